What follows belongs to an exercise in optimizing a design on an open flow for small area; a production flow would make more cautious choices.
At most, simulation tests tie the RTL to the original design; equivalence was not proved.
Order is by start time. A run may have started before the one above it ended, and the first run may already hold edits.
Some runs may be left out. An edit can pass the tests and still lose a function that they never use.
Only the layout flow was run in run 1; the RTL was not checked for function there.
Power and IR drop assume default switching activity.

File: config.mk
export PLATFORM = sky130hd
export DESIGN_NAME = frogger
export DESIGN_NICKNAME = frogger
export VERILOG_FILES = /design/flow/design.v
export SDC_FILE = /design/flow/constraint.sdc
export NUM_CORES = 4
export LEC_CHECK = 0
export CAP_MARGIN = 20
export CORE_MARGIN = 2
export CORE_UTILIZATION = 40
export SLEW_MARGIN = 20
File: constraint.sdc
create_clock -name core_clock -period 20.0 [get_ports {clk}]
set_input_delay 4.0000 -clock core_clock [delete_from_list [all_inputs] [get_ports {clk}]]
set_output_delay 4.0000 -clock core_clock [all_outputs]
set_load 0.01 [all_outputs]
File: design.v
`timescale 1ns / 1ps
module cars(
    output wire red_car1,
    output wire red_car2,
    output wire yellow_car1,
    output wire yellow_car2, 
	output wire signed [11:0]car1_s,
	output wire signed [11:0]car1_e,
	output wire signed [11:0]car2_s,
	output wire signed [11:0]car2_e,
	output wire signed [11:0]car3_s,
	output wire signed [11:0]car3_e,
	output wire signed [11:0]car4_s,
	output wire signed [11:0]car4_e,
	input clk,
  	input rst,
    input [15:0]sec_count,
    input [10:0]col,
    input [10:0]row
    );
wire [159:0]red_car[0:59];
assign red_car[0]  = 160'b0000001111111111111111111111111111111111000111111111111111111111111111111111111111111111111111111111111111111111111111111111111111111111111111111111111111000000;
assign red_car[1]  = 160'b0000111111111111111111111111111111111110001111111111111111111111111111111111111111111111111111111111111111111111111111111111111111111111111111111111111111110000;
assign red_car[2]  = 160'b0011111111111111111111111111111111111100011100000011111111100000011111111100000000000111111111111111111111111111111111111111111111111111111111111111111111111100;
assign red_car[3]  = 160'b0011111111111111111111111111111111111000100000000001111000000111000011110000001111000001111111111111111111111111111111111111111111111111111111111111111111111100;
assign red_car[4]  = 160'b0111111111111111111111111111111111110000000011111000000001111111111000000001111111111000000000111111111111111111111111111111111111111111111111111111111111111110;
assign red_car[5]  = 160'b0111111111111111111111111111111111100001111111111111111111111111111111111111111111111111100000000011111111111111111111111111111111111111111111111111111111111110;
assign red_car[6]  = 160'b1111111111111111111111111111111111000001111111111111111111111111111111111111111111111111111100000000111111111111111111111111111111111111111111111111111111111111;
assign red_car[7]  = 160'b1111111111111111111111111111111111000011111111111111111111111111111111111111111111111111111111111000000001111111111111111111111111111111111111111111111111111111;
assign red_car[8]  = 160'b1111111111111111111111111111111110000011111111111111111111111111111111111111111111111111111111111111100000000111111111111111111111111111111111111111111111111111;
assign red_car[9]  = 160'b1111111111111111111111111111111100000000000000000000000000000000000000000000000000000000000000000000000000000000000000000000000000000000000000000000000000000000;
assign red_car[10] = 160'b1111111111111111111111111111111100000000000000000000000000000000000000000000000000000000000000000000000000000000000000000000000000000000000000000000000000000000;
assign red_car[11] = 160'b1111111111111111111111111111111000000000000000000000000000000000000000000000000000000000000000000000000000000000000000000000000000000000000000000000000000000000;
assign red_car[12] = 160'b1111111111111111111111111111111000000000000000000000000000000000000000000000000000000000000000000000000000000000000000000000000000000000000000000000000000000000;
assign red_car[13] = 160'b1111111111111111111111111111110000001111111111111111110000000111111111111111111111111111111111111111111111111111111111111111111111000000000000111111111111111111;
assign red_car[14] = 160'b0011111111111111111111111111110000011111111111111111111111000000000011111111111111111111111111111111111111111111111111111111110000000000000111111111111111111111;
assign red_car[15] = 160'b0000111111111111111111111111100000011111111111111111111111111110000000000000000000000000000000000000000000000000000000000000000000001111111111111111111111111111;
assign red_car[16] = 160'b0000011111111111111111111111100000011111111111111111111111111111111111111111111111111111111111111111111111111111111111111111111111111111111111111111111111111111;
assign red_car[17] = 160'b0000001111111111111111111111000000011111111111111111111111111111111111111111111111111111111111111111111111111111111111111111111111111111111111111111111111111111;
assign red_car[18] = 160'b0000001111111111111111111111000000011111111111111111111111111111111111111111111111111111111111111111111111111111111111111111111111111111111111111111111111111111;
assign red_car[19] = 160'b0000001111111111111111111110000000011111111111111111111111111111111111111111111111111111111111111111111111111111111111111111111111111111111111111111111111111111;
assign red_car[20] = 160'b0000001111111111111111111110000000111111111110000000000111111111111111111111100000111111111111111000000001111111111111111111000000011111111111111111111111111111;
assign red_car[21] = 160'b0000001111111111111111111110000000111111110000000000000111111111111111111110000000011111111111111000000001111111111111110000000000011111111111111111111111111111;
assign red_car[22] = 160'b0000011111111111111111111100000000111111000011111110000111111111111111111100011110001111111111111000000001111111111111000011111000011111111111111111111111111111;
assign red_car[23] = 160'b0000111111111111111111111100000000111100000011111111000111111111111111111000111111000111111111111000000001111111111100000111111000011111111111111111111111111111;
assign red_car[24] = 160'b0011111111111111111111111100000000111111000011111111000111111111111111110001111111100011111111111000000001111111111100001111111000011111111111111111111111111111;
assign red_car[25] = 160'b1111111111111111111111111100000000111111100000000000000111111111111111100000000000000001111111111000000001111111111100001111111000011111111111111111111111111111;
assign red_car[26] = 160'b1111111111111111111111111100000000111111100000000001000111111111111111000000000000000000111111111000000001111111111110000111111000011111111111111111111111111111;
assign red_car[27] = 160'b1111111111111111111111111100000000111111000011111111000111111111111110001111111111111100011111111000000001111111111110000011111000011111111111111111111111111111;
assign red_car[28] = 160'b1111111111111111111111111100000000111100000111111111000111111111111100011111111111111110001111111000000001111111111111100000111000011111111111111111111111111111;
assign red_car[29] = 160'b1111111111111111111111111100000000111000000111111111000111111111111000111111111111111111000111111000000001111111111111111100000000011111111111111111111111111111;
assign red_car[30] = 160'b1111111111111111111111111100000000111110000000000001000111111111110001111111111111111111100011111000000001111111111111111111100000011111111111111111111111111111;
assign red_car[31] = 160'b1111111111111111111111111100000000111111111111111111111111111111111111111111111111111111111111111000000001111111111111111111111111111111111111111111111111111111;
assign red_car[32] = 160'b1111111111111111111111111100000000111111111111111111111111111111111111111111111111111111111111111000000001111111111111111111111111111111111111111111111111111111;
assign red_car[33] = 160'b1111111111111111111111111100000000111111111111111111111111111111111111111111111111111111111111111000000001111111111111111111111111111111111111111111111111111111;
assign red_car[34] = 160'b1111111111111111111111111100000000111111111111111111111111111111111111111111111111111111111111111000000001111111111111111111111111111111111111111111111111111111;
assign red_car[35] = 160'b0011111111111111111111111100000000111111111111111111000000000000000000000000000000000000000000000000000001111111111111111111111111111111111111111111111111111111;
assign red_car[36] = 160'b0000111111111111111111111100000000111111111111111111000000000000000000000000000000000000000000000000000001111111111111111111111111111111111111111111111111111111;
assign red_car[37] = 160'b0000011111111111111111111100000000111111111111111111111111111111111111111111111111111111111111111111111111111111111111111111111111111111111111111111111111111111;
assign red_car[38] = 160'b0000001111111111111111111110000000111111111111111111111111111111111111111111111111111111111111111111111111111111111111111111111111111111111111111111111111111111;
assign red_car[39] = 160'b0000001111111111111111111110000000111111111111111111111111111111111111111111111111111111111111111111111111111111111111111111111111111111111111111111111111111111;
assign red_car[40] = 160'b0000001111111111111111111110000000011111111111111111111111111111111111111111111111111111111111111111111111111111111111111111111111111111111111111111111111111111;
assign red_car[41] = 160'b0000001111111111111111111111000000011111111111111111111111111111111111111111111111111111111111111111111111111111111111111111111111111111111111111111111111111111;
assign red_car[42] = 160'b0000001111111111111111111111000000011111111111111111111111111111111111111111111111111111111111111111111111111111111111111111111111111111111111111111111111111111;
assign red_car[43] = 160'b0000011111111111111111111111100000011111111111111111111111111111111111111111111111111111111111111111111111111111111111111111111111111111111111111111111111111111;
assign red_car[44] = 160'b0000111111111111111111111111100000011111111111111111111111111110000000000000000000000000000000000000000000000000000000000000000000001111111111111111111111111111;
assign red_car[45] = 160'b0011111111111111111111111111110000011111111111111111111111000000000011111111111111111111111111111111111111111111111111111111110000000000000111111111111111111111;
assign red_car[46] = 160'b1111111111111111111111111111110000001111111111111111110000000111111111111111111111111111111111111111111111111111111111111111111111000000000000111111111111111111;
assign red_car[47] = 160'b1111111111111111111111111111111000000000000000000000000000000000000000000000000000000000000000000000000000000000000000000000000000000000000000000000000000000000;
assign red_car[48] = 160'b1111111111111111111111111111111000000000000000000000000000000000000000000000000000000000000000000000000000000000000000000000000000000000000000000000000000000000;
assign red_car[49] = 160'b1111111111111111111111111111111100000000000000000000000000000000000000000000000000000000000000000000000000000000000000000000000000000000000000000000000000000000;
assign red_car[50] = 160'b1111111111111111111111111111111100000000000000000000000000000000000000000000000000000000000000000000000000000000000000000000000000000000000000000000000000000000;
assign red_car[51] = 160'b1111111111111111111111111111111110000011111111111111111111111111111111111111111111111111111111111111100000000111111111111111111111111111111111111111111111111111;
assign red_car[52] = 160'b1111111111111111111111111111111111000011111111111111111111111111111111111111111111111111111111111000000001111111111111111111111111111111111111111111111111111111;
assign red_car[53] = 160'b1111111111111111111111111111111111000001111111111111111111111111111111111111111111111111111100000000111111111111111111111111111111111111111111111111111111111111;
assign red_car[54] = 160'b0111111111111111111111111111111111100001111111111111111111111111111111111111111111111111100000000011111111111111111111111111111111111111111111111111111111111110;
assign red_car[55] = 160'b0111111111111111111111111111111111110000000011111000000001111111111000000001111111111000000000111111111111111111111111111111111111111111111111111111111111111110;
assign red_car[56] = 160'b0011111111111111111111111111111111111000100000000001111000000111000011110000001111000001111111111111111111111111111111111111111111111111111111111111111111111100;
assign red_car[57] = 160'b0011111111111111111111111111111111111100011100000011111111100000011111111100000000000111111111111111111111111111111111111111111111111111111111111111111111111100;
assign red_car[58] = 160'b0000111111111111111111111111111111111110001111111111111111111111111111111111111111111111111111111111111111111111111111111111111111111111111111111111111111110000;
assign red_car[59] = 160'b0000001111111111111111111111111111111111000111111111111111111111111111111111111111111111111111111111111111111111111111111111111111111111111111111111111111000000;
reg [5:0]red_car_count;
reg [159:0]red_car_pix;
reg signed[11:0]red_car_flag1;
reg signed[11:0]red_car_start1;
reg signed[11:0]red_car_end1;
reg signed[11:0]red_car_flag2;
reg signed[11:0]red_car_start2;
reg signed[11:0]red_car_end2;
always@(posedge clk)
  if(rst)                                          red_car_count<=0;
  else if(row>510)                             red_car_count<=0;
  else if(row>450 && row <=510 && col==1000) red_car_count<=red_car_count+1;
  else                                             red_car_count<=red_car_count;
always@(posedge clk)
  if(rst)                                          red_car_pix<=0;
  else if(row>450 && row <=510)             red_car_pix<=red_car[red_car_count];
  else                                             red_car_pix<=0;    
always@(posedge clk)
  if(rst) red_car_flag1<=0;
  else if(sec_count==0)
    if(red_car_flag1<=180) red_car_flag1<=red_car_flag1+6;
    else red_car_flag1 <= -779;
  else red_car_flag1<=red_car_flag1;
always@(posedge clk)
  if(rst) red_car_flag2<=0;
  else if(sec_count==0)
    if(red_car_flag2<=580) red_car_flag2<=red_car_flag2+6;
    else red_car_flag2 <= -379;
  else red_car_flag2<=red_car_flag2;
always@(posedge clk)
  if(rst) begin
    red_car_start1<=620;
    red_car_end1<=779;
  end
  else begin
    red_car_start1<=620+red_car_flag1;
    red_car_end1<=779+red_car_flag1;
  end
always@(posedge clk)
  if(rst) begin
    red_car_start2<=220;
    red_car_end2<=379;
  end
  else begin
    red_car_start2<=220+red_car_flag2;
    red_car_end2<=379+red_car_flag2;
  end
wire signed[11:0]temp1;
wire signed[11:0]temp2;
assign temp1=(red_car_start1<=0)?0:red_car_start1;
assign temp2=(red_car_start2<=0)?0:red_car_start2;
assign red_car1=(row>450 && row <=510 && temp1+104<=col && red_car_end1+104 >=col)?red_car_pix[col-red_car_end1-104+159]:0;
assign red_car2=(row>450 && row <=510 && temp2+104<=col && red_car_end2+104 >=col)?red_car_pix[col-red_car_end2-104+159]:0;
reg [5:0]yellow_car_count;
reg [0:159]yellow_car_pix;
reg signed[11:0]yellow_car_flag1;
reg signed[11:0]yellow_car_start1;
reg signed[11:0]yellow_car_end1;
reg signed[11:0]yellow_car_flag2;
reg signed[11:0]yellow_car_start2;
reg signed[11:0]yellow_car_end2;
assign car1_s=red_car_start1+104;
assign car1_e=red_car_end1+104;
assign car2_s=red_car_start2+104;
assign car2_e=red_car_end2+104;
assign car3_s=yellow_car_start1+104;
assign car3_e=yellow_car_end1+104;
assign car4_s=yellow_car_start2+104;
assign car4_e=yellow_car_end2+104;
always@(posedge clk)
  if(rst)                                          yellow_car_count<=0;
  else if(row>430)                             yellow_car_count<=0;
  else if(row>370 && row <=430 && col==1000) yellow_car_count<=yellow_car_count+1;
  else                                             yellow_car_count<=yellow_car_count;
always@(posedge clk)
  if(rst)                                          yellow_car_pix<=0;
  else if(row>370 && row <=430)             yellow_car_pix<=red_car[yellow_car_count];
  else                                             yellow_car_pix<=0;    
always@(posedge clk)
  if(rst)                       yellow_car_flag1<=0;
  else if(sec_count==0)
      if(yellow_car_flag1>=-459)yellow_car_flag1<=yellow_car_flag1-8;
      else                      yellow_car_flag1 <= 500;
  else                          yellow_car_flag1<=yellow_car_flag1;
always@(posedge clk)
  if(rst)                       yellow_car_flag2<=0;
  else if(sec_count==0)
    if(yellow_car_flag2>=-779)  yellow_car_flag2<=yellow_car_flag2-8;
    else                        yellow_car_flag2 <= 180;
  else                          yellow_car_flag2<=yellow_car_flag2;
always@(posedge clk)
  if(rst) begin
    yellow_car_start1<=300;
    yellow_car_end1<=459;
  end
  else begin
    yellow_car_start1<=300+yellow_car_flag1;
    yellow_car_end1<=459+yellow_car_flag1;
  end
always@(posedge clk)
  if(rst) begin
    yellow_car_start2<=620;
    yellow_car_end2<=779;
  end
  else begin
    yellow_car_start2<=620+yellow_car_flag2;
    yellow_car_end2<=779+yellow_car_flag2;
  end
wire signed[11:0]temp3;
wire signed[11:0]temp4;
assign temp3=(yellow_car_end1>=800)?800:yellow_car_end1;
assign temp4=(yellow_car_end2>=800)?800:yellow_car_end2;
assign yellow_car1=(row>370 && row <=430 && yellow_car_start1+104<=col && temp3+104 >=col)?yellow_car_pix[col-yellow_car_end1-104+159]:0;
assign yellow_car2=(row>370 && row <=430 && yellow_car_start2+104<=col && temp4+104 >=col)?yellow_car_pix[col-yellow_car_end2-104+159]:0;
endmodule
`timescale 1ns / 1ps
module word(
    input clk,
  	input rst,
    input [10:0]col,
    input [10:0]row,
	output gameover
    );
reg [7:0]data;
reg [11:0]word_count;
reg [11:0]row_count;
always@(posedge clk)
  if(rst) word_count<=0;
  else begin
    case(col)
      184,264,344,424,504,584,664,744: word_count<=7;    
      194,274,354,434,514,594,674,754: word_count<=6;  
      204,284,364,444,524,604,684,764: word_count<=5;  
      214,294,374,454,534,614,694,774: word_count<=4;  
      224,304,384,464,544,624,704,784: word_count<=3;  
      234,314,394,474,554,634,714,794: word_count<=2;  
      244,324,404,484,564,644,724,804: word_count<=1;  
      254,334,414,494,574,654,734,814: word_count<=0;  
      default:word_count<=word_count;
     endcase   
  end
always@(posedge clk)
  if(rst) row_count<=0;
  else begin
    case(row)
      250,251,252,253,254,255,256,257,258,259: row_count<=0;    
      260,261,262,263,264,265,266,267,268,269: row_count<=1;   
      270,271,272,273,274,275,276,277,278,279: row_count<=2;   
      280,281,282,283,284,285,286,287,288,289: row_count<=3;   
      290,291,292,293,294,295,296,297,298,299: row_count<=4;   
      300,301,302,303,304,305,306,307,308,309: row_count<=5;   
      310,311,312,313,314,315,316,317,318,319: row_count<=6;   
      320,321,322,323,324,325,326,327,328,329: row_count<=7;   
      330,331,332,333,334,335,336,337,338,339: row_count<=8;   
      340,341,342,343,344,345,346,347,348,349: row_count<=9;   
      350,351,352,353,354,355,356,357,358,359: row_count<=10;   
      360,361,362,363,364,365,366,367,368,369: row_count<=11;   
      370,371,372,373,374,375,376,377,378,379: row_count<=12;   
      380,381,382,383,384,385,386,387,388,389: row_count<=13;   
      390,391,392,393,394,395,396,397,398,399: row_count<=14;    
      default:row_count<=row_count;
     endcase   
  end
assign gameover=(row>=250 && row <400 && col>=184 && col<824) ? data[word_count]:0;
always@(posedge clk)
  if(rst) data<=0;
  else if(row<400 && row>=250) 
      case (col)
         183:      
         case  (row_count) 
             0:   data <= 8'b00000000; 
             1:   data <= 8'b00111100;  
             2:   data <= 8'b01100110;  
             3:   data <= 8'b11000010;  
             4:   data <= 8'b11000000;  
             5:   data <= 8'b11000000;  
             6:   data <= 8'b11011110;  
             7:   data <= 8'b11000110;  
             8:   data <= 8'b11000110;  
             9:   data <= 8'b01100110;  
             10:  data <= 8'b00111010;  
             11:  data <= 8'b00000000; 
             12:  data <= 8'b00000000; 
             13:  data <= 8'b00000000; 
             14:  data <= 8'b00000000; 
             default: data<=data;
         endcase
         263:
         case  (row_count) 
             0:   data <= 8'b00000000; 
             1:   data <= 8'b00010000;  
             2:   data <= 8'b00111000;  
             3:   data <= 8'b01101100;  
             4:   data <= 8'b11000110;  
             5:   data <= 8'b11000110;  
             6:   data <= 8'b11111110;  
             7:   data <= 8'b11000110;  
             8:   data <= 8'b11000110;  
             9:   data <= 8'b11000110;  
             10:  data <= 8'b11000110;  
             11:  data <= 8'b00000000; 
             12:  data <= 8'b00000000; 
             13:  data <= 8'b00000000; 
             14:  data <= 8'b00000000; 
             default: data<=data;
         endcase
         343 :      
         case  (row_count) 
             0:   data <= 8'b00000000; 
             1:   data <= 8'b11000011;  
             2:   data <= 8'b11100111;  
             3:   data <= 8'b11111111;  
             4:   data <= 8'b11111111;  
             5:   data <= 8'b11011011;  
             6:   data <= 8'b11000011;  
             7:   data <= 8'b11000011;  
             8:   data <= 8'b11000011;  
             9:   data <= 8'b11000011;  
             10:  data <= 8'b11000011;  
             11:  data <= 8'b00000000; 
             12:  data <= 8'b00000000; 
             13:  data <= 8'b00000000; 
             14:  data <= 8'b00000000; 
             default: data<=data;
         endcase
         423:
         case  (row_count) 
             0:   data <= 8'b00000000; 
             1:   data <= 8'b11111110;  
             2:   data <= 8'b01100110;  
             3:   data <= 8'b01100010;  
             4:   data <= 8'b01101000;  
             5:   data <= 8'b01111000;  
             6:   data <= 8'b01101000;  
             7:   data <= 8'b01100000;  
             8:   data <= 8'b01100010;  
             9:   data <= 8'b01100110;  
             10:  data <= 8'b11111110;  
             11:  data <= 8'b00000000; 
             12:  data <= 8'b00000000; 
             13:  data <= 8'b00000000; 
             14:  data <= 8'b00000000; 
             default: data<=data;
         endcase         
         503:
         case  (row_count) 
             0:   data <= 8'b00000000; 
             1:   data <= 8'b01111100;  
             2:   data <= 8'b11000110;  
             3:   data <= 8'b11000110;  
             4:   data <= 8'b11000110;  
             5:   data <= 8'b11000110;  
             6:   data <= 8'b11000110;  
             7:   data <= 8'b11000110;  
             8:   data <= 8'b11000110;  
             9:   data <= 8'b11000110;  
             10:  data <= 8'b01111100;  
             11:  data <= 8'b00000000; 
             12:  data <= 8'b00000000; 
             13:  data <= 8'b00000000; 
             14:  data <= 8'b00000000; 
             default: data<=data;
         endcase 
         583:
         case  (row_count) 
             0:   data <= 8'b00000000; 
             1:   data <= 8'b11000011;  
             2:   data <= 8'b11000011;  
             3:   data <= 8'b11000011;  
             4:   data <= 8'b11000011;  
             5:   data <= 8'b11000011;  
             6:   data <= 8'b11000011;  
             7:   data <= 8'b11000011;  
             8:   data <= 8'b01100110;  
             9:   data <= 8'b00111100;  
             10:  data <= 8'b00011000;  
             11:  data <= 8'b00000000; 
             12:  data <= 8'b00000000; 
             13:  data <= 8'b00000000; 
             14:  data <= 8'b00000000; 
             default: data<=data;
         endcase 
         663:
         case  (row_count) 
             0:   data <= 8'b00000000; 
             1:   data <= 8'b11111110;  
             2:   data <= 8'b01100110;  
             3:   data <= 8'b01100010;  
             4:   data <= 8'b01101000;  
             5:   data <= 8'b01111000;  
             6:   data <= 8'b01101000;  
             7:   data <= 8'b01100000;  
             8:   data <= 8'b01100010;  
             9:   data <= 8'b01100110;  
             10:  data <= 8'b11111110;  
             11:  data <= 8'b00000000; 
             12:  data <= 8'b00000000; 
             13:  data <= 8'b00000000; 
             14:  data <= 8'b00000000; 
             default: data<=data;
         endcase               
         743:	
         case  (row_count) 
             0:   data <= 8'b00000000; 
             1:   data <= 8'b11111100;  
             2:   data <= 8'b01100110;  
             3:   data <= 8'b01100110;  
             4:   data <= 8'b01100110;  
             5:   data <= 8'b01111100;  
             6:   data <= 8'b01101100;  
             7:   data <= 8'b01101100;  
             8:   data <= 8'b01101100;  
             9:   data <= 8'b01100110;  
             10:  data <= 8'b11100110;  
             11:  data <= 8'b00000000; 
             12:  data <= 8'b00000000; 
             13:  data <= 8'b00000000; 
             14:  data <= 8'b00000000; 
             default: data<=data;
         endcase
         default: data<=data;
   endcase
   else data<=data;
endmodule
`timescale 1ns / 1ps
module skull(
	input clk,
	input rst,
	input [10:0]col,
	input [10:0]row,
	output danger
    );
reg [10:0]row_count;
reg [10:0]col_count;
reg [41:0]sk;
assign danger=(row>=210&&row<=460&&col>=294&&col<714)?sk[col_count]:0;
always@(posedge clk) begin
	if(rst)
		col_count<=0;
	else begin
		case(col)
			294: col_count<=41;
			304: col_count<=40;
			314: col_count<=39;
			324: col_count<=38;
			334: col_count<=37;
			344: col_count<=36;
			354: col_count<=35;
			364: col_count<=34;
			374: col_count<=33;
			384: col_count<=32;
			394: col_count<=31;
			404: col_count<=30;
			414: col_count<=29;
			424: col_count<=28;
			434: col_count<=27;
			444: col_count<=26;
			454: col_count<=25;
			464: col_count<=24;
			474: col_count<=23;
			484: col_count<=22;
			494: col_count<=21;
			504: col_count<=20;
			514: col_count<=19;
			524: col_count<=18;
			534: col_count<=17;
			544: col_count<=16;
			554: col_count<=15;
			564: col_count<=14;
			574: col_count<=13;
			584: col_count<=12;
			594: col_count<=11;
			604: col_count<=10;
			614: col_count<=9;
			624: col_count<=8;
			634: col_count<=7;
			644: col_count<=6;
			654: col_count<=5;
			664: col_count<=4;
			674: col_count<=3;
			684: col_count<=2;
			694: col_count<=1;
			704: col_count<=0;
			default:col_count<=col_count;
		endcase
	end
end
always@(posedge clk) begin
	if(rst)
		row_count<=0;
	else begin
		case(row)
			210:	row_count<=0;
			220:	row_count<=1;
			230:	row_count<=2;
			240:	row_count<=3;
			250:	row_count<=4;
			260:	row_count<=5;
			270:	row_count<=6;
			280:	row_count<=7;
			290:	row_count<=8;
			300:	row_count<=9;
			310:	row_count<=10;
			320:	row_count<=11;
			330:	row_count<=12;
			340:	row_count<=13;
			350:	row_count<=14;
			360:	row_count<=15;
			370:	row_count<=16;
			380:	row_count<=17;
			390:	row_count<=18;
			400:	row_count<=19;
			410:	row_count<=20;
			420:	row_count<=21;
			430:	row_count<=22;
			440:	row_count<=23;
			450:	row_count<=24;
			460:	row_count<=25;
			default:row_count<=row_count;
		endcase
	end
end
always@(posedge clk) begin
	if(rst)
		sk<=0;
	else if(row>=210&&row<=460) begin
		case(col)
			294:
			case (row_count)
				0:	sk<=42'b000000000000000011111110000000000000000000;
				1:	sk<=42'b000000000000011111111111111100000000000000;
				2:	sk<=42'b000000000011111111111111111111100000000000;
				3:	sk<=42'b000000000111111111111111111111110000000000;
				4:	sk<=42'b000000001111111111111111111111111000000000;
				5:	sk<=42'b000000011111111111111111111111111100000000;
				6:	sk<=42'b000000011111111111111111111111111100000000;
				7:	sk<=42'b000000011111110001111100011111111100000000;
				8:	sk<=42'b000000011111100000011100000001111100000000;
				9:	sk<=42'b000000001111000000011100000001111000000000;
				10:	sk<=42'b000000001111000000111110000001111000000000;
				11:	sk<=42'b000000000111111111100011111111110000000000;
				12:	sk<=42'b000000000011111111100011111111100000000000;
				13:	sk<=42'b000000000000111111111111111110000000000000;
				14:	sk<=42'b000000000000011111111111111100000000000000;
				15:	sk<=42'b001110000000011110101010111100000001110000;
				16:	sk<=42'b011111000000001111111111111000000011111000;
				17:	sk<=42'b001111111000000111111111110000011111111000;
				18:	sk<=42'b111111111111110000111110000111111111111110;
				19:	sk<=42'b111111111111111111110001111111111111111110;
				20:	sk<=42'b011100000011111111111111101111110000000000;
				21:	sk<=42'b000000000001111011111111111111100000000000;
				22:	sk<=42'b001111111111111111110111111111111111111100;
				23:	sk<=42'b001111111111111100000000000111111111111110;
				24:	sk<=42'b000111111100000000000000000000001111111100;
				25:	sk<=42'b000001111000000000000000000000000011111000;
				default:sk<=sk;
			endcase         
			default:sk<=sk;           
		endcase             
	end                     
	else                    
		sk<=sk;
end
endmodule
`timescale 1ns / 1ps
module frog_mona(
	input clk,
	input rst,
	input [10:0]col,
	input [10:0]row,
	input [10:0]frog_s,
	input [10:0]frog_e,
	input [10:0]frog_up,
	input [10:0]frog_down,
	output fro
    );
reg [10:0]row_count;
reg [10:0]col_count;
reg [63:0]mona; 
assign fro=(row>frog_up-2&&row<=frog_down-2&&col>frog_s&&col<=frog_e)?mona[col_count]:0;
always@(posedge clk) begin
	if(rst)
		col_count<=0;
	else begin
		case(col)
			frog_s+1:	col_count<=63;
			frog_s+2:	col_count<=62;
			frog_s+3:	col_count<=61;
			frog_s+4:	col_count<=60;
			frog_s+5:	col_count<=59;
			frog_s+6:	col_count<=58;
			frog_s+7:	col_count<=57;
			frog_s+8:	col_count<=56;
			frog_s+9:	col_count<=55;
			frog_s+10:	col_count<=54;
			frog_s+11:	col_count<=53;
			frog_s+12:	col_count<=52;
			frog_s+13:	col_count<=51;
			frog_s+14:	col_count<=50;
			frog_s+15:	col_count<=49;
			frog_s+16:	col_count<=48;
			frog_s+17:	col_count<=47;
			frog_s+18:	col_count<=46;
			frog_s+19:	col_count<=45;
			frog_s+20:	col_count<=44;
			frog_s+21:	col_count<=43;
			frog_s+22:	col_count<=42;
			frog_s+23:	col_count<=41;
			frog_s+24:	col_count<=40;
			frog_s+25:	col_count<=39;
			frog_s+26:	col_count<=38;
			frog_s+27:	col_count<=37;
			frog_s+28:	col_count<=36;
			frog_s+29:	col_count<=35;
			frog_s+30:	col_count<=34;
			frog_s+31:	col_count<=33;
			frog_s+32:	col_count<=32;
			frog_s+33:	col_count<=31;
			frog_s+34:	col_count<=30;
			frog_s+35:	col_count<=29;
			frog_s+36:	col_count<=28;
			frog_s+37:	col_count<=27;
			frog_s+38:	col_count<=26;
			frog_s+39:	col_count<=25;
			frog_s+40:	col_count<=24;
			frog_s+41:	col_count<=23;
			frog_s+42:	col_count<=22;
			frog_s+43:	col_count<=21;
			frog_s+44:	col_count<=20;
			frog_s+45:	col_count<=19;
			frog_s+46:	col_count<=18;
			frog_s+47:	col_count<=17;
			frog_s+48:	col_count<=16;
			frog_s+49:	col_count<=15;
			frog_s+50:	col_count<=14;
			frog_s+51:	col_count<=13;
			frog_s+52:	col_count<=12;
			frog_s+53:	col_count<=11;
			frog_s+54:	col_count<=10;
			frog_s+55:	col_count<=9;
			frog_s+56:	col_count<=8;
			frog_s+57:	col_count<=7;
			frog_s+58:	col_count<=6;
			frog_s+59:	col_count<=5;
			frog_s+60:	col_count<=4;
			frog_s+61:	col_count<=3;
			frog_s+62:	col_count<=2;
			frog_s+63:	col_count<=1;
			frog_s+64:	col_count<=0;
			default:	col_count<=col_count;
		endcase
	end
end
always@(posedge clk) begin
	if(rst)
		mona<=0;
	else if(row>frog_up-2&&row<=frog_down-2) begin
		case(row)
			frog_up-1:	mona<=64'b0000000000000000000000000000011111110000000000000000000000000000;
			frog_up:	mona<=64'b0000000000000000000000011111111111111111110000000000000000000000;
			frog_up+1:	mona<=64'b0000000000000000000111111111111111111111111110000000000000000000;
			frog_up+2:	mona<=64'b0000000000000000011111111111111111111111111111100000000000000000;
			frog_up+3:	mona<=64'b0000000000000001111111111111111111111111111111111100000000000000;
			frog_up+4:	mona<=64'b0000000000000011111111111111111111111111111111111110000000000000;
			frog_up+5:	mona<=64'b0000000000000111111111111111111111111111111111111111000000000000;
			frog_up+6:	mona<=64'b0000000000001111111000000000011111111111111111111111110000000000;
			frog_up+7:	mona<=64'b0000000000011111000000000001100111111111111111111111111100000000;
			frog_up+8:	mona<=64'b0000000000111101000000000000000101111111111111111111111110000000;
			frog_up+9:	mona<=64'b0000000001111000000000000000000001111111111111111111111111000000;
			frog_up+10:	mona<=64'b0000000011111000000000000000000001111111111111111111111111000000;
			frog_up+11:	mona<=64'b0000000111110000000000000000000001111111111111111111111110000000;
            frog_up+12:	mona<=64'b0000001111110000000000000000000001111111111111111111111111000000;
			frog_up+13:	mona<=64'b0000001111110000000000000000000000111111111111111111111111000000;
			frog_up+14:	mona<=64'b0000001111110000000000000000000000101111111111111111111111100000;
           	frog_up+15:	mona<=64'b0000001111110000000000000000000000101111111111111111111111100000;
            frog_up+16:	mona<=64'b0000001111110000000000000000000010001111111111111111111111100000;
            frog_up+17:	mona<=64'b0000001111110000000000000000000000001111111111111111111111000000;
			frog_up+18:	mona<=64'b0000001111110000000000000000000000001011111111111111111111100000;
			frog_up+19:	mona<=64'b0000011111110000000000000000000000001001111111111111111111110000;
			frog_up+20:	mona<=64'b0000011111100000000000000000000000001111111111111111111111110000;
			frog_up+21:	mona<=64'b0000011111110000000000000011111110111111111111111111111111110000;
			frog_up+22:	mona<=64'b0000011111101111111000000111111111111111111111111111111111110000;
            frog_up+23:	mona<=64'b0000011111111111111000001111111111111111111111111111111111110000;
			frog_up+24:	mona<=64'b0000011111111111111100001111111111111111111111111111111111110000;
			frog_up+25:	mona<=64'b0000111111111101111110001110000011111111111111111111111111110000;
			frog_up+26:	mona<=64'b0000011111111000111110011110000011111101111111111111111111110000;
			frog_up+27:	mona<=64'b0000111111011000111100001111001111111000011111111111111111111100;
			frog_up+28:	mona<=64'b0000111111000000000000001110000000000000111111111111111111111000;
			frog_up+29:	mona<=64'b0000111111000000000000011100000000000001111111111111111111111000;
            frog_up+30:	mona<=64'b0000111111100000000000001001000000000001111111111111111111111000;
			frog_up+31:	mona<=64'b0000011101100000000000000110000000000000111111111111111111111000;
			frog_up+32:	mona<=64'b0000111111100000000000001001000000000001111111111111111111111000;
			frog_up+33:	mona<=64'b0000011101100000000000000110000000000000111111111111111111111000;
			frog_up+34:	mona<=64'b0001010111110000000000001111000000000001111111111111111111110110;
			frog_up+35:	mona<=64'b0001111111110000000100011111000000000011111111111111111011111100;
			frog_up+36:	mona<=64'b0001111111110000000111111111000000000111111101111011110111111010;
			frog_up+37:	mona<=64'b0001111111111000000011111111000000001111011011101111111111101110;
            frog_up+38:	mona<=64'b0000111111111100000111111111000000001111011011101111111111101110;
            frog_up+39:	mona<=64'b0000111111111110000111111111000000001111011011101111111111101110;
			frog_up+40:	mona<=64'b0001101111111110000000111111100000011111101111111110111111111110;
			frog_up+41:	mona<=64'b0001111101111110100010111111100000011111111111110111111111111010;
			frog_up+42:	mona<=64'b0000111110111110001111111111100000011111111111111110111110101110;
            frog_up+43:	mona<=64'b0001111111111111000011111111100000111111011111111111111111111110;
			frog_up+44:	mona<=64'b0000111111111111100001111111000010011111011111111111111111111110;
			frog_up+45:	mona<=64'b0000111110111110100001110010000000110111111111011111111111111110;
            frog_up+46:	mona<=64'b0001111111101110101000000000000001101111111111111111111111011110;
			frog_up+47:	mona<=64'b0001111111101110100000000000010011101111111111111111111111011110;
			frog_up+48:	mona<=64'b0010111111111111110000000000010011101111011111101111111011111110;
			frog_up+49:	mona<=64'b0001111110111111111100000000000110111111111111111111111111011110;
			frog_up+50:	mona<=64'b0010110101111111111111000000011011111111111111111111111110111110;
			frog_up+51:	mona<=64'b0000101111111111111111100001111111111101111111111111111111111110;
			frog_up+52:	mona<=64'b0001111011111111111111111111111111111111101110111111111111111110;
			frog_up+53:	mona<=64'b0001111110111111111111111111111011011111111111111111110111111110;
			frog_up+54:	mona<=64'b0001111111111111111111111101111111111111111111111110111111111010;
			frog_up+55:	mona<=64'b0001111111111111111111111000011111110111111111011111111111110110;
			frog_up+56:	mona<=64'b0001111010111111111111111000000111111111111111011111110111111110;
			frog_up+57:	mona<=64'b0001111111101110111111111100000000010000001101111111111101111110;
			frog_up+58:	mona<=64'b0001111111111111111111111101000000000000001011111111111111111110;
            frog_up+59:	mona<=64'b0001111111111111111111111101000000000000000011111111111111111110;
            frog_up+60:	mona<=64'b0001111111111111111111111101000000000000000011111111111111111110;
            frog_up+61:	mona<=64'b0001111111111111111111111101111111111110011001111111111111111110;
            frog_up+62:	mona<=64'b0001111111111111111111111111111111111111111111111111111111111110;
			default:	mona<=mona;
		endcase
	end
	else
		mona<=mona;
end
endmodule
`timescale 1ns / 1ps
module frogger(
	input clk,
	input PS2_CLK,
	input PS2_DATA,
	input rst,
	input [3:0]SW,
	output reg [4:0]LED,
	output VGA_RED,
	output VGA_GREEN,
	output VGA_BLUE,
	output VGA_HSYNC,
	output VGA_VSYNC,
	output reg LCD_E,
	output reg LCD_RS,
	output reg LCD_RW,
	output reg SF_8,
	output reg SF_9,
	output reg SF_10,
	output reg SF_11
    );
reg current_state,next_state;
reg crazy;
reg [21:0] key_reg;
reg [10:0] key_data;
reg [3:0] key_counter;
reg [7:0]move;
reg [12:0] count;
reg flag;
wire check;
always@(posedge clk) begin
	if(rst) begin
		current_state<=0;
		next_state<=0;
	end
	else begin
		current_state<=next_state;
		next_state<=PS2_CLK;
	end
end
reg [47:0]row1;
reg [63:0]row2;
reg [15:0]score1;
reg [39:0]score2;
reg [17:0]lcd_count;
reg [5:0]code;
reg refresh;
parameter IDLE=0,PLAY=1,OVER=2,CRAZY=3,PLUGIN=4,DANGER=5;
reg [16:0] count4;
reg flag4,flag5;
reg [2:0] cstate,nstate;
reg [3:0]over;
always@(posedge clk) begin
	if(rst)
		score1<=16'b0010000000100000;
    else if(crazy)
        score1<=16'b0011111100111111;
	else begin
		if(LED>9) begin
			score1[15:8]<=8'h31;
            case(LED)
                10:  score1[7:0]<=8'h30;
                11:  score1[7:0]<=8'h31;
                12:  score1[7:0]<=8'h32;
                13:  score1[7:0]<=8'h33;
                14:  score1[7:0]<=8'h34;
                15:  score1[7:0]<=8'h35;
                default:    score1<=score1;
            endcase
		end
        else begin
            score1[15:8]<=8'h30;
            case(LED)
                0:  score1[7:0]<=8'h30;
                1:  score1[7:0]<=8'h31;
                2:  score1[7:0]<=8'h32;
                3:  score1[7:0]<=8'h33;
                4:  score1[7:0]<=8'h34;
                5:  score1[7:0]<=8'h35;
                6:  score1[7:0]<=8'h36;
                7:  score1[7:0]<=8'h37;
                8:  score1[7:0]<=8'h38;
                9:  score1[7:0]<=8'h39;
                default:    score1<=score1;
            endcase
        end
	end
end
always@(posedge clk) begin
	if(rst)
		row1<=48'b010011000110010101110110011001010110110000111010;
	else row1<=row1;
end
always@(posedge clk) begin
	if(rst)
		row2<=64'b0010000000100000001000000010000000100000001000000010000000100000;
	else if(cstate==OVER)
		row2<=64'b0101100101101111011101010010000001000100011010010110010100100001;
	else if(crazy)
		row2<=64'b0100010001000001010011100100011101000101010100100010000100100001;
	else
		row2<=64'b0010000000100000001000000010000000100000001000000010000000100000;
end
always@(posedge clk)begin
  if(rst) begin
    code<=0;
    lcd_count<=0;
  end 
  else begin
    lcd_count<=lcd_count+1;
    case(lcd_count[17:8])
      0:  code<=6'h03;
      1:  code<=6'h03;
      2:  code<=6'h03;
      3:  code<=6'h02;
      4:  code<=6'b000010;
      5:  code<=6'b001000;
      6:  code<=6'b000000;
      7:  code<=6'b000110;
      8:  code<=6'b000000;
      9:  code<=6'b001100;
     10:  code<=6'b000000;
     11:  code<=6'b000001;
	 12:  code<=32+row1[47:44];
	 13:  code<=32+row1[43:40];
	 14:  code<=32+row1[39:36];
	 15:  code<=32+row1[35:32];
	 16:  code<=32+row1[31:28];
	 17:  code<=32+row1[27:24];
	 18:  code<=32+row1[23:20];
	 19:  code<=32+row1[19:16];
	 20:  code<=32+row1[15:12];
	 21:  code<=32+row1[11:8];
	 22:  code<=32+row1[7:4];
	 23:  code<=32+row1[3:0];
	 24:  code<=32+score1[15:12];
	 25:  code<=32+score1[11:8];
	 26:  code<=32+score1[7:4];
	 27:  code<=32+score1[3:0];
	 28:  code<=6'b001100;
     29:  code<=6'b000000;
     30:  code<=32+row2[63:60];
     31:  code<=32+row2[59:56];
     32:  code<=32+row2[55:52];
     33:  code<=32+row2[51:48];
	 34:  code<=32+row2[47:44];
	 35:  code<=32+row2[43:40];
	 36:  code<=32+row2[39:36];
	 37:  code<=32+row2[35:32];
	 38:  code<=32+row2[31:28];
	 39:  code<=32+row2[27:24];
	 40:  code<=32+row2[23:20];
	 41:  code<=32+row2[19:16];
	 42:  code<=32+row2[15:12];
	 43:  code<=32+row2[11:8];
	 44:  code<=32+row2[7:4];
	 45:  code<=32+row2[3:0];
     46:  code<=6'b001000;
     47:  code<=6'b000000;
     default:
          lcd_count<=18'b000000110000000000; 
    endcase
    refresh<=lcd_count[7];
    {LCD_E,LCD_RS,LCD_RW,SF_11,SF_10,SF_9,SF_8}<={refresh,code};
  end
end
always@(posedge clk) begin
	if(rst)
		key_reg<=0;
	else begin
		case({current_state,next_state})
			2'b10: key_reg <= {PS2_DATA, key_reg[21:1]};
            default: key_reg <= key_reg; 
		endcase
	end
end
assign check = key_reg[1]^key_reg[2]^key_reg[3]^key_reg[4]^key_reg[5]^key_reg[6]^key_reg[7]^key_reg[8]^key_reg[9];
always@(posedge clk) begin
	if(rst)
		key_counter<=0;
	else if(PS2_CLK)
		key_counter<= (key_counter<11)? key_counter+1:0;
	else 
		key_counter<=key_counter;
end
always@(posedge clk) begin
	if(rst)
		count4<=0;
	else if(cstate==IDLE) begin
		if(count4<=50000)
			count4<=count4+1;
		else
			count4<=count4;
	end
	else if(cstate==DANGER) begin
		if(count4<=100000)
			count4<=count4+1;
		else
			count4<=count4;
	end
	else
		count4<=0;
end
always@(posedge clk) begin
	if(rst)
		flag5<=0;
	else if(cstate==DANGER)
		flag5<=(count4>=100000)?1:0;
	else
		flag5<=0;
end
always@(posedge clk) begin
	if(rst)
		flag4<=0;
	else if(cstate==IDLE)
		flag4<=(count4>=50000)?1:0;
	else
		flag4<=0;
end
always@(posedge clk) begin
	if(rst)
		cstate<=0;
	else
		cstate<=nstate;
end
always@(*) begin
	case(cstate)
        IDLE:begin
            if(flag4)
				nstate<=PLAY;
			else
				nstate<=IDLE;
        end
		PLAY:begin
			if(over==1)
				nstate<=OVER;
            else if(over==2)
                nstate<=IDLE;
            else if(key_data==8'h76)
                nstate<=DANGER;
            else if(key_data==8'h01)
                nstate<=PLUGIN;
			else
				nstate<=PLAY;
		end
		OVER:begin
			if(key_data==8'h14)
				nstate<=PLAY;
			else
				nstate<=OVER;
		end
        CRAZY: begin
            if(over==1)
                nstate<=OVER;
            else if(over==2)
                nstate<=IDLE;
            else if(key_data==8'h01)
                nstate<=PLUGIN;
            else
                nstate<=CRAZY;
        end
        PLUGIN: begin
            if(over==1)
                nstate<=OVER;
            else if(over==2)
                nstate<=IDLE;
            else
                nstate<=PLUGIN;
        end
		DANGER: begin
			if(flag5)
				nstate<=CRAZY;
			else
				nstate<=DANGER;
		end
		default:nstate<=0;
	endcase
end
always @(posedge clk) begin
    if(rst||cstate==IDLE) 
		key_data <= 0;
    else if(key_counter == 4'd11 && check == 1) begin
        if(key_reg[8:1]==8'hf0)
			key_data<=0;
        else 
			key_data <= key_reg[19:12];
    end
    else 
		key_data <= key_data;
end
always@(posedge clk) begin
	if(rst||cstate==IDLE)
		move<=0;
	else begin
		case(key_data)
			8'h75:	move<=1;
			8'h72:	move<=2;
			8'h6b:	move<=3;
			8'h74:	move<=4;
			default:move<=0;
		endcase
	end
end
always@(posedge clk) begin
	if(rst||key_data==8'hf0)
		LED<=SW;
	else begin
		LED<=SW;
	end
end
reg [2:0]color;
wire visible;
reg [10:0]col,row;
assign {VGA_RED,VGA_GREEN,VGA_BLUE}=color;
always@(posedge clk) begin
	if(rst)	col<=0;
	else if(col==1039)	col<=0;
	else	col<=col+1;
end
always@(posedge clk) begin
	if(rst)	row<=0;
	else if(row==665)	row<=0;
	else if(col==1039)	row<=row+1;
	else	row<=row;
end
assign VGA_HSYNC = ~((col>=919)&(col<1039));
assign VGA_VSYNC = ~((row>=659)&row<665);
assign visible	= ((col>=104)&(col<904)&(row>=23)&(row<623));
reg frog;
always@(posedge clk) begin
	if(rst)
		count<=0;
    else if(crazy) begin
        if(count==100)
            count<=0;
        else
            count<=count+1;
    end
	else begin
		case(LED)
			0: begin
				if(count==6000)
					count<=0;
				else
					count<=count+1;
			end
			1: begin
				if(count==5500)
					count<=0;
				else
					count<=count+1;
			end
			2: begin
				if(count==5000)
					count<=0;
				else
					count<=count+1;
			end
			3: begin
				if(count==4500)
					count<=0;
				else
					count<=count+1;
			end
			4: begin
				if(count==4000)
					count<=0;
				else
					count<=count+1;
			end
			5: begin
				if(count==3500)
					count<=0;
				else
					count<=count+1;
			end
			6: begin
				if(count==3000)
					count<=0;
				else
					count<=count+1;
			end
			7: begin
				if(count==2500)
					count<=0;
				else
					count<=count+1;
			end
			8: begin
				if(count==2000)
					count<=0;
				else
					count<=count+1;
			end
			9: begin
				if(count==1500)
					count<=0;
				else
					count<=count+1;
			end
			10: begin
				if(count==1000)
					count<=0;
				else
					count<=count+1;
			end
			11: begin
				if(count==850)
					count<=0;
				else
					count<=count+1;
			end
			12: begin
				if(count==700)
					count<=0;
				else
					count<=count+1;
			end
			13: begin
				if(count==550)
					count<=0;
				else
					count<=count+1;
			end
			14: begin
				if(count==400)
					count<=0;
				else
					count<=count+1;
			end
			15: begin
				if(count==250)
					count<=0;
				else
					count<=count+1;
			end
		endcase
	end
end
reg flag2;
reg [10:0]count2;
reg [15:0]count3;
reg flag3;
always@(posedge clk) begin
    if(rst)
        count3<=0;
    else
        count3<=count3+1;
end
always@(posedge clk) begin
    if(rst)
        flag3<=0;
    else
        flag3<=count3[15];
end
always@(posedge clk) begin
	if(rst)
		count2<=0;
	else begin
		if(count2==2000)
			count2<=0;
		else
			count2<=count2+1;
	end
end
always@(posedge clk) begin
	if(rst)
		flag2<=0;
	else begin
		if(count2==0)
			flag2<=!flag2;
		else
			flag2<=flag2;
	end
end
always@(posedge clk) begin
	if(rst)
		flag<=0;
	else begin
		if(count==0)
			flag<=!flag;
		else
			flag<=flag;
	end
end
reg signed [10:0]a,b,c,d,e,f,g,h;
wire flag_rise=(count==0)&&!flag;
wire flag2_rise=(count2==0)&&!flag2;
reg [15:0]sec_count;
reg signed [10:0] x,y,z,w;
reg f1;
wire signed [11:0] car1_s,car1_e,car2_s,car2_e,car3_s,car3_e,car4_s,car4_e;
wire signed [11:0] t_s,t_e;
wire  red_car_1,red_car_2,yellow_car_1,yellow_car_2;
wire  white_train,last;
wire leaf1,leaf2,leaf3,leaf4,leaf5,leaf6,leaf7;
wire frog_1;
wire signed [10:0]x1,y1;
assign x1=x+w+z;
assign y1=y;
assign white_train=(500+h>0)?(((row>290&&row<=350)&&(col>500+h&&col<=750+h))):(750+h>0)?(((row>290&&row<=350)&&(col>0&&col<=750+h))):((row>290&&row<=350)&&(col>0&&col<=80));
assign leaf1=(((row-160)*(row-160)+(col+b-200)*(col+b-200))<=900)?1:0;
assign leaf2=(((row-160)*(row-160)+(col+a-260)*(col+a-260))<=900)?1:0;
assign leaf3=(((row-160)*(row-160)+(col+c-650)*(col+c-650))<=900)?1:0;
assign leaf4=(((row-160)*(row-160)+(col+d-710)*(col+d-710))<=900)?1:0;
assign leaf5=(((row-240)*(row-240)+(col+e-500)*(col+e-500))<=900)?1:0;
assign leaf6=(((row-240)*(row-240)+(col+f-560)*(col+f-560))<=900)?1:0;
assign leaf7=(((row-240)*(row-240)+(col+g-620)*(col+g-620))<=900)?1:0;
always@(posedge clk) begin
	if(rst)
		a<=0;
	else if(!flag_rise)
		a<=a;
	else if(key_data==8'h14)
		a<=0;
	else begin
		if(a<-670)
			a<=170;
		else
			a<=a-10;
	end
end
always@(posedge clk) begin
	if(rst)
		b<=0;
	else if(!flag_rise)
		b<=b;
	else if(key_data==8'h14)
		b<=0;
	else begin
		if(b<-730)
			b<=110;
		else
			b<=b-10;
	end
end
always@(posedge clk) begin
	if(rst)
		c<=0;
	else if(!flag_rise)
		c<=c;
	else if(key_data==8'h14)
		c<=0;
	else begin
		if(c<-280)
			c<=560;
		else
			c<=c-10;
	end
end
always@(posedge clk) begin
	if(rst)
		d<=0;
	else if(!flag_rise)
		d<=d;
	else if(key_data==8'h14)
		d<=0;
	else begin
		if(d<-220)
			d<=620;
		else
			d<=d-10;
	end
end
always@(posedge clk) begin
	if(rst)
		e<=0;
	else if(!flag_rise)
		e<=e;
	else if(key_data==8'h14)
		e<=0;
	else begin
		if(e>410)
			e<=-430;
		else
			e<=e+10;
	end
end
always@(posedge clk) begin
	if(rst)
		f<=0;
	else if(!flag_rise)
		f<=f;
	else if(key_data==8'h14)
		f<=0;
	else begin
		if(f>470)
			f<=-370;
		else
			f<=f+10;
	end
end
always@(posedge clk) begin
	if(rst)
		g<=0;
	else if(!flag_rise)
		g<=g;
	else if(key_data==8'h14)
		g<=0;
	else begin
		if(g>530)
			g<=-310;
		else
			g<=g+10;
	end
end
always@(posedge clk) begin
	if(rst)
		h<=0;
	else if(!flag_rise)
		h<=h;
	else if(key_data==8'h14)
		h<=0;
	else begin
		if(h>400)
			h<=-900;
		else
			h<=h+15;
	end
end
wire danger;
cars car(.red_car1(red_car1),.red_car2(red_car2),.yellow_car1(yellow_car1),.yellow_car2(yellow_car2),.car1_s(car1_s),.car1_e(car1_e),.car2_s(car2_s),.car2_e(car2_e),.car3_s(car3_s),.car3_e(car3_e),.car4_s(car4_s),.car4_e(car4_e),.sec_count(sec_count),.clk(clk),.rst(rst),.col(col),.row(row));
word word(.gameover(gameover),.clk(clk),.rst(rst),.col(col),.row(row));
skull skull(.clk(clk),.rst(rst),.col(col),.row(row),.danger(danger));
frog_mona mona(.clk(clk),.rst(rst),.row(row),.col(col),.fro(frog_1),.frog_s(x1),.frog_e(x1+64),.frog_up(y1),.frog_down(y1+64));
always@(posedge clk) begin
	if(rst) begin
		x<=840;
		y<=530;
	end
	else if(!flag2_rise) begin
		x<=x;
		y<=y;
	end
	else if(key_data==8'h14||cstate==IDLE) begin
		x<=840;
		y<=530;
	end
	else if(cstate==PLUGIN) begin
		case(move)
				1: begin
					x<=x;
					if(y>=130)
						y<=y-80;
				end
				2: begin
					x<=x;
					if(y<=450)
						y<=y+80;
				end
				3: begin
					if(x>=150)
						x<=x-30;
					y<=y;
				end
				4: begin
					if(x<=810)
						x<=x+30;
					y<=y;
				end
				default: begin
					x<=x;
					y<=y;
				end
			endcase
	end
	else if(cstate==PLAY||cstate==CRAZY)begin
		begin
			case(move)
				1: begin
					x<=x;
					if(y>=130)
						y<=y-80;
				end
				2: begin
					x<=x;
					if(y<=450)
						y<=y+80;
				end
				3: begin
					if(x+z+w>=150)
						x<=x-30;
					y<=y;
				end
				4: begin
					if(x+z+w<=810)
						x<=x+30;
					y<=y;
				end
				default: begin
					x<=x;
					y<=y;
				end
			endcase
		end
	end
end
always@(posedge clk) begin
	if(rst)
		z<=0;
	else if(!flag_rise)
		z<=z;
	else if(key_data==8'h14||cstate==IDLE||cstate==PLUGIN)
		z<=0;
	else if((y==130&&((x+w+z+60>200-b-30))&&((x+w+z<260-a+30))))begin
		if(x+z+w>900)
			z<=60-x-w;
		else
			z<=z+10;
	end
	else if(y==130&&((x+z+w+60>650-c-30))&&((x+z+w<710-d+30))) begin
		if(x+w+z>900)
			z<=60-x-w;
		else
			z<=z+10;
	end
	else
		z<=z;
end
always@(posedge clk) begin
	if(rst)
		w<=0;
	else if(!flag_rise)
		w<=w;
	else if(key_data==8'h14||cstate==IDLE||cstate==PLUGIN)
		w<=0;
	else if(y==210&&((x+w+z+60>500-e-30)&&(x+w+z<620-g+30))) begin
		if(x+w+z<100)
            w<=900-x-z;
        else
            w<=w-10;
	end
	else
		w<=w;
end
always@(posedge clk) begin
	if(key_data==8'h14||cstate==IDLE) begin
		frog<=((row>530&row<=590)&(col>840&col<=900));
		over<=0;
	end
    else if(cstate==PLUGIN) begin
        if(y==50&&x>=60&&x<=180) begin
            frog<=((row>530&row<=590)&(col>840&col<=900));
            over<=2;
		end
        else begin
            frog<=((row>y&row<=y+60)&(col>x&col<=60+x));
			over<=over;
        end     
    end
	else if(cstate==PLAY||cstate==CRAZY)begin
		if(y==50&&x+z+w>=60&&x+z+w<=180) begin
            frog<=((row>530&row<=590)&(col>840&col<=900));
            over<=2;
		end
		else if(y==130) begin
			if(x+z+w+60>909||x+w+z<104) begin
				frog<=((row>530&row<=590)&(col>840&col<=900));
				over<=1;
			end
			else if(x+w+z+60>200-b-30&&x+w+z<260-a+30)begin
				frog<=((row>y&row<=y+60)&(col>x+z+w&col<=60+x+z+w));
				over<=over;
			end
			else if(x+w+z+60>650-c-30&&x+w+z<710-d+30)begin
				frog<=((row>y&row<=y+60)&(col>x+z+w&col<=60+x+z+w));
				over<=over;
			end
			else begin
				frog<=((row>530&row<=590)&(col>840&col<=900));
				over<=1;
			end
		end
		else if(y==210) begin
			if(x+w+z+60>909||x+w+z<104) begin
				frog<=((row>530&row<=590)&(col>840&col<=900));
				over<=1;
			end
			else if(x+w+z+60>500-e-30&&x+w+z<620-g+30)
				frog<=((row>y&row<=y+60)&(col>x+w+z&col<=60+x+w+z));
			else begin
				frog<=((row>530&row<=590)&(col>840&col<=900));
				over<=1;
			end
		end
		else if(y==450&&((x+z+w+60>car1_s&x+z+w<car1_e)||(x+w+z+60>car2_s&&x+w+z<car2_e))) begin
			frog<=((row>530&row<=590)&(col>840&col<=900));
			over<=1;
		end
		else if(y==370&&((x+z+w+60>car3_s&x+w+z<car3_e)||(x+w+z+60>car4_s&x+w+z<car4_e))) begin
			frog<=((row>530&row<=590)&(col>840&col<=900));
			over<=1;
		end
		else if(y==290&&(x+z+w+60>500+h&x+z+w<750+h)) begin
			frog<=((row>530&row<=590)&(col>840&col<=900));
			over<=1;
		end
		else begin
			frog<=((row>y&row<=y+60)&(col>x+z+w&col<=60+x+z+w));
			over<=over;
		end
	end
end
wire ground,road,river,line,rail,rail2,cave2;
reg cave;
assign road=(row<=600&row>360&col>104&col<=904);
assign ground=(((row>280&row<=360)||(row>40&row<=120))&(col>104&col<=904));
assign river=(row>120&row<=280&col>104&col<=904);
assign line=((row>118&row<=122)||(row>518&row<=522)||(row>438&row<=442)||(row>358&row<=362)||(row>278&row<=282));	 
assign rail=((row>303&row<=307)||(row>333&row<=337));
assign rail2=((row>295&row<345));
assign cave2=(row<=120)?(((((120-row)*(120-row)+(180-col)*(180-col))>=3600)&(((120-row)*(120-row)+(180-col)*(180-col))<=3900))?1:0):0;
always@(posedge clk) begin
	if(rst)
		cave<=0;
	else if(row<=120)
		cave<=(((120-row)*(120-row)+(180-col)*(180-col))<=3600)?1:0;
	else 
		cave<=cave;
end
always@(posedge clk) begin
  if(rst)
    sec_count<=0;
    else if(crazy) begin
        if(sec_count==599)
            sec_count<=0;
        else
            sec_count<=sec_count+1;
    end
	else begin
		case(LED)
			0:	begin
				if(sec_count==19999)
					sec_count<=0;
				else
					sec_count<=sec_count+1;
			end
			1:	begin
				if(sec_count==18999)
					sec_count<=0;
				else
					sec_count<=sec_count+1;
			end
			2:	begin
				if(sec_count==17999)
					sec_count<=0;
				else
					sec_count<=sec_count+1;
			end
			3:	begin
				if(sec_count==16999)
					sec_count<=0;
				else
					sec_count<=sec_count+1;
			end
			4:	begin
				if(sec_count==15999)
					sec_count<=0;
				else
					sec_count<=sec_count+1;
			end
			5:	begin
				if(sec_count==14999)
					sec_count<=0;
				else
					sec_count<=sec_count+1;
			end
			6:	begin
				if(sec_count==13999)
					sec_count<=0;
				else
					sec_count<=sec_count+1;
			end
			7:	begin
				if(sec_count==12999)
					sec_count<=0;
				else
					sec_count<=sec_count+1;
			end
			8:	begin
				if(sec_count==10999)
					sec_count<=0;
				else
					sec_count<=sec_count+1;
			end
			9:	begin
				if(sec_count==8999)
					sec_count<=0;
				else
					sec_count<=sec_count+1;
			end
			10:	begin
				if(sec_count==69999)
					sec_count<=0;
				else
					sec_count<=sec_count+1;
			end
			11:	begin
				if(sec_count==4999)
					sec_count<=0;
				else
					sec_count<=sec_count+1;
			end
			12:	begin
				if(sec_count==3999)
					sec_count<=0;
				else
					sec_count<=sec_count+1;
			end
			13:	begin
				if(sec_count==2999)
					sec_count<=0;
				else
					sec_count<=sec_count+1;
			end
			14:	begin
				if(sec_count==1999)
					sec_count<=0;
				else
					sec_count<=sec_count+1;
			end
			15:	begin
				if(sec_count==1599)
					sec_count<=0;
				else
					sec_count<=sec_count+1;
			end
		endcase
	end
end
always@(posedge clk) begin
    if(rst||cstate==IDLE||cstate==OVER) 
        crazy<=0;
    else if(key_data==8'h76)
        crazy<=1;
    else
        crazy<=crazy;
end
always@(posedge clk) begin
    if(rst)
        f1<=0;
    else begin
        f1<=count3[14];
    end
end
always@(posedge clk) begin
	if(rst)
		color<=0;    
	else if(visible) begin
        if(cstate==OVER) begin
          if(gameover)
            color<=3'b111;
          else
            color<=3'b000;
        end
		else if(cstate==DANGER) begin
			if(danger)
				color<=3'b111;
			else
				color<=0;
		end
        else if(cstate==PLUGIN) begin
            if(frog_1) begin
                if(f1)
                    color<=(flag3)?3'b101:3'b111;
                else 
                    color<=(flag3)?3'b011:3'b110;
            end
            else if(line) begin
				if(((row>358&&row<=362)||(row>278&&row<=282))&&h<-640) begin
					if(flag)
						color<=3'b100;
					else
						color<=3'b111;
				end	
				else
					color<=3'b111;
			end
            else if(red_car1||red_car2)
                color<=3'b100;          
            else if(yellow_car1||yellow_car2)
                color<=3'b110;
			else if(white_train)
				color<=3'b111;
            else if(leaf1||leaf2||leaf3||leaf4||leaf5||leaf6||leaf7) 
                color<=3'b010;
            else if(cave)
                color<=0;
            else if(cave2)
                color<=3'b110;
            else if(rail)
                color<=0;
            else if(rail2) begin
                if((col>110&col<114)||(col>140&col<144)||(col>170&col<174)||(col>200&col<204)||(col>230&col<234)||(col>260&col<264)||(col>290&col<294)||(col>320&col<324)||(col>350&col<354)||(col>380&col<384)||(col>410&col<414)||(col>440&col<444)||(col>470&col<474)||(col>500&col<504)||(col>530&col<534))
                    color<=0;
                else if((col>560&col<564)||(col>590&col<594)||(col>620&col<624)||(col>650&col<654)||(col>680&col<684)||(col>710&col<714)||(col>740&col<744)||(col>770&col<774)||(col>800&col<804)||(col>830&col<834)||(col>860&col<864)||(col>890&col<894))
                    color<=0;
                else
                    color<=3'b010;
            end		
            else if(road) begin
                if(row>450&&row<=510) begin
                    if((col>car1_s&&col<=car1_e)||(col>car2_s&&col<=car2_e)) begin
                        if((col<=car1_e-10&&col>car1_s)||(col<=car2_e-10&&col>car2_s)) begin   
                            color<=(flag3==1)?3'b110:3'b000;
                        end
                        else begin
                            if(row>460&&row<=500) begin
                                if(flag)
                                    color<=3'b110;
                                else
                                    color<=0;
                            end
                            else
                                color<=0;
                        end
                    end
                    else begin
                        if((row%2)^(col%2))
							color<=3'b111;
						else
							color<=0;
					end
                end
                else if(row>370&&row<=430) begin
                    if((col>car3_s&&col<=car3_e)||(col>car4_s&&col<=car4_e)) begin
                        if((col>car3_s+10&&col<=car3_e)||(col>car4_s+10&&col<=car4_e))
                            color<=(flag3==1)?3'b100:0;
                        else begin
                            if(row>380&&row<=420) begin
                                if(flag)
                                    color<=3'b100;
                                else
                                    color<=0;
                            end
                            else
                                color<=0;
                        end
                    end
                    else begin
                        if((row%2)^(col%2))
							color<=3'b111;
						else
							color<=0;
					end
                end
                else begin
                        if((row%2)^(col%2))
							color<=3'b111;
						else
							color<=0;
				end
            end
            else if(ground)
                color<=3'b010;
            else if(river)
                color<=3'b001;
            else 
                color<=3'b011;
        end
        else begin
            if(line) begin
                if(((row>358&&row<=362)||(row>278&&row<=282))&&h<-640) begin
					if(flag)
						color<=3'b100;
					else
						color<=3'b111;				
				end
				else
					color<=3'b111;
			end
            else if(red_car1||red_car2)
                color<=3'b100;          
            else if(yellow_car1||yellow_car2)
                color<=3'b110;
			else if(white_train)
				color<=3'b111;
            else if(frog_1)
                color<=(3'b110+3'b100)/2;
            else if(leaf1||leaf2||leaf3||leaf4||leaf5||leaf6||leaf7) 
                color<=3'b010;
            else if(cave)
                color<=0;
            else if(cave2)
                color<=3'b110;
            else if(rail)
                color<=0;
            else if(rail2) begin
                if((col>110&col<114)||(col>140&col<144)||(col>170&col<174)||(col>200&col<204)||(col>230&col<234)||(col>260&col<264)||(col>290&col<294)||(col>320&col<324)||(col>350&col<354)||(col>380&col<384)||(col>410&col<414)||(col>440&col<444)||(col>470&col<474)||(col>500&col<504)||(col>530&col<534))
                    color<=0;
                else if((col>560&col<564)||(col>590&col<594)||(col>620&col<624)||(col>650&col<654)||(col>680&col<684)||(col>710&col<714)||(col>740&col<744)||(col>770&col<774)||(col>800&col<804)||(col>830&col<834)||(col>860&col<864)||(col>890&col<894))
                    color<=0;
                else
                    color<=3'b010;
            end		
            else if(road) begin
                if(row>450&&row<=510) begin
                    if((col>car1_s&&col<=car1_e)||(col>car2_s&&col<=car2_e)) begin
                        if((col<=car1_e-10&&col>car1_s)||(col<=car2_e-10&&col>car2_s)) begin   
                            color<=(flag3==1)?3'b110:3'b000;
                        end
                        else begin
                            if(row>460&&row<=500) begin
                                if(flag)
                                    color<=3'b110;
                                else
                                    color<=0;
                            end
                            else
                                color<=0;
                        end
                    end
                    else begin
                        if((row%2)^(col%2))
							color<=3'b111;
						else
							color<=0;
					end
                end
                else if(row>370&&row<=430) begin
                    if((col>car3_s&&col<=car3_e)||(col>car4_s&&col<=car4_e)) begin
                        if((col>car3_s+10&&col<=car3_e)||(col>car4_s+10&&col<=car4_e))
                            color<=(flag3==1)?3'b100:0;
                        else begin
                            if(row>380&&row<=420) begin
                                if(flag)
                                    color<=3'b100;
                                else
                                    color<=0;
                            end
                            else
                                color<=0;
                        end
                    end
                    else begin
                        if((row%2)^(col%2))
							color<=3'b111;
						else
							color<=0;
					end
                end
                else begin
                    if((row%2)^(col%2))
						color<=3'b111;
					else
						color<=0;
				end
            end
            else if(ground)
                color<=3'b010;
            else if(river)
                color<=3'b001;
            else 
                color<=3'b011;
        end
    end
	else
		color<=0;
end
endmodule
File: run.sh
#!/bin/bash
# synth_recipe.tcl (not shown) runs the flow's synth.tcl, then flattens the netlist and writes it again
# the make line also repeats each setting of config.mk as NAME=value (left out here)
make -C /OpenROAD-flow-scripts/flow DESIGN_CONFIG=/design/flow/config.mk WORK_HOME=/design/flow/orfs CLKGATE_MAP_FILE= SYNTH_SCRIPT=/design/flow/synth_recipe.tcl finish
==> run notes, run 1 <==
Logic synthesis
After Yosys synthesis, XOR and XNOR cells account for between 6 and 7% of the synthesized area. sky130_fd_sc_hd__fa_1 takes more of the synthesized area than any other cell. During synthesis, Yosys emitted a total of 12 warnings. After synthesis, the cell types taking the most area are sky130_fd_sc_hd__fa_1 (25%), sky130_fd_sc_hd__ha_1 (14%), sky130_fd_sc_hd__dfxtp_1 (11%). Dividing the synthesized area by the synthesized cell count gives 8.17 um2. Of the total synthesized cell area, the portion taken by AND, OR, NAND and NOR gates is 17.5%. In the synthesized netlist, the number of instances is 17,566. The proportion of synthesized chip area in sequential cells is 10.7%. Synthesis inferred 761 register bits. The most used flip-flop cell after synthesis is sky130_fd_sc_hd__dfxtp_1.

The number of synthesized flops with an enable pin is 7. By area, the combinational part of the netlist is dominated by adder cells. After synthesis, the share of flip-flops with an asynchronous set or reset is 0%. Summing the areas of all fa, ha and maj instances in the mapped netlist gives between 30% and 40% of the synthesized area. The share of cell area taken by muxes after synthesis is 2.42%. The synthesized area is 143,000 um2. The number of different library cells used by synthesis comes to ~120. Summing the areas of all compound-gate instances in the mapped netlist gives about 15% of the synthesized area. After synthesis, the largest area contributor takes up approximately 25% of total cell area.

Place
The congestion estimate from routability-driven global placement came to between 1 and 1.5. Buffers placed on the I/O ports in this run total 22. The half-perimeter wire length of the detailed placement result is 398,000 um.

Worst setup path
The worst setup slack for register-to-register paths is around 4.3 ns. The required time of the worst setup path is 20.61 ns. The slowest stage of the critical path belongs to the cell sky130_fd_sc_hd__o41ai_1. Among cell families on the critical path, the largest total delay comes from adder cells. STA classifies the critical path startpoint as a register. In this design, the stage delay of the slowest critical-path cell is 0.78 ns. The worst setup path is captured at a register.

In this run the worst path has a maximum fanout of 21. The count of buffer and inverter cells on the critical path is 6. The critical path arrival is roughly 16 ns. The class of the most critical setup path is reg -> reg. The cell seen most often among critical-path stages is sky130_fd_sc_hd__fa_1.

Clock tree
The longest clock path from root to sink contains 3 buffers. The post-cts resize count is 0. CTS placed an instance of sky130_fd_sc_hd__clkbuf_16 at the clock tree root. For this design, the CTS-stage hold fixing added 0 buffers. The post-CTS setup buffer count is 0. For the worst-skew pair, the clock arrives at the later sink with an insertion delay of 0.78 ns. In this run, CTS created clock tree buffers numbering 92. CTS saw 761 sinks.

The clock-pin slew on the worst setup and hold paths is 0.06 ns. CTS built an H-tree with a depth of 3. The CTS tree is done.

Floorplan
The die is 603 um tall. The top-level I/O count is 25. After floorplanning, the core was sized to cover 356,000 um2. The die covers 363,000 um2. The initial cell density of the core is 40.2%. The chip width is 603 um. Row generation in the floorplan step produced approximately 220 rows.

Timing
The transition time at the pin with the least slew margin is around 1.2 ns. The tightest slew margin relative to the limit is between 10% and 20%. Setup repair after global routing left no endpoint under its margin. The number of hold violations in the final report came to 0. The final-report max-slew violation count is 0.

The timing-limited maximum frequency is 0.0637 GHz. On the final layout, the worst clock skew is between 0.06 and 0.07 ns. The number of setup violations in the final report is 0.

The smallest clock period supported by the final layout is computed as 15.69 ns. The final critical path takes up 78.5% of the cycle. Hold is met by 0.425 ns.

The final total negative setup slack is 0 ns.

Global route
The final global-route overflow total is 0. Entering global routing, the biggest net connects 73 pins. The first global-routing pass estimated 774,000 um of wire.

The initial antenna violation count is 33. The all-layer global routing usage is roughly 28%. The number of global-route vias before repair is 125,134.

Drt
Once detail routing completed, the nets flagged for antenna violations numbered 0. The average detailed-routed wire length per instance is 22.9 um. After detailed routing, the total wire length is 509,000 um.

Dividing the detail-routed via count by the number of cells gives 5.73. The number of design rule violations left after detail routing is 0. After the first detailed-routing iteration, the DRC count stood at around 12,000. The total iterations of the first detailed-routing run is 7.

The via count is about 130k.

Cells and area
Leaving out fill and tap cells, the most frequent cell in the layout is sky130_fd_sc_hd__inv_1. In the layout the commonest cells are sky130_fd_sc_hd__inv_1 (2,637), sky130_fd_sc_hd__fa_1 (1,793), sky130_fd_sc_hd__nor2_1 (1,649). Relative to the synthesized area, the layout overhead comes to 6.94%. The final-stage net count is 20,730. Cells with a size suffix above 1 make up 4.69% of the layout.

Status
The flow ran to the end and the layout has no timing, DRC or antenna violations.

Run
The max-capacitance violation count is 0.

Hold path
The class of the worst hold path is reg -> reg.
## path summary, 6_finish.rpt
| check | from | to | cells after the start |
|---|---|---|---|
| max | row[4] | color[2] | 48 |
| min | refresh | LCD_E | 0 |
| max reg2reg | row[4] | color[2] | 48 |
| min reg2reg | refresh | LCD_E | 0 |
## per-layer routing
metal	up-vias	part of all wire (%)	global-route usage, %
met3	1245	9.0	5.71
met5	-	0.024	0
li1	58420	-	-
met2	5556	43	42.8
met4	18	4.9	11.3
met1	61787	43	37.2
## metrics by stage
step / setup WS [ns] / cell area (um2) / util, % / instances
after floorplan: 7.27 / 144000 / - / 17581
after global placement: 4.86 / 150000 / 42.1 / 21987
after CTS: 4.33 / 153000 / 43.0 / 22160
after detailed placement: 4.41 / 150000 / 42.1 / 21988
final: 4.31 / 153000 / 43.0 / 22172
after global routing: 3.06 / 153000 / 43.0 / 22163
## cells by family (layout without fill, tap and decap cells)
family	after synthesis	after routing
buffers and inverters	3400	3229
adder cells (fa/ha/maj)	3391	3391
flip-flops	761	761
other	2	28
AND/OR/NAND/NOR	5353	5353
XOR/XNOR	962	962
multiplexers	246	246
AO/OA/AOI/OAI	3451	3451
## cells in the mapped netlist (all sizes together) (32+ instances only)
cell     instances
and3           124
nand2         1538
nor2b          179
a41oi           46
nor2          1654
a21o           221
nand2b         176
and2           160
nand4          203
mux2            32
clkinv          41
a22oi           47
nor4           160
o21a           130
a31oi          206
fa            1794
a311oi          38
or4             34
o21bai         109
inv           2649
a211o           32
a221oi          35
o21ai          691
xor2           279
dfxtp          754
nor3           377
ha            1596
buf            142
or2             54
mux4            78
mux2i          136
nand3b          48
clkbuf         568
or3             99
nor3b           46
nand3          382
o31ai           62
a211oi         130
o22ai           81
a21boi          35
a2111oi         62
a21oi         1096
xnor2          661
o2111ai         53
o211ai          92
## area by class of cell
class / count / area (um2)
diodes: 11 / 27.5
clock buffers: 120 / 2580
clock inverters: 52 / 847
fillers: 36027 / 203000
inverters: 2690 / 10100
multi-input cells: 13420 / 116000
flip-flops and latches: 761 / 15300
well taps: 4751 / 5940
repair buffers: 367 / 2830
Power of run 1 is left out: the tool's default activity adds up to more than one toggle a clock period on the data nets, which glitch-free logic cannot reach.
==> inputs of run 2 (changes only) <==
==> design.v (replaced) <==
module car_rom(input [5:0] r, output reg [159:0] v);
always @* begin
  case (r)
    6'd0: v = 160'b0000001111111111111111111111111111111111000111111111111111111111111111111111111111111111111111111111111111111111111111111111111111111111111111111111111111000000;
    6'd1: v = 160'b0000111111111111111111111111111111111110001111111111111111111111111111111111111111111111111111111111111111111111111111111111111111111111111111111111111111110000;
    6'd2: v = 160'b0011111111111111111111111111111111111100011100000011111111100000011111111100000000000111111111111111111111111111111111111111111111111111111111111111111111111100;
    6'd3: v = 160'b0011111111111111111111111111111111111000100000000001111000000111000011110000001111000001111111111111111111111111111111111111111111111111111111111111111111111100;
    6'd4: v = 160'b0111111111111111111111111111111111110000000011111000000001111111111000000001111111111000000000111111111111111111111111111111111111111111111111111111111111111110;
    6'd5: v = 160'b0111111111111111111111111111111111100001111111111111111111111111111111111111111111111111100000000011111111111111111111111111111111111111111111111111111111111110;
    6'd6: v = 160'b1111111111111111111111111111111111000001111111111111111111111111111111111111111111111111111100000000111111111111111111111111111111111111111111111111111111111111;
    6'd7: v = 160'b1111111111111111111111111111111111000011111111111111111111111111111111111111111111111111111111111000000001111111111111111111111111111111111111111111111111111111;
    6'd8: v = 160'b1111111111111111111111111111111110000011111111111111111111111111111111111111111111111111111111111111100000000111111111111111111111111111111111111111111111111111;
    6'd9: v = 160'b1111111111111111111111111111111100000000000000000000000000000000000000000000000000000000000000000000000000000000000000000000000000000000000000000000000000000000;
    6'd10: v = 160'b1111111111111111111111111111111100000000000000000000000000000000000000000000000000000000000000000000000000000000000000000000000000000000000000000000000000000000;
    6'd11: v = 160'b1111111111111111111111111111111000000000000000000000000000000000000000000000000000000000000000000000000000000000000000000000000000000000000000000000000000000000;
    6'd12: v = 160'b1111111111111111111111111111111000000000000000000000000000000000000000000000000000000000000000000000000000000000000000000000000000000000000000000000000000000000;
    6'd13: v = 160'b1111111111111111111111111111110000001111111111111111110000000111111111111111111111111111111111111111111111111111111111111111111111000000000000111111111111111111;
    6'd14: v = 160'b0011111111111111111111111111110000011111111111111111111111000000000011111111111111111111111111111111111111111111111111111111110000000000000111111111111111111111;
    6'd15: v = 160'b0000111111111111111111111111100000011111111111111111111111111110000000000000000000000000000000000000000000000000000000000000000000001111111111111111111111111111;
    6'd16: v = 160'b0000011111111111111111111111100000011111111111111111111111111111111111111111111111111111111111111111111111111111111111111111111111111111111111111111111111111111;
    6'd17: v = 160'b0000001111111111111111111111000000011111111111111111111111111111111111111111111111111111111111111111111111111111111111111111111111111111111111111111111111111111;
    6'd18: v = 160'b0000001111111111111111111111000000011111111111111111111111111111111111111111111111111111111111111111111111111111111111111111111111111111111111111111111111111111;
    6'd19: v = 160'b0000001111111111111111111110000000011111111111111111111111111111111111111111111111111111111111111111111111111111111111111111111111111111111111111111111111111111;
    6'd20: v = 160'b0000001111111111111111111110000000111111111110000000000111111111111111111111100000111111111111111000000001111111111111111111000000011111111111111111111111111111;
    6'd21: v = 160'b0000001111111111111111111110000000111111110000000000000111111111111111111110000000011111111111111000000001111111111111110000000000011111111111111111111111111111;
    6'd22: v = 160'b0000011111111111111111111100000000111111000011111110000111111111111111111100011110001111111111111000000001111111111111000011111000011111111111111111111111111111;
    6'd23: v = 160'b0000111111111111111111111100000000111100000011111111000111111111111111111000111111000111111111111000000001111111111100000111111000011111111111111111111111111111;
    6'd24: v = 160'b0011111111111111111111111100000000111111000011111111000111111111111111110001111111100011111111111000000001111111111100001111111000011111111111111111111111111111;
    6'd25: v = 160'b1111111111111111111111111100000000111111100000000000000111111111111111100000000000000001111111111000000001111111111100001111111000011111111111111111111111111111;
    6'd26: v = 160'b1111111111111111111111111100000000111111100000000001000111111111111111000000000000000000111111111000000001111111111110000111111000011111111111111111111111111111;
    6'd27: v = 160'b1111111111111111111111111100000000111111000011111111000111111111111110001111111111111100011111111000000001111111111110000011111000011111111111111111111111111111;
    6'd28: v = 160'b1111111111111111111111111100000000111100000111111111000111111111111100011111111111111110001111111000000001111111111111100000111000011111111111111111111111111111;
    6'd29: v = 160'b1111111111111111111111111100000000111000000111111111000111111111111000111111111111111111000111111000000001111111111111111100000000011111111111111111111111111111;
    6'd30: v = 160'b1111111111111111111111111100000000111110000000000001000111111111110001111111111111111111100011111000000001111111111111111111100000011111111111111111111111111111;
    6'd31: v = 160'b1111111111111111111111111100000000111111111111111111111111111111111111111111111111111111111111111000000001111111111111111111111111111111111111111111111111111111;
    6'd32: v = 160'b1111111111111111111111111100000000111111111111111111111111111111111111111111111111111111111111111000000001111111111111111111111111111111111111111111111111111111;
    6'd33: v = 160'b1111111111111111111111111100000000111111111111111111111111111111111111111111111111111111111111111000000001111111111111111111111111111111111111111111111111111111;
    6'd34: v = 160'b1111111111111111111111111100000000111111111111111111111111111111111111111111111111111111111111111000000001111111111111111111111111111111111111111111111111111111;
    6'd35: v = 160'b0011111111111111111111111100000000111111111111111111000000000000000000000000000000000000000000000000000001111111111111111111111111111111111111111111111111111111;
    6'd36: v = 160'b0000111111111111111111111100000000111111111111111111000000000000000000000000000000000000000000000000000001111111111111111111111111111111111111111111111111111111;
    6'd37: v = 160'b0000011111111111111111111100000000111111111111111111111111111111111111111111111111111111111111111111111111111111111111111111111111111111111111111111111111111111;
    6'd38: v = 160'b0000001111111111111111111110000000111111111111111111111111111111111111111111111111111111111111111111111111111111111111111111111111111111111111111111111111111111;
    6'd39: v = 160'b0000001111111111111111111110000000111111111111111111111111111111111111111111111111111111111111111111111111111111111111111111111111111111111111111111111111111111;
    6'd40: v = 160'b0000001111111111111111111110000000011111111111111111111111111111111111111111111111111111111111111111111111111111111111111111111111111111111111111111111111111111;
    6'd41: v = 160'b0000001111111111111111111111000000011111111111111111111111111111111111111111111111111111111111111111111111111111111111111111111111111111111111111111111111111111;
    6'd42: v = 160'b0000001111111111111111111111000000011111111111111111111111111111111111111111111111111111111111111111111111111111111111111111111111111111111111111111111111111111;
    6'd43: v = 160'b0000011111111111111111111111100000011111111111111111111111111111111111111111111111111111111111111111111111111111111111111111111111111111111111111111111111111111;
    6'd44: v = 160'b0000111111111111111111111111100000011111111111111111111111111110000000000000000000000000000000000000000000000000000000000000000000001111111111111111111111111111;
    6'd45: v = 160'b0011111111111111111111111111110000011111111111111111111111000000000011111111111111111111111111111111111111111111111111111111110000000000000111111111111111111111;
    6'd46: v = 160'b1111111111111111111111111111110000001111111111111111110000000111111111111111111111111111111111111111111111111111111111111111111111000000000000111111111111111111;
    6'd47: v = 160'b1111111111111111111111111111111000000000000000000000000000000000000000000000000000000000000000000000000000000000000000000000000000000000000000000000000000000000;
    6'd48: v = 160'b1111111111111111111111111111111000000000000000000000000000000000000000000000000000000000000000000000000000000000000000000000000000000000000000000000000000000000;
    6'd49: v = 160'b1111111111111111111111111111111100000000000000000000000000000000000000000000000000000000000000000000000000000000000000000000000000000000000000000000000000000000;
    6'd50: v = 160'b1111111111111111111111111111111100000000000000000000000000000000000000000000000000000000000000000000000000000000000000000000000000000000000000000000000000000000;
    6'd51: v = 160'b1111111111111111111111111111111110000011111111111111111111111111111111111111111111111111111111111111100000000111111111111111111111111111111111111111111111111111;
    6'd52: v = 160'b1111111111111111111111111111111111000011111111111111111111111111111111111111111111111111111111111000000001111111111111111111111111111111111111111111111111111111;
    6'd53: v = 160'b1111111111111111111111111111111111000001111111111111111111111111111111111111111111111111111100000000111111111111111111111111111111111111111111111111111111111111;
    6'd54: v = 160'b0111111111111111111111111111111111100001111111111111111111111111111111111111111111111111100000000011111111111111111111111111111111111111111111111111111111111110;
    6'd55: v = 160'b0111111111111111111111111111111111110000000011111000000001111111111000000001111111111000000000111111111111111111111111111111111111111111111111111111111111111110;
    6'd56: v = 160'b0011111111111111111111111111111111111000100000000001111000000111000011110000001111000001111111111111111111111111111111111111111111111111111111111111111111111100;
    6'd57: v = 160'b0011111111111111111111111111111111111100011100000011111111100000011111111100000000000111111111111111111111111111111111111111111111111111111111111111111111111100;
    6'd58: v = 160'b0000111111111111111111111111111111111110001111111111111111111111111111111111111111111111111111111111111111111111111111111111111111111111111111111111111111110000;
    6'd59: v = 160'b0000001111111111111111111111111111111111000111111111111111111111111111111111111111111111111111111111111111111111111111111111111111111111111111111111111111000000;
    default: v = 160'b0000000000000000000000000000000000000000000000000000000000000000000000000000000000000000000000000000000000000000000000000000000000000000000000000000000000000000;
  endcase
end
endmodule
module word_rom(input [6:0] r, output reg [7:0] v);
always @* begin
  case (r)
    7'd0: v = 8'b00000000;
    7'd1: v = 8'b00111100;
    7'd2: v = 8'b01100110;
    7'd3: v = 8'b01000011;
    7'd4: v = 8'b00000011;
    7'd5: v = 8'b00000011;
    7'd6: v = 8'b01111011;
    7'd7: v = 8'b01100011;
    7'd8: v = 8'b01100011;
    7'd9: v = 8'b01100110;
    7'd10: v = 8'b01011100;
    7'd11: v = 8'b00000000;
    7'd12: v = 8'b00000000;
    7'd13: v = 8'b00000000;
    7'd14: v = 8'b00000000;
    7'd15: v = 8'b00000000;
    7'd16: v = 8'b00000000;
    7'd17: v = 8'b00001000;
    7'd18: v = 8'b00011100;
    7'd19: v = 8'b00110110;
    7'd20: v = 8'b01100011;
    7'd21: v = 8'b01100011;
    7'd22: v = 8'b01111111;
    7'd23: v = 8'b01100011;
    7'd24: v = 8'b01100011;
    7'd25: v = 8'b01100011;
    7'd26: v = 8'b01100011;
    7'd27: v = 8'b00000000;
    7'd28: v = 8'b00000000;
    7'd29: v = 8'b00000000;
    7'd30: v = 8'b00000000;
    7'd31: v = 8'b00000000;
    7'd32: v = 8'b00000000;
    7'd33: v = 8'b11000011;
    7'd34: v = 8'b11100111;
    7'd35: v = 8'b11111111;
    7'd36: v = 8'b11111111;
    7'd37: v = 8'b11011011;
    7'd38: v = 8'b11000011;
    7'd39: v = 8'b11000011;
    7'd40: v = 8'b11000011;
    7'd41: v = 8'b11000011;
    7'd42: v = 8'b11000011;
    7'd43: v = 8'b00000000;
    7'd44: v = 8'b00000000;
    7'd45: v = 8'b00000000;
    7'd46: v = 8'b00000000;
    7'd47: v = 8'b00000000;
    7'd48: v = 8'b00000000;
    7'd49: v = 8'b01111111;
    7'd50: v = 8'b01100110;
    7'd51: v = 8'b01000110;
    7'd52: v = 8'b00010110;
    7'd53: v = 8'b00011110;
    7'd54: v = 8'b00010110;
    7'd55: v = 8'b00000110;
    7'd56: v = 8'b01000110;
    7'd57: v = 8'b01100110;
    7'd58: v = 8'b01111111;
    7'd59: v = 8'b00000000;
    7'd60: v = 8'b00000000;
    7'd61: v = 8'b00000000;
    7'd62: v = 8'b00000000;
    7'd63: v = 8'b00000000;
    7'd64: v = 8'b00000000;
    7'd65: v = 8'b00111110;
    7'd66: v = 8'b01100011;
    7'd67: v = 8'b01100011;
    7'd68: v = 8'b01100011;
    7'd69: v = 8'b01100011;
    7'd70: v = 8'b01100011;
    7'd71: v = 8'b01100011;
    7'd72: v = 8'b01100011;
    7'd73: v = 8'b01100011;
    7'd74: v = 8'b00111110;
    7'd75: v = 8'b00000000;
    7'd76: v = 8'b00000000;
    7'd77: v = 8'b00000000;
    7'd78: v = 8'b00000000;
    7'd79: v = 8'b00000000;
    7'd80: v = 8'b00000000;
    7'd81: v = 8'b11000011;
    7'd82: v = 8'b11000011;
    7'd83: v = 8'b11000011;
    7'd84: v = 8'b11000011;
    7'd85: v = 8'b11000011;
    7'd86: v = 8'b11000011;
    7'd87: v = 8'b11000011;
    7'd88: v = 8'b01100110;
    7'd89: v = 8'b00111100;
    7'd90: v = 8'b00011000;
    7'd91: v = 8'b00000000;
    7'd92: v = 8'b00000000;
    7'd93: v = 8'b00000000;
    7'd94: v = 8'b00000000;
    7'd95: v = 8'b00000000;
    7'd96: v = 8'b00000000;
    7'd97: v = 8'b01111111;
    7'd98: v = 8'b01100110;
    7'd99: v = 8'b01000110;
    7'd100: v = 8'b00010110;
    7'd101: v = 8'b00011110;
    7'd102: v = 8'b00010110;
    7'd103: v = 8'b00000110;
    7'd104: v = 8'b01000110;
    7'd105: v = 8'b01100110;
    7'd106: v = 8'b01111111;
    7'd107: v = 8'b00000000;
    7'd108: v = 8'b00000000;
    7'd109: v = 8'b00000000;
    7'd110: v = 8'b00000000;
    7'd111: v = 8'b00000000;
    7'd112: v = 8'b00000000;
    7'd113: v = 8'b00111111;
    7'd114: v = 8'b01100110;
    7'd115: v = 8'b01100110;
    7'd116: v = 8'b01100110;
    7'd117: v = 8'b00111110;
    7'd118: v = 8'b00110110;
    7'd119: v = 8'b00110110;
    7'd120: v = 8'b00110110;
    7'd121: v = 8'b01100110;
    7'd122: v = 8'b01100111;
    7'd123: v = 8'b00000000;
    7'd124: v = 8'b00000000;
    7'd125: v = 8'b00000000;
    7'd126: v = 8'b00000000;
    7'd127: v = 8'b00000000;
    default: v = 8'b00000000;
  endcase
end
endmodule
module skull_rom(input [4:0] r, output reg [41:0] v);
always @* begin
  case (r)
    5'd0: v = 42'b000000000000000000011111110000000000000000;
    5'd1: v = 42'b000000000000001111111111111110000000000000;
    5'd2: v = 42'b000000000001111111111111111111110000000000;
    5'd3: v = 42'b000000000011111111111111111111111000000000;
    5'd4: v = 42'b000000000111111111111111111111111100000000;
    5'd5: v = 42'b000000001111111111111111111111111110000000;
    5'd6: v = 42'b000000001111111111111111111111111110000000;
    5'd7: v = 42'b000000001111111110001111100011111110000000;
    5'd8: v = 42'b000000001111100000001110000001111110000000;
    5'd9: v = 42'b000000000111100000001110000000111100000000;
    5'd10: v = 42'b000000000111100000011111000000111100000000;
    5'd11: v = 42'b000000000011111111110001111111111000000000;
    5'd12: v = 42'b000000000001111111110001111111110000000000;
    5'd13: v = 42'b000000000000011111111111111111000000000000;
    5'd14: v = 42'b000000000000001111111111111110000000000000;
    5'd15: v = 42'b000011100000001111010101011110000000011100;
    5'd16: v = 42'b000111110000000111111111111100000000111110;
    5'd17: v = 42'b000111111110000011111111111000000111111100;
    5'd18: v = 42'b011111111111111000011111000011111111111111;
    5'd19: v = 42'b011111111111111111100011111111111111111111;
    5'd20: v = 42'b000000000011111101111111111111110000001110;
    5'd21: v = 42'b000000000001111111111111110111100000000000;
    5'd22: v = 42'b001111111111111111111011111111111111111100;
    5'd23: v = 42'b011111111111111000000000001111111111111100;
    5'd24: v = 42'b001111111100000000000000000000001111111000;
    5'd25: v = 42'b000111110000000000000000000000000111100000;
    default: v = 42'b000000000000000000000000000000000000000000;
  endcase
end
endmodule
module frog_rom(input [5:0] r, output reg [63:0] v);
always @* begin
  case (r)
    6'd0: v = 64'b0000000000000000000000000000011111110000000000000000000000000000;
    6'd1: v = 64'b0000000000000000000000011111111111111111110000000000000000000000;
    6'd2: v = 64'b0000000000000000000111111111111111111111111110000000000000000000;
    6'd3: v = 64'b0000000000000000011111111111111111111111111111100000000000000000;
    6'd4: v = 64'b0000000000000001111111111111111111111111111111111100000000000000;
    6'd5: v = 64'b0000000000000011111111111111111111111111111111111110000000000000;
    6'd6: v = 64'b0000000000000111111111111111111111111111111111111111000000000000;
    6'd7: v = 64'b0000000000001111111000000000011111111111111111111111110000000000;
    6'd8: v = 64'b0000000000011111000000000001100111111111111111111111111100000000;
    6'd9: v = 64'b0000000000111101000000000000000101111111111111111111111110000000;
    6'd10: v = 64'b0000000001111000000000000000000001111111111111111111111111000000;
    6'd11: v = 64'b0000000011111000000000000000000001111111111111111111111111000000;
    6'd12: v = 64'b0000000111110000000000000000000001111111111111111111111110000000;
    6'd13: v = 64'b0000001111110000000000000000000001111111111111111111111111000000;
    6'd14: v = 64'b0000001111110000000000000000000000111111111111111111111111000000;
    6'd15: v = 64'b0000001111110000000000000000000000101111111111111111111111100000;
    6'd16: v = 64'b0000001111110000000000000000000000101111111111111111111111100000;
    6'd17: v = 64'b0000001111110000000000000000000010001111111111111111111111100000;
    6'd18: v = 64'b0000001111110000000000000000000000001111111111111111111111000000;
    6'd19: v = 64'b0000001111110000000000000000000000001011111111111111111111100000;
    6'd20: v = 64'b0000011111110000000000000000000000001001111111111111111111110000;
    6'd21: v = 64'b0000011111100000000000000000000000001111111111111111111111110000;
    6'd22: v = 64'b0000011111110000000000000011111110111111111111111111111111110000;
    6'd23: v = 64'b0000011111101111111000000111111111111111111111111111111111110000;
    6'd24: v = 64'b0000011111111111111000001111111111111111111111111111111111110000;
    6'd25: v = 64'b0000011111111111111100001111111111111111111111111111111111110000;
    6'd26: v = 64'b0000111111111101111110001110000011111111111111111111111111110000;
    6'd27: v = 64'b0000011111111000111110011110000011111101111111111111111111110000;
    6'd28: v = 64'b0000111111011000111100001111001111111000011111111111111111111100;
    6'd29: v = 64'b0000111111000000000000001110000000000000111111111111111111111000;
    6'd30: v = 64'b0000111111000000000000011100000000000001111111111111111111111000;
    6'd31: v = 64'b0000111111100000000000001001000000000001111111111111111111111000;
    6'd32: v = 64'b0000011101100000000000000110000000000000111111111111111111111000;
    6'd33: v = 64'b0000111111100000000000001001000000000001111111111111111111111000;
    6'd34: v = 64'b0000011101100000000000000110000000000000111111111111111111111000;
    6'd35: v = 64'b0001010111110000000000001111000000000001111111111111111111110110;
    6'd36: v = 64'b0001111111110000000100011111000000000011111111111111111011111100;
    6'd37: v = 64'b0001111111110000000111111111000000000111111101111011110111111010;
    6'd38: v = 64'b0001111111111000000011111111000000001111011011101111111111101110;
    6'd39: v = 64'b0000111111111100000111111111000000001111011011101111111111101110;
    6'd40: v = 64'b0000111111111110000111111111000000001111011011101111111111101110;
    6'd41: v = 64'b0001101111111110000000111111100000011111101111111110111111111110;
    6'd42: v = 64'b0001111101111110100010111111100000011111111111110111111111111010;
    6'd43: v = 64'b0000111110111110001111111111100000011111111111111110111110101110;
    6'd44: v = 64'b0001111111111111000011111111100000111111011111111111111111111110;
    6'd45: v = 64'b0000111111111111100001111111000010011111011111111111111111111110;
    6'd46: v = 64'b0000111110111110100001110010000000110111111111011111111111111110;
    6'd47: v = 64'b0001111111101110101000000000000001101111111111111111111111011110;
    6'd48: v = 64'b0001111111101110100000000000010011101111111111111111111111011110;
    6'd49: v = 64'b0010111111111111110000000000010011101111011111101111111011111110;
    6'd50: v = 64'b0001111110111111111100000000000110111111111111111111111111011110;
    6'd51: v = 64'b0010110101111111111111000000011011111111111111111111111110111110;
    6'd52: v = 64'b0000101111111111111111100001111111111101111111111111111111111110;
    6'd53: v = 64'b0001111011111111111111111111111111111111101110111111111111111110;
    6'd54: v = 64'b0001111110111111111111111111111011011111111111111111110111111110;
    6'd55: v = 64'b0001111111111111111111111101111111111111111111111110111111111010;
    6'd56: v = 64'b0001111111111111111111111000011111110111111111011111111111110110;
    6'd57: v = 64'b0001111010111111111111111000000111111111111111011111110111111110;
    6'd58: v = 64'b0001111111101110111111111100000000010000001101111111111101111110;
    6'd59: v = 64'b0001111111111111111111111101000000000000001011111111111111111110;
    6'd60: v = 64'b0001111111111111111111111101000000000000000011111111111111111110;
    6'd61: v = 64'b0001111111111111111111111101000000000000000011111111111111111110;
    6'd62: v = 64'b0001111111111111111111111101111111111110011001111111111111111110;
    6'd63: v = 64'b0001111111111111111111111111111111111111111111111111111111111110;
    default: v = 64'b0000000000000000000000000000000000000000000000000000000000000000;
  endcase
end
endmodule
`timescale 1ns / 1ps
module frogger(
	input clk,
	input PS2_CLK,
	input PS2_DATA,
	input rst,
	input [3:0]SW,
	output [4:0]LED,
	output VGA_RED,
	output VGA_GREEN,
	output VGA_BLUE,
	output VGA_HSYNC,
	output VGA_VSYNC,
	output reg LCD_E,
	output reg LCD_RS,
	output reg LCD_RW,
	output reg SF_8,
	output reg SF_9,
	output reg SF_10,
	output reg SF_11
    );
localparam IDLE=3'd0, PLAY=3'd1, OVER=3'd2, CRAZY=3'd3, PLUGIN=3'd4, DANGER=3'd5;
function [4:0] leaf_hw;
  input [4:0] i;
  begin
    case (i)
      5'd0: leaf_hw = 5'd30;
      5'd1: leaf_hw = 5'd29;
      5'd2: leaf_hw = 5'd29;
      5'd3: leaf_hw = 5'd29;
      5'd4: leaf_hw = 5'd29;
      5'd5: leaf_hw = 5'd29;
      5'd6: leaf_hw = 5'd29;
      5'd7: leaf_hw = 5'd29;
      5'd8: leaf_hw = 5'd28;
      5'd9: leaf_hw = 5'd28;
      5'd10: leaf_hw = 5'd28;
      5'd11: leaf_hw = 5'd27;
      5'd12: leaf_hw = 5'd27;
      5'd13: leaf_hw = 5'd27;
      5'd14: leaf_hw = 5'd26;
      5'd15: leaf_hw = 5'd25;
      5'd16: leaf_hw = 5'd25;
      5'd17: leaf_hw = 5'd24;
      5'd18: leaf_hw = 5'd24;
      5'd19: leaf_hw = 5'd23;
      5'd20: leaf_hw = 5'd22;
      5'd21: leaf_hw = 5'd21;
      5'd22: leaf_hw = 5'd20;
      5'd23: leaf_hw = 5'd19;
      5'd24: leaf_hw = 5'd18;
      5'd25: leaf_hw = 5'd16;
      5'd26: leaf_hw = 5'd14;
      5'd27: leaf_hw = 5'd13;
      5'd28: leaf_hw = 5'd10;
      5'd29: leaf_hw = 5'd7;
      5'd30: leaf_hw = 5'd0;
      default: leaf_hw = 5'd0;
    endcase
  end
endfunction
function [5:0] cave_a;
  input [5:0] i;
  begin
    case (i)
      6'd0: cave_a = 6'd60;
      6'd1: cave_a = 6'd59;
      6'd2: cave_a = 6'd59;
      6'd3: cave_a = 6'd59;
      6'd4: cave_a = 6'd59;
      6'd5: cave_a = 6'd59;
      6'd6: cave_a = 6'd59;
      6'd7: cave_a = 6'd59;
      6'd8: cave_a = 6'd59;
      6'd9: cave_a = 6'd59;
      6'd10: cave_a = 6'd59;
      6'd11: cave_a = 6'd58;
      6'd12: cave_a = 6'd58;
      6'd13: cave_a = 6'd58;
      6'd14: cave_a = 6'd58;
      6'd15: cave_a = 6'd58;
      6'd16: cave_a = 6'd57;
      6'd17: cave_a = 6'd57;
      6'd18: cave_a = 6'd57;
      6'd19: cave_a = 6'd56;
      6'd20: cave_a = 6'd56;
      6'd21: cave_a = 6'd56;
      6'd22: cave_a = 6'd55;
      6'd23: cave_a = 6'd55;
      6'd24: cave_a = 6'd54;
      6'd25: cave_a = 6'd54;
      6'd26: cave_a = 6'd54;
      6'd27: cave_a = 6'd53;
      6'd28: cave_a = 6'd53;
      6'd29: cave_a = 6'd52;
      6'd30: cave_a = 6'd51;
      6'd31: cave_a = 6'd51;
      6'd32: cave_a = 6'd50;
      6'd33: cave_a = 6'd50;
      6'd34: cave_a = 6'd49;
      6'd35: cave_a = 6'd48;
      6'd36: cave_a = 6'd48;
      6'd37: cave_a = 6'd47;
      6'd38: cave_a = 6'd46;
      6'd39: cave_a = 6'd45;
      6'd40: cave_a = 6'd44;
      6'd41: cave_a = 6'd43;
      6'd42: cave_a = 6'd42;
      6'd43: cave_a = 6'd41;
      6'd44: cave_a = 6'd40;
      6'd45: cave_a = 6'd39;
      6'd46: cave_a = 6'd38;
      6'd47: cave_a = 6'd37;
      6'd48: cave_a = 6'd36;
      6'd49: cave_a = 6'd34;
      6'd50: cave_a = 6'd33;
      6'd51: cave_a = 6'd31;
      6'd52: cave_a = 6'd29;
      6'd53: cave_a = 6'd28;
      6'd54: cave_a = 6'd26;
      6'd55: cave_a = 6'd23;
      6'd56: cave_a = 6'd21;
      6'd57: cave_a = 6'd18;
      6'd58: cave_a = 6'd15;
      6'd59: cave_a = 6'd10;
      6'd60: cave_a = 6'd0;
      default: cave_a = 6'd0;
    endcase
  end
endfunction
function [5:0] cave_b;
  input [5:0] i;
  begin
    case (i)
      6'd0: cave_b = 6'd60;
      6'd1: cave_b = 6'd60;
      6'd2: cave_b = 6'd60;
      6'd3: cave_b = 6'd60;
      6'd4: cave_b = 6'd60;
      6'd5: cave_b = 6'd60;
      6'd6: cave_b = 6'd60;
      6'd7: cave_b = 6'd60;
      6'd8: cave_b = 6'd60;
      6'd9: cave_b = 6'd60;
      6'd10: cave_b = 6'd60;
      6'd11: cave_b = 6'd59;
      6'd12: cave_b = 6'd59;
      6'd13: cave_b = 6'd59;
      6'd14: cave_b = 6'd59;
      6'd15: cave_b = 6'd59;
      6'd16: cave_b = 6'd58;
      6'd17: cave_b = 6'd58;
      6'd18: cave_b = 6'd58;
      6'd19: cave_b = 6'd57;
      6'd20: cave_b = 6'd57;
      6'd21: cave_b = 6'd57;
      6'd22: cave_b = 6'd56;
      6'd23: cave_b = 6'd56;
      6'd24: cave_b = 6'd55;
      6'd25: cave_b = 6'd55;
      6'd26: cave_b = 6'd55;
      6'd27: cave_b = 6'd54;
      6'd28: cave_b = 6'd54;
      6'd29: cave_b = 6'd53;
      6'd30: cave_b = 6'd52;
      6'd31: cave_b = 6'd52;
      6'd32: cave_b = 6'd51;
      6'd33: cave_b = 6'd51;
      6'd34: cave_b = 6'd50;
      6'd35: cave_b = 6'd49;
      6'd36: cave_b = 6'd48;
      6'd37: cave_b = 6'd48;
      6'd38: cave_b = 6'd47;
      6'd39: cave_b = 6'd46;
      6'd40: cave_b = 6'd45;
      6'd41: cave_b = 6'd44;
      6'd42: cave_b = 6'd43;
      6'd43: cave_b = 6'd42;
      6'd44: cave_b = 6'd41;
      6'd45: cave_b = 6'd40;
      6'd46: cave_b = 6'd39;
      6'd47: cave_b = 6'd38;
      6'd48: cave_b = 6'd36;
      6'd49: cave_b = 6'd35;
      6'd50: cave_b = 6'd34;
      6'd51: cave_b = 6'd32;
      6'd52: cave_b = 6'd30;
      6'd53: cave_b = 6'd29;
      6'd54: cave_b = 6'd27;
      6'd55: cave_b = 6'd24;
      6'd56: cave_b = 6'd22;
      6'd57: cave_b = 6'd19;
      6'd58: cave_b = 6'd16;
      6'd59: cave_b = 6'd11;
      6'd60: cave_b = 6'd0;
      6'd61: cave_b = 6'd0;
      6'd62: cave_b = 6'd0;
      default: cave_b = 6'd0;
    endcase
  end
endfunction
function [5:0] cave_c;
  input [5:0] i;
  begin
    case (i)
      6'd0: cave_c = 6'd62;
      6'd1: cave_c = 6'd62;
      6'd2: cave_c = 6'd62;
      6'd3: cave_c = 6'd62;
      6'd4: cave_c = 6'd62;
      6'd5: cave_c = 6'd62;
      6'd6: cave_c = 6'd62;
      6'd7: cave_c = 6'd62;
      6'd8: cave_c = 6'd61;
      6'd9: cave_c = 6'd61;
      6'd10: cave_c = 6'd61;
      6'd11: cave_c = 6'd61;
      6'd12: cave_c = 6'd61;
      6'd13: cave_c = 6'd61;
      6'd14: cave_c = 6'd60;
      6'd15: cave_c = 6'd60;
      6'd16: cave_c = 6'd60;
      6'd17: cave_c = 6'd60;
      6'd18: cave_c = 6'd59;
      6'd19: cave_c = 6'd59;
      6'd20: cave_c = 6'd59;
      6'd21: cave_c = 6'd58;
      6'd22: cave_c = 6'd58;
      6'd23: cave_c = 6'd58;
      6'd24: cave_c = 6'd57;
      6'd25: cave_c = 6'd57;
      6'd26: cave_c = 6'd56;
      6'd27: cave_c = 6'd56;
      6'd28: cave_c = 6'd55;
      6'd29: cave_c = 6'd55;
      6'd30: cave_c = 6'd54;
      6'd31: cave_c = 6'd54;
      6'd32: cave_c = 6'd53;
      6'd33: cave_c = 6'd53;
      6'd34: cave_c = 6'd52;
      6'd35: cave_c = 6'd51;
      6'd36: cave_c = 6'd51;
      6'd37: cave_c = 6'd50;
      6'd38: cave_c = 6'd49;
      6'd39: cave_c = 6'd48;
      6'd40: cave_c = 6'd47;
      6'd41: cave_c = 6'd47;
      6'd42: cave_c = 6'd46;
      6'd43: cave_c = 6'd45;
      6'd44: cave_c = 6'd44;
      6'd45: cave_c = 6'd43;
      6'd46: cave_c = 6'd42;
      6'd47: cave_c = 6'd41;
      6'd48: cave_c = 6'd39;
      6'd49: cave_c = 6'd38;
      6'd50: cave_c = 6'd37;
      6'd51: cave_c = 6'd36;
      6'd52: cave_c = 6'd34;
      6'd53: cave_c = 6'd33;
      6'd54: cave_c = 6'd31;
      6'd55: cave_c = 6'd29;
      6'd56: cave_c = 6'd27;
      6'd57: cave_c = 6'd25;
      6'd58: cave_c = 6'd23;
      6'd59: cave_c = 6'd20;
      6'd60: cave_c = 6'd17;
      6'd61: cave_c = 6'd13;
      6'd62: cave_c = 6'd7;
      default: cave_c = 6'd0;
    endcase
  end
endfunction
function [4:0] div10;
  input [7:0] i;
  begin
    case (i)
      8'd0: div10 = 5'd0;
      8'd1: div10 = 5'd0;
      8'd2: div10 = 5'd0;
      8'd3: div10 = 5'd0;
      8'd4: div10 = 5'd0;
      8'd5: div10 = 5'd0;
      8'd6: div10 = 5'd0;
      8'd7: div10 = 5'd0;
      8'd8: div10 = 5'd0;
      8'd9: div10 = 5'd0;
      8'd10: div10 = 5'd1;
      8'd11: div10 = 5'd1;
      8'd12: div10 = 5'd1;
      8'd13: div10 = 5'd1;
      8'd14: div10 = 5'd1;
      8'd15: div10 = 5'd1;
      8'd16: div10 = 5'd1;
      8'd17: div10 = 5'd1;
      8'd18: div10 = 5'd1;
      8'd19: div10 = 5'd1;
      8'd20: div10 = 5'd2;
      8'd21: div10 = 5'd2;
      8'd22: div10 = 5'd2;
      8'd23: div10 = 5'd2;
      8'd24: div10 = 5'd2;
      8'd25: div10 = 5'd2;
      8'd26: div10 = 5'd2;
      8'd27: div10 = 5'd2;
      8'd28: div10 = 5'd2;
      8'd29: div10 = 5'd2;
      8'd30: div10 = 5'd3;
      8'd31: div10 = 5'd3;
      8'd32: div10 = 5'd3;
      8'd33: div10 = 5'd3;
      8'd34: div10 = 5'd3;
      8'd35: div10 = 5'd3;
      8'd36: div10 = 5'd3;
      8'd37: div10 = 5'd3;
      8'd38: div10 = 5'd3;
      8'd39: div10 = 5'd3;
      8'd40: div10 = 5'd4;
      8'd41: div10 = 5'd4;
      8'd42: div10 = 5'd4;
      8'd43: div10 = 5'd4;
      8'd44: div10 = 5'd4;
      8'd45: div10 = 5'd4;
      8'd46: div10 = 5'd4;
      8'd47: div10 = 5'd4;
      8'd48: div10 = 5'd4;
      8'd49: div10 = 5'd4;
      8'd50: div10 = 5'd5;
      8'd51: div10 = 5'd5;
      8'd52: div10 = 5'd5;
      8'd53: div10 = 5'd5;
      8'd54: div10 = 5'd5;
      8'd55: div10 = 5'd5;
      8'd56: div10 = 5'd5;
      8'd57: div10 = 5'd5;
      8'd58: div10 = 5'd5;
      8'd59: div10 = 5'd5;
      8'd60: div10 = 5'd6;
      8'd61: div10 = 5'd6;
      8'd62: div10 = 5'd6;
      8'd63: div10 = 5'd6;
      8'd64: div10 = 5'd6;
      8'd65: div10 = 5'd6;
      8'd66: div10 = 5'd6;
      8'd67: div10 = 5'd6;
      8'd68: div10 = 5'd6;
      8'd69: div10 = 5'd6;
      8'd70: div10 = 5'd7;
      8'd71: div10 = 5'd7;
      8'd72: div10 = 5'd7;
      8'd73: div10 = 5'd7;
      8'd74: div10 = 5'd7;
      8'd75: div10 = 5'd7;
      8'd76: div10 = 5'd7;
      8'd77: div10 = 5'd7;
      8'd78: div10 = 5'd7;
      8'd79: div10 = 5'd7;
      8'd80: div10 = 5'd8;
      8'd81: div10 = 5'd8;
      8'd82: div10 = 5'd8;
      8'd83: div10 = 5'd8;
      8'd84: div10 = 5'd8;
      8'd85: div10 = 5'd8;
      8'd86: div10 = 5'd8;
      8'd87: div10 = 5'd8;
      8'd88: div10 = 5'd8;
      8'd89: div10 = 5'd8;
      8'd90: div10 = 5'd9;
      8'd91: div10 = 5'd9;
      8'd92: div10 = 5'd9;
      8'd93: div10 = 5'd9;
      8'd94: div10 = 5'd9;
      8'd95: div10 = 5'd9;
      8'd96: div10 = 5'd9;
      8'd97: div10 = 5'd9;
      8'd98: div10 = 5'd9;
      8'd99: div10 = 5'd9;
      8'd100: div10 = 5'd10;
      8'd101: div10 = 5'd10;
      8'd102: div10 = 5'd10;
      8'd103: div10 = 5'd10;
      8'd104: div10 = 5'd10;
      8'd105: div10 = 5'd10;
      8'd106: div10 = 5'd10;
      8'd107: div10 = 5'd10;
      8'd108: div10 = 5'd10;
      8'd109: div10 = 5'd10;
      8'd110: div10 = 5'd11;
      8'd111: div10 = 5'd11;
      8'd112: div10 = 5'd11;
      8'd113: div10 = 5'd11;
      8'd114: div10 = 5'd11;
      8'd115: div10 = 5'd11;
      8'd116: div10 = 5'd11;
      8'd117: div10 = 5'd11;
      8'd118: div10 = 5'd11;
      8'd119: div10 = 5'd11;
      8'd120: div10 = 5'd12;
      8'd121: div10 = 5'd12;
      8'd122: div10 = 5'd12;
      8'd123: div10 = 5'd12;
      8'd124: div10 = 5'd12;
      8'd125: div10 = 5'd12;
      8'd126: div10 = 5'd12;
      8'd127: div10 = 5'd12;
      8'd128: div10 = 5'd12;
      8'd129: div10 = 5'd12;
      8'd130: div10 = 5'd13;
      8'd131: div10 = 5'd13;
      8'd132: div10 = 5'd13;
      8'd133: div10 = 5'd13;
      8'd134: div10 = 5'd13;
      8'd135: div10 = 5'd13;
      8'd136: div10 = 5'd13;
      8'd137: div10 = 5'd13;
      8'd138: div10 = 5'd13;
      8'd139: div10 = 5'd13;
      8'd140: div10 = 5'd14;
      8'd141: div10 = 5'd14;
      8'd142: div10 = 5'd14;
      8'd143: div10 = 5'd14;
      8'd144: div10 = 5'd14;
      8'd145: div10 = 5'd14;
      8'd146: div10 = 5'd14;
      8'd147: div10 = 5'd14;
      8'd148: div10 = 5'd14;
      8'd149: div10 = 5'd14;
      8'd150: div10 = 5'd15;
      8'd151: div10 = 5'd15;
      8'd152: div10 = 5'd15;
      8'd153: div10 = 5'd15;
      8'd154: div10 = 5'd15;
      8'd155: div10 = 5'd15;
      8'd156: div10 = 5'd15;
      8'd157: div10 = 5'd15;
      8'd158: div10 = 5'd15;
      8'd159: div10 = 5'd15;
      8'd160: div10 = 5'd16;
      8'd161: div10 = 5'd16;
      8'd162: div10 = 5'd16;
      8'd163: div10 = 5'd16;
      8'd164: div10 = 5'd16;
      8'd165: div10 = 5'd16;
      8'd166: div10 = 5'd16;
      8'd167: div10 = 5'd16;
      8'd168: div10 = 5'd16;
      8'd169: div10 = 5'd16;
      8'd170: div10 = 5'd17;
      8'd171: div10 = 5'd17;
      8'd172: div10 = 5'd17;
      8'd173: div10 = 5'd17;
      8'd174: div10 = 5'd17;
      8'd175: div10 = 5'd17;
      8'd176: div10 = 5'd17;
      8'd177: div10 = 5'd17;
      8'd178: div10 = 5'd17;
      8'd179: div10 = 5'd17;
      8'd180: div10 = 5'd18;
      8'd181: div10 = 5'd18;
      8'd182: div10 = 5'd18;
      8'd183: div10 = 5'd18;
      8'd184: div10 = 5'd18;
      8'd185: div10 = 5'd18;
      8'd186: div10 = 5'd18;
      8'd187: div10 = 5'd18;
      8'd188: div10 = 5'd18;
      8'd189: div10 = 5'd18;
      8'd190: div10 = 5'd19;
      8'd191: div10 = 5'd19;
      8'd192: div10 = 5'd19;
      8'd193: div10 = 5'd19;
      8'd194: div10 = 5'd19;
      8'd195: div10 = 5'd19;
      8'd196: div10 = 5'd19;
      8'd197: div10 = 5'd19;
      8'd198: div10 = 5'd19;
      8'd199: div10 = 5'd19;
      8'd200: div10 = 5'd20;
      8'd201: div10 = 5'd20;
      8'd202: div10 = 5'd20;
      8'd203: div10 = 5'd20;
      8'd204: div10 = 5'd20;
      8'd205: div10 = 5'd20;
      8'd206: div10 = 5'd20;
      8'd207: div10 = 5'd20;
      8'd208: div10 = 5'd20;
      8'd209: div10 = 5'd20;
      8'd210: div10 = 5'd21;
      8'd211: div10 = 5'd21;
      8'd212: div10 = 5'd21;
      8'd213: div10 = 5'd21;
      8'd214: div10 = 5'd21;
      8'd215: div10 = 5'd21;
      8'd216: div10 = 5'd21;
      8'd217: div10 = 5'd21;
      8'd218: div10 = 5'd21;
      8'd219: div10 = 5'd21;
      8'd220: div10 = 5'd22;
      8'd221: div10 = 5'd22;
      8'd222: div10 = 5'd22;
      8'd223: div10 = 5'd22;
      8'd224: div10 = 5'd22;
      8'd225: div10 = 5'd22;
      8'd226: div10 = 5'd22;
      8'd227: div10 = 5'd22;
      8'd228: div10 = 5'd22;
      8'd229: div10 = 5'd22;
      8'd230: div10 = 5'd23;
      8'd231: div10 = 5'd23;
      8'd232: div10 = 5'd23;
      8'd233: div10 = 5'd23;
      8'd234: div10 = 5'd23;
      8'd235: div10 = 5'd23;
      8'd236: div10 = 5'd23;
      8'd237: div10 = 5'd23;
      8'd238: div10 = 5'd23;
      8'd239: div10 = 5'd23;
      8'd240: div10 = 5'd24;
      8'd241: div10 = 5'd24;
      8'd242: div10 = 5'd24;
      8'd243: div10 = 5'd24;
      8'd244: div10 = 5'd24;
      8'd245: div10 = 5'd24;
      8'd246: div10 = 5'd24;
      8'd247: div10 = 5'd24;
      8'd248: div10 = 5'd24;
      8'd249: div10 = 5'd24;
      8'd250: div10 = 5'd25;
      8'd251: div10 = 5'd25;
      8'd252: div10 = 5'd25;
      8'd253: div10 = 5'd25;
      8'd254: div10 = 5'd25;
      8'd255: div10 = 5'd25;
      default: div10 = 5'd0;
    endcase
  end
endfunction
reg [3:0] led;
assign LED = {1'b0, led};
always @(posedge clk) led <= SW;
reg ps_cur, ps_nxt;
reg [21:1] key_reg;
reg [3:0] key_counter;
reg [7:0] key_data;
reg [2:0] move;
reg [2:0] cstate;
reg crazy;
always @(posedge clk) begin
	if (rst) begin
		ps_cur <= 1'b0;
		ps_nxt <= 1'b0;
	end else begin
		ps_cur <= ps_nxt;
		ps_nxt <= PS2_CLK;
	end
end
always @(posedge clk) begin
	if (rst)
		key_reg <= 21'd0;
	else if (ps_cur & ~ps_nxt)
		key_reg <= {PS2_DATA, key_reg[21:2]};
end
wire check = ^key_reg[9:1];
always @(posedge clk) begin
	if (rst)
		key_counter <= 4'd0;
	else if (PS2_CLK)
		key_counter <= (key_counter < 4'd11) ? key_counter + 4'd1 : 4'd0;
end
always @(posedge clk) begin
	if (rst || cstate == IDLE)
		key_data <= 8'd0;
	else if (key_counter == 4'd11 && check)
		key_data <= (key_reg[8:1] == 8'hf0) ? 8'd0 : key_reg[19:12];
end
wire key14 = (key_data == 8'h14);
always @(posedge clk) begin
	if (rst || cstate == IDLE)
		move <= 3'd0;
	else case (key_data)
		8'h75: move <= 3'd1;
		8'h72: move <= 3'd2;
		8'h6b: move <= 3'd3;
		8'h74: move <= 3'd4;
		default: move <= 3'd0;
	endcase
end
reg [16:0] count4;
reg [1:0] over;
always @(posedge clk) begin
	if (rst)
		count4 <= 17'd0;
	else if (cstate == IDLE) begin
		if (count4 <= 17'd50000) count4 <= count4 + 17'd1;
	end else if (cstate == DANGER) begin
		if (count4 <= 17'd100000) count4 <= count4 + 17'd1;
	end else
		count4 <= 17'd0;
end
wire flag4 = (count4 == 17'd50001);
wire flag5 = (count4 == 17'd100001);
reg [2:0] nstate;
always @(*) begin
	case (cstate)
		IDLE:   nstate = flag4 ? PLAY : IDLE;
		PLAY:   nstate = (over == 2'd1) ? OVER : (over == 2'd2) ? IDLE :
		                 (key_data == 8'h76) ? DANGER : (key_data == 8'h01) ? PLUGIN : PLAY;
		OVER:   nstate = key14 ? PLAY : OVER;
		CRAZY:  nstate = (over == 2'd1) ? OVER : (over == 2'd2) ? IDLE :
		                 (key_data == 8'h01) ? PLUGIN : CRAZY;
		PLUGIN: nstate = (over == 2'd1) ? OVER : (over == 2'd2) ? IDLE : PLUGIN;
		DANGER: nstate = flag5 ? CRAZY : DANGER;
		default: nstate = IDLE;
	endcase
end
always @(posedge clk) begin
	if (rst) cstate <= IDLE;
	else cstate <= nstate;
end
always @(posedge clk) begin
	if (rst || cstate == IDLE || cstate == OVER)
		crazy <= 1'b0;
	else if (key_data == 8'h76)
		crazy <= 1'b1;
end
reg [12:0] count;
reg flag;
reg [11:0] cnt2;           
reg [15:0] count3;         
reg [15:0] sec_count;
reg [12:0] count_lim;
always @(*) begin
	if (crazy) count_lim = 13'd100;
	else case (led)
		4'd0: count_lim = 13'd6000;
		4'd1: count_lim = 13'd5500;
		4'd2: count_lim = 13'd5000;
		4'd3: count_lim = 13'd4500;
		4'd4: count_lim = 13'd4000;
		4'd5: count_lim = 13'd3500;
		4'd6: count_lim = 13'd3000;
		4'd7: count_lim = 13'd2500;
		4'd8: count_lim = 13'd2000;
		4'd9: count_lim = 13'd1500;
		4'd10: count_lim = 13'd1000;
		4'd11: count_lim = 13'd850;
		4'd12: count_lim = 13'd700;
		4'd13: count_lim = 13'd550;
		4'd14: count_lim = 13'd400;
		default: count_lim = 13'd250;
	endcase
end
always @(posedge clk) begin
	if (rst) count <= 13'd0;
	else if (count == count_lim) count <= 13'd0;
	else count <= count + 13'd1;
end
always @(posedge clk) begin
	if (rst) flag <= 1'b0;
	else if (count == 13'd0) flag <= ~flag;
end
wire flag_rise = (count == 13'd0) && !flag;
always @(posedge clk) begin
	if (rst) cnt2 <= 12'd0;
	else if (cnt2 == 12'd4001) cnt2 <= 12'd0;
	else cnt2 <= cnt2 + 12'd1;
end
wire flag2_rise = (cnt2 == 12'd0);
always @(posedge clk) begin
	if (rst) count3 <= 16'hffff;
	else count3 <= count3 + 16'd1;
end
wire flag3 = count3[15];
wire f1 = count3[14];
reg [15:0] sec_lim;
reg sec_nolim;
always @(*) begin
	sec_nolim = 1'b0;
	if (crazy) sec_lim = 16'd599;
	else case (led)
		4'd0: sec_lim = 16'd19999;
		4'd1: sec_lim = 16'd18999;
		4'd2: sec_lim = 16'd17999;
		4'd3: sec_lim = 16'd16999;
		4'd4: sec_lim = 16'd15999;
		4'd5: sec_lim = 16'd14999;
		4'd6: sec_lim = 16'd13999;
		4'd7: sec_lim = 16'd12999;
		4'd8: sec_lim = 16'd10999;
		4'd9: sec_lim = 16'd8999;
		4'd10: begin sec_lim = 16'd0; sec_nolim = 1'b1; end
		4'd11: sec_lim = 16'd4999;
		4'd12: sec_lim = 16'd3999;
		4'd13: sec_lim = 16'd2999;
		4'd14: sec_lim = 16'd1999;
		default: sec_lim = 16'd1599;
	endcase
end
always @(posedge clk) begin
	if (rst) sec_count <= 16'd0;
	else if (!sec_nolim && sec_count == sec_lim) sec_count <= 16'd0;
	else sec_count <= sec_count + 16'd1;
end
reg [10:0] col, row;
always @(posedge clk) begin
	if (rst) col <= 11'd0;
	else if (col == 11'd1039) col <= 11'd0;
	else col <= col + 11'd1;
end
always @(posedge clk) begin
	if (rst) row <= 11'd0;
	else if (row == 11'd665) row <= 11'd0;
	else if (col == 11'd1039) row <= row + 11'd1;
end
assign VGA_HSYNC = ~((col >= 11'd919) & (col < 11'd1039));
assign VGA_VSYNC = ~((row >= 11'd659) & (row < 11'd665));
wire visible = (col >= 11'd104) & (col < 11'd904) & (row >= 11'd23) & (row < 11'd623);
reg [3:0] cm;
reg [6:0] ck;
reg [1:0] ck3;
always @(posedge clk) begin
	if (rst || col == 11'd1039) begin
		cm <= 4'd5;
		ck <= 7'd0;
		ck3 <= 2'd0;
	end else if (cm == 4'd9) begin
		cm <= 4'd0;
		ck <= ck + 7'd1;
		ck3 <= (ck3 == 2'd2) ? 2'd0 : ck3 + 2'd1;
	end else
		cm <= cm + 4'd1;
end
reg [9:0] P;
reg signed [10:0] h;
always @(posedge clk) begin
	if (rst) P <= 10'd0;
	else if (flag_rise) begin
		if (key14) P <= 10'd0;
		else if (P == 10'd850) P <= 10'd0;
		else P <= P + 10'd10;
	end
end
always @(posedge clk) begin
	if (rst) h <= 11'sd0;
	else if (flag_rise) begin
		if (key14) h <= 11'sd0;
		else if (h > 11'sd400) h <= -11'sd900;
		else h <= h + 11'sd15;
	end
end
reg signed [11:0] s1, s2, s3, s4;
wire car_step = (sec_count == 16'd1);
always @(posedge clk) begin
	if (rst) begin
		s1 <= 12'sd620;
		s2 <= 12'sd220;
		s3 <= 12'sd300;
		s4 <= 12'sd620;
	end else if (car_step) begin
		s1 <= (s1 <= 12'sd800) ? s1 + 12'sd6 : -12'sd159;
		s2 <= (s2 <= 12'sd800) ? s2 + 12'sd6 : -12'sd159;
		s3 <= (s3 >= -12'sd159) ? s3 - 12'sd8 : 12'sd800;
		s4 <= (s4 >= -12'sd159) ? s4 - 12'sd8 : 12'sd800;
	end
end
reg signed [10:0] x, z, w;
reg [2:0] iy;                  
wire signed [13:0] x1 = x + z + w;
wire signed [13:0] P14 = {4'd0, P};
wire signed [13:0] V = x1 - P14;
wire signed [13:0] W = x1 + P14;
wire lb_w = (P >= 10'd750);
wire la_w = (P >= 10'd690);
wire lc_w = (P >= 10'd300);
wire ld_w = (P >= 10'd240);
wire le_w = (P >= 10'd430);
wire lg_w = (P >= 10'd550);
wire on_ab = (lb_w ? (V > -14'sd750) : (V > 14'sd110)) && (la_w ? (V < -14'sd570) : (V < 14'sd290));
wire on_cd = (lc_w ? (V > -14'sd300) : (V > 14'sd560)) && (ld_w ? (V < -14'sd120) : (V < 14'sd740));
wire on_eg = (le_w ? (W > 14'sd1270) : (W > 14'sd410)) && (lg_w ? (W < 14'sd1510) : (W < 14'sd650));
always @(posedge clk) begin
	if (rst) begin
		x <= 11'sd840;
		iy <= 3'd6;
	end else if (flag2_rise) begin
		if (key14 || cstate == IDLE) begin
			x <= 11'sd840;
			iy <= 3'd6;
		end else if (cstate == PLUGIN || cstate == PLAY || cstate == CRAZY) begin
			case (move)
				3'd1: if (iy >= 3'd1) iy <= iy - 3'd1;
				3'd2: if (iy <= 3'd5) iy <= iy + 3'd1;
				3'd3: if (cstate == PLUGIN ? (x >= 11'sd150) : (x1 >= 14'sd150)) x <= x - 11'sd30;
				3'd4: if (cstate == PLUGIN ? (x <= 11'sd810) : (x1 <= 14'sd810)) x <= x + 11'sd30;
				default: ;
			endcase
		end
	end
end
wire signed [13:0] z_wrap = 14'sd60 - x - w;
wire signed [13:0] w_wrap = 14'sd900 - x - z;
always @(posedge clk) begin
	if (rst) z <= 11'sd0;
	else if (flag_rise) begin
		if (key14 || cstate == IDLE || cstate == PLUGIN)
			z <= 11'sd0;
		else if (iy == 3'd1 && (on_ab || on_cd))
			z <= (x1 > 14'sd900) ? z_wrap[10:0] : z + 11'sd10;
	end
end
always @(posedge clk) begin
	if (rst) w <= 11'sd0;
	else if (flag_rise) begin
		if (key14 || cstate == IDLE || cstate == PLUGIN)
			w <= 11'sd0;
		else if (iy == 3'd2 && on_eg)
			w <= (x1 < 14'sd100) ? w_wrap[10:0] : w - 11'sd10;
	end
end
wire signed [12:0] sca = (iy == 3'd5) ? s1 : s3;
wire signed [12:0] scb = (iy == 3'd5) ? s2 : s4;
wire signed [13:0] dca = x1 - sca;
wire signed [13:0] dcb = x1 - scb;
wire car_hit = ((dca > 14'sd44) && (dca < 14'sd263)) || ((dcb > 14'sd44) && (dcb < 14'sd263));
wire signed [13:0] dth = x1 - h;
wire train_hit = (dth > 14'sd440) && (dth < 14'sd750);
wire x1_out = (x1 > 14'sd849) || (x1 < 14'sd104);
always @(posedge clk) begin
	if (key14 || cstate == IDLE)
		over <= 2'd0;
	else if (cstate == PLUGIN) begin
		if (iy == 3'd0 && x >= 11'sd60 && x <= 11'sd180) over <= 2'd2;
	end else if (cstate == PLAY || cstate == CRAZY) begin
		if (iy == 3'd0 && x1 >= 14'sd60 && x1 <= 14'sd180) over <= 2'd2;
		else if (iy == 3'd1) begin
			if (x1_out || !(on_ab || on_cd)) over <= 2'd1;
		end else if (iy == 3'd2) begin
			if (x1_out || !on_eg) over <= 2'd1;
		end else if ((iy == 3'd5 || iy == 3'd4) && car_hit) over <= 2'd1;
		else if (iy == 3'd3 && train_hit) over <= 2'd1;
	end
end
reg [9:0] ytop;                
always @(*) begin
	case (iy)
		3'd0: ytop = 10'd49;
		3'd1: ytop = 10'd129;
		3'd2: ytop = 10'd209;
		3'd3: ytop = 10'd289;
		3'd4: ytop = 10'd369;
		3'd5: ytop = 10'd449;
		default: ytop = 10'd529;
	endcase
end
wire [10:0] frog_s = x1[10:0];
wire signed [11:0] col12 = {1'b0, col};
wire signed [11:0] row12 = {1'b0, row};
wire signed [11:0] fs12 = {1'b0, frog_s};
wire signed [11:0] yt12 = {2'b0, ytop};
wire signed [11:0] fdc = col12 - fs12;
wire signed [11:0] fdr = row12 - yt12;
wire fcol_in = (fdc >= 12'sd1) && (fdc <= 12'sd64);
wire frow_in = (fdr >= 12'sd0) && (fdr <= 12'sd63);
reg [5:0] jrow, fcol;
reg mzero;
always @(posedge clk) begin
	if (rst) begin
		jrow <= 6'd0;
		mzero <= 1'b1;
	end else if (frow_in) begin
		jrow <= fdr[5:0];
		mzero <= 1'b0;
	end
end
always @(posedge clk) begin
	if (rst) fcol <= 6'd0;
	else if (fcol_in) fcol <= 6'd0 - fdc[5:0];
end
wire [63:0] frog_row;
frog_rom frog_rom_i(.r(jrow), .v(frog_row));
wire frog_1 = frow_in && fcol_in && !mzero && frog_row[fcol];
wire signed [12:0] col13 = {2'b0, col};
wire band_r = (row > 11'd450) && (row <= 11'd510);
wire band_y = (row > 11'd370) && (row <= 11'd430);
wire signed [11:0] sa = band_r ? s1 : s3;
wire signed [11:0] sb = band_r ? s2 : s4;
wire signed [12:0] ua = col13 - 13'sd104 - sa;
wire signed [12:0] ub = col13 - 13'sd104 - sb;
wire in_a = (ua >= 13'sd0) && (ua <= 13'sd159);
wire in_b = (ub >= 13'sd0) && (ub <= 13'sd159);
wire draw_a = in_a && (band_r || !sa[11]);
wire draw_b = in_b && (band_r || !sb[11]);
wire [7:0] uab = draw_a ? ua[7:0] : ub[7:0];
wire [7:0] cidx = band_r ? uab : 8'd159 - uab;
wire [10:0] crow_full = row - (band_r ? 11'd451 : 11'd371);
wire [159:0] car_row;
car_rom car_rom_i(.r(crow_full[5:0]), .v(car_row));
wire car_pix = (band_r || band_y) && (draw_a || draw_b) && car_row[cidx];
wire red_car = band_r && car_pix;
wire yellow_car = band_y && car_pix;
wire span_a = (sa >= -12'sd104) && (ua >= 13'sd1) && (ua <= 13'sd159);
wire span_b = (sb >= -12'sd104) && (ub >= 13'sd1) && (ub <= 13'sd159);
wire inner_a = span_a && (band_r ? (ua <= 13'sd149) : (ua >= 13'sd11));
wire inner_b = span_b && (band_r ? (ub <= 13'sd149) : (ub >= 13'sd11));
wire signed [12:0] tcol = col13 - h;
wire white_train = (row > 11'd290) && (row <= 11'd350) &&
                   ((!h[10] && (tcol > 13'sd500) && (tcol <= 13'sd750)) ||
                    ((h >= -11'sd749) && (h <= -11'sd500)));
wire bandA = (row >= 11'd130) && (row <= 11'd190);
wire bandB = (row >= 11'd210) && (row <= 11'd270);
wire [10:0] dyl = row - (bandA ? 11'd160 : 11'd240);
wire [4:0] ady = dyl[10] ? 5'd0 - dyl[4:0] : dyl[4:0];
wire [4:0] hw = leaf_hw(ady);
wire Pz = (P == 10'd0);
wire [9:0] Pp = Pz ? 10'd860 : P;
wire signed [12:0] Pp13 = {3'b0, Pp};
wire signed [12:0] P13 = {3'b0, P};
wire signed [12:0] T = col13 - Pp13;
wire signed [12:0] U = col13 + P13;
function inleaf;
	input signed [12:0] d;
	input [4:0] hwv;
	reg signed [12:0] hs;
	begin
		hs = {8'd0, hwv};
		inleaf = (d >= -hs) && (d <= hs);
	end
endfunction
wire leaf1 = bandA && (Pz || P >= 10'd750) && inleaf(T + 13'sd660, hw);
wire leaf2 = bandA && (Pz || P >= 10'd690) && inleaf(T + 13'sd600, hw);
wire leaf3 = bandA && (Pz || P >= 10'd300) && inleaf(T + 13'sd210, hw);
wire leaf4 = bandA && (Pz || P >= 10'd240) && inleaf(T + 13'sd150, hw);
wire leaf5 = bandB && (P < 10'd430) && inleaf(U - 13'sd500, hw);
wire leaf6 = bandB && (P < 10'd490) && inleaf(U - 13'sd560, hw);
wire leaf7 = bandB && (P < 10'd550) && inleaf(U - 13'sd620, hw);
wire leaf = leaf1 | leaf2 | leaf3 | leaf4 | leaf5 | leaf6 | leaf7;
wire [10:0] cdy = 11'd120 - row;
wire signed [12:0] cdx = col13 - 13'sd180;
wire [5:0] ca = cave_a(cdy[5:0]);
wire [5:0] cb = cave_b(cdy[5:0]);
wire [5:0] cc = cave_c(cdy[5:0]);
wire signed [12:0] ca13 = {7'd0, ca};
wire signed [12:0] cb13 = {7'd0, cb};
wire signed [12:0] cc13 = {7'd0, cc};
wire cave = (row <= 11'd120) && (cdy <= 11'd60) &&
            (cdx >= 13'sd1 - ca13) && (cdx <= 13'sd1 + ca13);
wire cave2 = (row <= 11'd120) && (cdy <= 11'd62) &&
             (((cdx >= cb13) && (cdx <= cc13)) ||
              ((cdx <= -cb13) && (cdx >= -cc13)));
wire [7:0] rdiff = row[7:0] - 8'd210;
wire [4:0] rblk = div10(rdiff);
wire [6:0] sq = ck - 7'd30;
wire [41:0] sk_row;
skull_rom skull_rom_i(.r(rblk), .v(sk_row));
wire danger = (row >= 11'd210) && (row <= 11'd460) && (col >= 11'd295) && (col < 11'd714) && sk_row[sq[5:0]];
wire [6:0] ckl = ((cm == 4'd9) ? ck + 7'd1 : ck) - 7'd19;
wire [2:0] wl = ckl[5:3];
wire [2:0] wt = ck[2:0] + 3'd5;
wire [4:0] wrow = rblk - 5'd4;
wire [7:0] w_row;
word_rom word_rom_i(.r({wl, wrow[3:0]}), .v(w_row));
wire gameover = (row >= 11'd250) && (row < 11'd400) && (col >= 11'd184) && (col < 11'd824) && w_row[wt];
wire line = ((row > 11'd118) && (row <= 11'd122)) || ((row > 11'd518) && (row <= 11'd522)) ||
            ((row > 11'd438) && (row <= 11'd442)) || ((row > 11'd358) && (row <= 11'd362)) ||
            ((row > 11'd278) && (row <= 11'd282));
wire line_blink = (((row > 11'd358) && (row <= 11'd362)) || ((row > 11'd278) && (row <= 11'd282))) && (h < -11'sd640);
wire rail = ((row > 11'd303) && (row <= 11'd307)) || ((row > 11'd333) && (row <= 11'd337));
wire rail2 = (row > 11'd295) && (row < 11'd345);
wire tie = (ck3 == 2'd2) && (cm >= 4'd6) && (cm <= 4'd8) && (col >= 11'd111);
wire incol = (col > 11'd104) && (col <= 11'd904);
wire road = (row <= 11'd600) && (row > 11'd360) && incol;
wire ground = (((row > 11'd280) && (row <= 11'd360)) || ((row > 11'd40) && (row <= 11'd120))) && incol;
wire river = (row > 11'd120) && (row <= 11'd280) && incol;
wire chk = row[0] ^ col[0];
reg [2:0] scene;       
always @(*) begin
	if (leaf) scene = 3'b010;
	else if (cave) scene = 3'b000;
	else if (cave2) scene = 3'b110;
	else if (rail) scene = 3'b000;
	else if (rail2) scene = tie ? 3'b000 : 3'b010;
	else if (road) begin
		if (band_r) begin
			if (span_a || span_b) begin
				if (inner_a || inner_b) scene = flag3 ? 3'b110 : 3'b000;
				else scene = ((row > 11'd460) && (row <= 11'd500) && flag) ? 3'b110 : 3'b000;
			end else scene = chk ? 3'b111 : 3'b000;
		end else if (band_y) begin
			if (span_a || span_b) begin
				if (inner_a || inner_b) scene = flag3 ? 3'b100 : 3'b000;
				else scene = ((row > 11'd380) && (row <= 11'd420) && flag) ? 3'b100 : 3'b000;
			end else scene = chk ? 3'b111 : 3'b000;
		end else scene = chk ? 3'b111 : 3'b000;
	end
	else if (ground) scene = 3'b010;
	else if (river) scene = 3'b001;
	else scene = 3'b011;
end
reg [2:0] top;         
reg top_hit;
always @(*) begin
	top_hit = 1'b1;
	if (line) top = (line_blink && flag) ? 3'b100 : 3'b111;
	else if (red_car) top = 3'b100;
	else if (yellow_car) top = 3'b110;
	else if (white_train) top = 3'b111;
	else begin top = 3'b000; top_hit = 1'b0; end
end
reg [2:0] color;
assign {VGA_RED, VGA_GREEN, VGA_BLUE} = color;
always @(posedge clk) begin
	if (rst) color <= 3'b000;
	else if (visible) begin
		if (cstate == OVER) color <= gameover ? 3'b111 : 3'b000;
		else if (cstate == DANGER) color <= danger ? 3'b111 : 3'b000;
		else if (cstate == PLUGIN) begin
			if (frog_1) color <= f1 ? (flag3 ? 3'b101 : 3'b111) : (flag3 ? 3'b011 : 3'b110);
			else if (top_hit) color <= top;
			else color <= scene;
		end else begin
			if (top_hit) color <= top;
			else if (frog_1) color <= 3'b101;
			else color <= scene;
		end
	end else color <= 3'b000;
end
reg [13:0] lcd_count;
reg [5:0] code;
reg refresh;
reg [3:0] led_d;       
reg crazy_d;
reg r2_over, r2_crazy;  
always @(posedge clk) begin
	led_d <= led;
	crazy_d <= crazy;
end
always @(posedge clk) begin
	if (rst) begin
		r2_over <= 1'b0;
		r2_crazy <= 1'b0;
	end else begin
		r2_over <= (cstate == OVER);
		r2_crazy <= crazy;
	end
end
wire ten = (led_d > 4'd9);
wire [3:0] sc_hi = crazy_d ? 4'hf : {3'd0, ten};
wire [3:0] sc_lo = crazy_d ? 4'hf : (ten ? led_d - 4'd10 : led_d);
reg [63:0] row2;
always @(*) begin
	if (r2_over) row2 = 64'b0101100101101111011101010010000001000100011010010110010100100001;
	else if (r2_crazy) row2 = 64'b0100010001000001010011100100011101000101010100100010000100100001;
	else row2 = 64'b0010000000100000001000000010000000100000001000000010000000100000;
end
localparam [47:0] ROW1 = 48'b010011000110010101110110011001010110110000111010;
wire [5:0] step = lcd_count[13:8];
reg [5:0] code_n;
always @(*) begin
	case (step)
		6'd0, 6'd1, 6'd2: code_n = 6'h03;
		6'd3, 6'd4: code_n = 6'h02;
		6'd5: code_n = 6'h08;
		6'd7: code_n = 6'h06;
		6'd9: code_n = 6'h0c;
		6'd11: code_n = 6'h01;
		6'd12: code_n = {2'b10, ROW1[47:44]};
		6'd13: code_n = {2'b10, ROW1[43:40]};
		6'd14: code_n = {2'b10, ROW1[39:36]};
		6'd15: code_n = {2'b10, ROW1[35:32]};
		6'd16: code_n = {2'b10, ROW1[31:28]};
		6'd17: code_n = {2'b10, ROW1[27:24]};
		6'd18: code_n = {2'b10, ROW1[23:20]};
		6'd19: code_n = {2'b10, ROW1[19:16]};
		6'd20: code_n = {2'b10, ROW1[15:12]};
		6'd21: code_n = {2'b10, ROW1[11:8]};
		6'd22: code_n = {2'b10, ROW1[7:4]};
		6'd23: code_n = {2'b10, ROW1[3:0]};
		6'd24: code_n = {2'b10, 4'h3};
		6'd25: code_n = {2'b10, sc_hi};
		6'd26: code_n = {2'b10, 4'h3};
		6'd27: code_n = {2'b10, sc_lo};
		6'd28: code_n = 6'h0c;
		6'd30: code_n = {2'b10, row2[63:60]};
		6'd31: code_n = {2'b10, row2[59:56]};
		6'd32: code_n = {2'b10, row2[55:52]};
		6'd33: code_n = {2'b10, row2[51:48]};
		6'd34: code_n = {2'b10, row2[47:44]};
		6'd35: code_n = {2'b10, row2[43:40]};
		6'd36: code_n = {2'b10, row2[39:36]};
		6'd37: code_n = {2'b10, row2[35:32]};
		6'd38: code_n = {2'b10, row2[31:28]};
		6'd39: code_n = {2'b10, row2[27:24]};
		6'd40: code_n = {2'b10, row2[23:20]};
		6'd41: code_n = {2'b10, row2[19:16]};
		6'd42: code_n = {2'b10, row2[15:12]};
		6'd43: code_n = {2'b10, row2[11:8]};
		6'd44: code_n = {2'b10, row2[7:4]};
		6'd45: code_n = {2'b10, row2[3:0]};
		6'd46: code_n = 6'h08;
		default: code_n = 6'h00;    
	endcase
end
always @(posedge clk) begin
	if (rst) begin
		code <= 6'd0;
		lcd_count <= 14'd0;
	end else begin
		lcd_count <= (step == 6'd48) ? 14'h0c00 : lcd_count + 14'd1;
		code <= code_n;
		refresh <= lcd_count[7];
		{LCD_E, LCD_RS, LCD_RW, SF_11, SF_10, SF_9, SF_8} <= {refresh, code};
	end
end
endmodule
==> run 2 against run 1 <==
The flow now stops in 1_2_yosys.
==> run notes, run 2 <==
Status
The run stopped with a tool error. The failing step is 1_2_yosys. The tool reported: "ERROR: TCL interpreter returned an error: Source files actually used in the design:".

Logic synthesis
During synthesis, Yosys emitted a total of 5 warnings.
==> inputs of run 3 (changes only) <==
--- a/design.v
+++ b/design.v
@@ -1,308 +1,244 @@
-module car_rom(input [5:0] r, output reg [159:0] v);
-always @* begin
-  case (r)
-    6'd0: v = 160'b0000001111111111111111111111111111111111000111111111111111111111111111111111111111111111111111111111111111111111111111111111111111111111111111111111111111000000;
-    6'd1: v = 160'b0000111111111111111111111111111111111110001111111111111111111111111111111111111111111111111111111111111111111111111111111111111111111111111111111111111111110000;
-    6'd2: v = 160'b0011111111111111111111111111111111111100011100000011111111100000011111111100000000000111111111111111111111111111111111111111111111111111111111111111111111111100;
-    6'd3: v = 160'b0011111111111111111111111111111111111000100000000001111000000111000011110000001111000001111111111111111111111111111111111111111111111111111111111111111111111100;
-    6'd4: v = 160'b0111111111111111111111111111111111110000000011111000000001111111111000000001111111111000000000111111111111111111111111111111111111111111111111111111111111111110;
-    6'd5: v = 160'b0111111111111111111111111111111111100001111111111111111111111111111111111111111111111111100000000011111111111111111111111111111111111111111111111111111111111110;
-    6'd6: v = 160'b1111111111111111111111111111111111000001111111111111111111111111111111111111111111111111111100000000111111111111111111111111111111111111111111111111111111111111;
-    6'd7: v = 160'b1111111111111111111111111111111111000011111111111111111111111111111111111111111111111111111111111000000001111111111111111111111111111111111111111111111111111111;
-    6'd8: v = 160'b1111111111111111111111111111111110000011111111111111111111111111111111111111111111111111111111111111100000000111111111111111111111111111111111111111111111111111;
-    6'd9: v = 160'b1111111111111111111111111111111100000000000000000000000000000000000000000000000000000000000000000000000000000000000000000000000000000000000000000000000000000000;
-    6'd10: v = 160'b1111111111111111111111111111111100000000000000000000000000000000000000000000000000000000000000000000000000000000000000000000000000000000000000000000000000000000;
-    6'd11: v = 160'b1111111111111111111111111111111000000000000000000000000000000000000000000000000000000000000000000000000000000000000000000000000000000000000000000000000000000000;
-    6'd12: v = 160'b1111111111111111111111111111111000000000000000000000000000000000000000000000000000000000000000000000000000000000000000000000000000000000000000000000000000000000;
-    6'd13: v = 160'b1111111111111111111111111111110000001111111111111111110000000111111111111111111111111111111111111111111111111111111111111111111111000000000000111111111111111111;
-    6'd14: v = 160'b0011111111111111111111111111110000011111111111111111111111000000000011111111111111111111111111111111111111111111111111111111110000000000000111111111111111111111;
-    6'd15: v = 160'b0000111111111111111111111111100000011111111111111111111111111110000000000000000000000000000000000000000000000000000000000000000000001111111111111111111111111111;
-    6'd16: v = 160'b0000011111111111111111111111100000011111111111111111111111111111111111111111111111111111111111111111111111111111111111111111111111111111111111111111111111111111;
-    6'd17: v = 160'b0000001111111111111111111111000000011111111111111111111111111111111111111111111111111111111111111111111111111111111111111111111111111111111111111111111111111111;
-    6'd18: v = 160'b0000001111111111111111111111000000011111111111111111111111111111111111111111111111111111111111111111111111111111111111111111111111111111111111111111111111111111;
-    6'd19: v = 160'b0000001111111111111111111110000000011111111111111111111111111111111111111111111111111111111111111111111111111111111111111111111111111111111111111111111111111111;
-    6'd20: v = 160'b0000001111111111111111111110000000111111111110000000000111111111111111111111100000111111111111111000000001111111111111111111000000011111111111111111111111111111;
-    6'd21: v = 160'b0000001111111111111111111110000000111111110000000000000111111111111111111110000000011111111111111000000001111111111111110000000000011111111111111111111111111111;
-    6'd22: v = 160'b0000011111111111111111111100000000111111000011111110000111111111111111111100011110001111111111111000000001111111111111000011111000011111111111111111111111111111;
-    6'd23: v = 160'b0000111111111111111111111100000000111100000011111111000111111111111111111000111111000111111111111000000001111111111100000111111000011111111111111111111111111111;
-    6'd24: v = 160'b0011111111111111111111111100000000111111000011111111000111111111111111110001111111100011111111111000000001111111111100001111111000011111111111111111111111111111;
-    6'd25: v = 160'b1111111111111111111111111100000000111111100000000000000111111111111111100000000000000001111111111000000001111111111100001111111000011111111111111111111111111111;
-    6'd26: v = 160'b1111111111111111111111111100000000111111100000000001000111111111111111000000000000000000111111111000000001111111111110000111111000011111111111111111111111111111;
-    6'd27: v = 160'b1111111111111111111111111100000000111111000011111111000111111111111110001111111111111100011111111000000001111111111110000011111000011111111111111111111111111111;
-    6'd28: v = 160'b1111111111111111111111111100000000111100000111111111000111111111111100011111111111111110001111111000000001111111111111100000111000011111111111111111111111111111;
-    6'd29: v = 160'b1111111111111111111111111100000000111000000111111111000111111111111000111111111111111111000111111000000001111111111111111100000000011111111111111111111111111111;
-    6'd30: v = 160'b1111111111111111111111111100000000111110000000000001000111111111110001111111111111111111100011111000000001111111111111111111100000011111111111111111111111111111;
-    6'd31: v = 160'b1111111111111111111111111100000000111111111111111111111111111111111111111111111111111111111111111000000001111111111111111111111111111111111111111111111111111111;
-    6'd32: v = 160'b1111111111111111111111111100000000111111111111111111111111111111111111111111111111111111111111111000000001111111111111111111111111111111111111111111111111111111;
-    6'd33: v = 160'b1111111111111111111111111100000000111111111111111111111111111111111111111111111111111111111111111000000001111111111111111111111111111111111111111111111111111111;
-    6'd34: v = 160'b1111111111111111111111111100000000111111111111111111111111111111111111111111111111111111111111111000000001111111111111111111111111111111111111111111111111111111;
-    6'd35: v = 160'b0011111111111111111111111100000000111111111111111111000000000000000000000000000000000000000000000000000001111111111111111111111111111111111111111111111111111111;
-    6'd36: v = 160'b0000111111111111111111111100000000111111111111111111000000000000000000000000000000000000000000000000000001111111111111111111111111111111111111111111111111111111;
-    6'd37: v = 160'b0000011111111111111111111100000000111111111111111111111111111111111111111111111111111111111111111111111111111111111111111111111111111111111111111111111111111111;
-    6'd38: v = 160'b0000001111111111111111111110000000111111111111111111111111111111111111111111111111111111111111111111111111111111111111111111111111111111111111111111111111111111;
-    6'd39: v = 160'b0000001111111111111111111110000000111111111111111111111111111111111111111111111111111111111111111111111111111111111111111111111111111111111111111111111111111111;
-    6'd40: v = 160'b0000001111111111111111111110000000011111111111111111111111111111111111111111111111111111111111111111111111111111111111111111111111111111111111111111111111111111;
-    6'd41: v = 160'b0000001111111111111111111111000000011111111111111111111111111111111111111111111111111111111111111111111111111111111111111111111111111111111111111111111111111111;
-    6'd42: v = 160'b0000001111111111111111111111000000011111111111111111111111111111111111111111111111111111111111111111111111111111111111111111111111111111111111111111111111111111;
-    6'd43: v = 160'b0000011111111111111111111111100000011111111111111111111111111111111111111111111111111111111111111111111111111111111111111111111111111111111111111111111111111111;
-    6'd44: v = 160'b0000111111111111111111111111100000011111111111111111111111111110000000000000000000000000000000000000000000000000000000000000000000001111111111111111111111111111;
-    6'd45: v = 160'b0011111111111111111111111111110000011111111111111111111111000000000011111111111111111111111111111111111111111111111111111111110000000000000111111111111111111111;
-    6'd46: v = 160'b1111111111111111111111111111110000001111111111111111110000000111111111111111111111111111111111111111111111111111111111111111111111000000000000111111111111111111;
-    6'd47: v = 160'b1111111111111111111111111111111000000000000000000000000000000000000000000000000000000000000000000000000000000000000000000000000000000000000000000000000000000000;
-    6'd48: v = 160'b1111111111111111111111111111111000000000000000000000000000000000000000000000000000000000000000000000000000000000000000000000000000000000000000000000000000000000;
-    6'd49: v = 160'b1111111111111111111111111111111100000000000000000000000000000000000000000000000000000000000000000000000000000000000000000000000000000000000000000000000000000000;
-    6'd50: v = 160'b1111111111111111111111111111111100000000000000000000000000000000000000000000000000000000000000000000000000000000000000000000000000000000000000000000000000000000;
-    6'd51: v = 160'b1111111111111111111111111111111110000011111111111111111111111111111111111111111111111111111111111111100000000111111111111111111111111111111111111111111111111111;
-    6'd52: v = 160'b1111111111111111111111111111111111000011111111111111111111111111111111111111111111111111111111111000000001111111111111111111111111111111111111111111111111111111;
-    6'd53: v = 160'b1111111111111111111111111111111111000001111111111111111111111111111111111111111111111111111100000000111111111111111111111111111111111111111111111111111111111111;
-    6'd54: v = 160'b0111111111111111111111111111111111100001111111111111111111111111111111111111111111111111100000000011111111111111111111111111111111111111111111111111111111111110;
-    6'd55: v = 160'b0111111111111111111111111111111111110000000011111000000001111111111000000001111111111000000000111111111111111111111111111111111111111111111111111111111111111110;
-    6'd56: v = 160'b0011111111111111111111111111111111111000100000000001111000000111000011110000001111000001111111111111111111111111111111111111111111111111111111111111111111111100;
-    6'd57: v = 160'b0011111111111111111111111111111111111100011100000011111111100000011111111100000000000111111111111111111111111111111111111111111111111111111111111111111111111100;
-    6'd58: v = 160'b0000111111111111111111111111111111111110001111111111111111111111111111111111111111111111111111111111111111111111111111111111111111111111111111111111111111110000;
-    6'd59: v = 160'b0000001111111111111111111111111111111111000111111111111111111111111111111111111111111111111111111111111111111111111111111111111111111111111111111111111111000000;
-    default: v = 160'b0000000000000000000000000000000000000000000000000000000000000000000000000000000000000000000000000000000000000000000000000000000000000000000000000000000000000000;
-  endcase
-end
+module car_rom(input [5:0] r, output [159:0] v);
+assign v =
+  ({160{r == 6'd0}} & 160'b0000001111111111111111111111111111111111000111111111111111111111111111111111111111111111111111111111111111111111111111111111111111111111111111111111111111000000) |
+  ({160{r == 6'd1}} & 160'b0000111111111111111111111111111111111110001111111111111111111111111111111111111111111111111111111111111111111111111111111111111111111111111111111111111111110000) |
+  ({160{r == 6'd2}} & 160'b0011111111111111111111111111111111111100011100000011111111100000011111111100000000000111111111111111111111111111111111111111111111111111111111111111111111111100) |
+  ({160{r == 6'd3}} & 160'b0011111111111111111111111111111111111000100000000001111000000111000011110000001111000001111111111111111111111111111111111111111111111111111111111111111111111100) |
+  ({160{r == 6'd4}} & 160'b0111111111111111111111111111111111110000000011111000000001111111111000000001111111111000000000111111111111111111111111111111111111111111111111111111111111111110) |
+  ({160{r == 6'd5}} & 160'b0111111111111111111111111111111111100001111111111111111111111111111111111111111111111111100000000011111111111111111111111111111111111111111111111111111111111110) |
+  ({160{r == 6'd6}} & 160'b1111111111111111111111111111111111000001111111111111111111111111111111111111111111111111111100000000111111111111111111111111111111111111111111111111111111111111) |
+  ({160{r == 6'd7}} & 160'b1111111111111111111111111111111111000011111111111111111111111111111111111111111111111111111111111000000001111111111111111111111111111111111111111111111111111111) |
+  ({160{r == 6'd8}} & 160'b1111111111111111111111111111111110000011111111111111111111111111111111111111111111111111111111111111100000000111111111111111111111111111111111111111111111111111) |
+  ({160{r == 6'd9}} & 160'b1111111111111111111111111111111100000000000000000000000000000000000000000000000000000000000000000000000000000000000000000000000000000000000000000000000000000000) |
+  ({160{r == 6'd10}} & 160'b1111111111111111111111111111111100000000000000000000000000000000000000000000000000000000000000000000000000000000000000000000000000000000000000000000000000000000) |
+  ({160{r == 6'd11}} & 160'b1111111111111111111111111111111000000000000000000000000000000000000000000000000000000000000000000000000000000000000000000000000000000000000000000000000000000000) |
+  ({160{r == 6'd12}} & 160'b1111111111111111111111111111111000000000000000000000000000000000000000000000000000000000000000000000000000000000000000000000000000000000000000000000000000000000) |
+  ({160{r == 6'd13}} & 160'b1111111111111111111111111111110000001111111111111111110000000111111111111111111111111111111111111111111111111111111111111111111111000000000000111111111111111111) |
+  ({160{r == 6'd14}} & 160'b0011111111111111111111111111110000011111111111111111111111000000000011111111111111111111111111111111111111111111111111111111110000000000000111111111111111111111) |
+  ({160{r == 6'd15}} & 160'b0000111111111111111111111111100000011111111111111111111111111110000000000000000000000000000000000000000000000000000000000000000000001111111111111111111111111111) |
+  ({160{r == 6'd16}} & 160'b0000011111111111111111111111100000011111111111111111111111111111111111111111111111111111111111111111111111111111111111111111111111111111111111111111111111111111) |
+  ({160{r == 6'd17}} & 160'b0000001111111111111111111111000000011111111111111111111111111111111111111111111111111111111111111111111111111111111111111111111111111111111111111111111111111111) |
+  ({160{r == 6'd18}} & 160'b0000001111111111111111111111000000011111111111111111111111111111111111111111111111111111111111111111111111111111111111111111111111111111111111111111111111111111) |
+  ({160{r == 6'd19}} & 160'b0000001111111111111111111110000000011111111111111111111111111111111111111111111111111111111111111111111111111111111111111111111111111111111111111111111111111111) |
+  ({160{r == 6'd20}} & 160'b0000001111111111111111111110000000111111111110000000000111111111111111111111100000111111111111111000000001111111111111111111000000011111111111111111111111111111) |
+  ({160{r == 6'd21}} & 160'b0000001111111111111111111110000000111111110000000000000111111111111111111110000000011111111111111000000001111111111111110000000000011111111111111111111111111111) |
+  ({160{r == 6'd22}} & 160'b0000011111111111111111111100000000111111000011111110000111111111111111111100011110001111111111111000000001111111111111000011111000011111111111111111111111111111) |
+  ({160{r == 6'd23}} & 160'b0000111111111111111111111100000000111100000011111111000111111111111111111000111111000111111111111000000001111111111100000111111000011111111111111111111111111111) |
+  ({160{r == 6'd24}} & 160'b0011111111111111111111111100000000111111000011111111000111111111111111110001111111100011111111111000000001111111111100001111111000011111111111111111111111111111) |
+  ({160{r == 6'd25}} & 160'b1111111111111111111111111100000000111111100000000000000111111111111111100000000000000001111111111000000001111111111100001111111000011111111111111111111111111111) |
+  ({160{r == 6'd26}} & 160'b1111111111111111111111111100000000111111100000000001000111111111111111000000000000000000111111111000000001111111111110000111111000011111111111111111111111111111) |
+  ({160{r == 6'd27}} & 160'b1111111111111111111111111100000000111111000011111111000111111111111110001111111111111100011111111000000001111111111110000011111000011111111111111111111111111111) |
+  ({160{r == 6'd28}} & 160'b1111111111111111111111111100000000111100000111111111000111111111111100011111111111111110001111111000000001111111111111100000111000011111111111111111111111111111) |
+  ({160{r == 6'd29}} & 160'b1111111111111111111111111100000000111000000111111111000111111111111000111111111111111111000111111000000001111111111111111100000000011111111111111111111111111111) |
+  ({160{r == 6'd30}} & 160'b1111111111111111111111111100000000111110000000000001000111111111110001111111111111111111100011111000000001111111111111111111100000011111111111111111111111111111) |
+  ({160{r == 6'd31}} & 160'b1111111111111111111111111100000000111111111111111111111111111111111111111111111111111111111111111000000001111111111111111111111111111111111111111111111111111111) |
+  ({160{r == 6'd32}} & 160'b1111111111111111111111111100000000111111111111111111111111111111111111111111111111111111111111111000000001111111111111111111111111111111111111111111111111111111) |
+  ({160{r == 6'd33}} & 160'b1111111111111111111111111100000000111111111111111111111111111111111111111111111111111111111111111000000001111111111111111111111111111111111111111111111111111111) |
+  ({160{r == 6'd34}} & 160'b1111111111111111111111111100000000111111111111111111111111111111111111111111111111111111111111111000000001111111111111111111111111111111111111111111111111111111) |
+  ({160{r == 6'd35}} & 160'b0011111111111111111111111100000000111111111111111111000000000000000000000000000000000000000000000000000001111111111111111111111111111111111111111111111111111111) |
+  ({160{r == 6'd36}} & 160'b0000111111111111111111111100000000111111111111111111000000000000000000000000000000000000000000000000000001111111111111111111111111111111111111111111111111111111) |
+  ({160{r == 6'd37}} & 160'b0000011111111111111111111100000000111111111111111111111111111111111111111111111111111111111111111111111111111111111111111111111111111111111111111111111111111111) |
+  ({160{r == 6'd38}} & 160'b0000001111111111111111111110000000111111111111111111111111111111111111111111111111111111111111111111111111111111111111111111111111111111111111111111111111111111) |
+  ({160{r == 6'd39}} & 160'b0000001111111111111111111110000000111111111111111111111111111111111111111111111111111111111111111111111111111111111111111111111111111111111111111111111111111111) |
+  ({160{r == 6'd40}} & 160'b0000001111111111111111111110000000011111111111111111111111111111111111111111111111111111111111111111111111111111111111111111111111111111111111111111111111111111) |
+  ({160{r == 6'd41}} & 160'b0000001111111111111111111111000000011111111111111111111111111111111111111111111111111111111111111111111111111111111111111111111111111111111111111111111111111111) |
+  ({160{r == 6'd42}} & 160'b0000001111111111111111111111000000011111111111111111111111111111111111111111111111111111111111111111111111111111111111111111111111111111111111111111111111111111) |
+  ({160{r == 6'd43}} & 160'b0000011111111111111111111111100000011111111111111111111111111111111111111111111111111111111111111111111111111111111111111111111111111111111111111111111111111111) |
+  ({160{r == 6'd44}} & 160'b0000111111111111111111111111100000011111111111111111111111111110000000000000000000000000000000000000000000000000000000000000000000001111111111111111111111111111) |
+  ({160{r == 6'd45}} & 160'b0011111111111111111111111111110000011111111111111111111111000000000011111111111111111111111111111111111111111111111111111111110000000000000111111111111111111111) |
+  ({160{r == 6'd46}} & 160'b1111111111111111111111111111110000001111111111111111110000000111111111111111111111111111111111111111111111111111111111111111111111000000000000111111111111111111) |
+  ({160{r == 6'd47}} & 160'b1111111111111111111111111111111000000000000000000000000000000000000000000000000000000000000000000000000000000000000000000000000000000000000000000000000000000000) |
+  ({160{r == 6'd48}} & 160'b1111111111111111111111111111111000000000000000000000000000000000000000000000000000000000000000000000000000000000000000000000000000000000000000000000000000000000) |
+  ({160{r == 6'd49}} & 160'b1111111111111111111111111111111100000000000000000000000000000000000000000000000000000000000000000000000000000000000000000000000000000000000000000000000000000000) |
+  ({160{r == 6'd50}} & 160'b1111111111111111111111111111111100000000000000000000000000000000000000000000000000000000000000000000000000000000000000000000000000000000000000000000000000000000) |
+  ({160{r == 6'd51}} & 160'b1111111111111111111111111111111110000011111111111111111111111111111111111111111111111111111111111111100000000111111111111111111111111111111111111111111111111111) |
+  ({160{r == 6'd52}} & 160'b1111111111111111111111111111111111000011111111111111111111111111111111111111111111111111111111111000000001111111111111111111111111111111111111111111111111111111) |
+  ({160{r == 6'd53}} & 160'b1111111111111111111111111111111111000001111111111111111111111111111111111111111111111111111100000000111111111111111111111111111111111111111111111111111111111111) |
+  ({160{r == 6'd54}} & 160'b0111111111111111111111111111111111100001111111111111111111111111111111111111111111111111100000000011111111111111111111111111111111111111111111111111111111111110) |
+  ({160{r == 6'd55}} & 160'b0111111111111111111111111111111111110000000011111000000001111111111000000001111111111000000000111111111111111111111111111111111111111111111111111111111111111110) |
+  ({160{r == 6'd56}} & 160'b0011111111111111111111111111111111111000100000000001111000000111000011110000001111000001111111111111111111111111111111111111111111111111111111111111111111111100) |
+  ({160{r == 6'd57}} & 160'b0011111111111111111111111111111111111100011100000011111111100000011111111100000000000111111111111111111111111111111111111111111111111111111111111111111111111100) |
+  ({160{r == 6'd58}} & 160'b0000111111111111111111111111111111111110001111111111111111111111111111111111111111111111111111111111111111111111111111111111111111111111111111111111111111110000) |
+  ({160{r == 6'd59}} & 160'b0000001111111111111111111111111111111111000111111111111111111111111111111111111111111111111111111111111111111111111111111111111111111111111111111111111111000000);
 endmodule
-module word_rom(input [6:0] r, output reg [7:0] v);
-always @* begin
-  case (r)
-    7'd0: v = 8'b00000000;
-    7'd1: v = 8'b00111100;
-    7'd2: v = 8'b01100110;
-    7'd3: v = 8'b01000011;
-    7'd4: v = 8'b00000011;
-    7'd5: v = 8'b00000011;
-    7'd6: v = 8'b01111011;
-    7'd7: v = 8'b01100011;
-    7'd8: v = 8'b01100011;
-    7'd9: v = 8'b01100110;
-    7'd10: v = 8'b01011100;
-    7'd11: v = 8'b00000000;
-    7'd12: v = 8'b00000000;
-    7'd13: v = 8'b00000000;
-    7'd14: v = 8'b00000000;
-    7'd15: v = 8'b00000000;
-    7'd16: v = 8'b00000000;
-    7'd17: v = 8'b00001000;
-    7'd18: v = 8'b00011100;
-    7'd19: v = 8'b00110110;
-    7'd20: v = 8'b01100011;
-    7'd21: v = 8'b01100011;
-    7'd22: v = 8'b01111111;
-    7'd23: v = 8'b01100011;
-    7'd24: v = 8'b01100011;
-    7'd25: v = 8'b01100011;
-    7'd26: v = 8'b01100011;
-    7'd27: v = 8'b00000000;
-    7'd28: v = 8'b00000000;
-    7'd29: v = 8'b00000000;
-    7'd30: v = 8'b00000000;
-    7'd31: v = 8'b00000000;
-    7'd32: v = 8'b00000000;
-    7'd33: v = 8'b11000011;
-    7'd34: v = 8'b11100111;
-    7'd35: v = 8'b11111111;
-    7'd36: v = 8'b11111111;
-    7'd37: v = 8'b11011011;
-    7'd38: v = 8'b11000011;
-    7'd39: v = 8'b11000011;
-    7'd40: v = 8'b11000011;
-    7'd41: v = 8'b11000011;
-    7'd42: v = 8'b11000011;
-    7'd43: v = 8'b00000000;
-    7'd44: v = 8'b00000000;
-    7'd45: v = 8'b00000000;
-    7'd46: v = 8'b00000000;
-    7'd47: v = 8'b00000000;
-    7'd48: v = 8'b00000000;
-    7'd49: v = 8'b01111111;
-    7'd50: v = 8'b01100110;
-    7'd51: v = 8'b01000110;
-    7'd52: v = 8'b00010110;
-    7'd53: v = 8'b00011110;
-    7'd54: v = 8'b00010110;
-    7'd55: v = 8'b00000110;
-    7'd56: v = 8'b01000110;
-    7'd57: v = 8'b01100110;
-    7'd58: v = 8'b01111111;
-    7'd59: v = 8'b00000000;
-    7'd60: v = 8'b00000000;
-    7'd61: v = 8'b00000000;
-    7'd62: v = 8'b00000000;
-    7'd63: v = 8'b00000000;
-    7'd64: v = 8'b00000000;
-    7'd65: v = 8'b00111110;
-    7'd66: v = 8'b01100011;
-    7'd67: v = 8'b01100011;
-    7'd68: v = 8'b01100011;
-    7'd69: v = 8'b01100011;
-    7'd70: v = 8'b01100011;
-    7'd71: v = 8'b01100011;
-    7'd72: v = 8'b01100011;
-    7'd73: v = 8'b01100011;
-    7'd74: v = 8'b00111110;
-    7'd75: v = 8'b00000000;
-    7'd76: v = 8'b00000000;
-    7'd77: v = 8'b00000000;
-    7'd78: v = 8'b00000000;
-    7'd79: v = 8'b00000000;
-    7'd80: v = 8'b00000000;
-    7'd81: v = 8'b11000011;
-    7'd82: v = 8'b11000011;
-    7'd83: v = 8'b11000011;
-    7'd84: v = 8'b11000011;
-    7'd85: v = 8'b11000011;
-    7'd86: v = 8'b11000011;
-    7'd87: v = 8'b11000011;
-    7'd88: v = 8'b01100110;
-    7'd89: v = 8'b00111100;
-    7'd90: v = 8'b00011000;
-    7'd91: v = 8'b00000000;
-    7'd92: v = 8'b00000000;
-    7'd93: v = 8'b00000000;
-    7'd94: v = 8'b00000000;
-    7'd95: v = 8'b00000000;
-    7'd96: v = 8'b00000000;
-    7'd97: v = 8'b01111111;
-    7'd98: v = 8'b01100110;
-    7'd99: v = 8'b01000110;
-    7'd100: v = 8'b00010110;
-    7'd101: v = 8'b00011110;
-    7'd102: v = 8'b00010110;
-    7'd103: v = 8'b00000110;
-    7'd104: v = 8'b01000110;
-    7'd105: v = 8'b01100110;
-    7'd106: v = 8'b01111111;
-    7'd107: v = 8'b00000000;
-    7'd108: v = 8'b00000000;
-    7'd109: v = 8'b00000000;
-    7'd110: v = 8'b00000000;
-    7'd111: v = 8'b00000000;
-    7'd112: v = 8'b00000000;
-    7'd113: v = 8'b00111111;
-    7'd114: v = 8'b01100110;
-    7'd115: v = 8'b01100110;
-    7'd116: v = 8'b01100110;
-    7'd117: v = 8'b00111110;
-    7'd118: v = 8'b00110110;
-    7'd119: v = 8'b00110110;
-    7'd120: v = 8'b00110110;
-    7'd121: v = 8'b01100110;
-    7'd122: v = 8'b01100111;
-    7'd123: v = 8'b00000000;
-    7'd124: v = 8'b00000000;
-    7'd125: v = 8'b00000000;
-    7'd126: v = 8'b00000000;
-    7'd127: v = 8'b00000000;
-    default: v = 8'b00000000;
-  endcase
-end
+module word_rom(input [6:0] r, output [7:0] v);
+assign v =
+  ({8{r == 7'd1}} & 8'b00111100) |
+  ({8{r == 7'd2}} & 8'b01100110) |
+  ({8{r == 7'd3}} & 8'b01000011) |
+  ({8{r == 7'd4}} & 8'b00000011) |
+  ({8{r == 7'd5}} & 8'b00000011) |
+  ({8{r == 7'd6}} & 8'b01111011) |
+  ({8{r == 7'd7}} & 8'b01100011) |
+  ({8{r == 7'd8}} & 8'b01100011) |
+  ({8{r == 7'd9}} & 8'b01100110) |
+  ({8{r == 7'd10}} & 8'b01011100) |
+  ({8{r == 7'd17}} & 8'b00001000) |
+  ({8{r == 7'd18}} & 8'b00011100) |
+  ({8{r == 7'd19}} & 8'b00110110) |
+  ({8{r == 7'd20}} & 8'b01100011) |
+  ({8{r == 7'd21}} & 8'b01100011) |
+  ({8{r == 7'd22}} & 8'b01111111) |
+  ({8{r == 7'd23}} & 8'b01100011) |
+  ({8{r == 7'd24}} & 8'b01100011) |
+  ({8{r == 7'd25}} & 8'b01100011) |
+  ({8{r == 7'd26}} & 8'b01100011) |
+  ({8{r == 7'd33}} & 8'b11000011) |
+  ({8{r == 7'd34}} & 8'b11100111) |
+  ({8{r == 7'd35}} & 8'b11111111) |
+  ({8{r == 7'd36}} & 8'b11111111) |
+  ({8{r == 7'd37}} & 8'b11011011) |
+  ({8{r == 7'd38}} & 8'b11000011) |
+  ({8{r == 7'd39}} & 8'b11000011) |
+  ({8{r == 7'd40}} & 8'b11000011) |
+  ({8{r == 7'd41}} & 8'b11000011) |
+  ({8{r == 7'd42}} & 8'b11000011) |
+  ({8{r == 7'd49}} & 8'b01111111) |
+  ({8{r == 7'd50}} & 8'b01100110) |
+  ({8{r == 7'd51}} & 8'b01000110) |
+  ({8{r == 7'd52}} & 8'b00010110) |
+  ({8{r == 7'd53}} & 8'b00011110) |
+  ({8{r == 7'd54}} & 8'b00010110) |
+  ({8{r == 7'd55}} & 8'b00000110) |
+  ({8{r == 7'd56}} & 8'b01000110) |
+  ({8{r == 7'd57}} & 8'b01100110) |
+  ({8{r == 7'd58}} & 8'b01111111) |
+  ({8{r == 7'd65}} & 8'b00111110) |
+  ({8{r == 7'd66}} & 8'b01100011) |
+  ({8{r == 7'd67}} & 8'b01100011) |
+  ({8{r == 7'd68}} & 8'b01100011) |
+  ({8{r == 7'd69}} & 8'b01100011) |
+  ({8{r == 7'd70}} & 8'b01100011) |
+  ({8{r == 7'd71}} & 8'b01100011) |
+  ({8{r == 7'd72}} & 8'b01100011) |
+  ({8{r == 7'd73}} & 8'b01100011) |
+  ({8{r == 7'd74}} & 8'b00111110) |
+  ({8{r == 7'd81}} & 8'b11000011) |
+  ({8{r == 7'd82}} & 8'b11000011) |
+  ({8{r == 7'd83}} & 8'b11000011) |
+  ({8{r == 7'd84}} & 8'b11000011) |
+  ({8{r == 7'd85}} & 8'b11000011) |
+  ({8{r == 7'd86}} & 8'b11000011) |
+  ({8{r == 7'd87}} & 8'b11000011) |
+  ({8{r == 7'd88}} & 8'b01100110) |
+  ({8{r == 7'd89}} & 8'b00111100) |
+  ({8{r == 7'd90}} & 8'b00011000) |
+  ({8{r == 7'd97}} & 8'b01111111) |
+  ({8{r == 7'd98}} & 8'b01100110) |
+  ({8{r == 7'd99}} & 8'b01000110) |
+  ({8{r == 7'd100}} & 8'b00010110) |
+  ({8{r == 7'd101}} & 8'b00011110) |
+  ({8{r == 7'd102}} & 8'b00010110) |
+  ({8{r == 7'd103}} & 8'b00000110) |
+  ({8{r == 7'd104}} & 8'b01000110) |
+  ({8{r == 7'd105}} & 8'b01100110) |
+  ({8{r == 7'd106}} & 8'b01111111) |
+  ({8{r == 7'd113}} & 8'b00111111) |
+  ({8{r == 7'd114}} & 8'b01100110) |
+  ({8{r == 7'd115}} & 8'b01100110) |
+  ({8{r == 7'd116}} & 8'b01100110) |
+  ({8{r == 7'd117}} & 8'b00111110) |
+  ({8{r == 7'd118}} & 8'b00110110) |
+  ({8{r == 7'd119}} & 8'b00110110) |
+  ({8{r == 7'd120}} & 8'b00110110) |
+  ({8{r == 7'd121}} & 8'b01100110) |
+  ({8{r == 7'd122}} & 8'b01100111);
 endmodule
-module skull_rom(input [4:0] r, output reg [41:0] v);
-always @* begin
-  case (r)
-    5'd0: v = 42'b000000000000000000011111110000000000000000;
-    5'd1: v = 42'b000000000000001111111111111110000000000000;
-    5'd2: v = 42'b000000000001111111111111111111110000000000;
-    5'd3: v = 42'b000000000011111111111111111111111000000000;
-    5'd4: v = 42'b000000000111111111111111111111111100000000;
-    5'd5: v = 42'b000000001111111111111111111111111110000000;
-    5'd6: v = 42'b000000001111111111111111111111111110000000;
-    5'd7: v = 42'b000000001111111110001111100011111110000000;
-    5'd8: v = 42'b000000001111100000001110000001111110000000;
-    5'd9: v = 42'b000000000111100000001110000000111100000000;
-    5'd10: v = 42'b000000000111100000011111000000111100000000;
-    5'd11: v = 42'b000000000011111111110001111111111000000000;
-    5'd12: v = 42'b000000000001111111110001111111110000000000;
-    5'd13: v = 42'b000000000000011111111111111111000000000000;
-    5'd14: v = 42'b000000000000001111111111111110000000000000;
-    5'd15: v = 42'b000011100000001111010101011110000000011100;
-    5'd16: v = 42'b000111110000000111111111111100000000111110;
-    5'd17: v = 42'b000111111110000011111111111000000111111100;
-    5'd18: v = 42'b011111111111111000011111000011111111111111;
-    5'd19: v = 42'b011111111111111111100011111111111111111111;
-    5'd20: v = 42'b000000000011111101111111111111110000001110;
-    5'd21: v = 42'b000000000001111111111111110111100000000000;
-    5'd22: v = 42'b001111111111111111111011111111111111111100;
-    5'd23: v = 42'b011111111111111000000000001111111111111100;
-    5'd24: v = 42'b001111111100000000000000000000001111111000;
-    5'd25: v = 42'b000111110000000000000000000000000111100000;
-    default: v = 42'b000000000000000000000000000000000000000000;
-  endcase
-end
+module skull_rom(input [4:0] r, output [41:0] v);
+assign v =
+  ({42{r == 5'd0}} & 42'b000000000000000000011111110000000000000000) |
+  ({42{r == 5'd1}} & 42'b000000000000001111111111111110000000000000) |
+  ({42{r == 5'd2}} & 42'b000000000001111111111111111111110000000000) |
+  ({42{r == 5'd3}} & 42'b000000000011111111111111111111111000000000) |
+  ({42{r == 5'd4}} & 42'b000000000111111111111111111111111100000000) |
+  ({42{r == 5'd5}} & 42'b000000001111111111111111111111111110000000) |
+  ({42{r == 5'd6}} & 42'b000000001111111111111111111111111110000000) |
+  ({42{r == 5'd7}} & 42'b000000001111111110001111100011111110000000) |
+  ({42{r == 5'd8}} & 42'b000000001111100000001110000001111110000000) |
+  ({42{r == 5'd9}} & 42'b000000000111100000001110000000111100000000) |
+  ({42{r == 5'd10}} & 42'b000000000111100000011111000000111100000000) |
+  ({42{r == 5'd11}} & 42'b000000000011111111110001111111111000000000) |
+  ({42{r == 5'd12}} & 42'b000000000001111111110001111111110000000000) |
+  ({42{r == 5'd13}} & 42'b000000000000011111111111111111000000000000) |
+  ({42{r == 5'd14}} & 42'b000000000000001111111111111110000000000000) |
+  ({42{r == 5'd15}} & 42'b000011100000001111010101011110000000011100) |
+  ({42{r == 5'd16}} & 42'b000111110000000111111111111100000000111110) |
+  ({42{r == 5'd17}} & 42'b000111111110000011111111111000000111111100) |
+  ({42{r == 5'd18}} & 42'b011111111111111000011111000011111111111111) |
+  ({42{r == 5'd19}} & 42'b011111111111111111100011111111111111111111) |
+  ({42{r == 5'd20}} & 42'b000000000011111101111111111111110000001110) |
+  ({42{r == 5'd21}} & 42'b000000000001111111111111110111100000000000) |
+  ({42{r == 5'd22}} & 42'b001111111111111111111011111111111111111100) |
+  ({42{r == 5'd23}} & 42'b011111111111111000000000001111111111111100) |
+  ({42{r == 5'd24}} & 42'b001111111100000000000000000000001111111000) |
+  ({42{r == 5'd25}} & 42'b000111110000000000000000000000000111100000);
 endmodule
-module frog_rom(input [5:0] r, output reg [63:0] v);
-always @* begin
-  case (r)
-    6'd0: v = 64'b0000000000000000000000000000011111110000000000000000000000000000;
-    6'd1: v = 64'b0000000000000000000000011111111111111111110000000000000000000000;
-    6'd2: v = 64'b0000000000000000000111111111111111111111111110000000000000000000;
-    6'd3: v = 64'b0000000000000000011111111111111111111111111111100000000000000000;
-    6'd4: v = 64'b0000000000000001111111111111111111111111111111111100000000000000;
-    6'd5: v = 64'b0000000000000011111111111111111111111111111111111110000000000000;
-    6'd6: v = 64'b0000000000000111111111111111111111111111111111111111000000000000;
-    6'd7: v = 64'b0000000000001111111000000000011111111111111111111111110000000000;
-    6'd8: v = 64'b0000000000011111000000000001100111111111111111111111111100000000;
-    6'd9: v = 64'b0000000000111101000000000000000101111111111111111111111110000000;
-    6'd10: v = 64'b0000000001111000000000000000000001111111111111111111111111000000;
-    6'd11: v = 64'b0000000011111000000000000000000001111111111111111111111111000000;
-    6'd12: v = 64'b0000000111110000000000000000000001111111111111111111111110000000;
-    6'd13: v = 64'b0000001111110000000000000000000001111111111111111111111111000000;
-    6'd14: v = 64'b0000001111110000000000000000000000111111111111111111111111000000;
-    6'd15: v = 64'b0000001111110000000000000000000000101111111111111111111111100000;
-    6'd16: v = 64'b0000001111110000000000000000000000101111111111111111111111100000;
-    6'd17: v = 64'b0000001111110000000000000000000010001111111111111111111111100000;
-    6'd18: v = 64'b0000001111110000000000000000000000001111111111111111111111000000;
-    6'd19: v = 64'b0000001111110000000000000000000000001011111111111111111111100000;
-    6'd20: v = 64'b0000011111110000000000000000000000001001111111111111111111110000;
-    6'd21: v = 64'b0000011111100000000000000000000000001111111111111111111111110000;
-    6'd22: v = 64'b0000011111110000000000000011111110111111111111111111111111110000;
-    6'd23: v = 64'b0000011111101111111000000111111111111111111111111111111111110000;
-    6'd24: v = 64'b0000011111111111111000001111111111111111111111111111111111110000;
-    6'd25: v = 64'b0000011111111111111100001111111111111111111111111111111111110000;
-    6'd26: v = 64'b0000111111111101111110001110000011111111111111111111111111110000;
-    6'd27: v = 64'b0000011111111000111110011110000011111101111111111111111111110000;
-    6'd28: v = 64'b0000111111011000111100001111001111111000011111111111111111111100;
-    6'd29: v = 64'b0000111111000000000000001110000000000000111111111111111111111000;
-    6'd30: v = 64'b0000111111000000000000011100000000000001111111111111111111111000;
-    6'd31: v = 64'b0000111111100000000000001001000000000001111111111111111111111000;
-    6'd32: v = 64'b0000011101100000000000000110000000000000111111111111111111111000;
-    6'd33: v = 64'b0000111111100000000000001001000000000001111111111111111111111000;
-    6'd34: v = 64'b0000011101100000000000000110000000000000111111111111111111111000;
-    6'd35: v = 64'b0001010111110000000000001111000000000001111111111111111111110110;
-    6'd36: v = 64'b0001111111110000000100011111000000000011111111111111111011111100;
-    6'd37: v = 64'b0001111111110000000111111111000000000111111101111011110111111010;
-    6'd38: v = 64'b0001111111111000000011111111000000001111011011101111111111101110;
-    6'd39: v = 64'b0000111111111100000111111111000000001111011011101111111111101110;
-    6'd40: v = 64'b0000111111111110000111111111000000001111011011101111111111101110;
-    6'd41: v = 64'b0001101111111110000000111111100000011111101111111110111111111110;
-    6'd42: v = 64'b0001111101111110100010111111100000011111111111110111111111111010;
-    6'd43: v = 64'b0000111110111110001111111111100000011111111111111110111110101110;
-    6'd44: v = 64'b0001111111111111000011111111100000111111011111111111111111111110;
-    6'd45: v = 64'b0000111111111111100001111111000010011111011111111111111111111110;
-    6'd46: v = 64'b0000111110111110100001110010000000110111111111011111111111111110;
-    6'd47: v = 64'b0001111111101110101000000000000001101111111111111111111111011110;
-    6'd48: v = 64'b0001111111101110100000000000010011101111111111111111111111011110;
-    6'd49: v = 64'b0010111111111111110000000000010011101111011111101111111011111110;
-    6'd50: v = 64'b0001111110111111111100000000000110111111111111111111111111011110;
-    6'd51: v = 64'b0010110101111111111111000000011011111111111111111111111110111110;
-    6'd52: v = 64'b0000101111111111111111100001111111111101111111111111111111111110;
-    6'd53: v = 64'b0001111011111111111111111111111111111111101110111111111111111110;
-    6'd54: v = 64'b0001111110111111111111111111111011011111111111111111110111111110;
-    6'd55: v = 64'b0001111111111111111111111101111111111111111111111110111111111010;
-    6'd56: v = 64'b0001111111111111111111111000011111110111111111011111111111110110;
-    6'd57: v = 64'b0001111010111111111111111000000111111111111111011111110111111110;
-    6'd58: v = 64'b0001111111101110111111111100000000010000001101111111111101111110;
-    6'd59: v = 64'b0001111111111111111111111101000000000000001011111111111111111110;
-    6'd60: v = 64'b0001111111111111111111111101000000000000000011111111111111111110;
-    6'd61: v = 64'b0001111111111111111111111101000000000000000011111111111111111110;
-    6'd62: v = 64'b0001111111111111111111111101111111111110011001111111111111111110;
-    6'd63: v = 64'b0001111111111111111111111111111111111111111111111111111111111110;
-    default: v = 64'b0000000000000000000000000000000000000000000000000000000000000000;
-  endcase
-end
+module frog_rom(input [5:0] r, output [63:0] v);
+assign v =
+  ({64{r == 6'd0}} & 64'b0000000000000000000000000000011111110000000000000000000000000000) |
+  ({64{r == 6'd1}} & 64'b0000000000000000000000011111111111111111110000000000000000000000) |
+  ({64{r == 6'd2}} & 64'b0000000000000000000111111111111111111111111110000000000000000000) |
+  ({64{r == 6'd3}} & 64'b0000000000000000011111111111111111111111111111100000000000000000) |
+  ({64{r == 6'd4}} & 64'b0000000000000001111111111111111111111111111111111100000000000000) |
+  ({64{r == 6'd5}} & 64'b0000000000000011111111111111111111111111111111111110000000000000) |
+  ({64{r == 6'd6}} & 64'b0000000000000111111111111111111111111111111111111111000000000000) |
+  ({64{r == 6'd7}} & 64'b0000000000001111111000000000011111111111111111111111110000000000) |
+  ({64{r == 6'd8}} & 64'b0000000000011111000000000001100111111111111111111111111100000000) |
+  ({64{r == 6'd9}} & 64'b0000000000111101000000000000000101111111111111111111111110000000) |
+  ({64{r == 6'd10}} & 64'b0000000001111000000000000000000001111111111111111111111111000000) |
+  ({64{r == 6'd11}} & 64'b0000000011111000000000000000000001111111111111111111111111000000) |
+  ({64{r == 6'd12}} & 64'b0000000111110000000000000000000001111111111111111111111110000000) |
+  ({64{r == 6'd13}} & 64'b0000001111110000000000000000000001111111111111111111111111000000) |
+  ({64{r == 6'd14}} & 64'b0000001111110000000000000000000000111111111111111111111111000000) |
+  ({64{r == 6'd15}} & 64'b0000001111110000000000000000000000101111111111111111111111100000) |
+  ({64{r == 6'd16}} & 64'b0000001111110000000000000000000000101111111111111111111111100000) |
+  ({64{r == 6'd17}} & 64'b0000001111110000000000000000000010001111111111111111111111100000) |
+  ({64{r == 6'd18}} & 64'b0000001111110000000000000000000000001111111111111111111111000000) |
+  ({64{r == 6'd19}} & 64'b0000001111110000000000000000000000001011111111111111111111100000) |
+  ({64{r == 6'd20}} & 64'b0000011111110000000000000000000000001001111111111111111111110000) |
+  ({64{r == 6'd21}} & 64'b0000011111100000000000000000000000001111111111111111111111110000) |
+  ({64{r == 6'd22}} & 64'b0000011111110000000000000011111110111111111111111111111111110000) |
+  ({64{r == 6'd23}} & 64'b0000011111101111111000000111111111111111111111111111111111110000) |
+  ({64{r == 6'd24}} & 64'b0000011111111111111000001111111111111111111111111111111111110000) |
+  ({64{r == 6'd25}} & 64'b0000011111111111111100001111111111111111111111111111111111110000) |
+  ({64{r == 6'd26}} & 64'b0000111111111101111110001110000011111111111111111111111111110000) |
+  ({64{r == 6'd27}} & 64'b0000011111111000111110011110000011111101111111111111111111110000) |
+  ({64{r == 6'd28}} & 64'b0000111111011000111100001111001111111000011111111111111111111100) |
+  ({64{r == 6'd29}} & 64'b0000111111000000000000001110000000000000111111111111111111111000) |
+  ({64{r == 6'd30}} & 64'b0000111111000000000000011100000000000001111111111111111111111000) |
+  ({64{r == 6'd31}} & 64'b0000111111100000000000001001000000000001111111111111111111111000) |
+  ({64{r == 6'd32}} & 64'b0000011101100000000000000110000000000000111111111111111111111000) |
+  ({64{r == 6'd33}} & 64'b0000111111100000000000001001000000000001111111111111111111111000) |
+  ({64{r == 6'd34}} & 64'b0000011101100000000000000110000000000000111111111111111111111000) |
+  ({64{r == 6'd35}} & 64'b0001010111110000000000001111000000000001111111111111111111110110) |
+  ({64{r == 6'd36}} & 64'b0001111111110000000100011111000000000011111111111111111011111100) |
+  ({64{r == 6'd37}} & 64'b0001111111110000000111111111000000000111111101111011110111111010) |
+  ({64{r == 6'd38}} & 64'b0001111111111000000011111111000000001111011011101111111111101110) |
+  ({64{r == 6'd39}} & 64'b0000111111111100000111111111000000001111011011101111111111101110) |
+  ({64{r == 6'd40}} & 64'b0000111111111110000111111111000000001111011011101111111111101110) |
+  ({64{r == 6'd41}} & 64'b0001101111111110000000111111100000011111101111111110111111111110) |
+  ({64{r == 6'd42}} & 64'b0001111101111110100010111111100000011111111111110111111111111010) |
+  ({64{r == 6'd43}} & 64'b0000111110111110001111111111100000011111111111111110111110101110) |
+  ({64{r == 6'd44}} & 64'b0001111111111111000011111111100000111111011111111111111111111110) |
+  ({64{r == 6'd45}} & 64'b0000111111111111100001111111000010011111011111111111111111111110) |
+  ({64{r == 6'd46}} & 64'b0000111110111110100001110010000000110111111111011111111111111110) |
+  ({64{r == 6'd47}} & 64'b0001111111101110101000000000000001101111111111111111111111011110) |
+  ({64{r == 6'd48}} & 64'b0001111111101110100000000000010011101111111111111111111111011110) |
+  ({64{r == 6'd49}} & 64'b0010111111111111110000000000010011101111011111101111111011111110) |
+  ({64{r == 6'd50}} & 64'b0001111110111111111100000000000110111111111111111111111111011110) |
+  ({64{r == 6'd51}} & 64'b0010110101111111111111000000011011111111111111111111111110111110) |
+  ({64{r == 6'd52}} & 64'b0000101111111111111111100001111111111101111111111111111111111110) |
+  ({64{r == 6'd53}} & 64'b0001111011111111111111111111111111111111101110111111111111111110) |
+  ({64{r == 6'd54}} & 64'b0001111110111111111111111111111011011111111111111111110111111110) |
+  ({64{r == 6'd55}} & 64'b0001111111111111111111111101111111111111111111111110111111111010) |
+  ({64{r == 6'd56}} & 64'b0001111111111111111111111000011111110111111111011111111111110110) |
+  ({64{r == 6'd57}} & 64'b0001111010111111111111111000000111111111111111011111110111111110) |
+  ({64{r == 6'd58}} & 64'b0001111111101110111111111100000000010000001101111111111101111110) |
+  ({64{r == 6'd59}} & 64'b0001111111111111111111111101000000000000001011111111111111111110) |
+  ({64{r == 6'd60}} & 64'b0001111111111111111111111101000000000000000011111111111111111110) |
+  ({64{r == 6'd61}} & 64'b0001111111111111111111111101000000000000000011111111111111111110) |
+  ({64{r == 6'd62}} & 64'b0001111111111111111111111101111111111110011001111111111111111110) |
+  ({64{r == 6'd63}} & 64'b0001111111111111111111111111111111111111111111111111111111111110);
 endmodule
 `timescale 1ns / 1ps
 module frogger(
--- a/config.mk
+++ b/config.mk
@@ -5,6 +5,7 @@
 export SDC_FILE = /design/flow/constraint.sdc
 export NUM_CORES = 4
 export LEC_CHECK = 0
+export ABC_AREA = 1
 export CAP_MARGIN = 20
 export CORE_MARGIN = 2
 export CORE_UTILIZATION = 40
==> run 3 against run 2 <==
The run now finishes clean.
==> run notes, run 3 <==
Clock tree
The tree built by TritonCTS fans out to 328 sinks. The CTS tree is done. The clock root buffer master is sky130_fd_sc_hd__clkbuf_16.

The clock latency reported for the late side of the worst-skew pair is 0.61 ns. After clock tree synthesis, the clock-pin slew on the worst setup and hold paths is about 0.070 ns. The number of clock buffers added by TritonCTS is 40. The H-tree depth is 2. The number of setup buffers added after CTS is 0. Gates resized during post-CTS repair numbered 0.

In this run the deepest clock path goes through 3 buffers. The count of hold-fix buffers inserted at cts is 0.

Place
Detailed placement ended at an HPWL of 159,000 um. Port buffering added 22 buffers. At the end of routability-driven placement, the weighted congestion stood at about 1.1. The standard cell area after detailed placement is approximately 47,000 um2.

Logic synthesis
sky130_fd_sc_hd__nand2_1 is the most common cell in the netlist. After synthesis, the share of flip-flops with an asynchronous set or reset is 0%. The synthesized instance count is around 7,500. Yosys mapped a number of flops with a built-in enable equal to 7.

The number of distinct library cell variants in the gate-level netlist after synthesis is 91. The predominant post-synthesis flop cell is sky130_fd_sc_hd__dfxtp_1. The mapped netlist covers ~45,000 um2. The cell taking the most area after synthesis is sky130_fd_sc_hd__dfxtp_1. The number of warnings printed during yosys synthesis is 1. Counting flops and latches in the post-synthesis netlist gives ~330. In the synthesized netlist, the cells that appear most often are sky130_fd_sc_hd__nand2_1 (1,490), sky130_fd_sc_hd__nor2_1 (1,077), sky130_fd_sc_hd__inv_1 (1,063). The proportion of synthesized chip area in sequential cells is 14.7%. In this run the biggest area consumer among cell types represents between 10% and 20% of the synthesized area. In the post-synthesis netlist, the biggest area contributors are sky130_fd_sc_hd__dfxtp_1 (14%), sky130_fd_sc_hd__ha_1 (13%), sky130_fd_sc_hd__nand2_1 (12%). The average instance in the mapped netlist occupies 5.99 um2.

Timing
The timing-limited maximum frequency is approximately 0.11 GHz. After routing, the total negative slack on setup checks comes to 0 ns. The post-route clock skew is 0.0405 ns. The worst hold slack is 0.351 ns.

The number of setup violations in the final report is 0. The final-report max-slew violation count is 0. Setup repair after global routing left no endpoint under its margin. The number of hold violations in the final report is 0.

Measured against its own limit, the worst slew margin works out to 19.0%. The transition time at the pin with the least slew margin is ~1.2 ns. The share of the clock period used by the worst path after layout is 45.5%.

The clock period minus final worst setup slack is 9.10 ns.

Global route
met2 is the most crowded layer. The first global-routing pass estimated 299,000 um of wire. The final global-route overflow total is 0. The global routing met2 resource utilization is approximately 54%. The maximum number of pins on one net before global-route repair is between 50 and 60. The initial antenna violation count is 1. The number of global-route vias before repair is between 40,000 and 50,000. The global routing met1 resource utilization is 42.5%.

Global routing used 4.09% of the available met3 tracks. In the global route stage, overall resource usage came out at ~33%.

Worst setup path
The critical path is of the reg -> reg type. The cell type group with the largest total delay on the critical path is simple AND/OR/NAND/NOR gates. The slowest stage of the critical path belongs to the cell sky130_fd_sc_hd__a21oi_1. The delay of the slowest cell on the worst path is 0.76 ns.

STA classifies the critical path startpoint as a register. The critical path arrival is between 9 and 10 ns. The cell seen most often among critical-path stages is sky130_fd_sc_hd__nand2_1. Of all nets on the critical path, the largest fanout is 12. The sort of element at the end of the critical path is a register. The required time of the worst setup path is 20.54 ns. The count of buffer and inverter cells on the critical path is 9.

Power
The total power after layout is 0.00337 W. The total power density per cell area is 69.5 nW/um2. The static power due to leakage is between 20 and 25 nW. The highest ir drop seen on vdd is 0.0000727 V.

Floorplan
The floorplan step defined a core boundary enclosing 112,000 um2. The top-level I/O count is 25. The initial utilization of the core area, before any placement, comes to about two fifths. The total number of placement rows is ~120. The area enclosed by the die boundary is 115,000 um2.

The vertical die dimension is 340 um. The chip width is 340 um.

Cells and area
The area of the multi-input gates is 33,600 um2. The leading cell type in the layout, fill and taps excluded is sky130_fd_sc_hd__nand2_1. The area added between synthesis and finish is 7.36%. The count of fill cells added during filler insertion is 12,162. The register with the most flip-flops in the layout has 21 of them. With fillers left out, the area of the finished cells amounts to 48,400 um2.

In the final layout, flip-flops and latches occupy 6640 um2. The net count of the finished layout is 7,998. The ratio of cells with drive above 1 in the final layout is 4.97%. In the layout the commonest cells are sky130_fd_sc_hd__nand2_1 (1,489), sky130_fd_sc_hd__nor2_1 (1,075), sky130_fd_sc_hd__inv_1 (1,063).

Drt
Across all layers, the routed design uses 52,335 vias. The first TritonRoute pass finished after 6 iterations. The count of routing violations after the opening detailed-route iteration is 5,596. The final antenna-violating net count is 0. The average vias per placed instance is 5.78. The number of design rule violations left after detail routing is 0. The average detailed-routed wire length per instance is about 22 um. The overall routed net length is 199,000 um.

Run
The max-capacitance violation count is 0.

Status
The run finished with no timing, DRC or antenna violations.

Hold path
The tightest min-delay check is of the reg -> reg type.
-- run 3: final timing paths --
check,from,to,slack [ns],cells after the start
setup / recovery,row[2],color[0],10.90,44
hold reg to reg,led[3],led_d[3],0.35,0
setup reg to reg,row[2],color[0],10.90,44
hold / removal,led[3],led_d[3],0.35,0
-- run 3: kinds of logic (layout without fill, tap and decap cells) --
family,Yosys count,count (layout),synth area share [%]
AND/OR/NAND/NOR,3847,3847,37.9
AO/OA/AOI/OAI,1354,1354,17.8
buffers and inverters,1269,1282,11.0
adder cells (fa/ha/maj),476,476,13.6
flip-flops,328,328,14.7
XOR/XNOR,251,251,4.97
multiplexers,3,3,0.0694
other,2,7,0.0167
-- run 3: through the flow --
| stage | setup slack (ns) | cells | util (%) |
|---|---|---|---|
| 3_5_place_dp | 10.88 | 8972 | 41.9 |
| 3_3_place_gp | 11.09 | 8972 | 41.9 |
| 2_1_floorplan | 13.25 | 7533 | - |
| 5_1_grt | 10.06 | 9046 | 43.2 |
| 4_1_cts | 10.88 | 9046 | 43.2 |
| 6_report | 10.90 | 9048 | 43.2 |
-- run 3: layer usage --
layer / wire length, um / vias to the layer above / share of wire, %
li1: - / 25251 / -
met1: 83900 / 24168 / 42
met2: 88600 / 2350 / 45
met3: 14400 / 566 / 7.2
met4: 11900 / 0 / 6.0
met5: 0 / - / 0
-- run 3: layout make-up --
class	count	area share (%)
antenna	2	0.0103
clock buffer	56	2.40
clock inverter	18	0.527
inverter	1122	8.70
multi-input combinational	5936	69.3
sequential	328	13.7
tap	1500	3.88
timing repair buffer	86	1.44
-- run 3: power by group --
| part | switching [W] | internal [W] | total, W |
|---|---|---|---|
| sequential | 0.0000444 | 0.000691 | 0.000735 |
| combinational | 0.00121 | 0.000636 | 0.00184 |
| clock | 0.000325 | 0.000463 | 0.000788 |
| total | 0.00158 | 0.00179 | 0.00337 |
==> inputs of run 4 (changes only) <==
==> design.v (replaced) <==
module car_rom(input [5:0] r, input [7:0] c, output o);
wire [63:0] v = (c[7] ? (c[6] ? 64'b0000000000000000000000000000000000000000000000000000000000000000 : (c[5] ? 64'b0000000000000000000000000000000000000000000000000000000000000000 : (c[4] ? (c[3] ? (c[2] ? (c[1] ? (c[0] ? 64'b0000000000111111110000000000011111111110000000000011111111000000 : 64'b0000000011111111110000000000011111111110000000000011111111110000) : 64'b0000001111111111111000000000111111111111000000000111111111111100) : (c[1] ? (c[0] ? 64'b0000011111111111111100000001111111111111100000001111111111111110 : 64'b0000011111111111111110000011111111111111110000011111111111111110) : 64'b0000111111111111111111111111111111111111111111111111111111111111)) : 64'b0000111111111111111111111111111111111111111111111111111111111111) : (c[3] ? 64'b0000111111111111111111111111111111111111111111111111111111111111 : (c[2] ? (c[1] ? 64'b0000111111111111111111111111111111111111111111111111111111111111 : (c[0] ? 64'b0000111111111111111111111100000000000000001111111111111111111111 : 64'b0000111111111111111111100000000000000000000001111111111111111111)) : (c[1] ? (c[0] ? 64'b0000111111111111111110000000000000000000000000011111111111111111 : 64'b0000111111111111111000000000000000000000000000000111111111111111) : (c[0] ? 64'b0000111111111111100000000000000000000000000000000001111111111111 : 64'b0000111111111110000000000000000000000000000000000000011111111111))))))) : (c[6] ? (c[5] ? (c[4] ? (c[3] ? (c[2] ? (c[1] ? (c[0] ? 64'b0000111111111000000000000000000000000000000000000000000111111111 : 64'b0000111111110000000000000000000000000000000000000000000011111111) : (c[0] ? 64'b0000111111000000000000001111111111111111111100000000000000111111 : 64'b0000111110000000001111111111111111111111111111111100000000011111)) : (c[1] ? (c[0] ? 64'b0000111100000000011111111111111111111111111111111110000000001111 : 64'b0000111000000000011111111111111111011111111111111110000000000111) : (c[0] ? 64'b0000110000011000011111111111111111001111011111111110000110000011 : 64'b0000100001111000011111111111111110001111011111111110000111100001))) : (c[2] ? (c[1] ? (c[0] ? 64'b0000000101111000011111111111111110000110001111111110000111101000 : 64'b0000001001111000011111111111111110000000001111111110000111100100) : (c[0] ? 64'b0000011001111000011111111111111110000000000111111110000111100110 : 64'b0000111001111000011111111111111110110000000111111110000111100111)) : (c[1] ? (c[0] ? 64'b0000110011111000011111111111111110111001110111111110000111110011 : 64'b0000110011111000011111111111111110111001110011111110000111110011) : 64'b0000110011111000011111111111111110111001110011111110000111110011))) : (c[3] ? (c[2] ? (c[1] ? (c[0] ? 64'b0000110011111000011111111111111110111001110011111110000111110011 : 64'b0000110001111000011111111111111110111001110011111110000111100011) : (c[0] ? 64'b0000111001111000011111111111111110111001110011111110000111100111 : 64'b0000111101111000011111111111111111111101100011111110000111101111)) : (c[1] ? 64'b0000111101111000011111111110011110000000000011111110000111101111 : (c[0] ? 64'b0000111101111000001111111110011110000000000011111100000111101111 : 64'b0000111001111000001111111110011111111111111111111100000111100111))) : (c[2] ? (c[1] ? (c[0] ? 64'b0000111001111000001111111110011111111111111111111100000111100111 : 64'b0000111011111000001111111110011111111111111111111100000111110111) : (c[0] ? 64'b0000111011111000000111111110011111111111111111111000000111110111 : 64'b0000110011111000000111111110011111111111111111111000000111110011)) : (c[1] ? (c[0] ? 64'b0000110011111000000111111110011111111111111111111000000111110011 : 64'b0000110111111000010111111110011111111111111111111010000111111011) : (c[0] ? 64'b0000110111111000010111111110011111111111111111111010000111111011 : 64'b0000110111111000010011111110011111111111111111110010000111111011))))) : (c[4] ? (c[3] ? (c[2] ? (c[1] ? (c[0] ? 64'b0000110011111000010011111110011111111111111111110010000111110011 : 64'b0000111011111000010011111110011111111111111111110010000111110111) : (c[0] ? 64'b0000111011111000010011111110011110111111111111110010000111110111 : 64'b0000111001111000010011111110011110011111111111110010000111100111)) : (c[1] ? (c[0] ? 64'b0000111101111000011011111110011110001111111111110110000111101111 : 64'b0000111101111000011011111110011111000111111111110110000111101111) : (c[0] ? 64'b0000111101111000011011111110011111100011111111110110000111101111 : 64'b0000111101111000011011111110011111110001111111110110000111101111))) : (c[2] ? (c[1] ? (c[0] ? 64'b0000111001111000011011111110011111111000111111110110000111100111 : 64'b0000111001111000011011111110011111111000011111110110000111100111) : (c[0] ? 64'b0000110001111000011011111110011111111000001111110110000111100011 : 64'b0000110011111000011011111110011111111001000111110110000111110011)) : (c[1] ? (c[0] ? 64'b0000110011111000011011111110011111111001100111110110000111110011 : 64'b0000110011111000011011111110011111111001110011110110000111110011) : 64'b0000110111111000011011111110011111111001110011110110000111111011))) : (c[3] ? (c[2] ? (c[1] ? (c[0] ? 64'b0000110111111000011011111110011111111001110011110110000111111011 : 64'b0000110111111000011011111110011111111001100011110110000111111011) : (c[0] ? 64'b0000110011111000011011111110011111111001000111110110000111110011 : 64'b0000110011111000011011111110011111111000001111110110000111110011)) : (c[1] ? (c[0] ? 64'b0000110011111000011011111110011111111000011111110110000111110011 : 64'b0000111001111000011011111110011111111000111111110110000111100111) : (c[0] ? 64'b0000111001111000011011111110011111110001111111110110000111100111 : 64'b0000111101111000011011111110011111100011111111110110000111101111))) : (c[2] ? (c[1] ? (c[0] ? 64'b0000111101111000011011111110011111000111111111110110000111101111 : 64'b0000111100111000011011111110011110001111111111110110000111001111) : (c[0] ? 64'b0000111100111000011011111110011110011111111111110110000111001111 : 64'b0000111100111000011011111110011110111111111111110110000111001111)) : (c[1] ? 64'b0000111100011000011011111110011111111111111111110110000110001111 : 64'b0000111110011000011011111110011111111111111111110110000110011111))))) : (c[5] ? (c[4] ? (c[3] ? (c[2] ? (c[1] ? (c[0] ? 64'b0000111110011000011011111110011111111111111111110110000110011111 : 64'b0000111110001000011011111110000000000000000011110110000100011111) : 64'b0000111111001000011011111110000000000000000011110110000100111111) : (c[1] ? (c[0] ? 64'b0000111111101000011011111110000000000000000011110110000101111111 : 64'b0000111111100000011011111110000000000000000011110110000001111111) : 64'b0000111111100000011011111110000000000000000011110110000001111111)) : (c[2] ? (c[1] ? (c[0] ? 64'b0000111111100000011011111110000000000000000011110110000001111111 : 64'b0000111111110000011011111111111111111111111111110110000011111111) : 64'b0000111111110000011011111111111111111111111111110110000011111111) : (c[1] ? (c[0] ? 64'b0000111111110000011011111111111111111111111111110110000011111111 : 64'b0000111111111000011011111111111111111111111111110110000111111111) : 64'b0000111111111000011011111111111111111111111111110110000111111111))) : (c[3] ? (c[2] ? 64'b0000111111111000011011111111111111111111111111110110000111111111 : (c[1] ? (c[0] ? 64'b0000111111111000011011111111111111111100011111110110000111111111 : 64'b0000111111111000011011111111111111110000011111110110000111111111) : (c[0] ? 64'b0000111111111000011011111111111111110000001111110110000111111111 : 64'b0000111111111000011011111111111111100000001111110110000111111111))) : (c[2] ? (c[1] ? (c[0] ? 64'b0000111111111000011011111111111111100011000111110110000111111111 : 64'b0000111111111000011011111111111111100111100111110110000111111111) : 64'b0000111111111000011011111111111111001111110111110110000111111111) : (c[1] ? (c[0] ? 64'b0000111111111000011011111111111111011111110011110110000111111111 : 64'b0000111111111000011011111111111110011111110011110110000111111111) : (c[0] ? 64'b0000111111111000010011111111111110011111110011110010000111111111 : 64'b0000111111111000010011111111111110000000000011110010000111111111))))) : (c[4] ? (c[3] ? (c[2] ? (c[1] ? 64'b0000111111111000010011111111111110000000000011110010000111111111 : (c[0] ? 64'b0000111111111000000011111111111110000000000011110000000111111111 : 64'b0000111111111000000011111111111111111111111111110000000111111111)) : 64'b0000111111111000000111111111111111111111111111111000000111111111) : (c[2] ? (c[1] ? 64'b0000111111111000000111111111111111111111111111111000000111111111 : (c[0] ? 64'b0000111111111000000111111111111111111111111111111000000111111111 : 64'b0000111111111000001111111111111111111111111111111100000111111111)) : (c[1] ? 64'b0000111111111000001111111111111111111111111111111100000111111111 : 64'b0000111111111000011111111111111111111111111111111110000111111111))) : (c[3] ? 64'b0000111111111000011111111111111111111111111111111110000111111111 : (c[2] ? (c[1] ? 64'b0000111111111000011111111111111111111111111111111110000111111111 : 64'b0000011111111000011111111111111111111111111111111110000111111110) : (c[1] ? 64'b0000001111111000011111111111111111111111111111111110000111111100 : (c[0] ? 64'b0000000011111000011111111111111111111111111111111110000111110000 : 64'b0000000000111000011111111111111111111111111111111110000111000000))))))));
assign o = v[r];
endmodule
module word_rom(input [6:0] r, input [2:0] c, output o);
wire [127:0] v = (c[2] ? (c[1] ? (c[0] ? 128'b00000000000000000000000000000000000000001111111000000000000000000000000000000000000001111111111000000000000000000000000000000000 : 128'b00000110000111000000011100001110000000011111111000000011111111000000011100001110000001111111111000000111111100000000011111001100) : (c[0] ? 128'b00000111111111100000011000000110000000110000000000000111111111100000011000000110000000000001110000000111111110000000001111000110 : 128'b00000001111000100000010001110010000001100000000000000100000000100000010001110010000000000011100000000000010011000000010001000010)) : (c[1] ? (c[0] ? 128'b00000000001000100000010000100010000001100000000000000100000000100000010000100010000000000011100000000000010001100000010001000010 : 128'b00000111111111100000011111111110000000110000000000000100000000100000011111111110000000000001110000000000010011000000011000000110) : (c[0] ? 128'b00000111111111100000011111111110000000011111111000000111111111100000011111111110000001111111111000000111111110000000001111111100 : 128'b00000100000000100000010000000010000000001111111000000011111111000000010000000010000001111111111000000111111100000000000111111000)));
assign o = v[r];
endmodule
module skull_rom(input [4:0] r, input [5:0] c, output o);
wire [63:0] v = (r[4] ? (r[3] ? (r[2] ? 64'b0000000000000000000000000000000000000000000000000000000000000000 : (r[1] ? 64'b0000000000000000000000000000000000000000000000000000000000000000 : (r[0] ? 64'b0000000000000000000000000111110000000000000000000000000111100000 : 64'b0000000000000000000000001111111100000000000000000000001111111000))) : (r[2] ? (r[1] ? (r[0] ? 64'b0000000000000000000000011111111111111000000000001111111111111100 : 64'b0000000000000000000000001111111111111111111011111111111111111100) : (r[0] ? 64'b0000000000000000000000000000000001111111111111110111100000000000 : 64'b0000000000000000000000000000000011111101111111111111110000001110)) : (r[1] ? (r[0] ? 64'b0000000000000000000000011111111111111111100011111111111111111111 : 64'b0000000000000000000000011111111111111000011111000011111111111111) : (r[0] ? 64'b0000000000000000000000000111111110000011111111111000000111111100 : 64'b0000000000000000000000000111110000000111111111111100000000111110)))) : (r[3] ? (r[2] ? (r[1] ? (r[0] ? 64'b0000000000000000000000000011100000001111010101011110000000011100 : 64'b0000000000000000000000000000000000001111111111111110000000000000) : (r[0] ? 64'b0000000000000000000000000000000000011111111111111111000000000000 : 64'b0000000000000000000000000000000001111111110001111111110000000000)) : (r[1] ? (r[0] ? 64'b0000000000000000000000000000000011111111110001111111111000000000 : 64'b0000000000000000000000000000000111100000011111000000111100000000) : (r[0] ? 64'b0000000000000000000000000000000111100000001110000000111100000000 : 64'b0000000000000000000000000000001111100000001110000001111110000000))) : (r[2] ? (r[1] ? (r[0] ? 64'b0000000000000000000000000000001111111110001111100011111110000000 : 64'b0000000000000000000000000000001111111111111111111111111110000000) : (r[0] ? 64'b0000000000000000000000000000001111111111111111111111111110000000 : 64'b0000000000000000000000000000000111111111111111111111111100000000)) : (r[1] ? (r[0] ? 64'b0000000000000000000000000000000011111111111111111111111000000000 : 64'b0000000000000000000000000000000001111111111111111111110000000000) : (r[0] ? 64'b0000000000000000000000000000000000001111111111111110000000000000 : 64'b0000000000000000000000000000000000000000011111110000000000000000)))));
assign o = v[c];
endmodule
module frog_rom(input [5:0] r, input [5:0] c, output o);
assign o = (r[5] ? (c[5] ? (r[4] ? (c[4] ? (r[3] ? (c[3] ? (r[2] ? (c[2] ? (c[1] ? 1'b0 : (c[0] ? 1'b0 : 1'b1)) : 1'b1) : (c[2] ? (c[1] ? 1'b0 : (c[0] ? 1'b0 : 1'b1)) : (r[1] ? 1'b1 : (c[1] ? 1'b1 : (r[0] ? (c[0] ? 1'b1 : 1'b0) : 1'b1))))) : (r[2] ? 1'b1 : (c[2] ? (r[1] ? (c[1] ? 1'b1 : (r[0] ? 1'b1 : (c[0] ? 1'b1 : 1'b0))) : (c[1] ? (r[0] ? (c[0] ? 1'b1 : 1'b0) : 1'b1) : 1'b1)) : (r[1] ? (c[1] ? 1'b1 : (r[0] ? 1'b1 : (c[0] ? 1'b1 : 1'b0))) : 1'b1)))) : (c[3] ? (r[2] ? (c[2] ? (r[1] ? (c[1] ? 1'b0 : (c[0] ? 1'b0 : 1'b1)) : (c[1] ? 1'b0 : (r[0] ? (c[0] ? 1'b0 : 1'b1) : 1'b0))) : (r[1] ? 1'b1 : (c[1] ? (r[0] ? 1'b1 : (c[0] ? 1'b1 : 1'b0)) : (r[0] ? (c[0] ? 1'b1 : 1'b0) : 1'b1)))) : (c[2] ? (c[1] ? 1'b0 : (r[0] ? (c[0] ? 1'b1 : 1'b0) : (c[0] ? 1'b0 : 1'b1))) : (r[1] ? (c[1] ? 1'b1 : (r[0] ? (c[0] ? 1'b0 : 1'b1) : 1'b1)) : 1'b1))) : (r[2] ? (c[2] ? (r[1] ? (c[1] ? (r[0] ? 1'b1 : (c[0] ? 1'b1 : 1'b0)) : 1'b1) : 1'b1) : 1'b1) : (c[2] ? (r[1] ? (c[1] ? (r[0] ? (c[0] ? 1'b0 : 1'b1) : (c[0] ? 1'b1 : 1'b0)) : 1'b1) : (c[1] ? 1'b1 : (r[0] ? 1'b1 : (c[0] ? 1'b1 : 1'b0)))) : (r[1] ? 1'b1 : (c[1] ? 1'b1 : (r[0] ? 1'b1 : (c[0] ? 1'b1 : 1'b0)))))))) : (r[3] ? (c[3] ? 1'b1 : (r[2] ? (c[2] ? (r[1] ? (c[1] ? 1'b1 : (r[0] ? 1'b1 : (c[0] ? 1'b0 : 1'b1))) : (c[1] ? 1'b1 : (c[0] ? 1'b0 : 1'b1))) : (r[1] ? 1'b1 : 1'b0)) : (c[2] ? (r[1] ? (c[1] ? 1'b1 : (r[0] ? (c[0] ? 1'b0 : 1'b1) : 1'b0)) : (c[1] ? (c[0] ? 1'b1 : 1'b0) : 1'b0)) : (r[1] ? 1'b0 : (c[1] ? (r[0] ? 1'b0 : (c[0] ? 1'b0 : 1'b1)) : (r[0] ? (c[0] ? 1'b0 : 1'b1) : 1'b1)))))) : (c[3] ? (r[2] ? (c[2] ? 1'b1 : (r[1] ? 1'b1 : (c[1] ? 1'b1 : (r[0] ? 1'b1 : (c[0] ? 1'b1 : 1'b0))))) : (c[2] ? (r[1] ? 1'b1 : (c[1] ? (r[0] ? 1'b1 : (c[0] ? 1'b1 : 1'b0)) : 1'b0)) : (r[1] ? (c[1] ? (r[0] ? 1'b1 : 1'b0) : 1'b0) : 1'b0))) : (r[2] ? (c[2] ? (r[1] ? (c[1] ? 1'b1 : (r[0] ? (c[0] ? 1'b0 : 1'b1) : 1'b1)) : (c[1] ? (r[0] ? 1'b1 : 1'b0) : (r[0] ? 1'b1 : (c[0] ? 1'b0 : 1'b1)))) : (r[1] ? (c[1] ? 1'b1 : (r[0] ? 1'b1 : (c[0] ? 1'b1 : 1'b0))) : 1'b1)) : (c[2] ? 1'b0 : (r[1] ? (c[1] ? (r[0] ? (c[0] ? 1'b0 : 1'b1) : 1'b0) : (r[0] ? (c[0] ? 1'b1 : 1'b0) : (c[0] ? 1'b0 : 1'b1))) : (c[1] ? (c[0] ? 1'b0 : 1'b1) : 1'b0))))))) : (c[4] ? (r[3] ? (c[3] ? (r[2] ? (c[2] ? (r[1] ? (c[1] ? 1'b0 : (r[0] ? (c[0] ? 1'b0 : 1'b1) : 1'b0)) : (c[1] ? 1'b0 : (r[0] ? 1'b0 : (c[0] ? 1'b0 : 1'b1)))) : 1'b1) : (c[2] ? (r[1] ? (c[1] ? 1'b0 : (r[0] ? 1'b0 : (c[0] ? 1'b0 : 1'b1))) : (c[1] ? 1'b0 : (r[0] ? (c[0] ? 1'b0 : 1'b1) : 1'b0))) : (r[1] ? 1'b1 : (c[1] ? (r[0] ? (c[0] ? 1'b1 : 1'b0) : 1'b1) : 1'b1)))) : (r[2] ? (c[2] ? (r[1] ? (c[1] ? (r[0] ? 1'b1 : (c[0] ? 1'b1 : 1'b0)) : (r[0] ? (c[0] ? 1'b1 : 1'b0) : 1'b1)) : 1'b1) : (r[1] ? (c[1] ? 1'b1 : (c[0] ? 1'b1 : 1'b0)) : 1'b1)) : (c[2] ? (r[1] ? (c[1] ? (r[0] ? (c[0] ? 1'b1 : 1'b0) : (c[0] ? 1'b0 : 1'b1)) : 1'b1) : 1'b1) : (c[1] ? 1'b1 : (c[0] ? 1'b1 : 1'b0))))) : (c[3] ? (r[2] ? (c[2] ? (r[1] ? (c[1] ? 1'b0 : (r[0] ? 1'b0 : (c[0] ? 1'b0 : 1'b1))) : (c[1] ? 1'b0 : (c[0] ? 1'b0 : 1'b1))) : 1'b1) : (c[2] ? (r[1] ? (c[1] ? 1'b0 : (r[0] ? (c[0] ? 1'b0 : 1'b1) : 1'b0)) : 1'b0) : (r[1] ? (c[1] ? (c[0] ? 1'b0 : 1'b1) : (r[0] ? (c[0] ? 1'b0 : 1'b1) : 1'b1)) : (c[1] ? (r[0] ? 1'b1 : (c[0] ? 1'b0 : 1'b1)) : 1'b1)))) : (r[2] ? (c[2] ? 1'b1 : (r[1] ? (c[1] ? (r[0] ? 1'b1 : (c[0] ? 1'b1 : 1'b0)) : 1'b0) : 1'b0)) : (c[2] ? (r[1] ? (c[1] ? (r[0] ? 1'b1 : (c[0] ? 1'b0 : 1'b1)) : (r[0] ? 1'b1 : (c[0] ? 1'b1 : 1'b0))) : (c[1] ? (r[0] ? 1'b1 : (c[0] ? 1'b0 : 1'b1)) : (c[0] ? 1'b1 : 1'b0))) : 1'b0)))) : (r[3] ? (c[3] ? (r[2] ? (c[2] ? (r[1] ? (c[1] ? (c[0] ? 1'b1 : 1'b0) : (r[0] ? (c[0] ? 1'b1 : 1'b0) : 1'b0)) : (c[1] ? (r[0] ? (c[0] ? 1'b1 : 1'b0) : 1'b0) : 1'b0)) : (r[1] ? (c[1] ? (r[0] ? 1'b0 : (c[0] ? 1'b0 : 1'b1)) : (r[0] ? 1'b0 : 1'b1)) : (c[1] ? (r[0] ? (c[0] ? 1'b0 : 1'b1) : 1'b1) : 1'b1))) : (c[2] ? (r[1] ? (c[1] ? (r[0] ? 1'b0 : (c[0] ? 1'b1 : 1'b0)) : (r[0] ? 1'b1 : 1'b0)) : (c[1] ? 1'b0 : (r[0] ? 1'b0 : (c[0] ? 1'b0 : 1'b1)))) : (r[1] ? (c[1] ? (r[0] ? 1'b1 : (c[0] ? 1'b1 : 1'b0)) : 1'b1) : (c[1] ? (r[0] ? 1'b0 : 1'b1) : 1'b1)))) : (r[2] ? (c[2] ? (r[1] ? (c[1] ? 1'b0 : (r[0] ? 1'b0 : (c[0] ? 1'b1 : 1'b0))) : 1'b1) : (r[1] ? 1'b0 : (c[1] ? (r[0] ? 1'b0 : (c[0] ? 1'b1 : 1'b0)) : 1'b0))) : (c[2] ? 1'b1 : (r[1] ? (c[1] ? (c[0] ? 1'b1 : 1'b0) : 1'b0) : (c[1] ? (r[0] ? (c[0] ? 1'b1 : 1'b0) : 1'b0) : 1'b0))))) : (c[3] ? (r[2] ? (c[2] ? (r[1] ? (c[1] ? 1'b0 : (r[0] ? (c[0] ? 1'b0 : 1'b1) : 1'b0)) : (c[1] ? 1'b0 : (c[0] ? 1'b0 : 1'b1))) : (r[1] ? 1'b1 : (c[1] ? (r[0] ? 1'b1 : 1'b0) : (r[0] ? 1'b1 : (c[0] ? 1'b0 : 1'b1))))) : 1'b0) : (r[2] ? (c[2] ? 1'b1 : 1'b0) : (c[2] ? (r[1] ? (c[1] ? (r[0] ? 1'b1 : (c[0] ? 1'b0 : 1'b1)) : (r[0] ? 1'b1 : (c[0] ? 1'b1 : 1'b0))) : (c[1] ? (r[0] ? (c[0] ? 1'b1 : 1'b0) : (c[0] ? 1'b0 : 1'b1)) : (r[0] ? (c[0] ? 1'b0 : 1'b1) : (c[0] ? 1'b1 : 1'b0)))) : 1'b0)))))) : (r[4] ? (c[4] ? (r[3] ? (c[3] ? (r[2] ? (c[2] ? (r[1] ? 1'b1 : 1'b0) : (r[1] ? (c[1] ? 1'b1 : (r[0] ? 1'b1 : (c[0] ? 1'b1 : 1'b0))) : 1'b0)) : (c[2] ? (r[1] ? (c[1] ? 1'b0 : (r[0] ? 1'b0 : (c[0] ? 1'b0 : 1'b1))) : 1'b1) : (r[1] ? 1'b0 : (c[1] ? (r[0] ? 1'b1 : (c[0] ? 1'b0 : 1'b1)) : 1'b1)))) : (r[2] ? (c[2] ? (r[1] ? (c[1] ? (r[0] ? 1'b1 : (c[0] ? 1'b0 : 1'b1)) : (r[0] ? 1'b1 : (c[0] ? 1'b1 : 1'b0))) : 1'b0) : (r[1] ? (c[1] ? (r[0] ? 1'b1 : (c[0] ? 1'b0 : 1'b1)) : 1'b1) : 1'b1)) : (c[2] ? (r[1] ? (c[1] ? 1'b0 : (r[0] ? (c[0] ? 1'b1 : 1'b0) : 1'b1)) : 1'b1) : (r[1] ? (c[1] ? (r[0] ? 1'b1 : (c[0] ? 1'b0 : 1'b1)) : 1'b1) : (c[1] ? 1'b1 : (c[0] ? 1'b0 : 1'b1)))))) : (c[3] ? (r[2] ? (c[2] ? (r[1] ? (c[1] ? 1'b1 : (r[0] ? 1'b1 : (c[0] ? 1'b0 : 1'b1))) : 1'b1) : (r[1] ? 1'b1 : (c[1] ? 1'b1 : (r[0] ? 1'b1 : (c[0] ? 1'b0 : 1'b1))))) : (c[2] ? (r[1] ? (c[1] ? (r[0] ? 1'b1 : (c[0] ? 1'b1 : 1'b0)) : 1'b1) : (c[1] ? 1'b1 : (c[0] ? 1'b1 : 1'b0))) : 1'b1)) : (r[2] ? (r[1] ? 1'b1 : (c[1] ? (r[0] ? (c[0] ? 1'b1 : 1'b0) : 1'b1) : 1'b1)) : (c[2] ? (r[1] ? 1'b1 : (c[1] ? (r[0] ? (c[0] ? 1'b0 : 1'b1) : 1'b1) : 1'b1)) : (r[1] ? 1'b1 : (c[1] ? 1'b1 : (r[0] ? (c[0] ? 1'b1 : 1'b0) : 1'b1))))))) : (r[3] ? (c[3] ? (r[2] ? 1'b1 : (c[2] ? 1'b1 : (r[1] ? 1'b1 : (c[1] ? 1'b1 : (r[0] ? (c[0] ? 1'b0 : 1'b1) : 1'b1))))) : (r[2] ? (c[2] ? 1'b1 : (c[1] ? 1'b1 : (c[0] ? 1'b1 : 1'b0))) : (c[2] ? (r[1] ? (c[1] ? (r[0] ? 1'b1 : (c[0] ? 1'b0 : 1'b1)) : 1'b1) : 1'b1) : (r[1] ? (c[1] ? 1'b1 : (c[0] ? 1'b1 : 1'b0)) : (c[1] ? (r[0] ? 1'b1 : (c[0] ? 1'b0 : 1'b1)) : (c[0] ? 1'b1 : 1'b0)))))) : (c[3] ? (r[2] ? (c[2] ? (r[1] ? (c[1] ? 1'b1 : (r[0] ? (c[0] ? 1'b1 : 1'b0) : 1'b1)) : 1'b1) : (r[1] ? (c[1] ? 1'b1 : (r[0] ? 1'b1 : (c[0] ? 1'b0 : 1'b1))) : 1'b1)) : (c[2] ? 1'b1 : (r[1] ? 1'b1 : (c[1] ? 1'b1 : (r[0] ? (c[0] ? 1'b1 : 1'b0) : 1'b1))))) : (r[2] ? (c[2] ? 1'b1 : (r[1] ? (c[1] ? (r[0] ? (c[0] ? 1'b1 : 1'b0) : 1'b1) : (c[0] ? 1'b1 : 1'b0)) : (c[1] ? 1'b1 : (c[0] ? 1'b1 : 1'b0)))) : (c[2] ? (r[1] ? (c[1] ? (r[0] ? (c[0] ? 1'b1 : 1'b0) : 1'b1) : (r[0] ? 1'b1 : (c[0] ? 1'b0 : 1'b1))) : (c[1] ? 1'b1 : (r[0] ? 1'b1 : (c[0] ? 1'b0 : 1'b1)))) : (c[1] ? 1'b1 : (c[0] ? 1'b1 : 1'b0))))))) : (c[4] ? (r[3] ? (c[3] ? (r[2] ? (c[2] ? (r[1] ? (c[1] ? (r[0] ? (c[0] ? 1'b0 : 1'b1) : 1'b0) : (r[0] ? (c[0] ? 1'b1 : 1'b0) : 1'b1)) : (c[1] ? (r[0] ? (c[0] ? 1'b1 : 1'b0) : 1'b0) : (r[0] ? (c[0] ? 1'b0 : 1'b1) : 1'b1))) : (r[1] ? (c[1] ? (r[0] ? 1'b1 : (c[0] ? 1'b0 : 1'b1)) : 1'b1) : 1'b1)) : (c[2] ? (r[1] ? (c[1] ? 1'b0 : (c[0] ? 1'b0 : 1'b1)) : (c[1] ? 1'b0 : (r[0] ? (c[0] ? 1'b0 : 1'b1) : 1'b0))) : 1'b1)) : (r[2] ? (c[2] ? (r[1] ? 1'b1 : (c[1] ? (c[0] ? 1'b0 : 1'b1) : 1'b1)) : (r[1] ? (c[1] ? 1'b1 : (r[0] ? 1'b1 : (c[0] ? 1'b0 : 1'b1))) : 1'b1)) : (c[2] ? (r[1] ? 1'b1 : (c[1] ? (r[0] ? (c[0] ? 1'b1 : 1'b0) : (c[0] ? 1'b0 : 1'b1)) : (r[0] ? 1'b1 : (c[0] ? 1'b1 : 1'b0)))) : (r[1] ? 1'b1 : (c[1] ? 1'b1 : (r[0] ? 1'b1 : (c[0] ? 1'b1 : 1'b0))))))) : (c[3] ? (r[2] ? (c[2] ? 1'b0 : (r[1] ? 1'b1 : (c[1] ? (r[0] ? (c[0] ? 1'b0 : 1'b1) : 1'b0) : 1'b1))) : (c[2] ? 1'b0 : (c[1] ? 1'b0 : (r[0] ? (c[0] ? 1'b0 : 1'b1) : 1'b0)))) : (r[2] ? (c[2] ? (r[1] ? (c[1] ? (c[0] ? 1'b0 : 1'b1) : (c[0] ? 1'b1 : 1'b0)) : 1'b1) : (r[1] ? (c[1] ? 1'b1 : (c[0] ? 1'b1 : 1'b0)) : (c[1] ? (r[0] ? (c[0] ? 1'b0 : 1'b1) : 1'b1) : 1'b1))) : 1'b1))) : (r[3] ? (c[3] ? (r[2] ? 1'b1 : (c[2] ? (r[1] ? (c[1] ? (r[0] ? 1'b1 : (c[0] ? 1'b0 : 1'b1)) : (r[0] ? (c[0] ? 1'b1 : 1'b0) : 1'b1)) : (c[1] ? 1'b1 : (r[0] ? (c[0] ? 1'b1 : 1'b0) : 1'b1))) : 1'b1)) : (r[2] ? (c[2] ? (r[1] ? (c[1] ? 1'b1 : (r[0] ? (c[0] ? 1'b0 : 1'b1) : 1'b1)) : 1'b1) : (c[1] ? 1'b1 : (c[0] ? 1'b1 : 1'b0))) : (c[2] ? (r[1] ? (r[0] ? (c[0] ? 1'b1 : 1'b0) : 1'b1) : (c[1] ? 1'b1 : (r[0] ? 1'b1 : (c[0] ? 1'b1 : 1'b0)))) : (r[1] ? (c[1] ? (r[0] ? 1'b1 : (c[0] ? 1'b1 : 1'b0)) : (c[0] ? 1'b1 : 1'b0)) : (c[1] ? 1'b1 : (c[0] ? 1'b1 : 1'b0)))))) : (c[3] ? (r[2] ? (c[2] ? (r[1] ? 1'b1 : (c[1] ? (r[0] ? (c[0] ? 1'b1 : 1'b0) : 1'b1) : 1'b1)) : (r[1] ? 1'b1 : (c[1] ? 1'b1 : (r[0] ? (c[0] ? 1'b0 : 1'b1) : (c[0] ? 1'b1 : 1'b0))))) : 1'b1) : (r[2] ? (c[2] ? (r[1] ? (c[1] ? 1'b1 : (c[0] ? 1'b1 : 1'b0)) : 1'b1) : (r[1] ? (c[1] ? 1'b1 : (c[0] ? 1'b1 : 1'b0)) : (c[1] ? (r[0] ? (c[0] ? 1'b1 : 1'b0) : 1'b1) : (r[0] ? (c[0] ? 1'b1 : 1'b0) : 1'b0)))) : (c[2] ? 1'b1 : (r[1] ? (c[1] ? (r[0] ? (c[0] ? 1'b0 : 1'b1) : (c[0] ? 1'b1 : 1'b0)) : (r[0] ? (c[0] ? 1'b1 : 1'b0) : 1'b0)) : (c[1] ? (c[0] ? 1'b1 : 1'b0) : 1'b0))))))))) : (c[5] ? (r[4] ? (c[4] ? (r[3] ? (c[3] ? (r[2] ? (c[2] ? 1'b0 : 1'b1) : (c[2] ? 1'b0 : (r[1] ? (c[1] ? (r[0] ? (c[0] ? 1'b0 : 1'b1) : 1'b1) : 1'b1) : (c[1] ? (c[0] ? 1'b0 : 1'b1) : 1'b1)))) : (r[2] ? (c[2] ? (r[1] ? (c[1] ? 1'b1 : (r[0] ? (c[0] ? 1'b1 : 1'b0) : 1'b0)) : (c[1] ? 1'b1 : (r[0] ? 1'b0 : (c[0] ? 1'b0 : 1'b1)))) : (r[1] ? 1'b0 : (c[1] ? (r[0] ? 1'b0 : (c[0] ? 1'b1 : 1'b0)) : 1'b0))) : (c[2] ? 1'b1 : (r[1] ? (c[1] ? (r[0] ? (c[0] ? 1'b1 : 1'b0) : 1'b1) : (r[0] ? 1'b0 : (c[0] ? 1'b0 : 1'b1))) : 1'b1)))) : (c[3] ? (r[2] ? (c[2] ? 1'b0 : (c[1] ? (c[0] ? 1'b0 : 1'b1) : 1'b1)) : (c[2] ? 1'b0 : (c[1] ? 1'b0 : 1'b1))) : (r[2] ? (c[2] ? (c[1] ? 1'b1 : (r[0] ? (c[0] ? 1'b1 : 1'b0) : 1'b1)) : (r[1] ? (r[0] ? 1'b1 : 1'b0) : 1'b0)) : (c[2] ? 1'b1 : 1'b0)))) : (r[3] ? (c[3] ? (r[2] ? (c[2] ? (r[1] ? 1'b0 : (r[0] ? 1'b0 : 1'b1)) : (r[1] ? (c[1] ? 1'b0 : (r[0] ? 1'b0 : (c[0] ? 1'b0 : 1'b1))) : 1'b0)) : (c[2] ? (r[1] ? 1'b1 : (c[1] ? 1'b1 : (r[0] ? 1'b1 : (c[0] ? 1'b1 : 1'b0)))) : (r[1] ? (c[1] ? (c[0] ? 1'b1 : 1'b0) : (r[0] ? (c[0] ? 1'b0 : 1'b1) : 1'b0)) : 1'b0))) : (r[2] ? (c[2] ? (r[1] ? (c[1] ? (r[0] ? (c[0] ? 1'b1 : 1'b0) : 1'b1) : (r[0] ? (c[0] ? 1'b0 : 1'b1) : 1'b0)) : (c[1] ? 1'b1 : (r[0] ? (c[0] ? 1'b1 : 1'b0) : 1'b1))) : (r[1] ? 1'b0 : (c[1] ? 1'b0 : (r[0] ? 1'b0 : 1'b1)))) : (c[2] ? (r[1] ? (c[1] ? 1'b1 : (c[0] ? 1'b1 : 1'b0)) : 1'b1) : (r[1] ? 1'b0 : 1'b1)))) : (c[3] ? (r[2] ? (c[2] ? (r[1] ? (c[1] ? (r[0] ? 1'b1 : 1'b0) : (r[0] ? (c[0] ? 1'b1 : 1'b0) : 1'b0)) : 1'b0) : 1'b0) : 1'b0) : (r[2] ? (c[2] ? (r[1] ? (c[1] ? (r[0] ? (c[0] ? 1'b0 : 1'b1) : 1'b0) : 1'b1) : 1'b0) : (r[1] ? 1'b1 : 1'b0)) : 1'b0)))) : (c[4] ? (r[3] ? (c[3] ? (r[2] ? (c[2] ? 1'b0 : (r[1] ? (c[1] ? 1'b0 : 1'b1) : (c[1] ? 1'b0 : (r[0] ? 1'b1 : (c[0] ? 1'b0 : 1'b1))))) : 1'b0) : (r[2] ? (c[2] ? 1'b1 : 1'b0) : (c[2] ? (r[1] ? (c[1] ? (r[0] ? 1'b1 : (c[0] ? 1'b0 : 1'b1)) : 1'b1) : (c[1] ? 1'b0 : (r[0] ? 1'b1 : (c[0] ? 1'b0 : 1'b1)))) : (r[1] ? (c[1] ? (c[0] ? 1'b1 : 1'b0) : 1'b0) : (c[1] ? 1'b1 : (r[0] ? (c[0] ? 1'b0 : 1'b1) : 1'b1)))))) : (c[3] ? 1'b0 : (r[2] ? (c[2] ? 1'b0 : (r[1] ? (c[1] ? (r[0] ? 1'b1 : (c[0] ? 1'b0 : 1'b1)) : 1'b1) : (c[1] ? 1'b0 : (r[0] ? 1'b1 : (c[0] ? 1'b0 : 1'b1))))) : 1'b0))) : (r[3] ? (c[3] ? 1'b0 : (r[2] ? 1'b0 : (c[2] ? (r[1] ? 1'b0 : (c[1] ? 1'b0 : (r[0] ? 1'b0 : (c[0] ? 1'b0 : 1'b1)))) : (r[1] ? 1'b0 : (c[1] ? (r[0] ? 1'b0 : (c[0] ? 1'b1 : 1'b0)) : (c[0] ? 1'b0 : 1'b1)))))) : (c[3] ? (r[2] ? (c[2] ? (r[1] ? (c[1] ? 1'b1 : (r[0] ? (c[0] ? 1'b1 : 1'b0) : 1'b1)) : 1'b1) : (r[1] ? (r[0] ? 1'b0 : 1'b1) : 1'b1)) : (c[2] ? (r[1] ? (c[1] ? (r[0] ? (c[0] ? 1'b0 : 1'b1) : 1'b0) : (r[0] ? 1'b1 : (c[0] ? 1'b0 : 1'b1))) : 1'b0) : (r[1] ? 1'b1 : (c[1] ? 1'b0 : (r[0] ? (c[0] ? 1'b0 : 1'b1) : 1'b0))))) : (r[2] ? (c[2] ? (r[1] ? (r[0] ? 1'b0 : 1'b1) : 1'b1) : (r[1] ? (c[1] ? (r[0] ? (c[0] ? 1'b0 : 1'b1) : 1'b1) : 1'b1) : 1'b1)) : (c[2] ? (r[1] ? 1'b1 : (r[0] ? 1'b1 : 1'b0)) : (r[1] ? 1'b1 : (c[1] ? (r[0] ? 1'b1 : (c[0] ? 1'b0 : 1'b1)) : 1'b1)))))))) : (r[4] ? (c[4] ? (r[3] ? (c[3] ? (r[2] ? (c[2] ? (r[1] ? 1'b0 : (r[0] ? 1'b0 : 1'b1)) : (r[1] ? (c[1] ? 1'b0 : (c[0] ? 1'b0 : 1'b1)) : (c[1] ? (r[0] ? 1'b0 : (c[0] ? 1'b1 : 1'b0)) : 1'b0))) : (c[2] ? 1'b1 : (r[1] ? (c[1] ? 1'b1 : (r[0] ? (c[0] ? 1'b0 : 1'b1) : 1'b1)) : 1'b1))) : (r[2] ? (c[2] ? (r[1] ? 1'b1 : (c[1] ? (r[0] ? 1'b1 : (c[0] ? 1'b0 : 1'b1)) : 1'b1)) : 1'b1) : 1'b1)) : (c[3] ? (r[2] ? (c[2] ? (r[1] ? (c[1] ? (r[0] ? 1'b1 : (c[0] ? 1'b1 : 1'b0)) : 1'b1) : 1'b0) : (r[1] ? 1'b1 : (c[1] ? (r[0] ? 1'b1 : (c[0] ? 1'b1 : 1'b0)) : (r[0] ? 1'b1 : (c[0] ? 1'b0 : 1'b1))))) : (c[2] ? (r[1] ? 1'b0 : (c[1] ? (r[0] ? (c[0] ? 1'b1 : 1'b0) : 1'b0) : (r[0] ? 1'b0 : (c[0] ? 1'b1 : 1'b0)))) : (r[1] ? (c[1] ? (r[0] ? (c[0] ? 1'b1 : 1'b0) : 1'b1) : 1'b1) : 1'b1))) : 1'b1)) : (r[3] ? (c[3] ? 1'b1 : (r[2] ? (c[2] ? 1'b1 : (r[1] ? (c[1] ? (c[0] ? 1'b1 : 1'b0) : 1'b0) : (c[1] ? (r[0] ? (c[0] ? 1'b1 : 1'b0) : 1'b1) : 1'b0))) : (c[2] ? 1'b1 : 1'b0))) : (c[3] ? 1'b1 : (r[2] ? (c[2] ? 1'b1 : 1'b0) : (c[2] ? (r[1] ? (c[1] ? 1'b1 : (r[0] ? (c[0] ? 1'b1 : 1'b0) : 1'b0)) : (c[1] ? 1'b1 : (c[0] ? 1'b1 : 1'b0))) : 1'b0))))) : (c[4] ? (r[3] ? (c[3] ? (r[2] ? (c[2] ? (r[1] ? (c[1] ? 1'b0 : (r[0] ? (c[0] ? 1'b1 : 1'b0) : 1'b1)) : (c[1] ? (c[0] ? 1'b0 : 1'b1) : 1'b1)) : 1'b1) : (c[2] ? (r[1] ? (c[1] ? (c[0] ? 1'b0 : 1'b1) : 1'b1) : (c[1] ? (r[0] ? (c[0] ? 1'b0 : 1'b1) : 1'b1) : 1'b1)) : 1'b1)) : 1'b1) : (c[3] ? (r[2] ? 1'b1 : (c[2] ? 1'b1 : (r[1] ? 1'b1 : (r[0] ? 1'b1 : 1'b0)))) : (r[2] ? 1'b1 : (c[2] ? (r[1] ? 1'b1 : (c[1] ? (r[0] ? 1'b1 : 1'b0) : 1'b0)) : (r[1] ? (c[1] ? (r[0] ? 1'b1 : (c[0] ? 1'b1 : 1'b0)) : (r[0] ? (c[0] ? 1'b1 : 1'b0) : 1'b0)) : 1'b0))))) : (r[3] ? (c[3] ? 1'b1 : (r[2] ? (c[2] ? (r[1] ? (c[1] ? 1'b1 : (r[0] ? (c[0] ? 1'b1 : 1'b0) : 1'b0)) : (c[1] ? (r[0] ? 1'b1 : (c[0] ? 1'b1 : 1'b0)) : 1'b0)) : 1'b0) : (c[2] ? (r[1] ? (c[1] ? 1'b1 : 1'b0) : (c[1] ? (r[0] ? (c[0] ? 1'b1 : 1'b0) : 1'b0) : 1'b0)) : 1'b0))) : (c[3] ? (r[2] ? (c[2] ? (r[1] ? 1'b1 : (c[1] ? 1'b1 : (r[0] ? (c[0] ? 1'b1 : 1'b0) : 1'b0))) : (r[1] ? (c[1] ? (r[0] ? 1'b1 : 1'b0) : 1'b0) : 1'b0)) : 1'b0) : 1'b0))))));
endmodule
`timescale 1ns / 1ps
module frogger(
	input clk,
	input PS2_CLK,
	input PS2_DATA,
	input rst,
	input [3:0]SW,
	output [4:0]LED,
	output VGA_RED,
	output VGA_GREEN,
	output VGA_BLUE,
	output VGA_HSYNC,
	output VGA_VSYNC,
	output reg LCD_E,
	output reg LCD_RS,
	output reg LCD_RW,
	output reg SF_8,
	output reg SF_9,
	output reg SF_10,
	output reg SF_11
    );
localparam IDLE=3'd0, PLAY=3'd1, OVER=3'd2, CRAZY=3'd3, PLUGIN=3'd4, DANGER=3'd5;
function [12:0] count_tab;
  input [3:0] i;
  count_tab = (i[3] ? (i[2] ? (i[1] ? (i[0] ? 13'd250 : 13'd400) : (i[0] ? 13'd550 : 13'd700)) : (i[1] ? (i[0] ? 13'd850 : 13'd1000) : (i[0] ? 13'd1500 : 13'd2000))) : (i[2] ? (i[1] ? (i[0] ? 13'd2500 : 13'd3000) : (i[0] ? 13'd3500 : 13'd4000)) : (i[1] ? (i[0] ? 13'd4500 : 13'd5000) : (i[0] ? 13'd5500 : 13'd6000))));
endfunction
function [15:0] sec_tab;
  input [3:0] i;
  sec_tab = (i[3] ? (i[2] ? (i[1] ? (i[0] ? 16'd1599 : 16'd1999) : (i[0] ? 16'd2999 : 16'd3999)) : (i[1] ? (i[0] ? 16'd4999 : 16'd0) : (i[0] ? 16'd8999 : 16'd10999))) : (i[2] ? (i[1] ? (i[0] ? 16'd12999 : 16'd13999) : (i[0] ? 16'd14999 : 16'd15999)) : (i[1] ? (i[0] ? 16'd16999 : 16'd17999) : (i[0] ? 16'd18999 : 16'd19999))));
endfunction
function [9:0] ytop_tab;
  input [2:0] i;
  ytop_tab = (i[2] ? (i[1] ? 10'd529 : (i[0] ? 10'd449 : 10'd369)) : (i[1] ? (i[0] ? 10'd289 : 10'd209) : (i[0] ? 10'd129 : 10'd49)));
endfunction
function [4:0] leaf_hw;
  input [4:0] i;
  begin
    case (i)
      5'd0: leaf_hw = 5'd30;
      5'd1: leaf_hw = 5'd29;
      5'd2: leaf_hw = 5'd29;
      5'd3: leaf_hw = 5'd29;
      5'd4: leaf_hw = 5'd29;
      5'd5: leaf_hw = 5'd29;
      5'd6: leaf_hw = 5'd29;
      5'd7: leaf_hw = 5'd29;
      5'd8: leaf_hw = 5'd28;
      5'd9: leaf_hw = 5'd28;
      5'd10: leaf_hw = 5'd28;
      5'd11: leaf_hw = 5'd27;
      5'd12: leaf_hw = 5'd27;
      5'd13: leaf_hw = 5'd27;
      5'd14: leaf_hw = 5'd26;
      5'd15: leaf_hw = 5'd25;
      5'd16: leaf_hw = 5'd25;
      5'd17: leaf_hw = 5'd24;
      5'd18: leaf_hw = 5'd24;
      5'd19: leaf_hw = 5'd23;
      5'd20: leaf_hw = 5'd22;
      5'd21: leaf_hw = 5'd21;
      5'd22: leaf_hw = 5'd20;
      5'd23: leaf_hw = 5'd19;
      5'd24: leaf_hw = 5'd18;
      5'd25: leaf_hw = 5'd16;
      5'd26: leaf_hw = 5'd14;
      5'd27: leaf_hw = 5'd13;
      5'd28: leaf_hw = 5'd10;
      5'd29: leaf_hw = 5'd7;
      5'd30: leaf_hw = 5'd0;
      default: leaf_hw = 5'd0;
    endcase
  end
endfunction
function [5:0] cave_a;
  input [5:0] i;
  begin
    case (i)
      6'd0: cave_a = 6'd60;
      6'd1: cave_a = 6'd59;
      6'd2: cave_a = 6'd59;
      6'd3: cave_a = 6'd59;
      6'd4: cave_a = 6'd59;
      6'd5: cave_a = 6'd59;
      6'd6: cave_a = 6'd59;
      6'd7: cave_a = 6'd59;
      6'd8: cave_a = 6'd59;
      6'd9: cave_a = 6'd59;
      6'd10: cave_a = 6'd59;
      6'd11: cave_a = 6'd58;
      6'd12: cave_a = 6'd58;
      6'd13: cave_a = 6'd58;
      6'd14: cave_a = 6'd58;
      6'd15: cave_a = 6'd58;
      6'd16: cave_a = 6'd57;
      6'd17: cave_a = 6'd57;
      6'd18: cave_a = 6'd57;
      6'd19: cave_a = 6'd56;
      6'd20: cave_a = 6'd56;
      6'd21: cave_a = 6'd56;
      6'd22: cave_a = 6'd55;
      6'd23: cave_a = 6'd55;
      6'd24: cave_a = 6'd54;
      6'd25: cave_a = 6'd54;
      6'd26: cave_a = 6'd54;
      6'd27: cave_a = 6'd53;
      6'd28: cave_a = 6'd53;
      6'd29: cave_a = 6'd52;
      6'd30: cave_a = 6'd51;
      6'd31: cave_a = 6'd51;
      6'd32: cave_a = 6'd50;
      6'd33: cave_a = 6'd50;
      6'd34: cave_a = 6'd49;
      6'd35: cave_a = 6'd48;
      6'd36: cave_a = 6'd48;
      6'd37: cave_a = 6'd47;
      6'd38: cave_a = 6'd46;
      6'd39: cave_a = 6'd45;
      6'd40: cave_a = 6'd44;
      6'd41: cave_a = 6'd43;
      6'd42: cave_a = 6'd42;
      6'd43: cave_a = 6'd41;
      6'd44: cave_a = 6'd40;
      6'd45: cave_a = 6'd39;
      6'd46: cave_a = 6'd38;
      6'd47: cave_a = 6'd37;
      6'd48: cave_a = 6'd36;
      6'd49: cave_a = 6'd34;
      6'd50: cave_a = 6'd33;
      6'd51: cave_a = 6'd31;
      6'd52: cave_a = 6'd29;
      6'd53: cave_a = 6'd28;
      6'd54: cave_a = 6'd26;
      6'd55: cave_a = 6'd23;
      6'd56: cave_a = 6'd21;
      6'd57: cave_a = 6'd18;
      6'd58: cave_a = 6'd15;
      6'd59: cave_a = 6'd10;
      6'd60: cave_a = 6'd0;
      default: cave_a = 6'd0;
    endcase
  end
endfunction
function [5:0] cave_b;
  input [5:0] i;
  begin
    case (i)
      6'd0: cave_b = 6'd60;
      6'd1: cave_b = 6'd60;
      6'd2: cave_b = 6'd60;
      6'd3: cave_b = 6'd60;
      6'd4: cave_b = 6'd60;
      6'd5: cave_b = 6'd60;
      6'd6: cave_b = 6'd60;
      6'd7: cave_b = 6'd60;
      6'd8: cave_b = 6'd60;
      6'd9: cave_b = 6'd60;
      6'd10: cave_b = 6'd60;
      6'd11: cave_b = 6'd59;
      6'd12: cave_b = 6'd59;
      6'd13: cave_b = 6'd59;
      6'd14: cave_b = 6'd59;
      6'd15: cave_b = 6'd59;
      6'd16: cave_b = 6'd58;
      6'd17: cave_b = 6'd58;
      6'd18: cave_b = 6'd58;
      6'd19: cave_b = 6'd57;
      6'd20: cave_b = 6'd57;
      6'd21: cave_b = 6'd57;
      6'd22: cave_b = 6'd56;
      6'd23: cave_b = 6'd56;
      6'd24: cave_b = 6'd55;
      6'd25: cave_b = 6'd55;
      6'd26: cave_b = 6'd55;
      6'd27: cave_b = 6'd54;
      6'd28: cave_b = 6'd54;
      6'd29: cave_b = 6'd53;
      6'd30: cave_b = 6'd52;
      6'd31: cave_b = 6'd52;
      6'd32: cave_b = 6'd51;
      6'd33: cave_b = 6'd51;
      6'd34: cave_b = 6'd50;
      6'd35: cave_b = 6'd49;
      6'd36: cave_b = 6'd48;
      6'd37: cave_b = 6'd48;
      6'd38: cave_b = 6'd47;
      6'd39: cave_b = 6'd46;
      6'd40: cave_b = 6'd45;
      6'd41: cave_b = 6'd44;
      6'd42: cave_b = 6'd43;
      6'd43: cave_b = 6'd42;
      6'd44: cave_b = 6'd41;
      6'd45: cave_b = 6'd40;
      6'd46: cave_b = 6'd39;
      6'd47: cave_b = 6'd38;
      6'd48: cave_b = 6'd36;
      6'd49: cave_b = 6'd35;
      6'd50: cave_b = 6'd34;
      6'd51: cave_b = 6'd32;
      6'd52: cave_b = 6'd30;
      6'd53: cave_b = 6'd29;
      6'd54: cave_b = 6'd27;
      6'd55: cave_b = 6'd24;
      6'd56: cave_b = 6'd22;
      6'd57: cave_b = 6'd19;
      6'd58: cave_b = 6'd16;
      6'd59: cave_b = 6'd11;
      6'd60: cave_b = 6'd0;
      6'd61: cave_b = 6'd0;
      6'd62: cave_b = 6'd0;
      default: cave_b = 6'd0;
    endcase
  end
endfunction
function [5:0] cave_c;
  input [5:0] i;
  begin
    case (i)
      6'd0: cave_c = 6'd62;
      6'd1: cave_c = 6'd62;
      6'd2: cave_c = 6'd62;
      6'd3: cave_c = 6'd62;
      6'd4: cave_c = 6'd62;
      6'd5: cave_c = 6'd62;
      6'd6: cave_c = 6'd62;
      6'd7: cave_c = 6'd62;
      6'd8: cave_c = 6'd61;
      6'd9: cave_c = 6'd61;
      6'd10: cave_c = 6'd61;
      6'd11: cave_c = 6'd61;
      6'd12: cave_c = 6'd61;
      6'd13: cave_c = 6'd61;
      6'd14: cave_c = 6'd60;
      6'd15: cave_c = 6'd60;
      6'd16: cave_c = 6'd60;
      6'd17: cave_c = 6'd60;
      6'd18: cave_c = 6'd59;
      6'd19: cave_c = 6'd59;
      6'd20: cave_c = 6'd59;
      6'd21: cave_c = 6'd58;
      6'd22: cave_c = 6'd58;
      6'd23: cave_c = 6'd58;
      6'd24: cave_c = 6'd57;
      6'd25: cave_c = 6'd57;
      6'd26: cave_c = 6'd56;
      6'd27: cave_c = 6'd56;
      6'd28: cave_c = 6'd55;
      6'd29: cave_c = 6'd55;
      6'd30: cave_c = 6'd54;
      6'd31: cave_c = 6'd54;
      6'd32: cave_c = 6'd53;
      6'd33: cave_c = 6'd53;
      6'd34: cave_c = 6'd52;
      6'd35: cave_c = 6'd51;
      6'd36: cave_c = 6'd51;
      6'd37: cave_c = 6'd50;
      6'd38: cave_c = 6'd49;
      6'd39: cave_c = 6'd48;
      6'd40: cave_c = 6'd47;
      6'd41: cave_c = 6'd47;
      6'd42: cave_c = 6'd46;
      6'd43: cave_c = 6'd45;
      6'd44: cave_c = 6'd44;
      6'd45: cave_c = 6'd43;
      6'd46: cave_c = 6'd42;
      6'd47: cave_c = 6'd41;
      6'd48: cave_c = 6'd39;
      6'd49: cave_c = 6'd38;
      6'd50: cave_c = 6'd37;
      6'd51: cave_c = 6'd36;
      6'd52: cave_c = 6'd34;
      6'd53: cave_c = 6'd33;
      6'd54: cave_c = 6'd31;
      6'd55: cave_c = 6'd29;
      6'd56: cave_c = 6'd27;
      6'd57: cave_c = 6'd25;
      6'd58: cave_c = 6'd23;
      6'd59: cave_c = 6'd20;
      6'd60: cave_c = 6'd17;
      6'd61: cave_c = 6'd13;
      6'd62: cave_c = 6'd7;
      default: cave_c = 6'd0;
    endcase
  end
endfunction
function [4:0] div10;
  input [7:0] i;
  begin
    case (i)
      8'd0: div10 = 5'd0;
      8'd1: div10 = 5'd0;
      8'd2: div10 = 5'd0;
      8'd3: div10 = 5'd0;
      8'd4: div10 = 5'd0;
      8'd5: div10 = 5'd0;
      8'd6: div10 = 5'd0;
      8'd7: div10 = 5'd0;
      8'd8: div10 = 5'd0;
      8'd9: div10 = 5'd0;
      8'd10: div10 = 5'd1;
      8'd11: div10 = 5'd1;
      8'd12: div10 = 5'd1;
      8'd13: div10 = 5'd1;
      8'd14: div10 = 5'd1;
      8'd15: div10 = 5'd1;
      8'd16: div10 = 5'd1;
      8'd17: div10 = 5'd1;
      8'd18: div10 = 5'd1;
      8'd19: div10 = 5'd1;
      8'd20: div10 = 5'd2;
      8'd21: div10 = 5'd2;
      8'd22: div10 = 5'd2;
      8'd23: div10 = 5'd2;
      8'd24: div10 = 5'd2;
      8'd25: div10 = 5'd2;
      8'd26: div10 = 5'd2;
      8'd27: div10 = 5'd2;
      8'd28: div10 = 5'd2;
      8'd29: div10 = 5'd2;
      8'd30: div10 = 5'd3;
      8'd31: div10 = 5'd3;
      8'd32: div10 = 5'd3;
      8'd33: div10 = 5'd3;
      8'd34: div10 = 5'd3;
      8'd35: div10 = 5'd3;
      8'd36: div10 = 5'd3;
      8'd37: div10 = 5'd3;
      8'd38: div10 = 5'd3;
      8'd39: div10 = 5'd3;
      8'd40: div10 = 5'd4;
      8'd41: div10 = 5'd4;
      8'd42: div10 = 5'd4;
      8'd43: div10 = 5'd4;
      8'd44: div10 = 5'd4;
      8'd45: div10 = 5'd4;
      8'd46: div10 = 5'd4;
      8'd47: div10 = 5'd4;
      8'd48: div10 = 5'd4;
      8'd49: div10 = 5'd4;
      8'd50: div10 = 5'd5;
      8'd51: div10 = 5'd5;
      8'd52: div10 = 5'd5;
      8'd53: div10 = 5'd5;
      8'd54: div10 = 5'd5;
      8'd55: div10 = 5'd5;
      8'd56: div10 = 5'd5;
      8'd57: div10 = 5'd5;
      8'd58: div10 = 5'd5;
      8'd59: div10 = 5'd5;
      8'd60: div10 = 5'd6;
      8'd61: div10 = 5'd6;
      8'd62: div10 = 5'd6;
      8'd63: div10 = 5'd6;
      8'd64: div10 = 5'd6;
      8'd65: div10 = 5'd6;
      8'd66: div10 = 5'd6;
      8'd67: div10 = 5'd6;
      8'd68: div10 = 5'd6;
      8'd69: div10 = 5'd6;
      8'd70: div10 = 5'd7;
      8'd71: div10 = 5'd7;
      8'd72: div10 = 5'd7;
      8'd73: div10 = 5'd7;
      8'd74: div10 = 5'd7;
      8'd75: div10 = 5'd7;
      8'd76: div10 = 5'd7;
      8'd77: div10 = 5'd7;
      8'd78: div10 = 5'd7;
      8'd79: div10 = 5'd7;
      8'd80: div10 = 5'd8;
      8'd81: div10 = 5'd8;
      8'd82: div10 = 5'd8;
      8'd83: div10 = 5'd8;
      8'd84: div10 = 5'd8;
      8'd85: div10 = 5'd8;
      8'd86: div10 = 5'd8;
      8'd87: div10 = 5'd8;
      8'd88: div10 = 5'd8;
      8'd89: div10 = 5'd8;
      8'd90: div10 = 5'd9;
      8'd91: div10 = 5'd9;
      8'd92: div10 = 5'd9;
      8'd93: div10 = 5'd9;
      8'd94: div10 = 5'd9;
      8'd95: div10 = 5'd9;
      8'd96: div10 = 5'd9;
      8'd97: div10 = 5'd9;
      8'd98: div10 = 5'd9;
      8'd99: div10 = 5'd9;
      8'd100: div10 = 5'd10;
      8'd101: div10 = 5'd10;
      8'd102: div10 = 5'd10;
      8'd103: div10 = 5'd10;
      8'd104: div10 = 5'd10;
      8'd105: div10 = 5'd10;
      8'd106: div10 = 5'd10;
      8'd107: div10 = 5'd10;
      8'd108: div10 = 5'd10;
      8'd109: div10 = 5'd10;
      8'd110: div10 = 5'd11;
      8'd111: div10 = 5'd11;
      8'd112: div10 = 5'd11;
      8'd113: div10 = 5'd11;
      8'd114: div10 = 5'd11;
      8'd115: div10 = 5'd11;
      8'd116: div10 = 5'd11;
      8'd117: div10 = 5'd11;
      8'd118: div10 = 5'd11;
      8'd119: div10 = 5'd11;
      8'd120: div10 = 5'd12;
      8'd121: div10 = 5'd12;
      8'd122: div10 = 5'd12;
      8'd123: div10 = 5'd12;
      8'd124: div10 = 5'd12;
      8'd125: div10 = 5'd12;
      8'd126: div10 = 5'd12;
      8'd127: div10 = 5'd12;
      8'd128: div10 = 5'd12;
      8'd129: div10 = 5'd12;
      8'd130: div10 = 5'd13;
      8'd131: div10 = 5'd13;
      8'd132: div10 = 5'd13;
      8'd133: div10 = 5'd13;
      8'd134: div10 = 5'd13;
      8'd135: div10 = 5'd13;
      8'd136: div10 = 5'd13;
      8'd137: div10 = 5'd13;
      8'd138: div10 = 5'd13;
      8'd139: div10 = 5'd13;
      8'd140: div10 = 5'd14;
      8'd141: div10 = 5'd14;
      8'd142: div10 = 5'd14;
      8'd143: div10 = 5'd14;
      8'd144: div10 = 5'd14;
      8'd145: div10 = 5'd14;
      8'd146: div10 = 5'd14;
      8'd147: div10 = 5'd14;
      8'd148: div10 = 5'd14;
      8'd149: div10 = 5'd14;
      8'd150: div10 = 5'd15;
      8'd151: div10 = 5'd15;
      8'd152: div10 = 5'd15;
      8'd153: div10 = 5'd15;
      8'd154: div10 = 5'd15;
      8'd155: div10 = 5'd15;
      8'd156: div10 = 5'd15;
      8'd157: div10 = 5'd15;
      8'd158: div10 = 5'd15;
      8'd159: div10 = 5'd15;
      8'd160: div10 = 5'd16;
      8'd161: div10 = 5'd16;
      8'd162: div10 = 5'd16;
      8'd163: div10 = 5'd16;
      8'd164: div10 = 5'd16;
      8'd165: div10 = 5'd16;
      8'd166: div10 = 5'd16;
      8'd167: div10 = 5'd16;
      8'd168: div10 = 5'd16;
      8'd169: div10 = 5'd16;
      8'd170: div10 = 5'd17;
      8'd171: div10 = 5'd17;
      8'd172: div10 = 5'd17;
      8'd173: div10 = 5'd17;
      8'd174: div10 = 5'd17;
      8'd175: div10 = 5'd17;
      8'd176: div10 = 5'd17;
      8'd177: div10 = 5'd17;
      8'd178: div10 = 5'd17;
      8'd179: div10 = 5'd17;
      8'd180: div10 = 5'd18;
      8'd181: div10 = 5'd18;
      8'd182: div10 = 5'd18;
      8'd183: div10 = 5'd18;
      8'd184: div10 = 5'd18;
      8'd185: div10 = 5'd18;
      8'd186: div10 = 5'd18;
      8'd187: div10 = 5'd18;
      8'd188: div10 = 5'd18;
      8'd189: div10 = 5'd18;
      8'd190: div10 = 5'd19;
      8'd191: div10 = 5'd19;
      8'd192: div10 = 5'd19;
      8'd193: div10 = 5'd19;
      8'd194: div10 = 5'd19;
      8'd195: div10 = 5'd19;
      8'd196: div10 = 5'd19;
      8'd197: div10 = 5'd19;
      8'd198: div10 = 5'd19;
      8'd199: div10 = 5'd19;
      8'd200: div10 = 5'd20;
      8'd201: div10 = 5'd20;
      8'd202: div10 = 5'd20;
      8'd203: div10 = 5'd20;
      8'd204: div10 = 5'd20;
      8'd205: div10 = 5'd20;
      8'd206: div10 = 5'd20;
      8'd207: div10 = 5'd20;
      8'd208: div10 = 5'd20;
      8'd209: div10 = 5'd20;
      8'd210: div10 = 5'd21;
      8'd211: div10 = 5'd21;
      8'd212: div10 = 5'd21;
      8'd213: div10 = 5'd21;
      8'd214: div10 = 5'd21;
      8'd215: div10 = 5'd21;
      8'd216: div10 = 5'd21;
      8'd217: div10 = 5'd21;
      8'd218: div10 = 5'd21;
      8'd219: div10 = 5'd21;
      8'd220: div10 = 5'd22;
      8'd221: div10 = 5'd22;
      8'd222: div10 = 5'd22;
      8'd223: div10 = 5'd22;
      8'd224: div10 = 5'd22;
      8'd225: div10 = 5'd22;
      8'd226: div10 = 5'd22;
      8'd227: div10 = 5'd22;
      8'd228: div10 = 5'd22;
      8'd229: div10 = 5'd22;
      8'd230: div10 = 5'd23;
      8'd231: div10 = 5'd23;
      8'd232: div10 = 5'd23;
      8'd233: div10 = 5'd23;
      8'd234: div10 = 5'd23;
      8'd235: div10 = 5'd23;
      8'd236: div10 = 5'd23;
      8'd237: div10 = 5'd23;
      8'd238: div10 = 5'd23;
      8'd239: div10 = 5'd23;
      8'd240: div10 = 5'd24;
      8'd241: div10 = 5'd24;
      8'd242: div10 = 5'd24;
      8'd243: div10 = 5'd24;
      8'd244: div10 = 5'd24;
      8'd245: div10 = 5'd24;
      8'd246: div10 = 5'd24;
      8'd247: div10 = 5'd24;
      8'd248: div10 = 5'd24;
      8'd249: div10 = 5'd24;
      8'd250: div10 = 5'd25;
      8'd251: div10 = 5'd25;
      8'd252: div10 = 5'd25;
      8'd253: div10 = 5'd25;
      8'd254: div10 = 5'd25;
      8'd255: div10 = 5'd25;
      default: div10 = 5'd0;
    endcase
  end
endfunction
reg [3:0] led;
assign LED = {1'b0, led};
always @(posedge clk) led <= SW;
reg ps_cur, ps_nxt;
reg [21:1] key_reg;
reg [3:0] key_counter;
reg [7:0] key_data;
reg [2:0] move;
reg [2:0] cstate;
reg crazy;
always @(posedge clk) begin
	if (rst) begin
		ps_cur <= 1'b0;
		ps_nxt <= 1'b0;
	end else begin
		ps_cur <= ps_nxt;
		ps_nxt <= PS2_CLK;
	end
end
always @(posedge clk) begin
	if (rst)
		key_reg <= 21'd0;
	else if (ps_cur & ~ps_nxt)
		key_reg <= {PS2_DATA, key_reg[21:2]};
end
wire check = ^key_reg[9:1];
always @(posedge clk) begin
	if (rst)
		key_counter <= 4'd0;
	else if (PS2_CLK)
		key_counter <= (key_counter < 4'd11) ? key_counter + 4'd1 : 4'd0;
end
always @(posedge clk) begin
	if (rst || cstate == IDLE)
		key_data <= 8'd0;
	else if (key_counter == 4'd11 && check)
		key_data <= (key_reg[8:1] == 8'hf0) ? 8'd0 : key_reg[19:12];
end
wire key14 = (key_data == 8'h14);
always @(posedge clk) begin
	if (rst || cstate == IDLE)
		move <= 3'd0;
	else case (key_data)
		8'h75: move <= 3'd1;
		8'h72: move <= 3'd2;
		8'h6b: move <= 3'd3;
		8'h74: move <= 3'd4;
		default: move <= 3'd0;
	endcase
end
reg [16:0] count4;
reg [1:0] over;
always @(posedge clk) begin
	if (rst)
		count4 <= 17'd0;
	else if (cstate == IDLE) begin
		if (count4 <= 17'd50000) count4 <= count4 + 17'd1;
	end else if (cstate == DANGER) begin
		if (count4 <= 17'd100000) count4 <= count4 + 17'd1;
	end else
		count4 <= 17'd0;
end
wire flag4 = (count4 == 17'd50001);
wire flag5 = (count4 == 17'd100001);
reg [2:0] nstate;
always @(*) begin
	case (cstate)
		IDLE:   nstate = flag4 ? PLAY : IDLE;
		PLAY:   nstate = (over == 2'd1) ? OVER : (over == 2'd2) ? IDLE :
		                 (key_data == 8'h76) ? DANGER : (key_data == 8'h01) ? PLUGIN : PLAY;
		OVER:   nstate = key14 ? PLAY : OVER;
		CRAZY:  nstate = (over == 2'd1) ? OVER : (over == 2'd2) ? IDLE :
		                 (key_data == 8'h01) ? PLUGIN : CRAZY;
		PLUGIN: nstate = (over == 2'd1) ? OVER : (over == 2'd2) ? IDLE : PLUGIN;
		DANGER: nstate = flag5 ? CRAZY : DANGER;
		default: nstate = IDLE;
	endcase
end
always @(posedge clk) begin
	if (rst) cstate <= IDLE;
	else cstate <= nstate;
end
always @(posedge clk) begin
	if (rst || cstate == IDLE || cstate == OVER)
		crazy <= 1'b0;
	else if (key_data == 8'h76)
		crazy <= 1'b1;
end
reg [12:0] count;
reg flag;
reg [11:0] cnt2;           
reg [15:0] count3;         
reg [15:0] sec_count;
wire [12:0] count_lim = crazy ? 13'd100 : count_tab(led);
always @(posedge clk) begin
	if (rst) count <= 13'd0;
	else if (count == count_lim) count <= 13'd0;
	else count <= count + 13'd1;
end
always @(posedge clk) begin
	if (rst) flag <= 1'b0;
	else if (count == 13'd0) flag <= ~flag;
end
wire flag_rise = (count == 13'd0) && !flag;
always @(posedge clk) begin
	if (rst) cnt2 <= 12'd0;
	else if (cnt2 == 12'd4001) cnt2 <= 12'd0;
	else cnt2 <= cnt2 + 12'd1;
end
wire flag2_rise = (cnt2 == 12'd0);
always @(posedge clk) begin
	if (rst) count3 <= 16'hffff;
	else count3 <= count3 + 16'd1;
end
wire flag3 = count3[15];
wire f1 = count3[14];
wire [15:0] sec_lim = crazy ? 16'd599 : sec_tab(led);
wire sec_nolim = !crazy && (led == 4'd10);
always @(posedge clk) begin
	if (rst) sec_count <= 16'd0;
	else if (!sec_nolim && sec_count == sec_lim) sec_count <= 16'd0;
	else sec_count <= sec_count + 16'd1;
end
reg [10:0] col, row;
always @(posedge clk) begin
	if (rst) col <= 11'd0;
	else if (col == 11'd1039) col <= 11'd0;
	else col <= col + 11'd1;
end
always @(posedge clk) begin
	if (rst) row <= 11'd0;
	else if (row == 11'd665) row <= 11'd0;
	else if (col == 11'd1039) row <= row + 11'd1;
end
assign VGA_HSYNC = ~((col >= 11'd919) & (col < 11'd1039));
assign VGA_VSYNC = ~((row >= 11'd659) & (row < 11'd665));
wire visible = (col >= 11'd104) & (col < 11'd904) & (row >= 11'd23) & (row < 11'd623);
reg [3:0] cm;
reg [6:0] ck;
reg [1:0] ck3;
always @(posedge clk) begin
	if (rst || col == 11'd1039) begin
		cm <= 4'd5;
		ck <= 7'd0;
		ck3 <= 2'd0;
	end else if (cm == 4'd9) begin
		cm <= 4'd0;
		ck <= ck + 7'd1;
		ck3 <= (ck3 == 2'd2) ? 2'd0 : ck3 + 2'd1;
	end else
		cm <= cm + 4'd1;
end
reg [9:1] Ph;               
wire [9:0] P = {Ph, 1'b0};
reg signed [10:0] h;
always @(posedge clk) begin
	if (rst) Ph <= 9'd0;
	else if (flag_rise) begin
		if (key14) Ph <= 9'd0;
		else if (Ph == 9'd425) Ph <= 9'd0;
		else Ph <= Ph + 9'd5;
	end
end
always @(posedge clk) begin
	if (rst) h <= 11'sd0;
	else if (flag_rise) begin
		if (key14) h <= 11'sd0;
		else if (h > 11'sd400) h <= -11'sd900;
		else h <= h + 11'sd15;
	end
end
reg signed [11:0] s1, s2, s3, s4;
wire car_step = (sec_count == 16'd1);
always @(posedge clk) begin
	if (rst) begin
		s1 <= 12'sd620;
		s2 <= 12'sd220;
		s3 <= 12'sd300;
		s4 <= 12'sd620;
	end else if (car_step) begin
		s1 <= (s1 <= 12'sd800) ? s1 + 12'sd6 : -12'sd159;
		s2 <= (s2 <= 12'sd800) ? s2 + 12'sd6 : -12'sd159;
		s3 <= (s3 >= -12'sd159) ? s3 - 12'sd8 : 12'sd800;
		s4 <= (s4 >= -12'sd159) ? s4 - 12'sd8 : 12'sd800;
	end
end
reg signed [10:0] x, z, w;
reg [2:0] iy;                  
wire signed [13:0] xw = x + w;
wire signed [13:0] x1 = xw + z;
wire signed [13:0] P14 = {4'd0, P};
wire signed [13:0] V = x1 - P14;
wire signed [13:0] W = x1 + P14;
wire lb_w = (P >= 10'd750);
wire la_w = (P >= 10'd690);
wire lc_w = (P >= 10'd300);
wire ld_w = (P >= 10'd240);
wire le_w = (P >= 10'd430);
wire lg_w = (P >= 10'd550);
wire on_ab = (lb_w ? (V > -14'sd750) : (V > 14'sd110)) && (la_w ? (V < -14'sd570) : (V < 14'sd290));
wire on_cd = (lc_w ? (V > -14'sd300) : (V > 14'sd560)) && (ld_w ? (V < -14'sd120) : (V < 14'sd740));
wire on_eg = (le_w ? (W > 14'sd1270) : (W > 14'sd410)) && (lg_w ? (W < 14'sd1510) : (W < 14'sd650));
always @(posedge clk) begin
	if (rst) begin
		x <= 11'sd840;
		iy <= 3'd6;
	end else if (flag2_rise) begin
		if (key14 || cstate == IDLE) begin
			x <= 11'sd840;
			iy <= 3'd6;
		end else if (cstate == PLUGIN || cstate == PLAY || cstate == CRAZY) begin
			case (move)
				3'd1: if (iy >= 3'd1) iy <= iy - 3'd1;
				3'd2: if (iy <= 3'd5) iy <= iy + 3'd1;
				3'd3: if (cstate == PLUGIN ? (x >= 11'sd150) : (x1 >= 14'sd150)) x <= x - 11'sd30;
				3'd4: if (cstate == PLUGIN ? (x <= 11'sd810) : (x1 <= 14'sd810)) x <= x + 11'sd30;
				default: ;
			endcase
		end
	end
end
wire signed [13:0] z_wrap = 14'sd60 - xw;
wire signed [13:0] w_wrap = 14'sd900 - x1 + w;
always @(posedge clk) begin
	if (rst) z <= 11'sd0;
	else if (flag_rise) begin
		if (key14 || cstate == IDLE || cstate == PLUGIN)
			z <= 11'sd0;
		else if (iy == 3'd1 && (on_ab || on_cd))
			z <= (x1 > 14'sd900) ? z_wrap[10:0] : z + 11'sd10;
	end
end
always @(posedge clk) begin
	if (rst) w <= 11'sd0;
	else if (flag_rise) begin
		if (key14 || cstate == IDLE || cstate == PLUGIN)
			w <= 11'sd0;
		else if (iy == 3'd2 && on_eg)
			w <= (x1 < 14'sd100) ? w_wrap[10:0] : w - 11'sd10;
	end
end
wire signed [12:0] sca = (iy == 3'd5) ? s1 : s3;
wire signed [12:0] scb = (iy == 3'd5) ? s2 : s4;
wire signed [13:0] dca = x1 - sca;
wire signed [13:0] dcb = x1 - scb;
wire car_hit = ((dca > 14'sd44) && (dca < 14'sd263)) || ((dcb > 14'sd44) && (dcb < 14'sd263));
wire signed [13:0] dth = x1 - h;
wire train_hit = (dth > 14'sd440) && (dth < 14'sd750);
wire x1_out = (x1 > 14'sd849) || (x1 < 14'sd104);
always @(posedge clk) begin
	if (key14 || cstate == IDLE)
		over <= 2'd0;
	else if (cstate == PLUGIN) begin
		if (iy == 3'd0 && x >= 11'sd60 && x <= 11'sd180) over <= 2'd2;
	end else if (cstate == PLAY || cstate == CRAZY) begin
		if (iy == 3'd0 && x1 >= 14'sd60 && x1 <= 14'sd180) over <= 2'd2;
		else if (iy == 3'd1) begin
			if (x1_out || !(on_ab || on_cd)) over <= 2'd1;
		end else if (iy == 3'd2) begin
			if (x1_out || !on_eg) over <= 2'd1;
		end else if ((iy == 3'd5 || iy == 3'd4) && car_hit) over <= 2'd1;
		else if (iy == 3'd3 && train_hit) over <= 2'd1;
	end
end
wire [9:0] ytop = ytop_tab(iy);      
wire [10:0] frog_s = x1[10:0];
wire signed [11:0] col12 = {1'b0, col};
wire signed [11:0] row12 = {1'b0, row};
wire signed [11:0] fs12 = {1'b0, frog_s};
wire signed [11:0] yt12 = {2'b0, ytop};
wire signed [11:0] fdc = col12 - fs12;
wire signed [11:0] fdr = row12 - yt12;
wire fcol_in = (fdc >= 12'sd1) && (fdc <= 12'sd64);
wire frow_in = (fdr >= 12'sd0) && (fdr <= 12'sd63);
reg [5:0] jrow, fcol;
reg mzero;
always @(posedge clk) begin
	if (rst) mzero <= 1'b1;
	else if (frow_in) mzero <= 1'b0;
end
always @(posedge clk) begin
	if (frow_in) jrow <= fdr[5:0];
end
always @(posedge clk) begin
	if (fcol_in) fcol <= 6'd0 - fdc[5:0];
end
wire frog_bit;
frog_rom frog_rom_i(.r(jrow), .c(fcol), .o(frog_bit));
wire frog_1 = frow_in && fcol_in && !mzero && frog_bit;
wire signed [12:0] col13 = {2'b0, col};
wire band_r = (row > 11'd450) && (row <= 11'd510);
wire band_y = (row > 11'd370) && (row <= 11'd430);
wire signed [11:0] sa = band_r ? s1 : s3;
wire signed [11:0] sb = band_r ? s2 : s4;
wire signed [12:0] ua = col13 - 13'sd104 - sa;
wire signed [12:0] ub = col13 - 13'sd104 - sb;
wire in_a = (ua >= 13'sd0) && (ua <= 13'sd159);
wire in_b = (ub >= 13'sd0) && (ub <= 13'sd159);
wire draw_a = in_a && (band_r || !sa[11]);
wire draw_b = in_b && (band_r || !sb[11]);
wire [7:0] uab = draw_a ? ua[7:0] : ub[7:0];
wire [7:0] cidx = band_r ? uab : 8'd159 - uab;
wire [5:0] crow = row[5:0] - (band_r ? 6'd3 : 6'd51);    
wire car_bit;
car_rom car_rom_i(.r(crow), .c(cidx), .o(car_bit));
wire car_pix = (band_r || band_y) && (draw_a || draw_b) && car_bit;
wire red_car = band_r && car_pix;
wire yellow_car = band_y && car_pix;
wire span_a = (sa >= -12'sd104) && (ua >= 13'sd1) && (ua <= 13'sd159);
wire span_b = (sb >= -12'sd104) && (ub >= 13'sd1) && (ub <= 13'sd159);
wire inner_a = span_a && (band_r ? (ua <= 13'sd149) : (ua >= 13'sd11));
wire inner_b = span_b && (band_r ? (ub <= 13'sd149) : (ub >= 13'sd11));
wire signed [12:0] tcol = col13 - h;
wire white_train = (row > 11'd290) && (row <= 11'd350) &&
                   ((!h[10] && (tcol > 13'sd500) && (tcol <= 13'sd750)) ||
                    ((h >= -11'sd749) && (h <= -11'sd500)));
wire bandA = (row >= 11'd130) && (row <= 11'd190);
wire bandB = (row >= 11'd210) && (row <= 11'd270);
wire [10:0] dyl = row - (bandA ? 11'd160 : 11'd240);
wire [4:0] ady = dyl[10] ? 5'd0 - dyl[4:0] : dyl[4:0];
wire [4:0] hw = leaf_hw(ady);
wire [5:0] llo = 6'd32 - {1'b0, hw};
wire [5:0] lhi = 6'd32 + {1'b0, hw};
wire Pz = (P == 10'd0);
wire [9:0] Pp = Pz ? 10'd860 : P;
wire signed [12:0] Pp13 = {3'b0, Pp};
wire signed [12:0] P13 = {3'b0, P};
wire signed [12:0] T = col13 - Pp13;
wire signed [12:0] U = col13 + P13;
wire v1 = Pz || P >= 10'd750;
wire v2 = Pz || P >= 10'd690;
wire v3 = Pz || P >= 10'd300;
wire v4 = Pz || P >= 10'd240;
wire v5 = P < 10'd430;
wire v6 = P < 10'd490;
wire v7 = P < 10'd550;
reg lv, lin;
reg [5:0] lk;
always @(*) begin
	if (bandA) begin
		if (T <= -13'sd631 || (T == -13'sd630 && v1)) begin lv = v1; lin = (T >= -13'sd692); lk = 6'd52; end
		else if (T <= -13'sd400) begin lv = v2; lin = (T <= -13'sd569); lk = 6'd56; end
		else if (T <= -13'sd181 || (T == -13'sd180 && v3)) begin lv = v3; lin = (T >= -13'sd242); lk = 6'd50; end
		else begin lv = v4; lin = (T <= -13'sd119); lk = 6'd54; end
	end else begin
		if (U <= 13'sd529 || (U == 13'sd530 && v5)) begin lv = v5; lin = (U >= 13'sd468); lk = 6'd44; end
		else if (U <= 13'sd589 || (U == 13'sd590 && v6)) begin lv = v6; lin = 1'b1; lk = 6'd48; end
		else begin lv = v7; lin = (U <= 13'sd651); lk = 6'd52; end
	end
end
wire [5:0] le = (bandA ? T[5:0] : U[5:0]) + lk;
wire leaf = (bandA || bandB) && lv && lin && (le >= llo) && (le <= lhi);
wire [10:0] cdy = 11'd120 - row;
wire signed [12:0] cdx = col13 - 13'sd180;
wire [12:0] adx = cdx[12] ? -cdx : cdx;           
wire near = (adx[12:6] == 7'd0);
wire [5:0] ca = cave_a(cdy[5:0]);
wire [5:0] cb = cave_b(cdy[5:0]);
wire [5:0] cc = cave_c(cdy[5:0]);
wire cave = (row <= 11'd120) && (cdy <= 11'd60) && near &&
            ((col >= 11'd181) ? (adx[5:0] <= ca + 6'd1) : (adx[5:0] < ca));
wire cave2 = (row <= 11'd120) && (cdy <= 11'd62) && near && (adx[5:0] >= cb) && (adx[5:0] <= cc);
wire [7:0] rdiff = row[7:0] - 8'd210;
wire [4:0] rblk = div10(rdiff);
wire [6:0] sq = ck - 7'd30;
wire sk_bit;
skull_rom skull_rom_i(.r(rblk), .c(sq[5:0]), .o(sk_bit));
wire danger = (row >= 11'd210) && (row <= 11'd460) && (col >= 11'd295) && (col < 11'd714) && sk_bit;
wire [6:0] ckl = ((cm == 4'd9) ? ck + 7'd1 : ck) - 7'd19;
wire [2:0] wl = ckl[5:3];
wire [2:0] wt = ck[2:0] + 3'd5;
wire [4:0] wrow = rblk - 5'd4;
wire w_bit;
word_rom word_rom_i(.r({wl, wrow[3:0]}), .c(wt), .o(w_bit));
wire gameover = (row >= 11'd250) && (row < 11'd400) && (col >= 11'd184) && (col < 11'd824) && w_bit;
wire line = ((row > 11'd118) && (row <= 11'd122)) || ((row > 11'd518) && (row <= 11'd522)) ||
            ((row > 11'd438) && (row <= 11'd442)) || ((row > 11'd358) && (row <= 11'd362)) ||
            ((row > 11'd278) && (row <= 11'd282));
wire line_blink = (((row > 11'd358) && (row <= 11'd362)) || ((row > 11'd278) && (row <= 11'd282))) && (h < -11'sd640);
wire rail = ((row > 11'd303) && (row <= 11'd307)) || ((row > 11'd333) && (row <= 11'd337));
wire rail2 = (row > 11'd295) && (row < 11'd345);
wire tie = (ck3 == 2'd2) && (cm >= 4'd6) && (cm <= 4'd8) && (col >= 11'd111);
wire incol = (col > 11'd104) && (col <= 11'd904);
wire road = (row <= 11'd600) && (row > 11'd360) && incol;
wire ground = (((row > 11'd280) && (row <= 11'd360)) || ((row > 11'd40) && (row <= 11'd120))) && incol;
wire river = (row > 11'd120) && (row <= 11'd280) && incol;
wire chk = row[0] ^ col[0];
reg [2:0] scene;       
always @(*) begin
	if (leaf) scene = 3'b010;
	else if (cave) scene = 3'b000;
	else if (cave2) scene = 3'b110;
	else if (rail) scene = 3'b000;
	else if (rail2) scene = tie ? 3'b000 : 3'b010;
	else if (road) begin
		if (band_r) begin
			if (span_a || span_b) begin
				if (inner_a || inner_b) scene = flag3 ? 3'b110 : 3'b000;
				else scene = ((row > 11'd460) && (row <= 11'd500) && flag) ? 3'b110 : 3'b000;
			end else scene = chk ? 3'b111 : 3'b000;
		end else if (band_y) begin
			if (span_a || span_b) begin
				if (inner_a || inner_b) scene = flag3 ? 3'b100 : 3'b000;
				else scene = ((row > 11'd380) && (row <= 11'd420) && flag) ? 3'b100 : 3'b000;
			end else scene = chk ? 3'b111 : 3'b000;
		end else scene = chk ? 3'b111 : 3'b000;
	end
	else if (ground) scene = 3'b010;
	else if (river) scene = 3'b001;
	else scene = 3'b011;
end
reg [2:0] top;         
reg top_hit;
always @(*) begin
	top_hit = 1'b1;
	if (line) top = (line_blink && flag) ? 3'b100 : 3'b111;
	else if (red_car) top = 3'b100;
	else if (yellow_car) top = 3'b110;
	else if (white_train) top = 3'b111;
	else begin top = 3'b000; top_hit = 1'b0; end
end
reg [2:0] color;
assign {VGA_RED, VGA_GREEN, VGA_BLUE} = color;
always @(posedge clk) begin
	if (visible) begin
		if (cstate == OVER) color <= gameover ? 3'b111 : 3'b000;
		else if (cstate == DANGER) color <= danger ? 3'b111 : 3'b000;
		else if (cstate == PLUGIN) begin
			if (frog_1) color <= f1 ? (flag3 ? 3'b101 : 3'b111) : (flag3 ? 3'b011 : 3'b110);
			else if (top_hit) color <= top;
			else color <= scene;
		end else begin
			if (top_hit) color <= top;
			else if (frog_1) color <= 3'b101;
			else color <= scene;
		end
	end else color <= 3'b000;
end
reg [13:0] lcd_count;
reg [5:0] code;
reg refresh;
reg [3:0] led_d;       
reg crazy_d;
reg r2_over, r2_crazy;  
always @(posedge clk) begin
	led_d <= led;
	crazy_d <= crazy;
end
always @(posedge clk) begin
	r2_over <= (cstate == OVER);
	r2_crazy <= crazy;
end
wire ten = (led_d > 4'd9);
wire [3:0] sc_hi = crazy_d ? 4'hf : {3'd0, ten};
wire [3:0] sc_lo = crazy_d ? 4'hf : (ten ? led_d - 4'd10 : led_d);
reg [63:0] row2;
always @(*) begin
	if (r2_over) row2 = 64'b0101100101101111011101010010000001000100011010010110010100100001;
	else if (r2_crazy) row2 = 64'b0100010001000001010011100100011101000101010100100010000100100001;
	else row2 = 64'b0010000000100000001000000010000000100000001000000010000000100000;
end
localparam [47:0] ROW1 = 48'b010011000110010101110110011001010110110000111010;
wire [5:0] step = lcd_count[13:8];
reg [5:0] code_n;
always @(*) begin
	case (step)
		6'd0, 6'd1, 6'd2: code_n = 6'h03;
		6'd3, 6'd4: code_n = 6'h02;
		6'd5: code_n = 6'h08;
		6'd7: code_n = 6'h06;
		6'd9: code_n = 6'h0c;
		6'd11: code_n = 6'h01;
		6'd12: code_n = {2'b10, ROW1[47:44]};
		6'd13: code_n = {2'b10, ROW1[43:40]};
		6'd14: code_n = {2'b10, ROW1[39:36]};
		6'd15: code_n = {2'b10, ROW1[35:32]};
		6'd16: code_n = {2'b10, ROW1[31:28]};
		6'd17: code_n = {2'b10, ROW1[27:24]};
		6'd18: code_n = {2'b10, ROW1[23:20]};
		6'd19: code_n = {2'b10, ROW1[19:16]};
		6'd20: code_n = {2'b10, ROW1[15:12]};
		6'd21: code_n = {2'b10, ROW1[11:8]};
		6'd22: code_n = {2'b10, ROW1[7:4]};
		6'd23: code_n = {2'b10, ROW1[3:0]};
		6'd24: code_n = {2'b10, 4'h3};
		6'd25: code_n = {2'b10, sc_hi};
		6'd26: code_n = {2'b10, 4'h3};
		6'd27: code_n = {2'b10, sc_lo};
		6'd28: code_n = 6'h0c;
		6'd30: code_n = {2'b10, row2[63:60]};
		6'd31: code_n = {2'b10, row2[59:56]};
		6'd32: code_n = {2'b10, row2[55:52]};
		6'd33: code_n = {2'b10, row2[51:48]};
		6'd34: code_n = {2'b10, row2[47:44]};
		6'd35: code_n = {2'b10, row2[43:40]};
		6'd36: code_n = {2'b10, row2[39:36]};
		6'd37: code_n = {2'b10, row2[35:32]};
		6'd38: code_n = {2'b10, row2[31:28]};
		6'd39: code_n = {2'b10, row2[27:24]};
		6'd40: code_n = {2'b10, row2[23:20]};
		6'd41: code_n = {2'b10, row2[19:16]};
		6'd42: code_n = {2'b10, row2[15:12]};
		6'd43: code_n = {2'b10, row2[11:8]};
		6'd44: code_n = {2'b10, row2[7:4]};
		6'd45: code_n = {2'b10, row2[3:0]};
		6'd46: code_n = 6'h08;
		default: code_n = 6'h00;    
	endcase
end
always @(posedge clk) begin
	code <= code_n;            
	if (rst) begin
		lcd_count <= 14'd0;
	end else begin
		lcd_count <= (step == 6'd48) ? 14'h0c00 : lcd_count + 14'd1;
		refresh <= lcd_count[7];
		{LCD_E, LCD_RS, LCD_RW, SF_11, SF_10, SF_9, SF_8} <= {refresh, code};
	end
end
endmodule
--- a/config.mk
+++ b/config.mk
@@ -9,4 +9,6 @@
 export CAP_MARGIN = 20
 export CORE_MARGIN = 2
 export CORE_UTILIZATION = 40
+export CTS_CLUSTER_DIAMETER = 150
+export CTS_CLUSTER_SIZE = 20
 export SLEW_MARGIN = 20
==> run 4 against run 3 <==
Final area is 22% lower. Via count is 24% lower. First-iteration DRC count is 24% lower. Hold slack better by 0.058 ns. Utilization is 0.83 points lower. Critical endpoint is now color[1]. Sequential share of layout area is 2.8 points higher. Die area is 20% lower. Final cell count is 23% lower. Critical path type unchanged. Maximum frequency is 5.7% higher. Combinational power is 54% lower. Sequential power is 8.8% lower. Critical path depth is 6 higher.
==> run notes, run 4 <==
Status
The flow ran to the end and the layout has no timing, DRC or antenna violations.

Clock tree
The clock drives 304 sinks. The number of setup buffers added after CTS is 0. For this design, the CTS-stage hold fixing added 0 buffers. After clock tree synthesis, the repair step resized 0 gates. The clock root buffer master is sky130_fd_sc_hd__clkbuf_16. The total CTS buffers is 19. The clock latency reported for the late side of the worst-skew pair is about 0.58 ns.

The H-tree depth is 1. The maximum clock path buffer count is 3. The clock-pin slew on the worst setup and hold paths is approximately 0.10 ns. The CTS tree is done.

Drt
The average vias per placed instance is 5.67. After detailed routing, the average wire length per cell comes to approximately 17 um. The detail route stage leaves a number of antenna-violating nets equal to 0. Detailed routing inserted a total of 39,740 vias.

The number of design rule violations left after detail routing is 0. After the first detailed-routing iteration, the DRC count stood at 4,247. The first TritonRoute pass finished after 8 iterations. The overall routed net length is 122,000 um.

Worst setup path
The critical path contains buffers and inverters numbering 6 combined. The cell that appears most often on the critical path is sky130_fd_sc_hd__nand2_1. The number of cells on the worst reg-to-reg path is 50. The logic depth of the worst setup path including buffers is 50. STA puts the critical path data arrival time at 9.05 ns. The largest fanout on the critical path is 60.

Among all stages on the critical path, the largest delay is contributed by sky130_fd_sc_hd__dfxtp_1. The sort of element at the end of the critical path is a register. The required time of the worst setup path is 20.45 ns. The setup path with the least slack is of type reg -> reg. The critical path launch point type is a register.

The delay of the slowest cell on the worst path is 0.59 ns. The kind of cell with the highest combined delay along the critical path is simple AND/OR/NAND/NOR gates.

Logic synthesis
The proportion of synthesized chip area in sequential cells is between 15 and 20%. Counting flops with a built-in enable in the synthesized netlist gives 19. Sorting the synthesized cells by how often they occur yields sky130_fd_sc_hd__nand2_1 (1,137), sky130_fd_sc_hd__inv_1 (844), sky130_fd_sc_hd__nor2_1 (732). For this run, the number of Yosys warnings is 1.

In the post-synthesis netlist, the biggest area contributors are sky130_fd_sc_hd__dfxtp_1 (16%), sky130_fd_sc_hd__nand2_1 (12%), sky130_fd_sc_hd__ha_1 (11%). The synthesized netlist occupies a cell area of around 36,000 um2. A synthesized cell averages just over 6 um2. In the synthesized netlist the async set-or-reset flop fraction comes to 0%. After synthesis, the netlist uses 81 different library cells. The synthesized design contains 304 register bits.

Of all cell types, the one taking the most synthesized area is sky130_fd_sc_hd__dfxtp_1. Among all flip-flop cells after synthesis, the most frequent one is sky130_fd_sc_hd__dfxtp_1. Of the post-synthesis cell area, the dominant cell type holds 15.8%. The cell count after synthesis came out at around 5,900. Among all cell types in the netlist, the one instantiated most often is sky130_fd_sc_hd__nand2_1.

Timing
The share of the clock period used by the worst path after layout is 43.0%. The tightest slew margin relative to the limit is 36.8%. The clock period minus final worst setup slack is 8.60 ns. Setup violations remaining at the end of the flow were counted as 0. For the pin with the worst max-slew slack, the measured transition is 0.944 ns. Setup repair after global routing left no endpoint under its margin. Across the routed clock network, the largest skew measured is around 0.032 ns. The final-report max-slew violation count is 0. The final total negative setup slack is 0 ns. Derived from the worst setup path, the maximum achievable clock frequency is around 0.12 GHz. The number of hold violations in the final report is 0.

Cells and area
The top cell types in the final layout, fill and taps aside, are sky130_fd_sc_hd__nand2_1 (1,137), sky130_fd_sc_hd__inv_1 (843), sky130_fd_sc_hd__nor2_1 (732). At the end of the flow, the number of nets in the layout was 6,175. Cells fill 42.3% of the core in the end. Relative to the synthesized area, the layout overhead comes to 5.23%.

The ratio of cells with drive above 1 in the final layout is 3.40%. The count of cells in the finished layout, fillers not included, comes to 7,007. The repair_antennas step left the layout with diodes totalling 0.

After routing the design area is 37,900 um2. The leading cell type in the layout, fill and taps excluded is sky130_fd_sc_hd__nand2_1. The flip-flop count of the largest register, all copies and words added is 21.

Floorplan
The die is between 300 and 400 um tall. In this run the count of I/O pins placed on the die edge is 25. After floorplanning, the core was sized to cover 89,600 um2. The area enclosed by the die boundary is 92,500 um2. The chip width is 304 um. The total number of placement rows is 110. For this configuration, the core starts out at a cell density of between 40% and 50%.

Run
The max-capacitance violation count is 0.

Place
The number of placed cells counting well taps is 6,980. The HPWL after detailed placement is between 90,000 and 100,000 um. The count of buffers added on input and output ports is 22. The global placement routability congestion is 1.04. The standard cell area after detailed placement is 37,400 um2.

Global route
The first global-routing pass estimated between 150,000 and 200,000 um of wire. Entering global routing, the biggest net connects ~60 pins. The all-layer global routing usage is 25.2%. The initial antenna violation count is 1. The number of global-route vias before repair is 36,447. The final global-route overflow total is 0.

Power
The total power after layout is 0.00193 W. The highest ir drop seen on vdd is 0.0000503 V. The static power due to leakage is about 17 nW. The total power density per cell area is 50.9 nW/um2.

Hold path
The hold path depth is 0. The worst hold path belongs to the class reg -> reg.
## run 4: cell types whose count changed after synthesis, moves of 93 or more
cell,change
sky130_fd_sc_hd__nand2_1,-353
sky130_fd_sc_hd__nor2_1,-345
sky130_fd_sc_hd__inv_1,-219
sky130_fd_sc_hd__nand3_1,-179
sky130_fd_sc_hd__ha_1,-125
sky130_fd_sc_hd__nor3_1,-101
sky130_fd_sc_hd__nand4_1,-93
## run 4: area by class of cell
type / instances / area, um2
clock inverters: 3 / 26.3
multi-input cells: 4556 / 25800
fillers: 9595 / 51700
flip-flops and latches: 304 / 6280
clock buffers: 24 / 504
well taps: 1176 / 1470
repair buffers: 55 / 465
inverters: 889 / 3340
## run 4: layer usage
metal	GRT usage [%]	up-vias	routed length, um	share of wire (%)
met5	0	-	0	0
li1	-	19691	-	-
met1	35.0	17996	55700	46
met3	2.68	318	8580	7.1
met4	8.77	0	4490	3.7
met2	40.5	1735	52800	43
## run 4: final timing paths
check / startpoint / to / slack (ns)
worst max-delay path: row[1] / color[1] / 11.40
worst min-delay path: code[2] / SF_10 / 0.41
worst max register to register: row[1] / color[1] / 11.40
worst min register to register: code[2] / SF_10 / 0.41
## run 4: per-stage QoR
step / hold slack, ns / worst slack, ns
floorplan: 0.384 / 12.57
global route: 0.418 / 10.55
CTS: 0.410 / 11.57
finish: 0.409 / 11.40
global placement: 0.387 / 11.80
detailed placement: 0.389 / 11.61
## run 4: kinds of logic after synthesis
family	Yosys count	synth area share [%]
AO/OA/AOI/OAI	1349	22.3
other	1	0.0104
flip-flops	304	17.4
adder cells (fa/ha/maj)	342	12.2
buffers and inverters	1029	11.0
XOR/XNOR	204	4.96
multiplexers	1	0.0278
AND/OR/NAND/NOR	2658	32.1
## run 4: where the power goes
part / leakage, nW / internal, W / total [W] / switching, W
combinational: 14.5 / 0.000285 / 0.000840 / 0.000556
clock: 0.259 / 0.000180 / 0.000419 / 0.000239
sequential: 2.51 / 0.000638 / 0.000670 / 0.0000318

==> what the ideal ports hide <==
How much do the figures lean on ideal ports? The routed layouts below were timed once more, with nothing changed but the port constraints. Step 1: set_driving_cell puts a clkbuf_16 on clk and a buf_2 on each other input, an assumption about the parent block. Step 2 times the ports against the registers' clock, not the clock port: input delays grow and output delays shrink by t, the midpoint of the rising clock arrivals with the driver on. Three values: ideal ports, drivers, drivers and shift; two values: the first two.
run	t (ns)	setup slack, ns	worst setup path after step 2	slew at the worst register clock pin (ns)
run 1	0.833	4.309 / 4.309 / 4.309	register to register	0.07 / 0.07
run 3	0.655	10.902 / 10.902 / 10.902	register to register	0.07 / 0.07
run 4	0.623	11.397 / 11.397 / 11.397	register to register	0.11 / 0.11
After both steps every run listed still meets setup and hold.
